What follows belongs to an exercise in optimizing a design on an open flow for small area; a production flow would make more cautious choices. Where RTL was checked, it was by simulation tests only, not by an equivalence proof against the original. Order is by start time. A run may have started before the one above it ended, and the first run may already hold edits. Some runs may be left out. An edit can pass the tests and still lose a function that they never use. Function not checked in runs 13 and 20: the RTL went through the layout flow alone. The clock cells of runs 10 to 20 come from the design's own scripts or RTL, not from TritonCTS. No driver is modelled on the clock port, so clock power and skew are understated where the tree is cut down; a real chip needs a root buffer or a tree. Power is estimated from default activity; no workload was simulated.

[flow/config.mk]
export PLATFORM = sky130hd
export DESIGN_NAME = main
export DESIGN_NICKNAME = main
export VERILOG_FILES = /design/flow/design.v
export SDC_FILE = /design/flow/constraint.sdc
export NUM_CORES = 4
export LEC_CHECK = 0
export CAP_MARGIN = 20
export CORE_MARGIN = 2
export CORE_UTILIZATION = 40
export SLEW_MARGIN = 20
[flow/constraint.sdc]
create_clock -name core_clock -period 10.0 [get_ports {clk}]
set_input_delay 2.0000 -clock core_clock [delete_from_list [all_inputs] [get_ports {clk}]]
set_output_delay 2.0000 -clock core_clock [all_outputs]
set_load 0.01 [all_outputs]
[flow/design.v]
`timescale 1ns / 1ps
module Debouncer #(parameter CNT_BITS = 20) (
    input clk,
    input rst,
    input signal,   
    output reg signal_state,   
    output signal_up    
);
reg signal_sync_0;  always @(posedge clk) signal_sync_0 <= rst ? 1'b0 : signal;
reg signal_sync_1;  always @(posedge clk) signal_sync_1 <= rst ? 1'b0 : signal_sync_0;
reg [CNT_BITS-1:0] signal_cnt;
wire signal_idle = (signal_state==signal_sync_1);
wire signal_cnt_max = &signal_cnt;	 
always @(posedge clk)
if(rst)
begin
    signal_cnt <= 0;
    signal_state <= 1'b0;
end
else if(signal_idle)
    signal_cnt <= 0;   
else
begin
    signal_cnt <= signal_cnt + 1'b1;   
    if(signal_cnt_max) signal_state <= ~signal_state;   
end
assign signal_up   = ~signal_idle & signal_cnt_max &  signal_state;
endmodule
`timescale 10s / 1s
module clock_divisor #(parameter DIV_MAX = 50000000, parameter DIV_BITS = 26) (
    input clk_100MHz,
    input rst,
	 input reset,
    output reg clk_1Hz 
    );
reg[DIV_BITS-1:0] contador;
reg reset_last;
always @(posedge clk_100MHz)
begin
	if (rst)
	begin
		contador = 0;
		clk_1Hz <= 0;
		reset_last = 0;
	end
	else if (reset && reset != reset_last)
	begin
		contador = 0;
		clk_1Hz <= 0;
		reset_last = reset;
	end
	else
	begin
		if(contador != DIV_MAX)	
		begin
			contador = contador + 1 ; 
		end
		else
		begin
			contador = 0;
			clk_1Hz <= ~clk_1Hz; 
		end
		reset_last = reset;
	end
end
endmodule
`timescale 1ns / 1ps
module temporizador #(parameter DIV_MAX = 50000000, parameter DIV_BITS = 26) (
	 input clk_100MHz,
	 input rst,
    input[1:0]    value,
	 input   start_timer,
    output reg  t_expired, 
	 output reg reset
    );
reg[1:0] counter;
reg counting;
reg add_one;
reg add_one_last;
reg clk_1Hz_last;
wire clk_1Hz;
clock_divisor #(.DIV_MAX(DIV_MAX), .DIV_BITS(DIV_BITS)) clk_dev(
	.clk_100MHz(clk_100MHz),
	.rst(rst),
	.clk_1Hz(clk_1Hz),
	.reset(reset)
 );
always @(posedge clk_100MHz)
begin
	if(rst)
	begin
		counter = 0;
		counting = 0;
		add_one_last = 0;
		t_expired <= 0;
		reset <= 0;
	end
	else if(counting)
	begin
		if(add_one_last != add_one)
		begin
			add_one_last = add_one;
			counter = counter + 1;
		end
		else
		begin
			counter = counter;
		end
		if(counter >= value)
		begin
			t_expired <= 1;
			counting = 0;
			reset <= 0;
			add_one_last = add_one;
		end
		else
		begin
			reset <= 1;
			counting = 1;
			t_expired <= 0;
		end
	end
	else
	begin
		add_one_last = add_one;
		t_expired <= 0;
		if(start_timer)
		begin
			counting = 1;
			reset <= 1;
			counter = 0;
		end
		else
		begin
			counting =0;
			reset <= 0;
			counter = 0;	
		end
	end	
end
always @(posedge clk_100MHz)
begin
	if(rst)
	begin
		clk_1Hz_last <= 0;
		add_one <= 0;
	end
	else
	begin
		clk_1Hz_last <= clk_1Hz;
		if(clk_1Hz && !clk_1Hz_last)
			add_one <= ~ add_one;
	end
end
endmodule
`timescale 1ns / 1ps
module FSM(
    input clk,
    input rst,
    input ok,
    input t_expired,
	 input reset,
	 input [2:0] c_type,
    output reg [2:0]ing_type,
	 output reg start_timer,
	 output reg[7:3] ingredientes,
	 output reg cobrar,
	 output reg [2:0] c_type_saved
    );
  parameter INICIO  = 4'b0000,AGUA = 4'b0010,CAFE = 4'b0100, MILK  = 4'b0110,CHOCO = 4'b1000,AZUC = 4'b1010, COBRAR_WAIT = 4'b1111;
  parameter LAGUA = 4'b0001,LCAFE = 4'b0011, LMILK  = 4'b0101,LCHOCO = 4'b0111,LAZUC = 4'b1001, COBRAR = 4'b1011;
  reg   [3:0] state;
always @ (posedge clk)
begin  
if(rst)
begin
	state <=  INICIO;
	c_type_saved <= 0;
end
else if(reset == 1'b1)
begin
	state <=  INICIO;
end
else begin	
	case(state)
		  INICIO : if (ok == 1'b1)
					  begin
						  state <= LAGUA;
						  c_type_saved <= c_type;
					  end
					  else 
						  state <= INICIO;
		  LAGUA : state <= AGUA;
		  AGUA : if (t_expired) begin
						  state <= LCAFE; end
					  else 
						  state <= AGUA;
		  LCAFE: state <= CAFE;
		  CAFE :if (t_expired)begin
						  state <= LMILK; end
					  else 
						  state <= CAFE;
		  LMILK: state <= MILK;			  
		  MILK :if (t_expired) begin
						  state <= LCHOCO; end
					  else 
						  state <= MILK;
		  LCHOCO : state <= CHOCO;
		  CHOCO : if (t_expired) begin
						  state <= LAZUC; end
					  else 
						  state <= CHOCO;
		  LAZUC: state <= AZUC;
		  AZUC : if (t_expired) begin
						  state <= COBRAR; end
					  else 
						  state <= AZUC;
		  COBRAR: begin
					c_type_saved <= 0;
					state <= COBRAR_WAIT;
					end
		  COBRAR_WAIT: begin
					c_type_saved <= 0;
					state <= INICIO;
					end
		  default : state <= INICIO;
		 endcase
 end
end
always @(state) 
     begin
	  case(state)
      INICIO : begin
			ing_type =  3'b000;
			start_timer =  1'b0;
			ingredientes =  5'b00000;
			cobrar = 0;
               end
		LAGUA : begin
			 ing_type =  3'b001;
			 start_timer =  1'b0;
			 ingredientes =  5'b10000;
			 cobrar = 0;
             end
      AGUA : begin
			 ing_type =  3'b001;
			 start_timer =  1'b1;
			 ingredientes =  5'b10000;
			 cobrar = 0;
             end
		LCAFE : begin
             ing_type =  3'b010;
	          start_timer =  1'b0;
	          ingredientes =  5'b01000;
		       cobrar = 0;
             end
      CAFE : begin
             ing_type =  3'b010;
	          start_timer =  1'b1;
	          ingredientes =  5'b01000;
			    cobrar = 0;
             end
		LMILK: begin
             ing_type =  3'b011;
	          start_timer =  1'b0;
	          ingredientes =  5'b00100;
			    cobrar = 0;
             end		 
	   MILK: begin
             ing_type =  3'b011;
	          start_timer =  1'b1;
	          ingredientes =  5'b00100;
			    cobrar = 0;
             end
		LCHOCO : begin
				ing_type =  3'b100;
				start_timer =  1'b0;
				ingredientes =  5'b00010;
			   cobrar = 0;
				end
      CHOCO : begin
				ing_type =  3'b100;
				start_timer =  1'b1;
				ingredientes =  5'b00010;
			   cobrar = 0;
				end
		LAZUC : begin
			ing_type =  3'b101;
			start_timer=  1'b0;
			ingredientes=  5'b00001;
			cobrar = 0;
			end
      AZUC : begin
			ing_type =  3'b101;
			start_timer=  1'b1;
			ingredientes=  5'b00001;
			cobrar = 0;
			end
		COBRAR : begin
			ing_type =  3'b000;
			start_timer=  1'b0;
			ingredientes=  5'b00000;
			cobrar = 1;
			end
		COBRAR_WAIT : begin
			ing_type =  3'b000;
			start_timer=  1'b0;
			ingredientes=  5'b00000;
			cobrar = 0;
			end
     default : begin
					ing_type =  3'b000;
					start_timer=  1'b0;
               ingredientes =  5'b00000;
					cobrar = 0;
               end
    endcase
   end
 endmodule  
`timescale 1ns / 1ps
module Comparador(
	 input clk,
	 input rst,
    input [3:0] dinero,
    input [2:0] c_type,
    output reg ok,
    output reg [3:0] cambio
    );
reg [3:0] precio;
always @ (posedge clk)
begin
	case(c_type)
		3'b001: precio = 3;
		3'b010: precio = 4;
		3'b011: precio = 5;
		3'b100: precio = 7;
		default: precio = 0;	
	endcase
	if (rst)
	begin
		ok <= 0;
		cambio <= 0;
	end
	else if (precio !=0)
	begin
		if(dinero >= precio)
		begin
			ok <= 1;
			cambio  <= dinero - precio;
		end
      else
		begin
			ok <= 0;
			cambio <= 0;
		end
	end
	else
	begin
		ok <= 0;
		cambio <= 0;
	end
end
endmodule
`timescale 1ns / 1ps
module Contador(
	 input clk,
	 input rst,
    input one,
    input five,
    input reset,
    output reg [3:0] total
    );
	always @(posedge clk)
		if (rst || reset) total <= 0 ;
		else 
		begin
			if (one) total <= total + 1 ;
			if (five) total <= total + 5 ;
		end
endmodule
`timescale 1ns / 1ps
module SelectBebida(
    input [3:0] switches,
    output reg [2:0] c_type
    );
always @(*)
begin
	case (switches)
			4'b0001 : c_type = 3'b001;
			4'b0010 : c_type = 3'b010;
			4'b0100 : c_type = 3'b011;
			4'b1000 : c_type = 3'b100;
			default : c_type = 3'b000;
	endcase
end
endmodule
`timescale 1ns / 1ps
module TimeSelector(
    input [2:0] c_type,
    input [2:0] ing_type,
    output reg [1:0] t_value
    );
always @(*)
begin
		if (c_type == 3'b001)
			case(ing_type)
				3'b001: t_value = 2;
				3'b010: t_value = 3;
				3'b011: t_value = 0;
				3'b100: t_value = 0;
				3'b101: t_value = 1;
				default: t_value = 0;
			endcase
		else if (c_type == 3'b010)
			case(ing_type)
				3'b001: t_value = 2;
				3'b010: t_value = 2;
				3'b011: t_value = 1;
				3'b100: t_value = 0;
				3'b101: t_value = 1;
				default: t_value = 0;
			endcase
		else if (c_type == 3'b011)
			case(ing_type)
				3'b001: t_value = 2;
				3'b010: t_value = 1;
				3'b011: t_value = 2;
				3'b100: t_value = 0;
				3'b101: t_value = 1;
				default: t_value = 0;
			endcase
		else if (c_type == 3'b100)
			case(ing_type)
				3'b001: t_value = 1;
				3'b010: t_value = 1;
				3'b011: t_value = 1;
				3'b100: t_value = 2;
				3'b101: t_value = 1;
				default: t_value = 0;
			endcase
		else
			t_value = 0;	
end
endmodule
`timescale 1ns / 1ps
module binto7seg(
	 input clk,
	 input rst,
    input  [3:0] binary,
    output reg [6:0] seg
    );
always @(posedge clk)
if (rst)
seg <= 7'b1000000;
else
case (binary)
4'b0000 :       
seg <= 7'b1000000;
4'b0001 :    	 
seg <= 7'b1111001;
4'b0010 :  		 
seg <= 7'b0100100; 
4'b0011 : 		 
seg <= 7'b0110000;
4'b0100 :		 
seg <= 7'b0011001;
4'b0101 :		 
seg <= 7'b0010010;  
4'b0110 :		 
seg <= 7'b0000010;
4'b0111 :		 
seg <= 7'b1111000;
4'b1000 :     	 
seg <= 7'b0000000;
4'b1001 :    	 
seg <= 7'b0010000;
4'b1010 :  		 
seg <= 7'b0001000; 
4'b1011 : 		 
seg <= 7'b0000011;
4'b1100 :		 
seg <= 7'b1000110;
4'b1101 :		 
seg <= 7'b0100001;
4'b1110 :		 
seg <= 7'b0000110;
4'b1111 :		 
seg <= 7'b0001110;
endcase
endmodule
`timescale 1ns / 1ps
module deco(
	 input clk,
	 input rst,
    input [1:0] in,
    output reg [3:0] out
    );
always@(posedge clk)
begin
	if (rst)
	  out <= 4'b1111;
	else
	case (in)
	  2'b00 : out <= 4'b1110;
	  2'b01 : out <= 4'b1101;
	  2'b10 : out <= 4'b1011;
	  2'b11 : out <= 4'b0111;
	  default : out <= 0;
	endcase
end
endmodule
`timescale 1ns / 1ps
module seven_segment #(parameter SEG_BITS = 17) (
	 input clk,
	 input rst,
    input [3:0] in,
    output [6:0] seg,
    output [3:0] an
  );
reg [SEG_BITS-1:0] contador; 
reg [1:0] an_select;
reg [3:0] x;
reg [3:0] unidades;
reg decenas;
binto7seg toseg (
		.clk(clk),
		.rst(rst),
		.binary(x),
		.seg(seg)
);
deco deco (
		.clk(clk),
		.rst(rst),
		.in(an_select),
		.out(an)
);
always @(posedge clk)
if (rst)
begin
contador <= 0;
an_select <= 0;
x <= 0;
unidades <= 0;
decenas <= 0;
end
else
begin
contador <= contador + 1; 
if(&contador)
 begin
	if (in > 9)
	begin
		decenas <= 1;
		unidades <= in - 10;
	end
	else
	begin
		decenas <= 0;
		unidades <= in;
	end
	contador <= 0;
	an_select <= an_select + 1;
	case (an_select)
			2'b01 : x <= unidades;
			2'b10 : x <= decenas;
			2'b11 : x <= 0;
			2'b00 : x <= 0;
			default : x <= 0;
	endcase
 end
end
endmodule
`timescale 1ns / 1ps
module main(
    input clk,
    input rst,
    input btnl,
	 input btnd,
	 input btnr,
	 input btnp,
	 input [3:0] speed,
    output [7:0] led,
	 output [6:0] seg,
	 output [3:0] an
    );
localparam DB_BITS  = 10;    
localparam DIV_MAX  = 2999;  
localparam DIV_BITS = 12;
localparam SEG_BITS = 10;    
wire [3:0] bebida;
wire [3:0] total;
wire [3:0] cambio;
reg [3:0] display;
wire reset_wire; 
wire reset_contador_wire;
wire cobrar_wire;
wire cancel_wire; 
wire hundred_wire; 
wire five_hundred_wire;
wire [2:0] c_type;
wire [2:0] c_type_saved;
wire t_expired;
wire [2:0] ing_type;
wire [1:0] t_value;
wire on_temp;
wire start_timer;
wire ok;
assign led[1:0] = 2'b00;
Debouncer #(.CNT_BITS(DB_BITS)) coffee(
	.clk(clk),
	.rst(rst),
	.signal(speed[0]),
	.signal_state(bebida[0])
);
Debouncer #(.CNT_BITS(DB_BITS)) coffee_milk(
	.clk(clk),
	.rst(rst),
	.signal(speed[1]),
	.signal_state(bebida[1])
);
Debouncer #(.CNT_BITS(DB_BITS)) cappuc(
	.clk(clk),
	.rst(rst),
	.signal(speed[2]),
	.signal_state(bebida[2])
);
Debouncer #(.CNT_BITS(DB_BITS)) mocca(
	.clk(clk),
	.rst(rst),
	.signal(speed[3]),
	.signal_state(bebida[3])
);
Debouncer #(.CNT_BITS(DB_BITS)) cancel(
		.clk(clk),
	.rst(rst),
		.signal(btnd),
		.signal_state(cancel_wire)
);
Debouncer #(.CNT_BITS(DB_BITS)) reset(
		.clk(clk),
	.rst(rst),
		.signal(btnp),
		.signal_state(reset_wire)
);
Debouncer #(.CNT_BITS(DB_BITS)) hundred_coin(
		.clk(clk),
	.rst(rst),
		.signal(btnl),
		.signal_up(hundred_wire)
);
Debouncer #(.CNT_BITS(DB_BITS)) five_hundred_coin(
		.clk(clk),
	.rst(rst),
		.signal(btnr),
		.signal_up(five_hundred_wire)
);
SelectBebida selector(
	.switches(bebida),
	.c_type(c_type)
);
seven_segment #(.SEG_BITS(SEG_BITS)) seven_seg(
		.clk(clk),
	.rst(rst),
		.in(display),
		.seg(seg),
		.an(an)
);
Comparador comparador (
	.clk(clk),
	.rst(rst),
	.dinero(total),
	.c_type(c_type),
	.cambio(cambio),
	.ok(ok)
);
assign reset_contador_wire = cancel_wire||cobrar_wire;
Contador monedero(
		.clk(clk),
	.rst(rst),
		.one(hundred_wire),
		.five(five_hundred_wire),
		.reset(reset_contador_wire),
		.total(total)
);
temporizador #(.DIV_MAX(DIV_MAX), .DIV_BITS(DIV_BITS)) temp(
	.clk_100MHz(clk),
	.rst(rst),
	.value(t_value),
	.start_timer(start_timer),
	.t_expired(t_expired),	
	.reset(on_temp)
);
clock_divisor #(.DIV_MAX(DIV_MAX), .DIV_BITS(DIV_BITS)) clk_1Hz(
	.clk_100MHz(clk),
	.rst(rst),
	.clk_1Hz(led[2]),
	.reset(on_temp)
 );
TimeSelector time_select(
	.c_type(c_type_saved),
	.ing_type(ing_type),
	.t_value(t_value)
 );
FSM fsm(
		.clk(clk),
	.rst(rst),
		.ok(ok),
		.c_type(c_type),
		.t_expired(t_expired),
		.reset(reset_wire),
		.ing_type(ing_type),
		.start_timer(start_timer),
		.ingredientes(led[7:3]),
		.cobrar(cobrar_wire),
		.c_type_saved(c_type_saved)
    );
always@(posedge clk)
begin
	if(rst)
		display <= 0;
	else if(cambio !=0)
		display <= cambio;
	else
		display <= total;
end
endmodule
[flow/run.sh]
#!/bin/bash
# synth_recipe.tcl (not shown) runs the flow's synth.tcl, then flattens the netlist and writes it again
# the make line also repeats each setting of config.mk as NAME=value (left out here)
make -C /OpenROAD-flow-scripts/flow DESIGN_CONFIG=/design/flow/config.mk WORK_HOME=/design/flow/orfs CLKGATE_MAP_FILE= SYNTH_SCRIPT=/design/flow/synth_recipe.tcl finish
==> flow_summary.ini, run 1 <==
[global_routing]
gr-total-overflow = 0
grt_pass1_wl_mm = 25.0
antenna_found_initial = 0
grt_pass1_vias = 5640
track_usage = 0.133
grt_max_degree = 82

[detailed_routing]
route.antenna.remaining_nets = 0
dr.first_iter.drc_count = 300
wire_per_inst_um = 11.1
via_per_inst = 4.81
vias = 6057
first_pass_iters = 5
drc_errors = 0
wl_mm = 13.9

[finish]
utilization = 0.458
multi_input_area_um2 = 4300
nets = 1016
antenna_cells = 0
seqCellArea_um2 = 4000
finish.instance_area_um2 = 9660
final_cells = 1258
area_delta_synth_final_pct = 12.0
drive_above_1_share = 0.0468
fillers = 2039

[setup_path]
crit_path_start = rst
reg2regPathDepth = 9
path_cells = buf_2 > buf_4 > or2_2 > a21oi_1 > o21a_1 > o21a_1 > ha_1 > a21boi_0 > o21ai_0 > a21o_1 > a21oi_1
worstPathMaxFanout = 81
crit_type = in2reg
end_kind = register
cpMaxStageDelayCell = or2_2
crit_path_max_incr_delay_ns = 0.48
r2r-start = fsm.state[3]
reg2reg_setup_slack_ns = 7.41
cp-start-kind = primary input
cp.arrival_ns = 4.44
cp.required_ns = 10.36

[clock_tree]
root_buffer = clkbuf_16
cts_resized = 0
insertion_delay_ns = 0.42
clk_pin_slew_ns = 0.07
cts_sinks = 200
htreeDepth = 4
cts_hold_buf = 0
cts_buffers = 17
cts_tree = built
cts_setup_buffers = 0
cts.path.max_buffers = 2

[placement]
portBuffers = 26
place_inst = 1228
gp_congestion = 0.786
hpwl_mm = 9.29
placed_cell_area_um2 = 9060

[pwr]
p_per_area_nw_per_um2 = 159
ir_worst_vdd_mv = 0.107
leakagePower_nw = 3.40

[timing]
worst_pin_slew_ns = 0.917
fmax_mhz = 245
setup_violations = 0
slew_viol_final = 0
rsz0062_at_grt = false
finalCritPeriodShare = 0.408
finalHoldViolCount = 0
relSlewSlack = 0.384
finalClockSkew_ns = 0.00895
min_period_ns = 4.08
setup_tns_ns = 0

[synth]
ys_seq_elements = 200
yosys_warnings = 12
synth_edf_count = 0
synth_largest_area_cell = dfxtp_1
yosysUniqueCellTypes = 59
synthTopCellsByCount = 200 x dfxtp_1, 151 x nor2_1, 63 x xor2_1
synth_top_flop_cell = dfxtp_1
post-synth-top-area-fraction = 0.464
synth-seq-area-share = 0.464
async_flop_share = 0
synth_cells = 965
syn_area_um2 = 8630
synth_most_common_cell = dfxtp_1
synth.top_cells.by_area = dfxtp_1 46%, nor2_1 6.6%, xor2_1 6.4%
syn_avg_cell_area_um2 = 8.94

[floorplan]
fp.dieH_um = 151
die_w_um = 151
io_pins = 29
core_area_um2 = 21100
fp-row-count = 53
initial_utilization = 0.409
dieArea_um2 = 22800

[min_path]
hold_class = reg2reg
hold_depth = 1
hp-start = clk_1Hz.contador[0]

[run]
cap_violations = 0

[run_status]
status = complete, no violations
## per-layer routing
layer / up-vias / part of all wire / GRT usage
li1: 3273 / - / -
met1: 2731 / 0.52 / 0.176
met2: 44 / 0.44 / 0.212
met3: 9 / 0.027 / 0.0370
met4: 0 / 0.010 / 0.0421
met5: - / 0 / 0
## worst paths after layout
check | end
min reg2reg | clk_1Hz.contador[0]
max reg2reg | led[4]
min | clk_1Hz.contador[0]
max | led[4]
## report_power, final
group	total (mW)	internal, mW	switching (mW)
combinational	0.0270	0.0113	0.0157
clock	0.700	0.408	0.292
sequential	0.809	0.804	0.00534
total	1.54	1.22	0.313
## per-stage QoR
stage | worst slack (ns) | hold WS [ns] | total power, mW
floorplan | 6.04 | 0.413 | 0.847
global placement | 5.52 | 0.419 | 0.855
detailed placement | 5.45 | 0.425 | 0.855
CTS | 5.90 | 0.442 | 1.56
global route | 5.68 | 0.464 | 1.60
finish | 5.92 | 0.436 | 1.54
## sequential cells by signal (all words and copies together), names as in the netlist, 5 cells and up
name / flops
coffee.signal_cnt: 10
seven_seg.toseg.seg: 7
hundred_coin.signal_cnt: 10
coffee_milk.signal_cnt: 10
seven_seg.contador: 10
reset.signal_cnt: 10
clk_1Hz.contador: 12
five_hundred_coin.signal_cnt: 10
cancel.signal_cnt: 10
cappuc.signal_cnt: 10
temp.clk_dev.contador: 12
led: 5
mocca.signal_cnt: 10
## worst max-delay path, delay by kind of cell
family | cells | cell delay [ns]
adders and majority gates | 1 | 0.25
buffers and inverters | 2 | 0.44
AOI/OAI and AO/OA | 7 | 1.25
and+or+nand+nor | 1 | 0.48
## cells by family (layout without fill, tap and decap cells)
logic type | Yosys count | count (layout) | share of synthesized area
AO/OA/AOI/OAI | 106 | 106 | 0.0744
XOR/XNOR | 107 | 107 | 0.109
adder cells (fa/ha/maj) | 34 | 34 | 0.0502
buffers and inverters | 81 | 98 | 0.0384
flip-flops | 200 | 200 | 0.464
multiplexers | 11 | 11 | 0.0132
other | 1 | 2 | 0.000434
AND/OR/NAND/NOR | 425 | 425 | 0.251
## cells in the final DEF, fill, tap and decap left out, types with 3 or more instances in the layout
cell,instances
nor3_1,24
and2_1,7
nor2_1,151
nand4_1,28
inv_6,3
clkdlybuf4s50_1,25
a21oi_1,41
a311oi_1,3
or2_2,3
nand3b_1,5
clkbuf_16,17
nand4b_1,3
ha_1,33
or3_1,8
and4_1,11
nand2b_1,20
o21ai_0,27
and3_1,13
a211oi_1,4
a31oi_1,6
nor3b_1,3
mux2i_1,8
a21o_1,5
nand3_1,47
nand2_1,54
inv_1,40
o21a_1,5
nor2b_1,24
bufinv_16,3
nor4b_1,3
dfxtp_1,200
xnor2_1,44
nor4_1,11
or4_4,3
xor2_1,63
## layout make-up
cell class | count | area share
multi-input cells | 685 | 0.445
flip-flops and latches | 200 | 0.414
clock buffers | 21 | 0.0476
well taps | 275 | 0.0356
repair buffers | 27 | 0.0272
inverters | 41 | 0.0159
clock inverters | 9 | 0.0145
==> run 2: changes to the inputs <==
==> flow/design.v (replaced) <==
module Debouncer (
    input  clk,
    input  rst,
    input  signal,
    output reg signal_state,
    output signal_up
);
reg s0, s1;
reg [9:0] cnt;
wire idle = (signal_state == s1);
wire low_zero = ~|cnt[8:0];
wire term = cnt[9] & low_zero;
wire fb = cnt[9] ^ cnt[6] ^ low_zero;
always @(posedge clk) begin
    s0 <= ~rst & signal;
    s1 <= ~rst & s0;
    if (rst | idle) cnt <= 10'd0;
    else cnt <= {cnt[8:0], fb};
    if (rst) signal_state <= 1'b0;
    else if (term) signal_state <= s1;
end
assign signal_up = term & signal_state & ~s1;
endmodule
module clock_divisor (
    input  clk,
    input  rst,
    input  restart,
    output reg out,
    output tick
);
reg [11:0] cnt;
assign tick = (cnt == 12'h742);
wire clr = rst | restart;
always @(posedge clk) begin
    if (clr | tick) cnt <= 12'd0;
    else cnt <= {cnt[10:0], ~(cnt[11] ^ cnt[10])};
    if (clr) out <= 1'b0;
    else if (tick) out <= ~out;
end
endmodule
module temporizador (
    input  clk,
    input  rst,
    input  [1:0] value,
    input  start_timer,
    output led_blink,
    output reg t_expired
);
reg counting;        
reg started;         
reg [1:0] counter;
reg blink_last;
reg pulse;
clock_divisor div (
    .clk(clk),
    .rst(rst),
    .restart(started),
    .out(led_blink),
    .tick()
);
wire [1:0] ctmp = counter + {1'b0, pulse};
wire expire = (ctmp >= value);
always @(posedge clk) begin
    blink_last <= ~rst & led_blink;
    pulse      <= ~rst & led_blink & ~blink_last;
    started    <= ~rst & ~counting & start_timer;
    t_expired  <= ~rst & counting & expire;
    counting   <= ~rst & (counting ? ~expire : start_timer);
    counter    <= counting ? ctmp : 2'd0;
end
endmodule
`timescale 1ns / 1ps
module FSM(
    input clk,
    input rst,
    input ok,
    input t_expired,
	 input reset,
	 input [2:0] c_type,
    output reg [2:0]ing_type,
	 output reg start_timer,
	 output reg[7:3] ingredientes,
	 output reg cobrar,
	 output reg [2:0] c_type_saved
    );
  parameter INICIO  = 4'b0000,AGUA = 4'b0010,CAFE = 4'b0100, MILK  = 4'b0110,CHOCO = 4'b1000,AZUC = 4'b1010, COBRAR_WAIT = 4'b1111;
  parameter LAGUA = 4'b0001,LCAFE = 4'b0011, LMILK  = 4'b0101,LCHOCO = 4'b0111,LAZUC = 4'b1001, COBRAR = 4'b1011;
  reg   [3:0] state;
always @ (posedge clk)
begin  
if(rst)
begin
	state <=  INICIO;
	c_type_saved <= 0;
end
else if(reset == 1'b1)
begin
	state <=  INICIO;
end
else begin	
	case(state)
		  INICIO : if (ok == 1'b1)
					  begin
						  state <= LAGUA;
						  c_type_saved <= c_type;
					  end
					  else 
						  state <= INICIO;
		  LAGUA : state <= AGUA;
		  AGUA : if (t_expired) begin
						  state <= LCAFE; end
					  else 
						  state <= AGUA;
		  LCAFE: state <= CAFE;
		  CAFE :if (t_expired)begin
						  state <= LMILK; end
					  else 
						  state <= CAFE;
		  LMILK: state <= MILK;			  
		  MILK :if (t_expired) begin
						  state <= LCHOCO; end
					  else 
						  state <= MILK;
		  LCHOCO : state <= CHOCO;
		  CHOCO : if (t_expired) begin
						  state <= LAZUC; end
					  else 
						  state <= CHOCO;
		  LAZUC: state <= AZUC;
		  AZUC : if (t_expired) begin
						  state <= COBRAR; end
					  else 
						  state <= AZUC;
		  COBRAR: begin
					c_type_saved <= 0;
					state <= COBRAR_WAIT;
					end
		  COBRAR_WAIT: begin
					c_type_saved <= 0;
					state <= INICIO;
					end
		  default : state <= INICIO;
		 endcase
 end
end
always @(state) 
     begin
	  case(state)
      INICIO : begin
			ing_type =  3'b000;
			start_timer =  1'b0;
			ingredientes =  5'b00000;
			cobrar = 0;
               end
		LAGUA : begin
			 ing_type =  3'b001;
			 start_timer =  1'b0;
			 ingredientes =  5'b10000;
			 cobrar = 0;
             end
      AGUA : begin
			 ing_type =  3'b001;
			 start_timer =  1'b1;
			 ingredientes =  5'b10000;
			 cobrar = 0;
             end
		LCAFE : begin
             ing_type =  3'b010;
	          start_timer =  1'b0;
	          ingredientes =  5'b01000;
		       cobrar = 0;
             end
      CAFE : begin
             ing_type =  3'b010;
	          start_timer =  1'b1;
	          ingredientes =  5'b01000;
			    cobrar = 0;
             end
		LMILK: begin
             ing_type =  3'b011;
	          start_timer =  1'b0;
	          ingredientes =  5'b00100;
			    cobrar = 0;
             end		 
	   MILK: begin
             ing_type =  3'b011;
	          start_timer =  1'b1;
	          ingredientes =  5'b00100;
			    cobrar = 0;
             end
		LCHOCO : begin
				ing_type =  3'b100;
				start_timer =  1'b0;
				ingredientes =  5'b00010;
			   cobrar = 0;
				end
      CHOCO : begin
				ing_type =  3'b100;
				start_timer =  1'b1;
				ingredientes =  5'b00010;
			   cobrar = 0;
				end
		LAZUC : begin
			ing_type =  3'b101;
			start_timer=  1'b0;
			ingredientes=  5'b00001;
			cobrar = 0;
			end
      AZUC : begin
			ing_type =  3'b101;
			start_timer=  1'b1;
			ingredientes=  5'b00001;
			cobrar = 0;
			end
		COBRAR : begin
			ing_type =  3'b000;
			start_timer=  1'b0;
			ingredientes=  5'b00000;
			cobrar = 1;
			end
		COBRAR_WAIT : begin
			ing_type =  3'b000;
			start_timer=  1'b0;
			ingredientes=  5'b00000;
			cobrar = 0;
			end
     default : begin
					ing_type =  3'b000;
					start_timer=  1'b0;
               ingredientes =  5'b00000;
					cobrar = 0;
               end
    endcase
   end
 endmodule  
module Comparador(
    input clk,
    input rst,
    input [3:0] dinero,
    input [2:0] c_type,
    output reg ok,
    output reg [3:0] cambio
    );
reg [3:0] precio;
always @(*)
	case(c_type)
		3'b001: precio = 4'd3;
		3'b010: precio = 4'd4;
		3'b011: precio = 4'd5;
		3'b100: precio = 4'd7;
		default: precio = 4'd0;
	endcase
wire hit = (precio != 4'd0) && (dinero >= precio);
always @(posedge clk) begin
	ok     <= ~rst & hit;
	cambio <= (~rst & hit) ? dinero - precio : 4'd0;
end
endmodule
module Contador(
    input clk,
    input rst,
    input one,
    input five,
    input reset,
    output reg [3:0] total
    );
always @(posedge clk)
	if (rst || reset) total <= 4'd0;
	else if (five) total <= total + 4'd5;
	else if (one) total <= total + 4'd1;
endmodule
module SelectBebida(
    input [3:0] switches,
    output reg [2:0] c_type
    );
always @(*)
begin
	case (switches)
		4'b0001 : c_type = 3'b001;
		4'b0010 : c_type = 3'b010;
		4'b0100 : c_type = 3'b011;
		4'b1000 : c_type = 3'b100;
		default : c_type = 3'b000;
	endcase
end
endmodule
`timescale 1ns / 1ps
module TimeSelector(
    input [2:0] c_type,
    input [2:0] ing_type,
    output reg [1:0] t_value
    );
always @(*)
begin
		if (c_type == 3'b001)
			case(ing_type)
				3'b001: t_value = 2;
				3'b010: t_value = 3;
				3'b011: t_value = 0;
				3'b100: t_value = 0;
				3'b101: t_value = 1;
				default: t_value = 0;
			endcase
		else if (c_type == 3'b010)
			case(ing_type)
				3'b001: t_value = 2;
				3'b010: t_value = 2;
				3'b011: t_value = 1;
				3'b100: t_value = 0;
				3'b101: t_value = 1;
				default: t_value = 0;
			endcase
		else if (c_type == 3'b011)
			case(ing_type)
				3'b001: t_value = 2;
				3'b010: t_value = 1;
				3'b011: t_value = 2;
				3'b100: t_value = 0;
				3'b101: t_value = 1;
				default: t_value = 0;
			endcase
		else if (c_type == 3'b100)
			case(ing_type)
				3'b001: t_value = 1;
				3'b010: t_value = 1;
				3'b011: t_value = 1;
				3'b100: t_value = 2;
				3'b101: t_value = 1;
				default: t_value = 0;
			endcase
		else
			t_value = 0;	
end
endmodule
module binto7seg(
    input  [3:0] binary,
    output reg [6:0] seg
    );
always @(*)
case (binary)
4'd0 : seg = 7'b1000000;
4'd1 : seg = 7'b1111001;
4'd2 : seg = 7'b0100100;
4'd3 : seg = 7'b0110000;
4'd4 : seg = 7'b0011001;
4'd5 : seg = 7'b0010010;
4'd6 : seg = 7'b0000010;
4'd7 : seg = 7'b1111000;
4'd8 : seg = 7'b0000000;
4'd9 : seg = 7'b0010000;
4'd10: seg = 7'b0001000;
4'd11: seg = 7'b0000011;
4'd12: seg = 7'b1000110;
4'd13: seg = 7'b0100001;
4'd14: seg = 7'b0000110;
default: seg = 7'b0001110;
endcase
endmodule
module deco(
    input clk,
    input rst,
    input step,
    output reg [3:0] out
    );
always @(posedge clk)
	if (rst) out <= 4'b1111;
	else if (step) out <= {out[2:0], ~&out[2:0]};
endmodule
module seven_segment (
    input clk,
    input rst,
    input [3:0] in,       
    output [6:0] seg,
    output [3:0] an
  );
reg [9:0] cnt;
reg [3:0] unidades;
reg decenas;
wire low_zero = ~|cnt[7:0];
wire at_zero = low_zero & ~cnt[8] & ~cnt[9];
wire at_load = low_zero & cnt[8] & ~cnt[9];
wire fb = cnt[9] ^ cnt[6] ^ (low_zero & ~cnt[8]);
deco deco (
	.clk(clk),
	.rst(rst),
	.step(at_zero),
	.out(an)
);
always @(posedge clk) begin
	if (rst) cnt <= 10'd0;
	else cnt <= {cnt[8:0], fb};
	if (at_load & ~an[0]) unidades <= (in > 4'd9) ? in - 4'd10 : in;
	if (at_load & ~an[1]) decenas <= (in > 4'd9);
end
wire [3:0] x = ~an[2] ? unidades : {3'b000, ~an[3] & decenas};
binto7seg toseg (
	.binary(x),
	.seg(seg)
);
endmodule
module main(
    input clk,
    input rst,
    input btnl,
    input btnd,
    input btnr,
    input btnp,
    input [3:0] speed,
    output [7:0] led,
    output [6:0] seg,
    output [3:0] an
    );
wire [3:0] bebida;
wire [3:0] total;
wire [3:0] cambio;
wire reset_wire;
wire cobrar_wire;
wire cancel_wire;
wire hundred_wire;
wire five_hundred_wire;
wire [2:0] c_type;
wire [2:0] c_type_saved;
wire t_expired;
wire [2:0] ing_type;
wire [1:0] t_value;
wire start_timer;
wire ok;
assign led[1:0] = 2'b00;
Debouncer coffee      (.clk(clk), .rst(rst), .signal(speed[0]), .signal_state(bebida[0]), .signal_up());
Debouncer coffee_milk (.clk(clk), .rst(rst), .signal(speed[1]), .signal_state(bebida[1]), .signal_up());
Debouncer cappuc      (.clk(clk), .rst(rst), .signal(speed[2]), .signal_state(bebida[2]), .signal_up());
Debouncer mocca       (.clk(clk), .rst(rst), .signal(speed[3]), .signal_state(bebida[3]), .signal_up());
Debouncer cancel      (.clk(clk), .rst(rst), .signal(btnd), .signal_state(cancel_wire), .signal_up());
Debouncer reset       (.clk(clk), .rst(rst), .signal(btnp), .signal_state(reset_wire), .signal_up());
Debouncer hundred_coin      (.clk(clk), .rst(rst), .signal(btnl), .signal_state(), .signal_up(hundred_wire));
Debouncer five_hundred_coin (.clk(clk), .rst(rst), .signal(btnr), .signal_state(), .signal_up(five_hundred_wire));
SelectBebida selector(.switches(bebida), .c_type(c_type));
Comparador comparador (.clk(clk), .rst(rst), .dinero(total), .c_type(c_type), .cambio(cambio), .ok(ok));
Contador monedero(.clk(clk), .rst(rst), .one(hundred_wire), .five(five_hundred_wire),
	.reset(cancel_wire | cobrar_wire), .total(total));
temporizador temp(.clk(clk), .rst(rst), .value(t_value), .start_timer(start_timer),
	.led_blink(led[2]), .t_expired(t_expired));
TimeSelector time_select(.c_type(c_type_saved), .ing_type(ing_type), .t_value(t_value));
FSM fsm(.clk(clk), .rst(rst), .ok(ok), .c_type(c_type), .t_expired(t_expired), .reset(reset_wire),
	.ing_type(ing_type), .start_timer(start_timer), .ingredientes(led[7:3]), .cobrar(cobrar_wire),
	.c_type_saved(c_type_saved));
seven_segment seven_seg(.clk(clk), .rst(rst), .in((cambio != 4'd0) ? cambio : total), .seg(seg), .an(an));
endmodule
==> run 2 against run 1 <==
Against the previous run:
- sequential share of layout area increased by 4.1 points
- still clean
- global-route usage about the same
- area after synthesis decreased by 25%
- cell count shrank 28%
- utilization grew 1.6 points
- synthesized cell count decreased by 32%
- clock power shrank 8.6%
==> flow_summary.ini, run 2 <==
[finish]
largest_register_ffs = 12
final_cell_mix = 164 x dfxtp_1, 90 x and2_1, 53 x nor2_1
drive_above_1_share = 0.0590
final_cells = 911
utilization = 0.474
finish.instance_area_um2 = 7530
antenna_cells = 0
final_common_cell = dfxtp_1
area_delta_synth_final_pct = 15.7
nets = 712
regMostFlops = temp.div.cnt

[setup_path]
cpMaxStageDelayCell = dfxtp_1
cp.required_ns = 8.00
cp.arrival_ns = 2.89
end_kind = output port
cp-start-kind = register
r2r_end = led[4]
r2r-start = fsm.state[3]
critPathTopFamily = multiplexers
reg2reg_setup_slack_ns = 7.35
path_cells = mux2i_1 > inv_1 > ha_1 > mux2_2 > a21oi_1 > o22ai_1 > clkdlybuf4s50_1
worst-path-buf-inv = 2
worstPathMaxFanout = 14
crit_path_max_incr_delay_ns = 0.57
reg2regPathDepth = 9
crit_type = reg2out

[detailed_routing]
first_pass_iters = 5
route.antenna.remaining_nets = 0
wire_per_inst_um = 11.7
vias = 4375
dr.first_iter.drc_count = 227
drc_errors = 0
via_per_inst = 4.80
wl_mm = 10.7

[floorplan]
io_pins = 29
dieArea_um2 = 17300
die_w_um = 132
fp-row-count = 46
initial_utilization = 0.410
fp.dieH_um = 132
core_area_um2 = 15900

[synth]
syn_area_um2 = 6510
synth-seq-area-share = 0.527
synth_most_common_cell = dfxtp_1
async_flop_share = 0
synth_largest_area_cell = dfxtp_1
synth_cells = 659
synthTopCellsByCount = 164 x dfxtp_1, 90 x and2_1, 53 x nor2_1
post-synth-top-area-fraction = 0.504
ys_seq_elements = 169
yosysUniqueCellTypes = 54
synth.top_cells.by_area = dfxtp_1 50%, and2_1 8.6%, ha_1 3.7%
syn_avg_cell_area_um2 = 9.88
synth_top_flop_cell = dfxtp_1
synth_edf_count = 5
yosys_warnings = 11

[global_routing]
gr-total-overflow = 0
grt_max_degree = 67
track_usage = 0.133
grt_pass1_vias = 4316
antenna_found_initial = 0
grt_pass1_wl_mm = 19.1

[timing]
finalCritPeriodShare = 0.489
min_period_ns = 4.89
relSlewSlack = 0.387
worst_pin_slew_ns = 0.917
fmax_mhz = 204
final.setup.worst_slack_ns = 5.11
setup_tns_ns = 0
whs_ns = 0.387
finalHoldViolCount = 0
setup_violations = 0
finalClockSkew_ns = 0.00770
rsz0062_at_grt = false
slew_viol_final = 0

[placement]
gp_congestion = 0.781
place_inst = 879
portBuffers = 26
pre_cts_ws_ns = 5.52
hpwl_mm = 7.37
placed_cell_area_um2 = 6940

[min_path]
hold_depth = 1
hp-start = temp.blink_last
whs_endpoint = temp.pulse
hold_class = reg2reg

[clock_tree]
cts_hold_buf = 0
cts.path.max_buffers = 2
cts_sinks = 169
root_buffer = clkbuf_16
insertion_delay_ns = 0.41
cts_setup_buffers = 0
cts_tree = built
cts_buffers = 17
clk_pin_slew_ns = 0.06
cts_resized = 0
htreeDepth = 4

[pwr]
leakagePower_nw = 3.00
p_per_area_nw_per_um2 = 186
total_power_mw = 1.40
ir_worst_vdd_mv = 0.171

[run_status]
status = complete, no violations

[run]
cap_violations = 0
[run 2: kinds of logic after synthesis]
family                     Yosys count  share of synthesized area
other                                1                   0.000576
and+or+nand+nor                    284                      0.250
xor gates and xnor gates            35                     0.0471
buffers and inverters               47                     0.0294
adders and majority gates           20                     0.0396
AOI/OAI and AO/OA                   89                     0.0840
muxes                               14                     0.0221
DFF                                169                      0.527
[run 2: how the worst max path moves through the flow]
stage | startpoint | end | slack [ns] | depth (start not counted)
2_1_floorplan | seven_seg.deco.out[2] | seg[3] | 6.04 | 7
3_3_place_gp | seven_seg.deco.out[2] | seg[3] | 5.60 | 7
3_5_place_dp | seven_seg.deco.out[2] | seg[3] | 5.52 | 7
4_1_cts | seven_seg.deco.out[2] | seg[3] | 5.06 | 7
5_1_grt | seven_seg.deco.out[2] | seg[3] | 4.85 | 7
6_report | seven_seg.deco.out[2] | seg[3] | 5.11 | 7
[run 2: cell type report]
cell class / count / area [um2]
clock buffers: 22 / 474
clock inverters: 10 / 118
fillers: 1489 / 8350
inverters: 23 / 86.3
multi-input cells: 444 / 2890
flip-flops and latches: 169 / 3430
well taps: 216 / 270
repair buffers: 27 / 263
[run 2: per-layer routing]
| layer | vias up | wire length [um] | track usage |
|---|---|---|---|
| met5 | - | 0 | 0 |
| met4 | 0 | 141 | 0.0459 |
| met3 | 11 | 413 | 0.0448 |
| met2 | 69 | 4860 | 0.214 |
| met1 | 2003 | 5240 | 0.166 |
| li1 | 2292 | - | - |
[run 2: where the power goes]
group	leakage [nW]	switching, mW	internal (mW)
Sequential	1.37	0.00771	0.685
Clock	0.290	0.251	0.388
Combinational	1.33	0.0317	0.0346
==> run 3: changes to the inputs <==
==> flow/design.v (replaced) <==
module Debouncer #(parameter N = 10, parameter K = 6) (
    input  clk,
    input  rst,
    input  signal,
    output reg signal_state,
    output signal_up
);
localparam [N-1:0] P = {(N+1)/2{2'b10}};    
reg s0_n;           
reg s1;
reg [N-1:0] f;
wire [N-1:0] c = f ^ P;
wire idle = ~(signal_state ^ s1);
wire low_zero = (f[N-2:0] == P[N-2:0]);
wire term = c[N-1] & low_zero;
wire fb = c[N-1] ^ c[K] ^ low_zero;
integer i;
always @(posedge clk) begin
    s0_n <= ~(~rst & signal);
    s1   <= ~(rst | s0_n);
    f[0] <= ~idle & fb;
    for (i = 1; i < N; i = i + 1)
        f[i] <= P[i] ? ~(~idle & f[i-1]) : ~(idle | f[i-1]);
    if (rst) signal_state <= 1'b0;
    else if (term) signal_state <= s1;
end
assign signal_up = term & signal_state & ~s1;
endmodule
module clock_divisor #(parameter W = 12, parameter K = 10, parameter [W-1:0] TERM = 12'h742) (
    input  clk,
    input  rst,
    input  restart,
    output reg out
);
localparam [W-1:0] P = {(W+1)/2{2'b10}};
reg [W-1:0] f;
wire [W-1:0] c = f ^ P;
wire tick = (f == (TERM ^ P));
wire clr = rst | restart | tick;
integer i;
always @(posedge clk) begin
    f[0] <= ~clr & ~(c[W-1] ^ c[K]);
    for (i = 1; i < W; i = i + 1)
        f[i] <= P[i] ? ~(~clr & f[i-1]) : ~(clr | f[i-1]);
    if (rst | restart) out <= 1'b0;
    else if (tick) out <= ~out;
end
endmodule
module temporizador #(parameter W = 12, parameter K = 10, parameter [W-1:0] TERM = 12'h742) (
    input  clk,
    input  rst,
    input  [1:0] value,
    input  start_timer,
    output led_blink,
    output reg t_expired
);
reg counting;        
reg started;         
reg [1:0] counter;   
reg blink_last;      
reg pulse;           
clock_divisor #(.W(W), .K(K), .TERM(TERM)) div (
    .clk(clk),
    .rst(rst),
    .restart(started),
    .out(led_blink)
);
wire [1:0] ctmp = counter + {1'b0, pulse};
wire expire = (ctmp >= value);
always @(posedge clk) begin
    blink_last <= led_blink;
    pulse      <= led_blink & ~blink_last;
    started    <= ~rst & ~counting & start_timer;
    t_expired  <= counting & expire;
    counting   <= ~rst & (counting ? ~expire : start_timer);
    counter    <= counting ? ctmp : 2'd0;
end
endmodule
module FSM(
    input clk,
    input rst,
    input ok,
    input t_expired,
    input reset,
    input [2:0] c_type,
    output [2:0] ing_type,
    output start_timer,
    output [7:3] ingredientes,
    output cobrar,
    output reg [2:0] c_type_saved
    );
reg [2:0] ph;
reg l;
always @(posedge clk) begin
	if (rst | reset) begin
		ph <= 3'd0;
		l <= 1'b0;
	end else if (l) begin
		l <= 1'b0;
	end else if (ph == 3'd0) begin
		if (ok) begin
			ph <= 3'd1;
			l <= 1'b1;
		end
	end else if (ph == 3'd6) begin
		ph <= 3'd0;
	end else if (t_expired) begin
		ph <= ph + 3'd1;
		l <= 1'b1;
	end
	if (~rst & ~reset & ~l & (ph == 3'd0) & ok)
		c_type_saved <= c_type;
end
assign ing_type = ph;
assign ingredientes = {ph == 3'd1, ph == 3'd2, ph == 3'd3, ph == 3'd4, ph == 3'd5};
assign start_timer = ~l & (ph != 3'd0) & (ph != 3'd6);
assign cobrar = l & (ph == 3'd6);
endmodule
module Comparador(
    input clk,
    input rst,
    input [3:0] dinero,
    input [2:0] c_type,
    output reg ok,
    output reg [3:0] cambio
    );
reg [3:0] precio;
always @(*)
	case(c_type)
		3'b001: precio = 4'd3;
		3'b010: precio = 4'd4;
		3'b011: precio = 4'd5;
		3'b100: precio = 4'd7;
		default: precio = 4'd0;
	endcase
wire hit = (precio != 4'd0) && (dinero >= precio);
always @(posedge clk) begin
	ok     <= ~rst & hit;
	cambio <= hit ? dinero - precio : 4'd0;
end
endmodule
module Contador(
    input clk,
    input rst,
    input one,
    input five,
    input reset,
    output reg [3:0] total
    );
always @(posedge clk)
	if (rst || reset) total <= 4'd0;
	else if (five) total <= total + 4'd5;
	else if (one) total <= total + 4'd1;
endmodule
module SelectBebida(
    input [3:0] switches,
    output reg [2:0] c_type
    );
always @(*)
begin
	case (switches)
		4'b0001 : c_type = 3'b001;
		4'b0010 : c_type = 3'b010;
		4'b0100 : c_type = 3'b011;
		4'b1000 : c_type = 3'b100;
		default : c_type = 3'b000;
	endcase
end
endmodule
`timescale 1ns / 1ps
module TimeSelector(
    input [2:0] c_type,
    input [2:0] ing_type,
    output reg [1:0] t_value
    );
always @(*)
begin
		if (c_type == 3'b001)
			case(ing_type)
				3'b001: t_value = 2;
				3'b010: t_value = 3;
				3'b011: t_value = 0;
				3'b100: t_value = 0;
				3'b101: t_value = 1;
				default: t_value = 0;
			endcase
		else if (c_type == 3'b010)
			case(ing_type)
				3'b001: t_value = 2;
				3'b010: t_value = 2;
				3'b011: t_value = 1;
				3'b100: t_value = 0;
				3'b101: t_value = 1;
				default: t_value = 0;
			endcase
		else if (c_type == 3'b011)
			case(ing_type)
				3'b001: t_value = 2;
				3'b010: t_value = 1;
				3'b011: t_value = 2;
				3'b100: t_value = 0;
				3'b101: t_value = 1;
				default: t_value = 0;
			endcase
		else if (c_type == 3'b100)
			case(ing_type)
				3'b001: t_value = 1;
				3'b010: t_value = 1;
				3'b011: t_value = 1;
				3'b100: t_value = 2;
				3'b101: t_value = 1;
				default: t_value = 0;
			endcase
		else
			t_value = 0;	
end
endmodule
module binto7seg(
    input  [3:0] binary,
    output [6:0] seg
    );
wire x3 = binary[3], x2 = binary[2], x1 = binary[1], x0 = binary[0];
wire a = x3 | x1 | ~(x2 ^ x0);
wire b = ~x2 | ~(x1 ^ x0);
wire c = x2 | ~x1 | x0;
wire d = x3 | (~x2 & ~x0) | (x1 & ~x0) | (~x2 & x1) | (x2 & ~x1 & x0);
wire e = (~x2 & ~x0) | (x1 & ~x0);
wire f = x3 | (~x1 & ~x0) | (x2 & ~x1) | (x2 & ~x0);
wire g = x3 | (x2 ^ x1) | (x1 & ~x0);
assign seg = ~{g, f, e, d, c, b, a};
endmodule
module deco(
    input clk,
    input rst,
    input step,
    output reg [3:0] out
    );
always @(posedge clk)
	if (rst) out <= 4'b1111;
	else if (step) out <= {out[2:0], ~&out[2:0]};
endmodule
module seven_segment #(parameter N = 10, parameter K = 6) (
    input clk,
    input rst,
    input [3:0] in,       
    output [6:0] seg,
    output [3:0] an
  );
localparam [N-1:0] P = {(N+1)/2{2'b10}};
reg [N-1:0] f;
wire [N-1:0] c = f ^ P;
reg [3:0] unidades;
reg decenas;
wire low_zero = (f[N-3:0] == P[N-3:0]);
wire at_zero = low_zero & ~c[N-2] & ~c[N-1];
wire at_load = low_zero & c[N-2] & ~c[N-1];
wire fb = c[N-1] ^ c[K] ^ (low_zero & ~c[N-2]);
deco deco (
	.clk(clk),
	.rst(rst),
	.step(at_zero),
	.out(an)
);
integer i;
always @(posedge clk) begin
	f[0] <= ~rst & fb;
	for (i = 1; i < N; i = i + 1)
		f[i] <= P[i] ? ~(~rst & f[i-1]) : ~(rst | f[i-1]);
	if (at_load & ~an[0]) unidades <= (in > 4'd9) ? in - 4'd10 : in;
	if (at_load & ~an[1]) decenas <= (in > 4'd9);
end
wire [3:0] x = ~an[2] ? unidades : {3'b000, ~an[3] & decenas};
binto7seg toseg (
	.binary(x),
	.seg(seg)
);
endmodule
module main(
    input clk,
    input rst,
    input btnl,
    input btnd,
    input btnr,
    input btnp,
    input [3:0] speed,
    output [7:0] led,
    output [6:0] seg,
    output [3:0] an
    );
wire [3:0] bebida;
wire [3:0] total;
wire [3:0] cambio;
wire reset_wire;
wire cobrar_wire;
wire cancel_wire;
wire hundred_wire;
wire five_hundred_wire;
wire [2:0] c_type;
wire [2:0] c_type_saved;
wire t_expired;
wire [2:0] ing_type;
wire [1:0] t_value;
wire start_timer;
wire ok;
localparam DB_N = 10, DB_K = 6;
localparam DIV_W = 12, DIV_K = 10;
localparam [DIV_W-1:0] DIV_TERM = 12'h742;
localparam SEG_N = 10, SEG_K = 6;
assign led[1:0] = 2'b00;
Debouncer #(.N(DB_N), .K(DB_K)) coffee      (.clk(clk), .rst(rst), .signal(speed[0]), .signal_state(bebida[0]), .signal_up());
Debouncer #(.N(DB_N), .K(DB_K)) coffee_milk (.clk(clk), .rst(rst), .signal(speed[1]), .signal_state(bebida[1]), .signal_up());
Debouncer #(.N(DB_N), .K(DB_K)) cappuc      (.clk(clk), .rst(rst), .signal(speed[2]), .signal_state(bebida[2]), .signal_up());
Debouncer #(.N(DB_N), .K(DB_K)) mocca       (.clk(clk), .rst(rst), .signal(speed[3]), .signal_state(bebida[3]), .signal_up());
Debouncer #(.N(DB_N), .K(DB_K)) cancel      (.clk(clk), .rst(rst), .signal(btnd), .signal_state(cancel_wire), .signal_up());
Debouncer #(.N(DB_N), .K(DB_K)) reset       (.clk(clk), .rst(rst), .signal(btnp), .signal_state(reset_wire), .signal_up());
Debouncer #(.N(DB_N), .K(DB_K)) hundred_coin      (.clk(clk), .rst(rst), .signal(btnl), .signal_state(), .signal_up(hundred_wire));
Debouncer #(.N(DB_N), .K(DB_K)) five_hundred_coin (.clk(clk), .rst(rst), .signal(btnr), .signal_state(), .signal_up(five_hundred_wire));
SelectBebida selector(.switches(bebida), .c_type(c_type));
Comparador comparador (.clk(clk), .rst(rst), .dinero(total), .c_type(c_type), .cambio(cambio), .ok(ok));
Contador monedero(.clk(clk), .rst(rst), .one(hundred_wire), .five(five_hundred_wire),
	.reset(cancel_wire | cobrar_wire), .total(total));
temporizador #(.W(DIV_W), .K(DIV_K), .TERM(DIV_TERM)) temp(.clk(clk), .rst(rst), .value(t_value), .start_timer(start_timer),
	.led_blink(led[2]), .t_expired(t_expired));
TimeSelector time_select(.c_type(c_type_saved), .ing_type(ing_type), .t_value(t_value));
FSM fsm(.clk(clk), .rst(rst), .ok(ok), .c_type(c_type), .t_expired(t_expired), .reset(reset_wire),
	.ing_type(ing_type), .start_timer(start_timer), .ingredientes(led[7:3]), .cobrar(cobrar_wire),
	.c_type_saved(c_type_saved));
seven_segment #(.N(SEG_N), .K(SEG_K)) seven_seg(.clk(clk), .rst(rst), .in((cambio != 4'd0) ? cambio : total), .seg(seg), .an(an));
endmodule
--- a/flow/config.mk
+++ b/flow/config.mk
@@ -8,4 +8,5 @@
 export CAP_MARGIN = 20
 export CORE_MARGIN = 2
 export CORE_UTILIZATION = 40
+export CTS_BUF_LIST = sky130_fd_sc_hd__clkbuf_4
 export SLEW_MARGIN = 20
==> run 3 against run 2 <==
Against the previous run:
- cell area decreased by 12%
- register-to-register slack better by 0.10 ns
- worst setup slack improved by 0.38 ns
- power fell by 18%
- area after synthesis is 9.9% lower
- via count fell by 12%
- largest power group unchanged
==> flow_summary.ini, run 3 <==
[setup_path]
cpMaxStageDelayCell = clkdlybuf4s50_1
cp.arrival_ns = 2.52
path_cells = nand2b_1 > inv_1 > ha_1 > nor2_1 > nor4b_1 > clkdlybuf4s50_1
crit_type = reg2out
worst-path-buf-inv = 2
end_kind = output port
reg2reg_setup_slack_ns = 7.45
cp.required_ns = 8.00
cp-start-kind = register
critPathTopFamily = buffers and inverters
worstPathMaxFanout = 9
crit_path_max_incr_delay_ns = 0.59

[global_routing]
track_usage = 0.133
gr-total-overflow = 0
grt_pass1_vias = 4002
antenna_found_initial = 1
grt_max_degree = 47
grt_pass1_wl_mm = 17.3

[pwr]
power_frac_seq = 0.575
netSwitchingFraction = 0.218
power_frac_comb = 0.065
p_int_mw = 0.892
p_per_area_nw_per_um2 = 173
clkPwrFrac = 0.361
switchingPower_mw = 0.249
leakagePower_nw = 2.52
ir_worst_vdd_mv = 0.0941

[timing]
min_period_ns = 4.52
fmax_mhz = 221
final.setup.worst_slack_ns = 5.48
finalCritPeriodShare = 0.452
worst_pin_slew_ns = 0.780
rsz0062_at_grt = false
finalClockSkew_ns = 0.0127
finalHoldViolCount = 0
relSlewSlack = 0.480
setup_violations = 0
slew_viol_final = 0
setup_tns_ns = 0

[detailed_routing]
first_pass_iters = 4
dr.first_iter.drc_count = 230
wl_mm = 9.46
vias = 3866
wire_per_inst_um = 11.7
route.antenna.remaining_nets = 0
via_per_inst = 4.79
drc_errors = 0

[finish]
nets = 637
largest_register_ffs = 12
final_cell_mix = 151 x dfxtp_1, 91 x nor2_1, 51 x nand2_1
final_cells = 807
area_delta_synth_final_pct = 12.5
final_common_cell = dfxtp_1
drive_above_1_share = 0.0675
regMostFlops = temp.div.f
fillers = 1357
finish.instance_area_um2 = 6600
utilization = 0.457

[min_path]
hold_class = reg2reg

[synth]
synth_most_common_cell = dfxtp_1
ys_seq_elements = 159
synth_edf_count = 8
post-synth-top-area-fraction = 0.516
synth-seq-area-share = 0.557
synth.top_cells.by_area = dfxtp_1 52%, nor2_1 5.8%, edfxtp_1 4.1%
synth_cells = 579
syn_avg_cell_area_um2 = 10.1
synth_top_flop_cell = dfxtp_1
yosys_warnings = 10
async_flop_share = 0
syn_area_um2 = 5860
synthTopCellsByCount = 151 x dfxtp_1, 91 x nor2_1, 51 x nand2_1
synth_largest_area_cell = dfxtp_1
yosysUniqueCellTypes = 55

[floorplan]
die_w_um = 125
dieArea_um2 = 15600
fp-row-count = 44
core_area_um2 = 14400
io_pins = 29
fp.dieH_um = 125
initial_utilization = 0.406

[clock_tree]
root_buffer = clkbuf_4
clk_pin_slew_ns = 0.12
htreeDepth = 4
cts_buffers = 17
cts_setup_buffers = 0
cts_resized = 0
cts_hold_buf = 0
cts_tree = built
insertion_delay_ns = 0.53
cts.path.max_buffers = 2
cts_sinks = 159

[placement]
pre_cts_ws_ns = 6.08
place_inst = 774
placed_cell_area_um2 = 6280
hpwl_mm = 6.84
portBuffers = 26
gp_congestion = 0.794

[run]
cap_violations = 0

[run_status]
status = complete, no violations
==> run 3: changes by cell type after synthesis, sizes merged, moves of 6 or more <==
cell,change
nor4bb,+8
nand4,-11
dfxtp,-13
inv,-8
nand2b,+14
xor2,+8
clkbuf,-6
nor2b,-18
nand2,+41
o21ai,-18
and4b,+6
a21oi,-10
and2,-83
nor2,+38
==> run 3: final cells by class <==
class / count / area [um2] / area share
multi-input combinational: 389 / 2460 / 0.374
tap: 184 / 230 / 0.0349
antenna: 1 / 2.50 / 0.000379
inverter: 16 / 65.1 / 0.00986
clock inverter: 12 / 166 / 0.0252
clock buffer: 20 / 150 / 0.0228
timing repair buffer: 26 / 255 / 0.0387
sequential: 159 / 3260 / 0.495
==> run 3: power by group through the flow <==
stage               clock network [mW]  registers, mW  logic [mW]
finish                           0.411          0.656      0.0738
global route                     0.457          0.658      0.0817
CTS                              0.429          0.656      0.0749
detailed placement                   0          0.670      0.0746
global placement                     0          0.669      0.0719
floorplan                            0          0.670      0.0426
==> run 3: path summary, 6_finish.rpt <==
| check | start | end | cells after the start |
|---|---|---|---|
| worst max-delay path | seven_seg.deco.out[2] | seg[3] | 6 |
| worst min-delay path | five_hundred_coin.f[0] | five_hundred_coin.f[1] | 1 |
| worst max register to register | coffee.signal_state | comparador.cambio[2] | 9 |
| worst min register to register | five_hundred_coin.f[0] | five_hundred_coin.f[1] | 1 |
==> run 3: cells by family (layout without fill, tap and decap cells) <==
group	after synthesis	count (layout)	synth area share
AO/OA/AOI/OAI	51	51	0.0566
XOR/XNOR	42	42	0.0627
adder cells (fa/ha/maj)	18	18	0.0397
buffers and inverters	32	74	0.0237
flip-flops	159	159	0.557
multiplexers	11	11	0.0188
other	1	3	0.000640
AND/OR/NAND/NOR	265	265	0.241
==> run 3: per-stage QoR <==
stage | total power [mW] | hold slack [ns]
6_report | 1.14 | 0.376
5_1_grt | 1.20 | 0.393
4_1_cts | 1.16 | 0.379
3_5_place_dp | 0.745 | 0.365
3_3_place_gp | 0.741 | 0.355
2_1_floorplan | 0.712 | 0.353
==> run 3: layer usage <==
layer	up-vias	track usage	wire, um
met5	-	0	0
met4	0	0.0614	175
met3	13	0.0398	356
met2	54	0.219	4450
met1	1784	0.159	4480
li1	2015	-	-
==> run 4: changes to the inputs <==
--- a/flow/config.mk
+++ b/flow/config.mk
@@ -7,6 +7,7 @@
 export LEC_CHECK = 0
 export CAP_MARGIN = 20
 export CORE_MARGIN = 2
-export CORE_UTILIZATION = 40
-export CTS_BUF_LIST = sky130_fd_sc_hd__clkbuf_4
+export CORE_UTILIZATION = 70
+export CTS_BUF_LIST = sky130_fd_sc_hd__clkbuf_8
+export CTS_CLUSTER_SIZE = 30
 export SLEW_MARGIN = 20
==> run 4 against run 3 <==
Against the previous run:
- area after synthesis did not move
- still clean
- non-clock buffer count up 1
- via count increased by 2.5%
- register-to-register slack worse by 0.12 ns
- highest routed layer unchanged
==> flow_summary.ini, run 4 <==
[finish]
drive_above_1_share = 0.0690
finish.instance_area_um2 = 6570
regMostFlops = temp.div.f
final_cell_mix = 151 x dfxtp_1, 91 x nor2_1, 51 x nand2_1
largest_register_ffs = 12
area_delta_synth_final_pct = 12.1
final_common_cell = dfxtp_1
antenna_cells = 0
nets = 638

[timing]
rsz0062_at_grt = false
setup_violations = 0
setup_tns_ns = 0
fmax_mhz = 228
finalCritPeriodShare = 0.438
worst_pin_slew_ns = 0.620
min_period_ns = 4.38
relSlewSlack = 0.581
finalHoldViolCount = 0
finalClockSkew_ns = 0.0116
slew_viol_final = 0

[setup_path]
crit_cells = 5
cp.arrival_ns = 2.38
worst-path-buf-inv = 1
crit_path_start = seven_seg.deco.out[2]
crit_type = reg2out
cp-start-kind = register
worstPathMaxFanout = 9
cpMaxStageDelayCell = clkdlybuf4s50_1
cp.required_ns = 8.00
critPathTopFamily = buffers and inverters
path_cells = mux2i_1 > ha_1 > nor2_1 > nor4b_1 > clkdlybuf4s50_1
crit_path_max_incr_delay_ns = 0.59
reg2regPathDepth = 9
r2r-start = coffee.signal_state
end_kind = output port

[synth]
post-synth-top-area-fraction = 0.516
syn_area_um2 = 5860
ys_seq_elements = 159
synth.top_cells.by_area = dfxtp_1 52%, nor2_1 5.8%, edfxtp_1 4.1%
synth_cells = 579
synth_edf_count = 8
synth_largest_area_cell = dfxtp_1
synth_most_common_cell = dfxtp_1
yosysUniqueCellTypes = 55
synth_top_flop_cell = dfxtp_1
yosys_warnings = 10
synth-seq-area-share = 0.557
synthTopCellsByCount = 151 x dfxtp_1, 91 x nor2_1, 51 x nand2_1
syn_avg_cell_area_um2 = 10.1
async_flop_share = 0

[clock_tree]
cts_setup_buffers = 0
cts_hold_buf = 0
cts_sinks = 159
cts.path.max_buffers = 2
root_buffer = clkbuf_8
cts_resized = 0
cts_buffers = 17
insertion_delay_ns = 0.43
clk_pin_slew_ns = 0.08
cts_tree = built
htreeDepth = 4

[run_status]
status = complete, no violations

[placement]
placed_cell_area_um2 = 6190
portBuffers = 26
gp_congestion = 0.789
hpwl_mm = 6.65

[floorplan]
fp.dieH_um = 95.5
dieArea_um2 = 9120
fp-row-count = 33
core_area_um2 = 8180
initial_utilization = 0.717
die_w_um = 95.5
io_pins = 29

[pwr]
netSwitchingFraction = 0.236
ir_worst_vdd_mv = 0.152
power_frac_seq = 0.560
p_int_mw = 0.894
p_per_area_nw_per_um2 = 178
power_frac_comb = 0.063
clkPwrFrac = 0.377
switchingPower_mw = 0.276
leakagePower_nw = 2.54
total_power_mw = 1.17

[detailed_routing]
first_pass_iters = 5
drc_errors = 0
route.antenna.remaining_nets = 0
wl_mm = 9.36
vias = 3963
dr.first_iter.drc_count = 121
wire_per_inst_um = 12.9
via_per_inst = 5.44

[global_routing]
grt_pass1_wl_mm = 16.1
track_usage = 0.227
antenna_found_initial = 0
grt_max_degree = 47
grt_pass1_vias = 3712
gr-total-overflow = 0

[min_path]
hold_class = reg2reg
hold_depth = 1
hp-start = mocca.s0_n

[run]
cap_violations = 0
## run 4: cell counts after synthesis
No cell type changed its count.
## run 4: per-layer routing
metal  share of wire  track usage
met4          0.0089       0.0726
met5               0            0
met1            0.46        0.276
met2            0.49        0.386
met3           0.034       0.0672
## run 4: kinds of logic (layout without fill, tap and decap cells)
family	count (synthesis)	count (layout)	synth area share
simple gates	265	265	0.241
flops	159	159	0.557
compound gates	51	51	0.0566
xor+xnor	42	42	0.0627
buf+inv	32	75	0.0237
fa+ha+maj	18	18	0.0397
mux	11	11	0.0188
other cells	1	2	0.000640
## run 4: worst paths after layout
check,end,slack (ns)
max,seg[3],5.62
min,mocca.s1,0.38
max reg2reg,comparador.cambio[2],7.33
min reg2reg,mocca.s1,0.38
## run 4: cell type report
class,count,area [um2]
Inverter,16,65.1
Clock inverter,14,131
Tap cell,105,131
Multi-Input combinational cell,389,2460
Fill cell,539,1600
Timing Repair Buffer,27,268
Clock buffer,18,248
Sequential cell,159,3260
## run 4: per-stage QoR
stage / util / setup slack [ns] / cells / hold WS (ns)
finish: 0.804 / 5.62 / 728 / 0.378
global route: 0.804 / 5.45 / 728 / 0.395
CTS: 0.804 / 5.61 / 728 / 0.377
detailed placement: 0.757 / 6.02 / 696 / 0.366
global placement: 0.757 / 6.07 / 696 / 0.358
floorplan: - / 6.42 / 580 / 0.353
## run 4: power by group through the flow
stage,registers (mW),clock network [mW],logic [mW]
floorplan,0.670,0,0.0426
global placement,0.669,0,0.0714
detailed placement,0.670,0,0.0737
CTS,0.655,0.453,0.0743
global route,0.657,0.481,0.0816
finish,0.655,0.441,0.0736
==> run 5: changes to the inputs <==
==> flow/flow/run.sh (new file) <==
#!/bin/bash
# Own flow: the standard flow, with three changes to how the layout is made:
#  1. after the standard synthesis, the combinational gates are re-mapped by
#     ABC for area (flip-flops untouched, see remap.tcl); the result is used
#     only if Yosys proves it equivalent to the standard netlist (equiv.tcl);
#  2. port buffers are the smallest buffer (buf_1) instead of the default;
#  3. clock tree synthesis uses clkbuf_4 buffers and inserts no dummy loads.
# Each tool's full output goes to a log file in the work folder.
set -euo pipefail
WORK=$(pwd)
FLOWDIR=$WORK/flow
export RES=$WORK/orfs/results/${FLOW_PLATFORM}/main/base
export ABC_SCRIPT=$FLOWDIR/area.abc

bash standard.sh synth > $WORK/log_synth.txt 2>&1
cp $RES/1_2_yosys.v $RES/1_2_yosys_std.v
if yosys -c $FLOWDIR/remap.tcl > $WORK/log_remap.txt 2>&1 &&
   yosys -c $FLOWDIR/equiv.tcl > $WORK/log_equiv.txt 2>&1; then
  cp $RES/1_2_yosys_remap.v $RES/1_2_yosys.v
  rm -f $RES/1_synth.odb $RES/1_synth.sdc
  echo "using re-mapped netlist"
else
  echo "re-map not proven; using the standard netlist"
fi

export BUFFER_PORTS_ARGS="-buffer_cell sky130_fd_sc_hd__buf_1"
export CTS_ARGS="-sink_clustering_enable -repair_clock_nets -buf_list sky130_fd_sc_hd__clkbuf_4 -dont_use_dummy_load"
bash standard.sh finish > $WORK/log_finish.txt 2>&1
==> flow/flow/area.abc (new file) <==
strash; dch -f; map -a; strash; dch -f; map -a; strash; dch -f; map -a; topo
==> flow/flow/equiv.tcl (new file) <==
# Prove the re-mapped netlist equivalent to the standard one (same flip-flops,
# paired by name; the gates between them must compute the same functions).
yosys -import
set lib $::env(FLOW_HOME)/platforms/sky130hd/lib/sky130_fd_sc_hd__tt_025C_1v80.lib
set res $::env(RES)
read_liberty -ignore_miss_func $lib
read_verilog $res/1_2_yosys_std.v
rename $::env(FLOW_TOP) gold
read_verilog $res/1_2_yosys_remap.v
rename $::env(FLOW_TOP) gate
hierarchy -check
flatten gold gate
opt_clean
rename -hide w:_*
equiv_make gold gate equiv
equiv_simple -seq 2
equiv_induct
equiv_status -assert
==> flow/flow/remap.tcl (new file) <==
# Re-map the combinational logic of the standard synthesis for area. Every
# flip-flop instance of the standard netlist is kept as it is (same name, same
# cell); only the gates between them are re-optimised and re-mapped by ABC.
yosys -import
set lib $::env(FLOW_HOME)/platforms/sky130hd/lib/sky130_fd_sc_hd__tt_025C_1v80.lib
set res $::env(RES)
set seq {sky130_fd_sc_hd__dfbbn_1 sky130_fd_sc_hd__dfbbn_2 sky130_fd_sc_hd__dfbbp_1 sky130_fd_sc_hd__dfrbp_1 sky130_fd_sc_hd__dfrbp_2 sky130_fd_sc_hd__dfrtn_1 sky130_fd_sc_hd__dfrtp_1 sky130_fd_sc_hd__dfrtp_2 sky130_fd_sc_hd__dfrtp_4 sky130_fd_sc_hd__dfsbp_1 sky130_fd_sc_hd__dfsbp_2 sky130_fd_sc_hd__dfstp_1 sky130_fd_sc_hd__dfstp_2 sky130_fd_sc_hd__dfstp_4 sky130_fd_sc_hd__dfxbp_1 sky130_fd_sc_hd__dfxbp_2 sky130_fd_sc_hd__dfxtp_1 sky130_fd_sc_hd__dfxtp_2 sky130_fd_sc_hd__dfxtp_4 sky130_fd_sc_hd__dlclkp_1 sky130_fd_sc_hd__dlclkp_2 sky130_fd_sc_hd__dlclkp_4 sky130_fd_sc_hd__dlrbn_1 sky130_fd_sc_hd__dlrbn_2 sky130_fd_sc_hd__dlrbp_1 sky130_fd_sc_hd__dlrbp_2 sky130_fd_sc_hd__dlrtn_1 sky130_fd_sc_hd__dlrtn_2 sky130_fd_sc_hd__dlrtn_4 sky130_fd_sc_hd__dlrtp_1 sky130_fd_sc_hd__dlrtp_2 sky130_fd_sc_hd__dlrtp_4 sky130_fd_sc_hd__dlxbn_1 sky130_fd_sc_hd__dlxbn_2 sky130_fd_sc_hd__dlxbp_1 sky130_fd_sc_hd__dlxtn_1 sky130_fd_sc_hd__dlxtn_2 sky130_fd_sc_hd__dlxtn_4 sky130_fd_sc_hd__dlxtp_1 sky130_fd_sc_hd__edfxbp_1 sky130_fd_sc_hd__edfxtp_1 sky130_fd_sc_hd__lpflow_inputisolatch_1 sky130_fd_sc_hd__sdfbbn_1 sky130_fd_sc_hd__sdfbbn_2 sky130_fd_sc_hd__sdfbbp_1 sky130_fd_sc_hd__sdfrbp_1 sky130_fd_sc_hd__sdfrbp_2 sky130_fd_sc_hd__sdfrtn_1 sky130_fd_sc_hd__sdfrtp_1 sky130_fd_sc_hd__sdfrtp_2 sky130_fd_sc_hd__sdfrtp_4 sky130_fd_sc_hd__sdfsbp_1 sky130_fd_sc_hd__sdfsbp_2 sky130_fd_sc_hd__sdfstp_1 sky130_fd_sc_hd__sdfstp_2 sky130_fd_sc_hd__sdfstp_4 sky130_fd_sc_hd__sdfxbp_1 sky130_fd_sc_hd__sdfxbp_2 sky130_fd_sc_hd__sdfxtp_1 sky130_fd_sc_hd__sdfxtp_2 sky130_fd_sc_hd__sdfxtp_4 sky130_fd_sc_hd__sdlclkp_1 sky130_fd_sc_hd__sdlclkp_2 sky130_fd_sc_hd__sdlclkp_4 sky130_fd_sc_hd__sedfxbp_1 sky130_fd_sc_hd__sedfxbp_2 sky130_fd_sc_hd__sedfxtp_1 sky130_fd_sc_hd__sedfxtp_2 sky130_fd_sc_hd__sedfxtp_4}
set dont_use {sky130_fd_sc_hd__lpflow_bleeder_1 sky130_fd_sc_hd__lpflow_clkbufkapwr_1 sky130_fd_sc_hd__lpflow_clkbufkapwr_16 sky130_fd_sc_hd__lpflow_clkbufkapwr_2 sky130_fd_sc_hd__lpflow_clkbufkapwr_4 sky130_fd_sc_hd__lpflow_clkbufkapwr_8 sky130_fd_sc_hd__lpflow_clkinvkapwr_1 sky130_fd_sc_hd__lpflow_clkinvkapwr_16 sky130_fd_sc_hd__lpflow_clkinvkapwr_2 sky130_fd_sc_hd__lpflow_clkinvkapwr_4 sky130_fd_sc_hd__lpflow_clkinvkapwr_8 sky130_fd_sc_hd__lpflow_decapkapwr_12 sky130_fd_sc_hd__lpflow_decapkapwr_3 sky130_fd_sc_hd__lpflow_decapkapwr_4 sky130_fd_sc_hd__lpflow_decapkapwr_6 sky130_fd_sc_hd__lpflow_decapkapwr_8 sky130_fd_sc_hd__lpflow_inputiso0n_1 sky130_fd_sc_hd__lpflow_inputiso0p_1 sky130_fd_sc_hd__lpflow_inputiso1n_1 sky130_fd_sc_hd__lpflow_inputiso1p_1 sky130_fd_sc_hd__lpflow_inputisolatch_1 sky130_fd_sc_hd__lpflow_isobufsrc_1 sky130_fd_sc_hd__lpflow_isobufsrc_16 sky130_fd_sc_hd__lpflow_isobufsrc_2 sky130_fd_sc_hd__lpflow_isobufsrc_4 sky130_fd_sc_hd__lpflow_isobufsrc_8 sky130_fd_sc_hd__lpflow_isobufsrckapwr_16 sky130_fd_sc_hd__lpflow_lsbuf_lh_hl_isowell_tap_1 sky130_fd_sc_hd__lpflow_lsbuf_lh_hl_isowell_tap_2 sky130_fd_sc_hd__lpflow_lsbuf_lh_hl_isowell_tap_4 sky130_fd_sc_hd__lpflow_lsbuf_lh_isowell_4 sky130_fd_sc_hd__lpflow_lsbuf_lh_isowell_tap_1 sky130_fd_sc_hd__lpflow_lsbuf_lh_isowell_tap_2 sky130_fd_sc_hd__lpflow_lsbuf_lh_isowell_tap_4 sky130_fd_sc_hd__probe_p_8 sky130_fd_sc_hd__probec_p_8 }
set du_args {}
foreach c $dont_use { lappend du_args -dont_use $c }
read_liberty -ignore_miss_func $lib
foreach c $seq { catch { setattr -mod -set blackbox 1 $c } }
read_verilog $res/1_2_yosys_std.v
hierarchy -top $::env(FLOW_TOP)
flatten
opt_clean
abc -script $::env(ABC_SCRIPT) -liberty $lib {*}$du_args
opt_clean -purge
# the cell modules read above were pruned by hierarchy; re-read them as blackboxes
read_liberty -lib -overwrite $lib
hilomap -singleton -hicell sky130_fd_sc_hd__conb_1 HI -locell sky130_fd_sc_hd__conb_1 LO
splitnets
opt_clean -purge
tee -o $res/remap_stat.txt stat -liberty $lib
check -assert
write_verilog -noattr -nohex -nodec $res/1_2_yosys_remap.v
==> flow/standard.sh (new file) <==
#!/bin/bash
# synth_recipe.tcl (not shown) runs the flow's synth.tcl, then flattens the netlist and writes it again
# the make line also repeats each setting of config.mk as NAME=value (left out here)
make -C /OpenROAD-flow-scripts/flow DESIGN_CONFIG=/design/flow/config.mk WORK_HOME=/design/flow/orfs CLKGATE_MAP_FILE= SYNTH_SCRIPT=/design/flow/synth_recipe.tcl "${@:-finish}"
--- a/flow/config.mk
+++ b/flow/config.mk
@@ -7,7 +7,5 @@
 export LEC_CHECK = 0
 export CAP_MARGIN = 20
 export CORE_MARGIN = 2
-export CORE_UTILIZATION = 70
-export CTS_BUF_LIST = sky130_fd_sc_hd__clkbuf_8
-export CTS_CLUSTER_SIZE = 30
+export CORE_UTILIZATION = 40
 export SLEW_MARGIN = 20
removed: flow/run.sh
==> run 5 against run 4 <==
Against the previous run:
- via count decreased by 2.9%
- first-iteration DRC count is 37% higher
- worst setup slack better by 0.30 ns
- worst hold slack got worse by 0.019 ns
- synthesized cell count did not move
- largest cell class unchanged
- still clean on timing, DRC and antenna
==> flow_summary.ini, run 5 <==
[run_status]
status = complete, no violations

[pwr]
clkPwrFrac = 0.263
leakagePower_nw = 2.36
p_int_mw = 0.750
p_per_area_nw_per_um2 = 155
ir_worst_vdd_mv = 0.0888
total_power_mw = 0.969
power_frac_seq = 0.676
switchingPower_mw = 0.219
power_frac_comb = 0.060
netSwitchingFraction = 0.226

[timing]
min_period_ns = 4.08
relSlewSlack = 0.392
finalHoldViolCount = 0
finalCritPeriodShare = 0.408
rsz0062_at_grt = false
worst_pin_slew_ns = 0.912
setup_violations = 0
setup_tns_ns = 0
fmax_mhz = 245
finalClockSkew_ns = 0.0273
slew_viol_final = 0

[min_path]
hold_class = reg2reg

[synth]
synth_edf_count = 8
synth.top_cells.by_area = dfxtp_1 52%, nor2_1 5.8%, edfxtp_1 4.1%
synth_cells = 579
synth_most_common_cell = dfxtp_1
synthTopCellsByCount = 151 x dfxtp_1, 91 x nor2_1, 51 x nand2_1
synth_top_flop_cell = dfxtp_1
yosys_warnings = 10
synth-seq-area-share = 0.557
post-synth-top-area-fraction = 0.516
yosysUniqueCellTypes = 55
ys_seq_elements = 159
syn_avg_cell_area_um2 = 10.1
syn_area_um2 = 5860
synth_largest_area_cell = dfxtp_1
async_flop_share = 0

[placement]
hpwl_mm = 6.74
placed_cell_area_um2 = 6120
gp_congestion = 0.779
portBuffers = 26

[setup_path]
worst-path-buf-inv = 1
crit_type = reg2out
cp-start-kind = register
path_cells = mux2i_1 > ha_1 > nor2_1 > nor4b_1 > buf_1
cp.required_ns = 8.00
end_kind = output port
critPathTopFamily = flip-flops
cpMaxStageDelayCell = dfxtp_1
worstPathMaxFanout = 9
cp.arrival_ns = 2.08
crit_path_max_incr_delay_ns = 0.50

[floorplan]
initial_utilization = 0.406
io_pins = 29
fp-row-count = 44
core_area_um2 = 14400
die_w_um = 125
dieArea_um2 = 15600
fp.dieH_um = 125

[global_routing]
track_usage = 0.128
antenna_found_initial = 0
grt_pass1_vias = 3818
grt_max_degree = 47
grt_pass1_wl_mm = 16.5
gr-total-overflow = 0

[detailed_routing]
dr.first_iter.drc_count = 166
wl_mm = 9.43
route.antenna.remaining_nets = 0
drc_errors = 0
vias = 3847
first_pass_iters = 4
via_per_inst = 4.86
wire_per_inst_um = 11.9

[finish]
finish.instance_area_um2 = 6250
nets = 637
utilization = 0.433
final_common_cell = dfxtp_1
largest_register_ffs = 12
antenna_cells = 0
drive_above_1_share = 0.0461
area_delta_synth_final_pct = 6.59
final_cell_mix = 151 x dfxtp_1, 91 x nor2_1, 51 x nand2_1
regMostFlops = temp.div.f
fillers = 1396

[clock_tree]
cts.path.max_buffers = 2
cts_hold_buf = 0
clk_pin_slew_ns = 0.11
cts_sinks = 159
cts_tree = built
cts_resized = 0
cts_setup_buffers = 0
htreeDepth = 4
insertion_delay_ns = 0.52
cts_buffers = 17
root_buffer = clkbuf_4

[run]
cap_violations = 0
[run 5: changes by cell type in the layout (fill, tap and decap cells not counted)]
| cell | before | now |
|---|---|---|
| clkdlybuf4s50_1 | 26 | 0 |
| buf_1 | 0 | 25 |
| clkbuf_8 | 18 | 0 |
| clkbuf_4 | 0 | 17 |
| inv_6 | 5 | 0 |
| clkinv_4 | 4 | 1 |
| clkinv_2 | 2 | 0 |
| clkinvlp_4 | 2 | 0 |
| buf_4 | 1 | 0 |
| bufinv_16 | 1 | 0 |
| clkbuf_2 | 0 | 1 |
| inv_4 | 1 | 0 |
[run 5: layout make-up]
cell class                      instances  area, um2  share of cell area
Clock buffer                           17        128              0.0204
Inverter                               16       65.1              0.0104
Multi-Input combinational cell        389       2460               0.394
Sequential cell                       159       3260               0.522
Tap cell                              184        230              0.0368
Timing Repair Buffer                   26       98.8              0.0158
[run 5: metrics by stage]
step / worst slack (ns) / hold slack [ns] / cells
after floorplan: 6.42 / 0.353 / 580
after global placement: 6.10 / 0.357 / 774
after detailed placement: 5.99 / 0.366 / 774
after CTS: 5.84 / 0.364 / 791
after global routing: 5.64 / 0.375 / 791
final: 5.92 / 0.359 / 791
[run 5: logic make-up (layout without fill, tap and decap cells)]
logic type,Yosys count,after routing,share of synthesized area
mux,11,11,0.0188
buf+inv,32,59,0.0237
simple gates,265,265,0.241
xor+xnor,42,42,0.0627
other cells,1,2,0.000640
compound gates,51,51,0.0566
flops,159,159,0.557
fa+ha+maj,18,18,0.0397
[run 5: power groups by stage]
stage / combinational (mW) / sequential, mW / clock, mW
after global placement: 0.0571 / 0.670 / 0
after global routing: 0.0667 / 0.657 / 0.295
after CTS: 0.0594 / 0.656 / 0.272
after floorplan: 0.0426 / 0.670 / 0
final: 0.0586 / 0.655 / 0.255
after detailed placement: 0.0591 / 0.670 / 0
[run 5: final timing paths]
| path | depth (start not counted) | slack (ns) | endpoint | start |
|---|---|---|---|---|
| max | 5 | 5.92 | seg[3] | seven_seg.deco.out[2] |
| min | 1 | 0.36 | reset.f[3] | reset.f[2] |
| min reg2reg | 1 | 0.36 | reset.f[3] | reset.f[2] |
| max reg2reg | 9 | 7.37 | comparador.cambio[2] | coffee.signal_state |
[run 5: worst reg2reg max path, delay by kind of cell, from the launching register on]
| family | cells | cell delay (ns) |
|---|---|---|
| AO/OA/AOI/OAI | 3 | 0.93 |
| adder cells (fa/ha/maj) | 2 | 0.63 |
| flip-flops | 1 | 0.57 |
| AND/OR/NAND/NOR | 2 | 0.16 |
| XOR/XNOR | 1 | 0.15 |
| buffers and inverters | 1 | 0.06 |
[run 5: layer usage]
layer  share of wire  global-route usage  wire length [um]
met1            0.48               0.154              4540
met2            0.46               0.209              4370
met3           0.043              0.0462               410
met4           0.012              0.0477               115
met5               0                   0                 0
==> run 6: changes to the inputs <==
--- a/flow/flow/run.sh
+++ b/flow/flow/run.sh
@@ -24,5 +24,5 @@
 fi
 
 export BUFFER_PORTS_ARGS="-buffer_cell sky130_fd_sc_hd__buf_1"
-export CTS_ARGS="-sink_clustering_enable -repair_clock_nets -buf_list sky130_fd_sc_hd__clkbuf_4 -dont_use_dummy_load"
+export CTS_ARGS="-sink_clustering_enable -repair_clock_nets -buf_list sky130_fd_sc_hd__clkbuf_8 -dont_use_dummy_load"
 bash standard.sh finish > $WORK/log_finish.txt 2>&1
--- a/flow/flow/equiv.tcl
+++ b/flow/flow/equiv.tcl
@@ -5,13 +5,13 @@
 set res $::env(RES)
 read_liberty -ignore_miss_func $lib
 read_verilog $res/1_2_yosys_std.v
-rename $::env(FLOW_TOP) gold
+yosys rename $::env(FLOW_TOP) gold
 read_verilog $res/1_2_yosys_remap.v
-rename $::env(FLOW_TOP) gate
+yosys rename $::env(FLOW_TOP) gate
 hierarchy -check
 flatten gold gate
 opt_clean
-rename -hide w:_*
+yosys rename -hide w:_*
 equiv_make gold gate equiv
 equiv_simple -seq 2
 equiv_induct
--- a/flow/config.mk
+++ b/flow/config.mk
@@ -7,5 +7,5 @@
 export LEC_CHECK = 0
 export CAP_MARGIN = 20
 export CORE_MARGIN = 2
-export CORE_UTILIZATION = 40
+export CORE_UTILIZATION = 60
 export SLEW_MARGIN = 20
==> run 6 against run 5 <==
Against the previous run:
- count of clock-buffer cells in the layout unchanged
- clock skew up 0.0065 ns
- register-to-register slack better by 0.40 ns
- largest cell class unchanged
==> flow_summary.ini, run 6 <==
[run_status]
status = complete, no violations

[finish]
final_common_cell = dfxtp_1
area_delta_synth_final_pct = 8.97
antenna_cells = 0
drive_above_1_share = 0.0404
final_cells = 776
nets = 680
final_cell_mix = 151 x dfxtp_1, 128 x nor2_1, 113 x nand2_1
regMostFlops = temp.div.f
largest_register_ffs = 12

[floorplan]
dieArea_um2 = 9650
fp.dieH_um = 98.2
initial_utilization = 0.614
io_pins = 29
fp-row-count = 34
core_area_um2 = 8680
die_w_um = 98.2

[global_routing]
grt_pass1_wl_mm = 15.5
track_usage = 0.194
gr-total-overflow = 0
grt_max_degree = 24
grt_pass1_vias = 3757
antenna_found_initial = 0

[synth]
syn_area_um2 = 5330
synth_cells = 623
syn_avg_cell_area_um2 = 8.55
yosys_warnings = 10

[setup_path]
crit_path_max_incr_delay_ns = 0.41
end_kind = output port
path_cells = nor2_1 > a31oi_1 > clkinv_1 > a21oi_1 > nor2_1 > nand3_1 > a21oi_1 > buf_1
worst-path-buf-inv = 2
cp-start-kind = register
worstPathMaxFanout = 6
critPathTopFamily = compound AO/OA/AOI/OAI gates
cp.arrival_ns = 1.82
crit_type = reg2out
cpMaxStageDelayCell = dfxtp_1
cp.required_ns = 8.00

[pwr]
total_power_mw = 1.02
ir_worst_vdd_mv = 0.129
p_per_area_nw_per_um2 = 176
leakagePower_nw = 2.22

[placement]
hpwl_mm = 6.18
pre_cts_ws_ns = 6.49
gp_congestion = 0.904
portBuffers = 26
place_inst = 759

[timing]
slew_viol_final = 0
relSlewSlack = 0.548
setup_tns_ns = 0
finalCritPeriodShare = 0.382
finalClockSkew_ns = 0.0338
setup_violations = 0
final.setup.worst_slack_ns = 6.18
worst_pin_slew_ns = 0.674
finalHoldViolCount = 0
fmax_mhz = 262
rsz0062_at_grt = false
min_period_ns = 3.82

[clock_tree]
cts_hold_buf = 0
clk_pin_slew_ns = 0.09
cts_sinks = 159
root_buffer = clkbuf_8
cts_tree = built
cts_setup_buffers = 0
insertion_delay_ns = 0.42
cts_resized = 0
htreeDepth = 4
cts_buffers = 17
cts.path.max_buffers = 2

[run]
cap_violations = 0

[detailed_routing]
vias = 3914
drc_errors = 0
dr.first_iter.drc_count = 113
wire_per_inst_um = 11.1
route.antenna.remaining_nets = 0
via_per_inst = 5.04
wl_mm = 8.64
first_pass_iters = 4

[min_path]
hold_class = reg2reg
## run 6: report_power, final
part	total [mW]	internal (mW)	switching, mW
clock	0.332	0.150	0.182
sequential	0.653	0.647	0.00555
combinational	0.0363	0.0118	0.0245
## run 6: per-stage QoR
step	cell area, um2	utilization	hold slack [ns]
after floorplan	5330	-	0.361
after global placement	5570	0.642	0.364
after detailed placement	5570	0.642	0.367
after CTS	5810	0.669	0.368
after global routing	5810	0.669	0.381
final	5810	0.669	0.368
## run 6: layout make-up
cell class / instances / area [um2]
clock buffers: 17 / 234
flip-flops and latches: 159 / 3260
repair buffers: 27 / 105
well taps: 108 / 135
inverters: 79 / 297
multi-input cells: 386 / 1770
fillers: 723 / 2870
## run 6: path summary, 6_finish.rpt
| path | depth (start not counted) | slack, ns | from | to |
|---|---|---|---|---|
| worst min-delay path | 1 | 0.37 | coffee.s0_n | coffee.s1 |
| worst min register to register | 1 | 0.37 | coffee.s0_n | coffee.s1 |
| worst max-delay path | 8 | 6.18 | seven_seg.deco.out[2] | seg[3] |
| worst max register to register | 11 | 7.77 | coffee_milk.signal_state | comparador.cambio[1] |
## run 6: worst reg2reg max path, delay by kind of cell (launching register included)
family / cells / cell delay (ns)
compound gates: 3 / 0.62
simple gates: 6 / 0.89
buf+inv: 2 / 0.24
flops: 1 / 0.37
## run 6: layer usage
layer  up-vias  track usage  share of wire
met5         -            0              0
met1      1753        0.240           0.50
met3         7       0.0565          0.035
met2        53        0.330           0.46
li1       2101            -              -
met4         0       0.0611         0.0066
==> run 7: changes to the inputs <==
--- a/flow/flow/run.sh
+++ b/flow/flow/run.sh
@@ -24,5 +24,5 @@
 fi
 
 export BUFFER_PORTS_ARGS="-buffer_cell sky130_fd_sc_hd__buf_1"
-export CTS_ARGS="-sink_clustering_enable -repair_clock_nets -buf_list sky130_fd_sc_hd__clkbuf_8 -dont_use_dummy_load"
+export CTS_ARGS="-sink_clustering_enable -repair_clock_nets -buf_list {sky130_fd_sc_hd__clkbuf_4 sky130_fd_sc_hd__clkbuf_8} -dont_use_dummy_load"
 bash standard.sh finish > $WORK/log_finish.txt 2>&1
==> run 7 against run 6 <==
Against the previous run:
- register-to-register slack about the same
- combinational power hardly changed
- worst hold slack is the same
- highest routed layer unchanged
- critical path type unchanged
==> flow_summary.ini, run 7 <==
[run_status]
status = complete, no violations

[global_routing]
track_usage = 0.194
grt_pass1_wl_mm = 15.5
gr-total-overflow = 0
grt_pass1_vias = 3757
antenna_found_initial = 0
grt_max_degree = 24

[detailed_routing]
vias = 3914
first_pass_iters = 4
drc_errors = 0
via_per_inst = 5.04
wire_per_inst_um = 11.1
dr.first_iter.drc_count = 113
wl_mm = 8.64
route.antenna.remaining_nets = 0

[finish]
largest_register_ffs = 12
final_common_cell = dfxtp_1
final_cells = 776
area_delta_synth_final_pct = 8.97
utilization = 0.669
drive_above_1_share = 0.0404
nets = 680
antenna_cells = 0
finish.instance_area_um2 = 5810
regMostFlops = temp.div.f
final_cell_mix = 151 x dfxtp_1, 128 x nor2_1, 113 x nand2_1

[clock_tree]
htreeDepth = 4
cts_buffers = 17
cts_tree = built
cts_resized = 0
cts_sinks = 159
clk_pin_slew_ns = 0.09
insertion_delay_ns = 0.42
root_buffer = clkbuf_8
cts_setup_buffers = 0
cts.path.max_buffers = 2
cts_hold_buf = 0

[min_path]
hold_class = reg2reg

[timing]
setup_violations = 0
worst_pin_slew_ns = 0.674
min_period_ns = 3.82
slew_viol_final = 0
setup_tns_ns = 0
rsz0062_at_grt = false
fmax_mhz = 262
finalCritPeriodShare = 0.382
relSlewSlack = 0.548
finalClockSkew_ns = 0.0338
finalHoldViolCount = 0

[setup_path]
path_cells = nor2_1 > a31oi_1 > clkinv_1 > a21oi_1 > nor2_1 > nand3_1 > a21oi_1 > buf_1
crit_type = reg2out
worst-path-buf-inv = 2
cpMaxStageDelayCell = dfxtp_1
end_kind = output port
cp-start-kind = register
critPathTopFamily = compound AO/OA/AOI/OAI gates
cp.required_ns = 8.00
crit_path_max_incr_delay_ns = 0.41
cp.arrival_ns = 1.82
worstPathMaxFanout = 6

[pwr]
ir_worst_vdd_mv = 0.129
leakagePower_nw = 2.22
p_per_area_nw_per_um2 = 176

[floorplan]
fp.dieH_um = 98.2
io_pins = 29
initial_utilization = 0.614
die_w_um = 98.2
dieArea_um2 = 9650
fp-row-count = 34
core_area_um2 = 8680

[placement]
hpwl_mm = 6.18
placed_cell_area_um2 = 5570
place_inst = 759
gp_congestion = 0.904
portBuffers = 26

[synth]
yosys_warnings = 10
synth_cells = 623
syn_avg_cell_area_um2 = 8.55
syn_area_um2 = 5330

[run]
cap_violations = 0
## run 7: cell counts in the layout (fill, tap and decap cells not counted)
Identical to the previous run, type by type.
## run 7: worst paths after layout
path	startpoint	to	slack (ns)	cells past startpoint
worst max-delay path	seven_seg.deco.out[2]	seg[3]	6.18	8
worst min-delay path	coffee.s0_n	coffee.s1	0.37	1
worst max register to register	coffee_milk.signal_state	comparador.cambio[1]	7.77	11
worst min register to register	coffee.s0_n	coffee.s1	0.37	1
## run 7: area by class of cell
type / instances / area [um2]
Clock buffer: 17 / 234
Fill cell: 723 / 2870
Inverter: 79 / 297
Multi-Input combinational cell: 386 / 1770
Sequential cell: 159 / 3260
Tap cell: 108 / 135
Timing Repair Buffer: 27 / 105
## run 7: worst reg2reg max path: stages (launching register included)
cell,delay [ns]
dfxtp_1,0.37
nor2_1,0.17
clkinv_1,0.10
nor3_1,0.28
clkinv_1,0.14
o21ai_0,0.13
nand2_1,0.15
a21oi_1,0.19
or2_2,0.15
nand2_1,0.06
o22ai_1,0.30
nor2_1,0.08
## run 7: layer usage
metal / vias to the layer above / wire (um) / track usage
li1: 2101 / - / -
met1: 1753 / 4300 / 0.240
met2: 53 / 3970 / 0.330
met3: 7 / 305 / 0.0565
met4: 0 / 57 / 0.0611
met5: - / 0 / 0
## run 7: report_power, final
group / leakage (nW) / internal [mW] / switching, mW
clock network: 0.122 / 0.150 / 0.182
logic: 0.795 / 0.0118 / 0.0245
registers: 1.30 / 0.647 / 0.00555
## run 7: through the flow
step	power (mW)	worst slack (ns)	hold WS [ns]
after floorplan	0.691	6.74	0.361
after global placement	0.702	6.55	0.364
after detailed placement	0.703	6.49	0.367
after CTS	1.03	6.18	0.368
after global routing	1.06	5.94	0.381
final	1.02	6.18	0.368
==> run 8: changes to the inputs <==
--- a/flow/flow/run.sh
+++ b/flow/flow/run.sh
@@ -24,5 +24,5 @@
 fi
 
 export BUFFER_PORTS_ARGS="-buffer_cell sky130_fd_sc_hd__buf_1"
-export CTS_ARGS="-sink_clustering_enable -repair_clock_nets -buf_list {sky130_fd_sc_hd__clkbuf_4 sky130_fd_sc_hd__clkbuf_8} -dont_use_dummy_load"
+export CTS_ARGS="-sink_clustering_enable -repair_clock_nets -buf_list sky130_fd_sc_hd__clkbuf_8 -sink_clustering_size 40 -sink_clustering_max_diameter 100 -dont_use_dummy_load"
 bash standard.sh finish > $WORK/log_finish.txt 2>&1
==> run 8 against run 7 <==
Against the previous run:
- utilization stayed put
- critical path depth unchanged
- clock power about the same
- power stayed put
- die area unchanged
- synthesized cell count did not move
- worst setup slack is the same
- cell area did not move
- wire length did not move
- still clean
- sequential cell count is the same
- first-iteration DRC count is the same
==> flow_summary.ini, run 8 <==
[clock_tree]
cts_hold_buf = 0
cts.path.max_buffers = 2
root_buffer = clkbuf_8
insertion_delay_ns = 0.42
cts_setup_buffers = 0
cts_buffers = 17
cts_tree = built
htreeDepth = 4
clk_pin_slew_ns = 0.09
cts_resized = 0
cts_sinks = 159

[floorplan]
dieArea_um2 = 9650
fp.dieH_um = 98.2
io_pins = 29
core_area_um2 = 8680
die_w_um = 98.2
fp-row-count = 34
initial_utilization = 0.614

[global_routing]
busiest_layer = met2
track_usage = 0.194
grt_use_met3 = 0.0565
grt.met1_usage = 0.240
gr-total-overflow = 0
grt_pass1_wl_mm = 15.5
antenna_found_initial = 0
grt_pass1_vias = 3757
grt_max_degree = 24
use_met2 = 0.330

[finish]
antenna_cells = 0
drive_above_1_share = 0.0404
regMostFlops = temp.div.f
area_delta_synth_final_pct = 8.97
finish.instance_area_um2 = 5810
final_cell_mix = 151 x dfxtp_1, 128 x nor2_1, 113 x nand2_1
final_common_cell = dfxtp_1
largest_register_ffs = 12
nets = 680

[setup_path]
worst-path-buf-inv = 2
cp.required_ns = 8.00
reg2reg_setup_slack_ns = 7.77
r2r_end = comparador.cambio[1]
critPathTopFamily = compound AO/OA/AOI/OAI gates
crit_path_max_incr_delay_ns = 0.41
cp-start-kind = register
cpMaxStageDelayCell = dfxtp_1
r2r-start = coffee_milk.signal_state
crit_path_start = seven_seg.deco.out[2]
cp.arrival_ns = 1.82
crit_type = reg2out
worstPathMaxFanout = 6
reg2regPathDepth = 11
path_cells = nor2_1 > a31oi_1 > clkinv_1 > a21oi_1 > nor2_1 > nand3_1 > a21oi_1 > buf_1
end_kind = output port

[synth]
synth_cells = 623
yosys_warnings = 10
syn_area_um2 = 5330
syn_avg_cell_area_um2 = 8.55

[detailed_routing]
wire_per_inst_um = 11.1
first_pass_iters = 4
dr.first_iter.drc_count = 113
wl_mm = 8.64
vias = 3914
drc_errors = 0
via_per_inst = 5.04
route.antenna.remaining_nets = 0

[placement]
portBuffers = 26
gp_congestion = 0.904
hpwl_mm = 6.18
pre_cts_ws_ns = 6.49
placed_cell_area_um2 = 5570

[min_path]
hp-start = coffee.s0_n
whs_endpoint = coffee.s1
hold_depth = 1
hold_class = reg2reg

[timing]
worst_pin_slew_ns = 0.674
setup_violations = 0
relSlewSlack = 0.548
finalHoldViolCount = 0
setup_tns_ns = 0
rsz0062_at_grt = false
finalCritPeriodShare = 0.382
min_period_ns = 3.82
final.setup.worst_slack_ns = 6.18
finalClockSkew_ns = 0.0338
fmax_mhz = 262
slew_viol_final = 0
whs_ns = 0.368

[pwr]
ir_worst_vdd_mv = 0.129
leakagePower_nw = 2.22
p_per_area_nw_per_um2 = 176
total_power_mw = 1.02

[run]
cap_violations = 0

[run_status]
status = complete, no violations
[run 8: metal layers]
layer  wire length (um)  part of all wire
met1               4300              0.50
met2               3970              0.46
met3                305             0.035
met4                 57            0.0066
met5                  0                 0
[run 8: layout make-up]
cell class,instances,area [um2]
multi-input combinational,386,1770
timing repair buffer,27,105
sequential,159,3260
fill,723,2870
clock buffer,17,234
inverter,79,297
tap,108,135
[run 8: stage by stage]
stage / util / std cells
2_1_floorplan: - / 624
3_3_place_gp: 0.642 / 759
3_5_place_dp: 0.642 / 759
4_1_cts: 0.669 / 776
5_1_grt: 0.669 / 776
6_report: 0.669 / 776
[run 8: how the worst max path moves through the flow]
stage	end	cells past startpoint
final	seg[3]	8
after global routing	seg[3]	8
after CTS	seg[3]	8
after detailed placement	mocca.signal_state	4
after global placement	mocca.signal_state	4
after floorplan	seg[3]	6
[run 8: worst register-to-register path: stages, from the launching register on]
cell,delay (ns)
dfxtp_1,0.37
nor2_1,0.17
clkinv_1,0.10
nor3_1,0.28
clkinv_1,0.14
o21ai_0,0.13
nand2_1,0.15
a21oi_1,0.19
or2_2,0.15
nand2_1,0.06
o22ai_1,0.30
nor2_1,0.08
[run 8: power breakdown]
group | switching [mW] | internal, mW
clock network | 0.182 | 0.150
registers | 0.00555 | 0.647
logic | 0.0245 | 0.0118
total | 0.212 | 0.809
==> run 9: changes to the inputs <==
--- a/flow/design.v
+++ b/flow/design.v
@@ -83,38 +83,57 @@
     input t_expired,
     input reset,
     input [2:0] c_type,
-    output [2:0] ing_type,
+    output reg [2:0] ing_type,
     output start_timer,
     output [7:3] ingredientes,
     output cobrar,
     output reg [2:0] c_type_saved
     );
+localparam [2:0] IDLE = 3'b000, WATER = 3'b001, COFFEE = 3'b011, MILK = 3'b010,
+                 CHOCO = 3'b110, SUGAR = 3'b111, CHARGE = 3'b101;
 reg [2:0] ph;
 reg l;
+reg [2:0] ph_next;
+always @(*)
+	case (ph)
+		WATER:   ph_next = COFFEE;
+		COFFEE:  ph_next = MILK;
+		MILK:    ph_next = CHOCO;
+		CHOCO:   ph_next = SUGAR;
+		default: ph_next = CHARGE;    
+	endcase
 always @(posedge clk) begin
 	if (rst | reset) begin
-		ph <= 3'd0;
+		ph <= IDLE;
 		l <= 1'b0;
 	end else if (l) begin
 		l <= 1'b0;
-	end else if (ph == 3'd0) begin
+	end else if (ph == IDLE) begin
 		if (ok) begin
-			ph <= 3'd1;
+			ph <= WATER;
 			l <= 1'b1;
 		end
-	end else if (ph == 3'd6) begin
-		ph <= 3'd0;
+	end else if (ph == CHARGE) begin
+		ph <= IDLE;
 	end else if (t_expired) begin
-		ph <= ph + 3'd1;
+		ph <= ph_next;
 		l <= 1'b1;
 	end
-	if (~rst & ~reset & ~l & (ph == 3'd0) & ok)
+	if (ph == IDLE)
 		c_type_saved <= c_type;
 end
-assign ing_type = ph;
-assign ingredientes = {ph == 3'd1, ph == 3'd2, ph == 3'd3, ph == 3'd4, ph == 3'd5};
-assign start_timer = ~l & (ph != 3'd0) & (ph != 3'd6);
-assign cobrar = l & (ph == 3'd6);
+always @(*)
+	case (ph)
+		WATER:   ing_type = 3'd1;
+		COFFEE:  ing_type = 3'd2;
+		MILK:    ing_type = 3'd3;
+		CHOCO:   ing_type = 3'd4;
+		SUGAR:   ing_type = 3'd5;
+		default: ing_type = 3'd0;
+	endcase
+assign ingredientes = {ph == WATER, ph == COFFEE, ph == MILK, ph == CHOCO, ph == SUGAR};
+assign start_timer = ~l & (ph != IDLE) & (ph != CHARGE);
+assign cobrar = l & (ph == CHARGE);
 endmodule
 module Comparador(
     input clk,
--- a/flow/flow/run.sh
+++ b/flow/flow/run.sh
@@ -24,5 +24,5 @@
 fi
 
 export BUFFER_PORTS_ARGS="-buffer_cell sky130_fd_sc_hd__buf_1"
-export CTS_ARGS="-sink_clustering_enable -repair_clock_nets -buf_list sky130_fd_sc_hd__clkbuf_8 -sink_clustering_size 40 -sink_clustering_max_diameter 100 -dont_use_dummy_load"
+export CTS_ARGS="-sink_clustering_enable -repair_clock_nets -buf_list sky130_fd_sc_hd__clkbuf_8 -dont_use_dummy_load"
 bash standard.sh finish > $WORK/log_finish.txt 2>&1
==> run 9 against run 8 <==
Against the previous run:
- synthesized cell count fell by 2.9%
- count of clock-buffer cells in the layout did not move
- largest power group unchanged
- global-route usage rose by 0.55 points
- maximum frequency decreased by 1.5%
- worst hold slack better by 0.0044 ns
- wire length increased by 1.5%
- area after synthesis down 1.3%
- sequential cell count unchanged
- still clean
- power rose by 1.3%
- worst setup slack worse by 0.058 ns
- sequential share of layout area up 0.67 points
- utilization fell by 0.14 points
==> flow_summary.ini, run 9 <==
[clock_tree]
insertion_delay_ns = 0.43
cts_tree = built
cts_resized = 0
htreeDepth = 4
clk_pin_slew_ns = 0.06
cts_buffers = 17
root_buffer = clkbuf_8
cts_hold_buf = 0
cts.path.max_buffers = 2
cts_setup_buffers = 0
cts_sinks = 159

[setup_path]
crit_type = reg2out
cp.arrival_ns = 1.88
cp.required_ns = 8.00
worstPathMaxFanout = 5
crit_path_start = seven_seg.deco.out[2]
end_kind = output port
r2r-start = mocca.signal_state
cp-start-kind = register

[floorplan]
die_w_um = 97.6
dieArea_um2 = 9530
initial_utilization = 0.612
fp.dieH_um = 97.6
io_pins = 29
core_area_um2 = 8590
fp-row-count = 34

[finish]
regMostFlops = temp.div.f
antenna_cells = 0
drive_above_1_share = 0.0415
utilization = 0.668
area_delta_synth_final_pct = 9.09
final_common_cell = dfxtp_1
seqCellArea_um2 = 3260
final_cell_mix = 151 x dfxtp_1, 126 x nor2_1, 109 x nand2_1
nets = 662
fillers = 750
largest_register_ffs = 12
multi_input_area_um2 = 1760

[detailed_routing]
route.antenna.remaining_nets = 0
wl_mm = 8.77
dr.first_iter.drc_count = 139
first_pass_iters = 5
drc_errors = 0
wire_per_inst_um = 11.6
vias = 3856
via_per_inst = 5.09

[pwr]
leakagePower_nw = 2.21
clkPwrFrac = 0.323
switchingPower_mw = 0.222
total_power_mw = 1.03
power_frac_seq = 0.632
p_per_area_nw_per_um2 = 180
p_int_mw = 0.813
ir_worst_vdd_mv = 0.110
power_frac_comb = 0.044
netSwitchingFraction = 0.214

[timing]
relSlewSlack = 0.596
setup_tns_ns = 0
rsz0062_at_grt = false
slew_viol_final = 0
finalCritPeriodShare = 0.388
finalHoldViolCount = 0
finalClockSkew_ns = 0.0282
min_period_ns = 3.88
fmax_mhz = 258
worst_pin_slew_ns = 0.602
setup_violations = 0

[global_routing]
gr-total-overflow = 0
track_usage = 0.200
antenna_found_initial = 0
grt_pass1_wl_mm = 15.8
grt_pass1_vias = 3735
grt_max_degree = 25

[synth]
yosys_warnings = 10
synth_cells = 605
syn_avg_cell_area_um2 = 8.69
syn_area_um2 = 5260

[run]
cap_violations = 0

[placement]
gp_congestion = 0.825
hpwl_mm = 6.26
portBuffers = 26

[min_path]
hp-start = temp.div.out
hold_class = reg2reg

[run_status]
status = complete, no violations
==> run 9: cell type report <==
cell class                      instances  area share
Clock buffer                           17      0.0408
Sequential cell                       159       0.569
Inverter                               65      0.0425
Tap cell                              108      0.0236
Multi-Input combinational cell        382       0.306
Timing Repair Buffer                   27      0.0183
==> run 9: worst max-delay path, stage by stage, from the launching register on <==
cell,delay [ns]
dfxtp_1,0.38
nand2_1,0.06
o21ai_0,0.42
nor2_1,0.15
a211oi_1,0.27
buf_1,0.19
==> run 9: final timing paths <==
| check | endpoint | slack (ns) | cells after the start |
|---|---|---|---|
| worst min-delay path | temp.blink_last | 0.37 | 0 |
| worst min register to register | temp.blink_last | 0.37 | 0 |
| worst max-delay path | seg[0] | 6.12 | 5 |
| worst max register to register | comparador.cambio[3] | 7.71 | 10 |
==> run 9: through the flow <==
step / area (um2) / std cells / hold WS, ns / setup slack [ns]
2_1_floorplan: 5260 / 606 / 0.361 / 6.74
3_3_place_gp: 5500 / 741 / 0.362 / 6.36
3_5_place_dp: 5500 / 741 / 0.365 / 6.30
4_1_cts: 5740 / 758 / 0.374 / 6.12
5_1_grt: 5740 / 758 / 0.380 / 5.95
6_report: 5740 / 758 / 0.372 / 6.12
==> run 9: power groups by stage <==
stage | sequential (mW) | combinational [mW] | clock [mW]
after floorplan | 0.669 | 0.0306 | 0
after global placement | 0.668 | 0.0452 | 0
after detailed placement | 0.668 | 0.0461 | 0
after CTS | 0.654 | 0.0463 | 0.344
after global routing | 0.655 | 0.0523 | 0.366
final | 0.654 | 0.0460 | 0.335
==> run 9: per-layer routing <==
| metal | track usage | vias to the layer above | wire, um | share of wire |
|---|---|---|---|---|
| li1 | - | 2040 | - | - |
| met1 | 0.259 | 1743 | 4240 | 0.48 |
| met2 | 0.323 | 66 | 4090 | 0.47 |
| met3 | 0.0597 | 7 | 342 | 0.039 |
| met4 | 0.0630 | 0 | 96 | 0.011 |
| met5 | 0 | - | 0 | 0 |
==> run 10: changes to the inputs <==
==> flow/flow/run.sh (replaced) <==
#!/bin/bash
# Own flow: the standard flow, with three changes to how the layout is made:
#  1. after the standard synthesis (standard.sh synth, unchanged), the gates
#     between the flip-flops are re-mapped by ABC for area with a few scripts
#     (remap.tcl; every flip-flop instance is kept as it is, same name and
#     cell); the smallest result that Yosys proves equivalent to the standard
#     netlist (equiv.tcl) replaces it; if none is proven, the standard one stays;
#  2. port buffers are the smallest buffer (buf_1) instead of the default;
#  3. the clock tree is built by cts.tcl instead of ORFS's CTS: the clock
#     port drives one root buffer, which drives a few leaf buffers, each at
#     the centre of a cluster of flip-flops and driving that cluster.
# Each tool's full output goes to a log file in the work folder.
set -euo pipefail
WORK=$(pwd)
FLOWDIR=$WORK/flow
export RES=$WORK/orfs/results/${FLOW_PLATFORM}/main/base

bash standard.sh synth > $WORK/log_synth.txt 2>&1
cp $RES/1_2_yosys.v $RES/1_2_yosys_std.v

cands=""
for s in $FLOWDIR/m*.abc; do
  t=$(basename $s .abc)
  if TAG=$t ABC_SCRIPT=$s yosys -c $FLOWDIR/remap.tcl > $WORK/log_remap_$t.txt 2>&1; then
    a=$(awk '/Chip area/ {print $NF}' $RES/remap_$t.txt)
    cands="$cands$a $t"$'\n'
  fi
done
echo "$cands" > $WORK/log_remap_areas.txt
chosen=""
for t in $(echo "$cands" | sort -g | awk 'NF==2 {print $2}'); do
  if CAND=$RES/remap_$t.v yosys -c $FLOWDIR/equiv.tcl > $WORK/log_equiv_$t.txt 2>&1; then
    chosen=$t
    break
  fi
done
if [[ -n "$chosen" ]]; then
  cp $RES/remap_$chosen.v $RES/1_2_yosys.v
  rm -f $RES/1_synth.odb $RES/1_synth.sdc
  echo "using re-mapped netlist $chosen"
else
  echo "no re-map proven; using the standard netlist"
fi

export BUFFER_PORTS_ARGS="-buffer_cell sky130_fd_sc_hd__buf_1"
bash standard.sh place > $WORK/log_place.txt 2>&1
FLOWDIR=$FLOWDIR CLK_LEAVES=8 CLK_LEAF_BUF=sky130_fd_sc_hd__clkbuf_16 CLK_ROOT_BUF=sky130_fd_sc_hd__clkbuf_8 \
  openroad -no_init -exit $FLOWDIR/cts.tcl > $WORK/log_cts.txt 2>&1
bash standard.sh finish > $WORK/log_finish.txt 2>&1
==> flow/flow/clocktree.tcl (new file) <==
# Build a two-level clock tree by hand: the clock port drives one root buffer,
# which drives K leaf buffers, each placed at the centre of a k-means cluster
# of flip-flop clock pins and driving that cluster.
proc build_clock_tree { K leaf_master root_master } {
  set db [ord::get_db]
  set block [ord::get_db_block]
  set clk_net [$block findNet clk]
  set sinks {}
  foreach it [$clk_net getITerms] {
    set inst [$it getInst]
    set bb [$inst getBBox]
    set x [expr {([$bb xMin] + [$bb xMax]) / 2.0}]
    set y [expr {([$bb yMin] + [$bb yMax]) / 2.0}]
    lappend sinks [list $it $x $y]
  }
  set n [llength $sinks]
  # k-means, centres seeded along the sorted x+y diagonal
  set sorted [lsort -real -index 1 [lmap s $sinks {list $s [expr {[lindex $s 1] + [lindex $s 2]}]}]]
  set cx {}; set cy {}
  for {set k 0} {$k < $K} {incr k} {
    set s [lindex [lindex $sorted [expr {int(($k + 0.5) * $n / $K)}]] 0]
    lappend cx [lindex $s 1]; lappend cy [lindex $s 2]
  }
  for {set iter 0} {$iter < 50} {incr iter} {
    set sx [lrepeat $K 0.0]; set sy [lrepeat $K 0.0]; set cnt [lrepeat $K 0]
    set assign {}
    foreach s $sinks {
      set best 0; set bd 1e30
      for {set k 0} {$k < $K} {incr k} {
        set d [expr {abs([lindex $s 1] - [lindex $cx $k]) + abs([lindex $s 2] - [lindex $cy $k])}]
        if {$d < $bd} { set bd $d; set best $k }
      }
      lappend assign $best
      lset sx $best [expr {[lindex $sx $best] + [lindex $s 1]}]
      lset sy $best [expr {[lindex $sy $best] + [lindex $s 2]}]
      lset cnt $best [expr {[lindex $cnt $best] + 1}]
    }
    for {set k 0} {$k < $K} {incr k} {
      if {[lindex $cnt $k] > 0} {
        lset cx $k [expr {[lindex $sx $k] / [lindex $cnt $k]}]
        lset cy $k [expr {[lindex $sy $k] / [lindex $cnt $k]}]
      }
    }
  }
  puts "clock tree: $n sinks, cluster sizes $cnt"
  set lm [$db findMaster $leaf_master]
  set rm [$db findMaster $root_master]
  # root buffer at the centre of the leaf buffers
  set rx 0.0; set ry 0.0
  for {set k 0} {$k < $K} {incr k} { set rx [expr {$rx + [lindex $cx $k] / $K}]; set ry [expr {$ry + [lindex $cy $k] / $K}] }
  set root [odb::dbInst_create $block $rm "clkroot_buf"]
  $root setLocation [expr {int($rx)}] [expr {int($ry)}]
  $root setPlacementStatus PLACED
  set root_net [odb::dbNet_create $block "clknet_root"]
  $root_net setSigType CLOCK
  [$root findITerm A] connect $clk_net
  [$root findITerm X] connect $root_net
  set leaf_nets {}
  for {set k 0} {$k < $K} {incr k} {
    set b [odb::dbInst_create $block $lm "clkleaf_buf_$k"]
    $b setLocation [expr {int([lindex $cx $k])}] [expr {int([lindex $cy $k])}]
    $b setPlacementStatus PLACED
    set net [odb::dbNet_create $block "clknet_leaf_$k"]
    $net setSigType CLOCK
    [$b findITerm A] connect $root_net
    [$b findITerm X] connect $net
    lappend leaf_nets $net
  }
  set i 0
  foreach s $sinks {
    set it [lindex $s 0]
    $it disconnect
    $it connect [lindex $leaf_nets [lindex $assign $i]]
    incr i
  }
}
==> flow/flow/cts.tcl (new file) <==
# Clock tree step, in place of ORFS's CTS: reads the placed design, builds a
# two-level clock tree by hand (clocktree.tcl), legalises it, repairs hold and
# writes the results under the names ORFS's later steps read.
set plat $::env(FLOW_HOME)/platforms/sky130hd
set res $::env(RES)
read_lef $plat/lef/sky130_fd_sc_hd.tlef
read_lef $plat/lef/sky130_fd_sc_hd_merged.lef
read_liberty $plat/lib/sky130_fd_sc_hd__tt_025C_1v80.lib
read_db $res/3_place.odb
read_sdc $res/3_place.sdc
source $plat/setRC.tcl
set_dont_use {sky130_fd_sc_hd__lpflow_bleeder_1 sky130_fd_sc_hd__lpflow_clkbufkapwr_1 sky130_fd_sc_hd__lpflow_clkbufkapwr_16 sky130_fd_sc_hd__lpflow_clkbufkapwr_2 sky130_fd_sc_hd__lpflow_clkbufkapwr_4 sky130_fd_sc_hd__lpflow_clkbufkapwr_8 sky130_fd_sc_hd__lpflow_clkinvkapwr_1 sky130_fd_sc_hd__lpflow_clkinvkapwr_16 sky130_fd_sc_hd__lpflow_clkinvkapwr_2 sky130_fd_sc_hd__lpflow_clkinvkapwr_4 sky130_fd_sc_hd__lpflow_clkinvkapwr_8 sky130_fd_sc_hd__lpflow_decapkapwr_12 sky130_fd_sc_hd__lpflow_decapkapwr_3 sky130_fd_sc_hd__lpflow_decapkapwr_4 sky130_fd_sc_hd__lpflow_decapkapwr_6 sky130_fd_sc_hd__lpflow_decapkapwr_8 sky130_fd_sc_hd__lpflow_inputiso0n_1 sky130_fd_sc_hd__lpflow_inputiso0p_1 sky130_fd_sc_hd__lpflow_inputiso1n_1 sky130_fd_sc_hd__lpflow_inputiso1p_1 sky130_fd_sc_hd__lpflow_inputisolatch_1 sky130_fd_sc_hd__lpflow_isobufsrc_1 sky130_fd_sc_hd__lpflow_isobufsrc_16 sky130_fd_sc_hd__lpflow_isobufsrc_2 sky130_fd_sc_hd__lpflow_isobufsrc_4 sky130_fd_sc_hd__lpflow_isobufsrc_8 sky130_fd_sc_hd__lpflow_isobufsrckapwr_16 sky130_fd_sc_hd__lpflow_lsbuf_lh_hl_isowell_tap_1 sky130_fd_sc_hd__lpflow_lsbuf_lh_hl_isowell_tap_2 sky130_fd_sc_hd__lpflow_lsbuf_lh_hl_isowell_tap_4 sky130_fd_sc_hd__lpflow_lsbuf_lh_isowell_4 sky130_fd_sc_hd__lpflow_lsbuf_lh_isowell_tap_1 sky130_fd_sc_hd__lpflow_lsbuf_lh_isowell_tap_2 sky130_fd_sc_hd__lpflow_lsbuf_lh_isowell_tap_4 sky130_fd_sc_hd__probe_p_8 sky130_fd_sc_hd__probec_p_8 }
source $::env(FLOWDIR)/clocktree.tcl
build_clock_tree $::env(CLK_LEAVES) $::env(CLK_LEAF_BUF) $::env(CLK_ROOT_BUF)
detailed_placement
set_propagated_clock [all_clocks]
estimate_parasitics -placement
report_clock_skew
report_worst_slack -max
report_worst_slack -min
repair_timing -hold
detailed_placement
check_placement -verbose
estimate_parasitics -placement
report_worst_slack -max
report_worst_slack -min
set worst 0
foreach pin [get_pins -hierarchical */CLK] {
  set s [get_property $pin slew_max]
  if {$s > $worst} {set worst $s}
}
puts "worst flip-flop clock pin slew (estimate): $worst"
write_db $res/4_1_cts.odb
write_sdc -no_timestamp $res/4_cts.sdc
--- a/flow/flow/equiv.tcl
+++ b/flow/flow/equiv.tcl
@@ -6,7 +6,7 @@
 read_liberty -ignore_miss_func $lib
 read_verilog $res/1_2_yosys_std.v
 yosys rename $::env(FLOW_TOP) gold
-read_verilog $res/1_2_yosys_remap.v
+read_verilog $::env(CAND)
 yosys rename $::env(FLOW_TOP) gate
 hierarchy -check
 flatten gold gate
@@ -15,4 +15,4 @@
 equiv_make gold gate equiv
 equiv_simple -seq 2
 equiv_induct
-equiv_status -assert
+equiv_status -assert equiv
==> flow/flow/m1.abc (new file) <==
strash; dch -f; map -a; strash; dch -f; map -a; strash; dch -f; map -a; topo
==> flow/flow/m2.abc (new file) <==
strash; dc2; dch -f; map -a; strash; dc2; dch -f; map -a; strash; dc2; dch -f; map -a; topo
==> flow/flow/m3.abc (new file) <==
strash; dch -f; amap; strash; dch -f; amap; topo
==> flow/flow/m4.abc (new file) <==
strash; dc2; dc2; dch -f; map -a; strash; dch -f; map -a; strash; dch -f; map -a; topo
==> flow/flow/m5.abc (new file) <==
strash; dch -f -r; map -a; strash; dch -f -r; map -a; strash; dch -f; map -a; topo
==> flow/flow/m6.abc (new file) <==
strash; dch -f; map -a; strash; dch -f; map -a; strash; dch -f; map -a; strash; dch -f; map -a; strash; dch -f; map -a; strash; dch -f; map -a; topo
==> flow/flow/m7.abc (new file) <==
strash; ifraig; dc2; strash; dch -f; map -a; topo
--- a/flow/flow/remap.tcl
+++ b/flow/flow/remap.tcl
@@ -21,6 +21,6 @@
 hilomap -singleton -hicell sky130_fd_sc_hd__conb_1 HI -locell sky130_fd_sc_hd__conb_1 LO
 splitnets
 opt_clean -purge
-tee -o $res/remap_stat.txt stat -liberty $lib
+tee -o $res/remap_$::env(TAG).txt stat -liberty $lib
 check -assert
-write_verilog -noattr -nohex -nodec $res/1_2_yosys_remap.v
+write_verilog -noattr -nohex -nodec $res/remap_$::env(TAG).v
removed: flow/flow/area.abc
==> run 10 against run 9 <==
Against the previous run:
- still clean
- sequential power about the same
- worst setup slack improved by 0.035 ns
- maximum frequency increased by 0.92%
- critical endpoint unchanged
- largest power group unchanged
==> flow_summary.ini, run 10 <==
[pwr]
p_int_mw = 0.813
clkPwrFrac = 0.317
power_frac_comb = 0.045
ir_worst_vdd_mv = 0.152
power_frac_seq = 0.638
total_power_mw = 1.02
netSwitchingFraction = 0.207
switchingPower_mw = 0.212
leakagePower_nw = 2.19
p_per_area_nw_per_um2 = 179

[setup_path]
crit_type = reg2out
path_cells = nand2_1 > o21ai_0 > nor2_1 > a211oi_1 > buf_1
cp.required_ns = 8.00
cp.arrival_ns = 1.84
cpMaxStageDelayCell = o21ai_0
critPathTopFamily = compound AO/OA/AOI/OAI gates
worst-path-buf-inv = 1
cp-start-kind = register
worstPathMaxFanout = 5
crit_path_max_incr_delay_ns = 0.40
end_kind = output port

[finish]
drive_above_1_share = 0.0296
final_cells = 750
final_common_cell = dfxtp_1
antenna_cells = 0
nets = 654
final_cell_mix = 151 x dfxtp_1, 126 x nor2_1, 109 x nand2_1
regMostFlops = temp.div.f
area_delta_synth_final_pct = 8.71
fillers = 753
largest_register_ffs = 12

[global_routing]
track_usage = 0.187
antenna_found_initial = 0
use_met2 = 0.319
grt_pass1_wl_mm = 15.7
grt_max_degree = 28
gr-total-overflow = 0
grt_use_met3 = 0.0245
grt_pass1_vias = 3705
grt.met1_usage = 0.258
busiest_layer = met2

[synth]
syn_area_um2 = 5260
synth_cells = 605
syn_avg_cell_area_um2 = 8.69
yosys_warnings = 10

[timing]
finalClockSkew_ns = 0.0339
rsz0062_at_grt = false
setup_tns_ns = 0
min_period_ns = 3.84
finalHoldViolCount = 0
slew_viol_final = 0
finalCritPeriodShare = 0.384
setup_violations = 0
whs_ns = 0.376
final.setup.worst_slack_ns = 6.16
worst_pin_slew_ns = 0.604
relSlewSlack = 0.595
fmax_mhz = 260

[detailed_routing]
vias = 3825
wl_mm = 8.73
wire_per_inst_um = 11.6
via_per_inst = 5.10
drc_errors = 0
dr.first_iter.drc_count = 128
route.antenna.remaining_nets = 0
first_pass_iters = 4

[clock_tree]
insertion_delay_ns = 0.42
clk_pin_slew_ns = 0.07

[min_path]
hold_class = reg2reg

[run]
cap_violations = 0

[placement]
portBuffers = 26
pre_cts_ws_ns = 6.30
hpwl_mm = 6.26
place_inst = 741
gp_congestion = 0.825

[run_status]
status = complete, no violations

[floorplan]
dieArea_um2 = 9530
fp.dieH_um = 97.6
core_area_um2 = 8590
die_w_um = 97.6
io_pins = 29
initial_utilization = 0.612
fp-row-count = 34
## run 10: cell types whose count changed in the layout (fill, tap and decap cells not counted)
cell | before | now
clkbuf_16 | 0 | 8
clkbuf_8 | 17 | 1
## run 10: power groups by stage
stage	clock network (mW)	registers (mW)	logic, mW
floorplan	0	0.669	0.0306
global placement	0	0.668	0.0452
detailed placement	0	0.668	0.0461
global route	0.357	0.655	0.0527
finish	0.325	0.653	0.0460
## run 10: path summary, 6_finish.rpt
check / cells after the start / slack, ns / start / to
worst max-delay path: 5 / 6.16 / seven_seg.deco.out[2] / seg[0]
worst min-delay path: 1 / 0.38 / coffee_milk.s0_n / coffee_milk.s1
worst max register to register: 10 / 7.66 / mocca.signal_state / comparador.cambio[2]
worst min register to register: 1 / 0.38 / coffee_milk.s0_n / coffee_milk.s1
## run 10: cell type report
| type | count | area, um2 | area share |
|---|---|---|---|
| inverter | 65 | 244 | 0.0427 |
| multi-input combinational | 382 | 1760 | 0.307 |
| timing repair buffer | 27 | 105 | 0.0184 |
| tap | 108 | 135 | 0.0236 |
| buffer | 9 | 214 | 0.0374 |
| sequential | 159 | 3260 | 0.571 |
## run 10: per-stage QoR
step | instance area (um2) | utilization
6_report | 5720 | 0.665
3_5_place_dp | 5500 | 0.641
2_1_floorplan | 5260 | -
3_3_place_gp | 5500 | 0.641
5_1_grt | 5720 | 0.665
## run 10: per-layer routing
layer	routed length, um	vias up
li1	-	2025
met1	4320	1730
met2	4050	60
met3	276	10
met4	88	0
met5	0	-
==> run 11: changes to the inputs <==
--- a/flow/flow/run.sh
+++ b/flow/flow/run.sh
@@ -8,7 +8,8 @@
 #  2. port buffers are the smallest buffer (buf_1) instead of the default;
 #  3. the clock tree is built by cts.tcl instead of ORFS's CTS: the clock
 #     port drives one root buffer, which drives a few leaf buffers, each at
-#     the centre of a cluster of flip-flops and driving that cluster.
+#     the centre of a cluster of flip-flops and driving that cluster, each
+#     sized to the smallest that keeps its flip-flops' clock slew in bounds.
 # Each tool's full output goes to a log file in the work folder.
 set -euo pipefail
 WORK=$(pwd)
@@ -44,6 +45,6 @@
 
 export BUFFER_PORTS_ARGS="-buffer_cell sky130_fd_sc_hd__buf_1"
 bash standard.sh place > $WORK/log_place.txt 2>&1
-FLOWDIR=$FLOWDIR CLK_LEAVES=8 CLK_LEAF_BUF=sky130_fd_sc_hd__clkbuf_16 CLK_ROOT_BUF=sky130_fd_sc_hd__clkbuf_8 \
+FLOWDIR=$FLOWDIR CLK_LEAVES=12 CLK_LEAF_BUF=sky130_fd_sc_hd__clkbuf_8 CLK_ROOT_BUF=sky130_fd_sc_hd__clkbuf_8 CLK_SLEW_TARGET=0.105 \
   openroad -no_init -exit $FLOWDIR/cts.tcl > $WORK/log_cts.txt 2>&1
 bash standard.sh finish > $WORK/log_finish.txt 2>&1
--- a/flow/flow/clocktree.tcl
+++ b/flow/flow/clocktree.tcl
@@ -74,3 +74,30 @@
     incr i
   }
 }
+# Size each leaf buffer to the smallest that keeps its flip-flops' clock pin
+# slew (estimated) under a target; buffers tried smallest first.
+proc leaf_worst_slew { leaf } {
+  set block [ord::get_db_block]
+  set net [[[$block findInst $leaf] findITerm X] getNet]
+  set worst 0
+  foreach it [$net getITerms] {
+    if {[$it isInputSignal]} {
+      set pin [get_pins [[$it getInst] getName]/[[$it getMTerm] getName]]
+      set s [get_property $pin slew_max]
+      if {$s > $worst} { set worst $s }
+    }
+  }
+  return $worst
+}
+proc size_leaves { K target masters } {
+  for {set k 0} {$k < $K} {incr k} {
+    set leaf "clkleaf_buf_$k"
+    foreach m $masters {
+      replace_cell $leaf $m
+      estimate_parasitics -placement
+      set s [leaf_worst_slew $leaf]
+      if {$s <= $target} { break }
+    }
+    puts "leaf $k: $m slew $s"
+  }
+}
--- a/flow/flow/cts.tcl
+++ b/flow/flow/cts.tcl
@@ -14,6 +14,9 @@
 build_clock_tree $::env(CLK_LEAVES) $::env(CLK_LEAF_BUF) $::env(CLK_ROOT_BUF)
 detailed_placement
 set_propagated_clock [all_clocks]
+estimate_parasitics -placement
+size_leaves $::env(CLK_LEAVES) $::env(CLK_SLEW_TARGET) {sky130_fd_sc_hd__clkbuf_2 sky130_fd_sc_hd__clkbuf_4 sky130_fd_sc_hd__clkbuf_8 sky130_fd_sc_hd__clkbuf_16}
+detailed_placement
 estimate_parasitics -placement
 report_clock_skew
 report_worst_slack -max
==> run 11 against run 10 <==
Against the previous run:
- wire length is 0.36% lower
- register-to-register slack gained 0.05 ns
- maximum frequency down 0.83%
- clock power fell by 12%
- critical path depth stayed put
- first-iteration DRC count up 12%
- still clean
- cell area is 0.74% lower
- via count hardly changed
- worst hold slack about the same
- sequential power barely moved
- critical path type unchanged
==> flow_summary.ini, run 11 <==
[global_routing]
track_usage = 0.187
grt_pass1_wl_mm = 15.8
antenna_found_initial = 0
grt_use_met3 = 0.0237
grt_max_degree = 25
busiest_layer = met2
use_met2 = 0.318
grt_pass1_vias = 3717
grt.met1_usage = 0.260
gr-total-overflow = 0

[floorplan]
core_area_um2 = 8590
die_w_um = 97.6
initial_utilization = 0.612
io_pins = 29
fp.dieH_um = 97.6
dieArea_um2 = 9530
fp-row-count = 34

[detailed_routing]
route.antenna.remaining_nets = 0
drc_errors = 0
vias = 3823
first_pass_iters = 4
wire_per_inst_um = 11.5
wl_mm = 8.70
dr.first_iter.drc_count = 143
via_per_inst = 5.07

[run]
cap_violations = 0

[finish]
final_cell_mix = 151 x dfxtp_1, 126 x nor2_1, 109 x nand2_1
drive_above_1_share = 0.0356
regMostFlops = temp.div.f
area_delta_synth_final_pct = 7.90
fillers = 756
largest_register_ffs = 12
antenna_cells = 0
final_common_cell = dfxtp_1
nets = 658

[timing]
min_period_ns = 3.88
slew_viol_final = 0
finalHoldViolCount = 0
fmax_mhz = 258
relSlewSlack = 0.587
rsz0062_at_grt = false
finalClockSkew_ns = 0.0184
setup_tns_ns = 0
setup_violations = 0
worst_pin_slew_ns = 0.615
finalCritPeriodShare = 0.388

[min_path]
hold_class = reg2reg

[setup_path]
worst-path-buf-inv = 1
crit_path_max_incr_delay_ns = 0.40
cp.arrival_ns = 1.88
end_kind = output port
cp.required_ns = 8.00
cpMaxStageDelayCell = dfxtp_1
critPathTopFamily = compound AO/OA/AOI/OAI gates
cp-start-kind = register
worstPathMaxFanout = 5
crit_type = reg2out
path_cells = nand2_1 > o21ai_0 > nor2_1 > a211oi_1 > buf_1

[synth]
synth_cells = 605
syn_avg_cell_area_um2 = 8.69
syn_area_um2 = 5260
yosys_warnings = 10

[placement]
hpwl_mm = 6.26
portBuffers = 26
gp_congestion = 0.825

[clock_tree]
clk_pin_slew_ns = 0.09
insertion_delay_ns = 0.42

[pwr]
total_power_mw = 0.987
leakagePower_nw = 2.17
ir_worst_vdd_mv = 0.124
p_per_area_nw_per_um2 = 174

[run_status]
status = complete, no violations
## run 11: cell type report
type,count,area (um2),area share
Timing Repair Buffer,27,105,0.0185
Tap cell,108,135,0.0238
Buffer,13,171,0.0302
Inverter,65,244,0.0430
Sequential cell,159,3260,0.575
Multi-Input combinational cell,382,1760,0.310
## run 11: metrics by stage
| stage | area (um2) | hold WS, ns | std cells | setup WS (ns) | utilization |
|---|---|---|---|---|---|
| detailed placement | 5500 | 0.365 | 741 | 6.30 | 0.641 |
| global route | 5680 | 0.388 | 754 | 5.90 | 0.660 |
| floorplan | 5260 | 0.361 | 606 | 6.74 | - |
| global placement | 5500 | 0.362 | 741 | 6.36 | 0.641 |
| finish | 5680 | 0.376 | 754 | 6.12 | 0.660 |
## run 11: worst paths after layout
path,from,end,slack [ns],cells after the start
min,cappuc.s0_n,cappuc.s1,0.38,1
min reg2reg,cappuc.s0_n,cappuc.s1,0.38,1
max,seven_seg.deco.out[2],seg[0],6.12,5
max reg2reg,mocca.signal_state,comparador.cambio[3],7.71,10
## run 11: report_power, final
group	internal (mW)	switching, mW
combinational	0.0151	0.0309
clock	0.112	0.175
sequential	0.647	0.00622
total	0.774	0.212
## run 11: per-layer routing
layer | up-vias | share of wire
met3 | 16 | 0.038
li1 | 2032 | -
met5 | - | 0
met4 | 0 | 0.016
met1 | 1712 | 0.49
met2 | 63 | 0.45
==> run 12: changes to the inputs <==
--- a/flow/design.v
+++ b/flow/design.v
@@ -52,10 +52,12 @@
     input  [1:0] value,
     input  start_timer,
     output led_blink,
-    output reg t_expired
+    output t_expired
 );
 reg counting;        
-reg started;         
+reg counting_last;
+wire started = counting & ~counting_last;      
+assign t_expired = ~counting & counting_last;  
 reg [1:0] counter;   
 reg blink_last;      
 reg pulse;           
@@ -70,8 +72,7 @@
 always @(posedge clk) begin
     blink_last <= led_blink;
     pulse      <= led_blink & ~blink_last;
-    started    <= ~rst & ~counting & start_timer;
-    t_expired  <= counting & expire;
+    counting_last <= ~rst & counting;
     counting   <= ~rst & (counting ? ~expire : start_timer);
     counter    <= counting ? ctmp : 2'd0;
 end
@@ -168,8 +169,7 @@
     );
 always @(posedge clk)
 	if (rst || reset) total <= 4'd0;
-	else if (five) total <= total + 4'd5;
-	else if (one) total <= total + 4'd1;
+	else total <= total + {1'b0, five, 1'b0, one | five};
 endmodule
 module SelectBebida(
     input [3:0] switches,
@@ -252,11 +252,24 @@
     input clk,
     input rst,
     input step,
-    output reg [3:0] out
+    output [3:0] out,
+    output [1:0] phase,
+    output valid
     );
-always @(posedge clk)
-	if (rst) out <= 4'b1111;
-	else if (step) out <= {out[2:0], ~&out[2:0]};
+reg [1:0] p;
+reg v;
+always @(posedge clk) begin
+	if (rst) begin
+		p <= 2'd0;
+		v <= 1'b0;
+	end else if (step) begin
+		if (v) p <= p + 2'd1;
+		v <= 1'b1;
+	end
+end
+assign out = ~({4{v}} & (4'b0001 << p));
+assign phase = p;
+assign valid = v;
 endmodule
 module seven_segment #(parameter N = 10, parameter K = 6) (
     input clk,
@@ -274,21 +287,25 @@
 wire at_zero = low_zero & ~c[N-2] & ~c[N-1];
 wire at_load = low_zero & c[N-2] & ~c[N-1];
 wire fb = c[N-1] ^ c[K] ^ (low_zero & ~c[N-2]);
+wire [1:0] ph;
+wire v;
 deco deco (
 	.clk(clk),
 	.rst(rst),
 	.step(at_zero),
-	.out(an)
+	.out(an),
+	.phase(ph),
+	.valid(v)
 );
 integer i;
 always @(posedge clk) begin
 	f[0] <= ~rst & fb;
 	for (i = 1; i < N; i = i + 1)
 		f[i] <= P[i] ? ~(~rst & f[i-1]) : ~(rst | f[i-1]);
-	if (at_load & ~an[0]) unidades <= (in > 4'd9) ? in - 4'd10 : in;
-	if (at_load & ~an[1]) decenas <= (in > 4'd9);
+	if (at_load & (ph == 2'd0)) unidades <= (in > 4'd9) ? in - 4'd10 : in;
+	if (at_load & (ph == 2'd1)) decenas <= (in > 4'd9);
 end
-wire [3:0] x = ~an[2] ? unidades : {3'b000, ~an[3] & decenas};
+wire [3:0] x = (v & (ph == 2'd2)) ? unidades : {3'b000, v & (ph == 2'd3) & decenas};
 binto7seg toseg (
 	.binary(x),
 	.seg(seg)
--- a/flow/flow/run.sh
+++ b/flow/flow/run.sh
@@ -45,6 +45,6 @@
 
 export BUFFER_PORTS_ARGS="-buffer_cell sky130_fd_sc_hd__buf_1"
 bash standard.sh place > $WORK/log_place.txt 2>&1
-FLOWDIR=$FLOWDIR CLK_LEAVES=12 CLK_LEAF_BUF=sky130_fd_sc_hd__clkbuf_8 CLK_ROOT_BUF=sky130_fd_sc_hd__clkbuf_8 CLK_SLEW_TARGET=0.105 \
+FLOWDIR=$FLOWDIR CLK_LEAVES=12 CLK_LEAF_BUF=sky130_fd_sc_hd__clkbuf_8 CLK_ROOT_BUF=sky130_fd_sc_hd__clkbuf_8 CLK_SLEW_TARGET=0.115 \
   openroad -no_init -exit $FLOWDIR/cts.tcl > $WORK/log_cts.txt 2>&1
 bash standard.sh finish > $WORK/log_finish.txt 2>&1
==> run 12 against run 11 <==
Against the previous run:
- clock power fell by 6%
- global-route usage fell by 0.40 points
- highest routed layer unchanged
- still clean
- synthesized cell count fell by 6.4%
- critical endpoint unchanged
- wire length barely moved
- worst setup slack got worse by 0.24 ns
- largest power group unchanged
- clock skew rose by 0.0086 ns
- utilization fell by 0.50 points
- sequential share of layout area fell by 0.28 points
- combinational power fell by 33%
==> flow_summary.ini, run 12 <==
[clock_tree]
clk_pin_slew_ns = 0.10
insertion_delay_ns = 0.43

[setup_path]
reg2reg_setup_slack_ns = 7.63
crit_path_start = seven_seg.deco.p[0]
r2r-start = cappuc.signal_state
end_kind = output port
crit_type = reg2out
cp-start-kind = register
r2r_end = comparador.cambio[2]
cp.required_ns = 8.00
crit_path_max_incr_delay_ns = 0.42
worst-path-buf-inv = 3
path_cells = clkinv_1 > nand4_1 > clkinv_1 > nor2_1 > nor2_1 > nor4_1 > buf_1
critPathTopFamily = simple AND/OR/NAND/NOR gates
cp.arrival_ns = 2.11
worstPathMaxFanout = 6
cpMaxStageDelayCell = dfxtp_1
reg2regPathDepth = 10

[global_routing]
antenna_found_initial = 0
gr-total-overflow = 0
track_usage = 0.183
grt_max_degree = 28
grt_pass1_wl_mm = 15.2
grt_pass1_vias = 3617

[finish]
nets = 619
antenna_cells = 0
largest_register_ffs = 12
drive_above_1_share = 0.0231
multi_input_area_um2 = 1790
regMostFlops = temp.div.f
utilization = 0.656
final_cells = 715
final_cell_mix = 149 x dfxtp_1, 124 x nor2_1, 60 x clkinv_1
finish.instance_area_um2 = 5630
fillers = 733
area_delta_synth_final_pct = 7.60
final_common_cell = dfxtp_1
seqCellArea_um2 = 3220

[detailed_routing]
wire_per_inst_um = 12.2
first_pass_iters = 4
wl_mm = 8.69
via_per_inst = 5.28
route.antenna.remaining_nets = 0
drc_errors = 0
dr.first_iter.drc_count = 99
vias = 3772

[floorplan]
fp-row-count = 34
initial_utilization = 0.609
core_area_um2 = 8590
io_pins = 29
die_w_um = 97.4
fp.dieH_um = 97.4
dieArea_um2 = 9490

[run_status]
status = complete, no violations

[timing]
finalCritPeriodShare = 0.411
whs_ns = 0.381
finalClockSkew_ns = 0.0270
slew_viol_final = 0
rsz0062_at_grt = false
fmax_mhz = 243
relSlewSlack = 0.423
final.setup.worst_slack_ns = 5.89
setup_tns_ns = 0
setup_violations = 0
min_period_ns = 4.11
worst_pin_slew_ns = 0.856
finalHoldViolCount = 0

[run]
cap_violations = 0

[synth]
syn_area_um2 = 5240
yosys_warnings = 10
synth_cells = 566
syn_avg_cell_area_um2 = 9.25

[min_path]
hold_depth = 0
whs_endpoint = temp.blink_last
hp-start = temp.div.out
hold_class = reg2reg

[placement]
hpwl_mm = 6.29
pre_cts_ws_ns = 6.01
placed_cell_area_um2 = 5480
portBuffers = 26
gp_congestion = 0.842
place_inst = 702

[pwr]
switchingPower_mw = 0.198
leakagePower_nw = 2.00
power_frac_seq = 0.681
power_frac_comb = 0.033
total_power_mw = 0.946
p_per_area_nw_per_um2 = 168
netSwitchingFraction = 0.209
ir_worst_vdd_mv = 0.129
p_int_mw = 0.749
clkPwrFrac = 0.287
==> run 12: cell types whose count changed in the layout (fill, tap and decap cells not counted), sizes merged, moves of 4 or more <==
cell and delta:
nand4 +6, a211oi +11, a21oi -4, clkinv -5, o21ai -15, or2 +17
nand2b +25, nand2 -72, xnor2 -7
==> run 12: worst max path at each step <==
stage	endpoint	depth (start not counted)
final	seg[0]	7
after floorplan	seg[0]	4
after global placement	temp.div.f[7]	6
after detailed placement	temp.div.f[9]	6
after global routing	seg[0]	7
==> run 12: worst register-to-register path, cell delays in order (launching register included) <==
cell and delay, ns:
dfxtp_1 0.39, clkinv_1 0.16, a2111oi_0 0.66, nor2_1 0.14
nor2_1 0.16, nor2_1 0.06, a21oi_1 0.15, nor2_1 0.08
a21oi_1 0.18, a21o_1 0.21, a211oi_1 0.06
==> run 12: layout make-up <==
| cell class | instances | share of cell area |
|---|---|---|
| multi-input cells | 350 | 0.318 |
| flip-flops and latches | 157 | 0.572 |
| repair buffers | 27 | 0.0187 |
| well taps | 108 | 0.0240 |
| plain buffers | 13 | 0.0273 |
| inverters | 60 | 0.0400 |
==> run 12: layer usage <==
layer	up-vias	share of wire	global-route usage
met5	-	0	0
met4	0	0.016	0.0353
met3	13	0.039	0.0259
met2	44	0.47	0.323
met1	1745	0.48	0.243
li1	1970	-	-
==> run 12: power groups by stage <==
stage	sequential (mW)	clock (mW)	combinational [mW]
after floorplan	0.657	0	0.0221
after global placement	0.658	0	0.0306
after detailed placement	0.659	0	0.0314
after global routing	0.646	0.304	0.0354
final	0.644	0.271	0.0310
==> run 13: changes to the inputs <==
--- a/flow/design.v
+++ b/flow/design.v
@@ -13,7 +13,7 @@
 wire idle = ~(signal_state ^ s1);
 wire low_zero = (f[N-2:0] == P[N-2:0]);
 wire term = c[N-1] & low_zero;
-wire fb = c[N-1] ^ c[K] ^ low_zero;
+wire fb = c[N-1] ^ (c[K] | low_zero);       
 integer i;
 always @(posedge clk) begin
     s0_n <= ~(~rst & signal);
@@ -123,15 +123,7 @@
 	if (ph == IDLE)
 		c_type_saved <= c_type;
 end
-always @(*)
-	case (ph)
-		WATER:   ing_type = 3'd1;
-		COFFEE:  ing_type = 3'd2;
-		MILK:    ing_type = 3'd3;
-		CHOCO:   ing_type = 3'd4;
-		SUGAR:   ing_type = 3'd5;
-		default: ing_type = 3'd0;
-	endcase
+always @(*) ing_type = ph;    
 assign ingredientes = {ph == WATER, ph == COFFEE, ph == MILK, ph == CHOCO, ph == SUGAR};
 assign start_timer = ~l & (ph != IDLE) & (ph != CHARGE);
 assign cobrar = l & (ph == CHARGE);
@@ -186,53 +178,31 @@
 	endcase
 end
 endmodule
-`timescale 1ns / 1ps
 module TimeSelector(
     input [2:0] c_type,
     input [2:0] ing_type,
     output reg [1:0] t_value
     );
 always @(*)
-begin
-		if (c_type == 3'b001)
-			case(ing_type)
-				3'b001: t_value = 2;
-				3'b010: t_value = 3;
-				3'b011: t_value = 0;
-				3'b100: t_value = 0;
-				3'b101: t_value = 1;
-				default: t_value = 0;
-			endcase
-		else if (c_type == 3'b010)
-			case(ing_type)
-				3'b001: t_value = 2;
-				3'b010: t_value = 2;
-				3'b011: t_value = 1;
-				3'b100: t_value = 0;
-				3'b101: t_value = 1;
-				default: t_value = 0;
-			endcase
-		else if (c_type == 3'b011)
-			case(ing_type)
-				3'b001: t_value = 2;
-				3'b010: t_value = 1;
-				3'b011: t_value = 2;
-				3'b100: t_value = 0;
-				3'b101: t_value = 1;
-				default: t_value = 0;
-			endcase
-		else if (c_type == 3'b100)
-			case(ing_type)
-				3'b001: t_value = 1;
-				3'b010: t_value = 1;
-				3'b011: t_value = 1;
-				3'b100: t_value = 2;
-				3'b101: t_value = 1;
-				default: t_value = 0;
-			endcase
-		else
-			t_value = 0;	
-end
+	case (c_type)
+		3'd1: case (ing_type)
+			3'b001: t_value = 2;  3'b011: t_value = 3;  3'b111: t_value = 1;
+			default: t_value = 0;
+		endcase
+		3'd2: case (ing_type)
+			3'b001: t_value = 2;  3'b011: t_value = 2;  3'b010: t_value = 1;  3'b111: t_value = 1;
+			default: t_value = 0;
+		endcase
+		3'd3: case (ing_type)
+			3'b001: t_value = 2;  3'b011: t_value = 1;  3'b010: t_value = 2;  3'b111: t_value = 1;
+			default: t_value = 0;
+		endcase
+		3'd4: case (ing_type)
+			3'b001: t_value = 1;  3'b011: t_value = 1;  3'b010: t_value = 1;  3'b110: t_value = 2;  3'b111: t_value = 1;
+			default: t_value = 0;
+		endcase
+		default: t_value = 0;
+	endcase
 endmodule
 module binto7seg(
     input  [3:0] binary,
@@ -286,7 +256,7 @@
 wire low_zero = (f[N-3:0] == P[N-3:0]);
 wire at_zero = low_zero & ~c[N-2] & ~c[N-1];
 wire at_load = low_zero & c[N-2] & ~c[N-1];
-wire fb = c[N-1] ^ c[K] ^ (low_zero & ~c[N-2]);
+wire fb = c[N-1] ^ (c[K] | (low_zero & ~c[N-2]));    
 wire [1:0] ph;
 wire v;
 deco deco (
--- a/flow/flow/run.sh
+++ b/flow/flow/run.sh
@@ -3,8 +3,9 @@
 #  1. after the standard synthesis (standard.sh synth, unchanged), the gates
 #     between the flip-flops are re-mapped by ABC for area with a few scripts
 #     (remap.tcl; every flip-flop instance is kept as it is, same name and
-#     cell); the smallest result that Yosys proves equivalent to the standard
-#     netlist (equiv.tcl) replaces it; if none is proven, the standard one stays;
+#     cell), in two rounds (the second starts from the first's smallest); the
+#     smallest result that Yosys proves equivalent to the standard netlist
+#     (equiv.tcl) replaces it; if none is proven, the standard one stays;
 #  2. port buffers are the smallest buffer (buf_1) instead of the default;
 #  3. the clock tree is built by cts.tcl instead of ORFS's CTS: the clock
 #     port drives one root buffer, which drives a few leaf buffers, each at
@@ -20,12 +21,18 @@
 cp $RES/1_2_yosys.v $RES/1_2_yosys_std.v
 
 cands=""
-for s in $FLOWDIR/m*.abc; do
-  t=$(basename $s .abc)
-  if TAG=$t ABC_SCRIPT=$s yosys -c $FLOWDIR/remap.tcl > $WORK/log_remap_$t.txt 2>&1; then
-    a=$(awk '/Chip area/ {print $NF}' $RES/remap_$t.txt)
-    cands="$cands$a $t"$'\n'
-  fi
+# round 1 from the standard netlist, round 2 from round 1's smallest
+IN=$RES/1_2_yosys_std.v
+for round in 1 2; do
+  for s in $FLOWDIR/m*.abc; do
+    t=r${round}$(basename $s .abc)
+    if IN=$IN TAG=$t ABC_SCRIPT=$s yosys -c $FLOWDIR/remap.tcl > $WORK/log_remap_$t.txt 2>&1; then
+      a=$(awk '/Chip area/ {print $NF}' $RES/remap_$t.txt)
+      cands="$cands$a $t"$'\n'
+    fi
+  done
+  best=$(echo "$cands" | sort -g | awk 'NF==2 {print $2; exit}')
+  [[ -n "$best" ]] && IN=$RES/remap_$best.v
 done
 echo "$cands" > $WORK/log_remap_areas.txt
 chosen=""
--- a/flow/flow/remap.tcl
+++ b/flow/flow/remap.tcl
@@ -10,7 +10,7 @@
 foreach c $dont_use { lappend du_args -dont_use $c }
 read_liberty -ignore_miss_func $lib
 foreach c $seq { catch { setattr -mod -set blackbox 1 $c } }
-read_verilog $res/1_2_yosys_std.v
+read_verilog $::env(IN)
 hierarchy -top $::env(FLOW_TOP)
 flatten
 opt_clean
==> run 13 against run 12 <==
Against the previous run:
- register-to-register slack improved by 0.16 ns
- sequential share of layout area increased by 0.71 points
- clock skew increased by 0.0026 ns
- wire length decreased by 3.2%
- cell count increased by 3.5%
- area after synthesis decreased by 1.0%
- via count about the same
- utilization increased by 1.5 points
- first-iteration DRC count increased by 68%
- critical endpoint unchanged
==> flow_summary.ini, run 13 <==
[finish]
area_delta_synth_final_pct = 7.36
antenna_cells = 0
finish.instance_area_um2 = 5560
final_common_cell = dfxtp_1
fillers = 723
largest_register_ffs = 12
drive_above_1_share = 0.0346
final_cell_mix = 149 x dfxtp_1, 114 x nor2_1, 99 x nand2_1
regMostFlops = temp.div.f
multi_input_area_um2 = 1710
nets = 647
seqCellArea_um2 = 3220

[detailed_routing]
dr.first_iter.drc_count = 166
met1_length_mm = 4.13
route.antenna.remaining_nets = 0
wl_mm = 8.41
drc_errors = 0
vias = 3774
top_layer = met4
routed-wl-met3_um = 358
wire_per_inst_um = 11.4
first_pass_iters = 5
dr_wl_met2_mm = 3.77
via_per_inst = 5.10

[pwr]
ir_worst_vdd_mv = 0.110
p_per_area_nw_per_um2 = 167
leakagePower_nw = 2.09
total_power_mw = 0.932

[placement]
gp_congestion = 0.863
placed_cell_area_um2 = 5420
pre_cts_ws_ns = 5.92
hpwl_mm = 6.20
portBuffers = 26

[timing]
rsz0062_at_grt = false
fmax_mhz = 222
worst_pin_slew_ns = 0.755
final.setup.worst_slack_ns = 5.50
slew_viol_final = 0
finalHoldViolCount = 0
setup_violations = 0
whs_ns = 0.365
min_period_ns = 4.50
relSlewSlack = 0.492
setup_tns_ns = 0
finalCritPeriodShare = 0.450
finalClockSkew_ns = 0.0296

[floorplan]
fp.dieH_um = 96.9
die_w_um = 96.9
io_pins = 29
fp-row-count = 33
dieArea_um2 = 9400
initial_utilization = 0.624
core_area_um2 = 8300

[setup_path]
end_kind = output port
path_cells = clkinv_1 > nor3_1 > clkinv_1 > o21ai_0 > clkinv_1 > a211oi_1 > buf_1
crit_type = reg2out
worstPathMaxFanout = 4
cpMaxStageDelayCell = o21ai_0
crit_top_cell = clkinv_1
crit_path_max_incr_delay_ns = 0.40
cp-start-kind = register
cp.required_ns = 8.00
cp.arrival_ns = 2.50

[run_status]
status = complete, no violations

[synth]
syn_avg_cell_area_um2 = 8.72
syn_area_um2 = 5180
yosys_warnings = 10
synth_cells = 594

[global_routing]
antenna_found_initial = 0
gr-total-overflow = 0
grt_max_degree = 26
track_usage = 0.179
grt_pass1_vias = 3508
grt_pass1_wl_mm = 15.0

[clock_tree]
clk_pin_slew_ns = 0.11
insertion_delay_ns = 0.41

[run]
cap_violations = 0

[min_path]
hold_class = reg2reg
run 13: changes by cell type in the layout (fill, tap and decap cells not counted), sizes merged, moves of 5 or more:
cell	delta
nor3	+17
a21oi	+11
nor2	-10
and3	+5
clkinv	+8
or2	-20
a211oi	-15
nand2	+62
o21ai	+11
xnor2	+9
nand2b	-25
run 13: final cells by class:
cell class | instances | area share
Inverter | 68 | 0.0459
Sequential cell | 157 | 0.579
Multi-Input combinational cell | 370 | 0.307
Buffer | 13 | 0.0254
Tap cell | 105 | 0.0236
Timing Repair Buffer | 27 | 0.0189
run 13: stage by stage:
step | std cells | utilization
3_3_place_gp | 727 | 0.653
2_1_floorplan | 595 | -
5_1_grt | 740 | 0.670
6_report | 740 | 0.670
3_5_place_dp | 727 | 0.653
run 13: critical path: cells and delay by family, from the launching register on:
family	cells	cell delay, ns
buffers and inverters	4	0.72
AOI/OAI and AO/OA	2	0.65
and+or+nand+nor	1	0.32
DFF	1	0.39
run 13: path summary, 6_finish.rpt:
| kind | from | endpoint | slack, ns | cells past startpoint |
|---|---|---|---|---|
| hold / removal | reset.s0_n | reset.s1 | 0.36 | 1 |
| hold reg to reg | reset.s0_n | reset.s1 | 0.36 | 1 |
| setup reg to reg | coffee_milk.signal_state | comparador.cambio[2] | 7.79 | 13 |
| setup / recovery | seven_seg.deco.p[1] | seg[0] | 5.50 | 7 |
run 13: per-layer routing:
metal / vias up / track usage
li1: 2010 / -
met1: 1693 / 0.252
met2: 57 / 0.304
met3: 14 / 0.0217
met4: 0 / 0.0303
met5: - / 0
run 13: report_power, final:
part	leakage [nW]	switching, mW	internal (mW)
combinational	0.721	0.0196	0.0101
sequential	1.29	0.00512	0.637
clock	0.0779	0.169	0.0910
total	2.09	0.193	0.739
==> run 14: changes to the inputs <==
--- a/flow/design.v
+++ b/flow/design.v
@@ -94,39 +94,38 @@
                  CHOCO = 3'b110, SUGAR = 3'b111, CHARGE = 3'b101;
 reg [2:0] ph;
 reg l;
-reg [2:0] ph_next;
-always @(*)
-	case (ph)
-		WATER:   ph_next = COFFEE;
-		COFFEE:  ph_next = MILK;
-		MILK:    ph_next = CHOCO;
-		CHOCO:   ph_next = SUGAR;
-		default: ph_next = CHARGE;    
-	endcase
+wire is_idle   = ~ph[1] & ~ph[0];
+wire is_charge = ph[2] & ~ph[1];
+wire is_water  = ~ph[2] & ~ph[1] & ph[0];
+wire is_coffee = ~ph[2] & ph[1] & ph[0];
+wire is_milk   = ~ph[2] & ph[1] & ~ph[0];
+wire is_choco  = ph[2] & ~ph[0];
+wire is_sugar  = ph[2] & ph[1] & ph[0];
+wire [2:0] ph_next = {ph[2] | is_milk, ~(ph[2] & ph[0]), ph[2] | ~ph[1]};
 always @(posedge clk) begin
 	if (rst | reset) begin
 		ph <= IDLE;
 		l <= 1'b0;
 	end else if (l) begin
 		l <= 1'b0;
-	end else if (ph == IDLE) begin
+	end else if (is_idle) begin
 		if (ok) begin
 			ph <= WATER;
 			l <= 1'b1;
 		end
-	end else if (ph == CHARGE) begin
+	end else if (is_charge) begin
 		ph <= IDLE;
 	end else if (t_expired) begin
 		ph <= ph_next;
 		l <= 1'b1;
 	end
-	if (ph == IDLE)
+	if (is_idle)
 		c_type_saved <= c_type;
 end
 always @(*) ing_type = ph;    
-assign ingredientes = {ph == WATER, ph == COFFEE, ph == MILK, ph == CHOCO, ph == SUGAR};
-assign start_timer = ~l & (ph != IDLE) & (ph != CHARGE);
-assign cobrar = l & (ph == CHARGE);
+assign ingredientes = {is_water, is_coffee, is_milk, is_choco, is_sugar};
+assign start_timer = ~l & ~is_idle & ~is_charge;
+assign cobrar = l & is_charge;
 endmodule
 module Comparador(
     input clk,
@@ -181,28 +180,17 @@
 module TimeSelector(
     input [2:0] c_type,
     input [2:0] ing_type,
-    output reg [1:0] t_value
+    output [1:0] t_value
     );
-always @(*)
-	case (c_type)
-		3'd1: case (ing_type)
-			3'b001: t_value = 2;  3'b011: t_value = 3;  3'b111: t_value = 1;
-			default: t_value = 0;
-		endcase
-		3'd2: case (ing_type)
-			3'b001: t_value = 2;  3'b011: t_value = 2;  3'b010: t_value = 1;  3'b111: t_value = 1;
-			default: t_value = 0;
-		endcase
-		3'd3: case (ing_type)
-			3'b001: t_value = 2;  3'b011: t_value = 1;  3'b010: t_value = 2;  3'b111: t_value = 1;
-			default: t_value = 0;
-		endcase
-		3'd4: case (ing_type)
-			3'b001: t_value = 1;  3'b011: t_value = 1;  3'b010: t_value = 1;  3'b110: t_value = 2;  3'b111: t_value = 1;
-			default: t_value = 0;
-		endcase
-		default: t_value = 0;
-	endcase
+wire [2:0] c = c_type, p = ing_type;
+wire water_coffee = ~p[2] & p[0];                        
+wire water_milk   = ~p[2] & (p[1] ^ p[0]);               
+wire choco        = p[2] & ~p[0];                        
+wire coffee_sugar = p[1] & p[0];                         
+wire milk_sugar   = p[1] & ~(p[2] ^ p[0]);               
+wire any_but_choco = (~p[2] & (p[1] | p[0])) | (p[1] & p[0]);   
+assign t_value[1] = ((c[1] ^ c[0]) & water_coffee) | (c[1] & c[0] & water_milk) | (c[2] & choco);
+assign t_value[0] = (c[0] & coffee_sugar) | (c[1] & ~c[0] & milk_sugar) | (c[2] & any_but_choco);
 endmodule
 module binto7seg(
     input  [3:0] binary,
--- a/flow/flow/run.sh
+++ b/flow/flow/run.sh
@@ -52,6 +52,6 @@
 
 export BUFFER_PORTS_ARGS="-buffer_cell sky130_fd_sc_hd__buf_1"
 bash standard.sh place > $WORK/log_place.txt 2>&1
-FLOWDIR=$FLOWDIR CLK_LEAVES=12 CLK_LEAF_BUF=sky130_fd_sc_hd__clkbuf_8 CLK_ROOT_BUF=sky130_fd_sc_hd__clkbuf_8 CLK_SLEW_TARGET=0.115 \
+FLOWDIR=$FLOWDIR CLK_LEAVES=12 CLK_LEAF_BUF=sky130_fd_sc_hd__clkbuf_8 CLK_ROOT_BUF=sky130_fd_sc_hd__clkbuf_8 CLK_SLEW_TARGET=0.110 \
   openroad -no_init -exit $FLOWDIR/cts.tcl > $WORK/log_cts.txt 2>&1
 bash standard.sh finish > $WORK/log_finish.txt 2>&1
==> run 14 against run 13 <==
Against the previous run:
- combinational power up 140%
- still clean
- worst setup slack gained 0.12 ns
- worst hold slack gained 0.0025 ns
- highest routed layer unchanged
- die area unchanged
- largest cell class unchanged
- via count grew 0.58%
==> flow_summary.ini, run 14 <==
[synth]
synth_cells = 591
syn_avg_cell_area_um2 = 8.77
yosys_warnings = 9
syn_area_um2 = 5180

[timing]
worst_pin_slew_ns = 0.682
finalClockSkew_ns = 0.0331
fmax_mhz = 228
relSlewSlack = 0.543
finalCritPeriodShare = 0.438
rsz0062_at_grt = false
min_period_ns = 4.38
slew_viol_final = 0
finalHoldViolCount = 0
setup_tns_ns = 0
setup_violations = 0

[pwr]
p_per_area_nw_per_um2 = 181
ir_worst_vdd_mv = 0.122
leakagePower_nw = 2.12

[run]
cap_violations = 0

[setup_path]
cpMaxStageDelayCell = dfxtp_1
cp.required_ns = 8.00
crit_path_max_incr_delay_ns = 0.41
crit_type = reg2out
cp.arrival_ns = 2.38
worst-path-buf-inv = 5
path_cells = clkinv_1 > nor3_1 > clkinv_1 > nor2_1 > clkinv_1 > nor2_1 > clkinv_1 > nand2_1 > nand3_1 > a21oi_1 > buf_1
end_kind = output port
cp-start-kind = register
critPathTopFamily = simple AND/OR/NAND/NOR gates
crit_top_cell = clkinv_1
worstPathMaxFanout = 5

[floorplan]
dieArea_um2 = 9400
initial_utilization = 0.624
io_pins = 29
die_w_um = 96.9
core_area_um2 = 8300
fp.dieH_um = 96.9
fp-row-count = 33

[finish]
finish.instance_area_um2 = 5580
nets = 644
final_common_cell = dfxtp_1
drive_above_1_share = 0.0443
area_delta_synth_final_pct = 7.61
antenna_cells = 0
largest_register_ffs = 12
regMostFlops = temp.div.f
final_cells = 737
final_cell_mix = 149 x dfxtp_1, 117 x nor2_1, 92 x nand2_1

[global_routing]
gr-total-overflow = 0
antenna_found_initial = 0
track_usage = 0.184
grt_pass1_wl_mm = 15.4
grt_pass1_vias = 3664
grt_max_degree = 25

[placement]
place_inst = 724
hpwl_mm = 6.16
gp_congestion = 0.810
portBuffers = 26
placed_cell_area_um2 = 5420

[detailed_routing]
route.antenna.remaining_nets = 0
vias = 3796
wl_mm = 8.46
via_per_inst = 5.15
dr.first_iter.drc_count = 95
drc_errors = 0
first_pass_iters = 4
wire_per_inst_um = 11.5

[clock_tree]
insertion_delay_ns = 0.42
clk_pin_slew_ns = 0.09

[run_status]
status = complete, no violations

[min_path]
hold_class = reg2reg
## run 14: layout make-up
cell class | count | area [um2]
sequential | 157 | 3220
fill | 690 | 2720
multi-input combinational | 368 | 1710
inverter | 67 | 251
buffer | 13 | 154
tap | 105 | 131
timing repair buffer | 27 | 105
## run 14: layer usage
layer  track usage  part of all wire  routed length (um)  vias to the layer above
met4        0.0347             0.017                 143                        0
met5             0                 0                   0                        -
met2         0.325              0.47                3990                       53
met1         0.245              0.47                4020                     1712
met3        0.0217             0.037                 309                       17
li1              -                 -                   -                     2014
## run 14: metrics by stage
| step | total power, mW | setup WS (ns) | hold slack [ns] | utilization |
|---|---|---|---|---|
| final | 1.01 | 5.62 | 0.367 | 0.672 |
| after global routing | 1.06 | 5.29 | 0.387 | 0.672 |
| after detailed placement | 0.753 | 6.05 | 0.359 | 0.653 |
| after global placement | 0.751 | 6.22 | 0.362 | 0.653 |
| after floorplan | 0.731 | 6.21 | 0.361 | - |
## run 14: final timing paths
kind	start	end	slack, ns	cells after the start
max	seven_seg.deco.p[1]	seg[3]	5.62	11
min reg2reg	temp.div.out	temp.blink_last	0.37	0
max reg2reg	cappuc.signal_state	comparador.cambio[2]	7.75	12
min	temp.div.out	temp.blink_last	0.37	0
## run 14: where the power goes
| group | leakage (nW) | internal [mW] | switching [mW] |
|---|---|---|---|
| Clock | 0.0831 | 0.0993 | 0.169 |
| Combinational | 0.742 | 0.0227 | 0.0497 |
| Sequential | 1.30 | 0.652 | 0.0145 |
## run 14: worst register-to-register path: cells and delay by family, from the launching register on
kind / cells / cell delay [ns]
AO/OA/AOI/OAI: 2 / 0.39
flip-flops: 1 / 0.36
AND/OR/NAND/NOR: 8 / 1.12
buffers and inverters: 2 / 0.26
==> run 15: changes to the inputs <==
--- a/flow/config.mk
+++ b/flow/config.mk
@@ -7,5 +7,5 @@
 export LEC_CHECK = 0
 export CAP_MARGIN = 20
 export CORE_MARGIN = 2
-export CORE_UTILIZATION = 60
+export CORE_UTILIZATION = 45
 export SLEW_MARGIN = 20
==> run 15 against run 14 <==
Against the previous run:
- clock skew is 0.010 ns lower
- first-iteration DRC count rose by 51%
- synthesized cell count is the same
- wire length up 3.4%
- combinational power up 1%
- clock power grew 7.8%
- area after synthesis unchanged
- maximum frequency down 0.40%
- sequential cell count unchanged
- power grew 2.1%
- via count fell by 0.42%
- critical endpoint unchanged
- highest routed layer unchanged
==> flow_summary.ini, run 15 <==
[run_status]
status = complete, no violations

[floorplan]
initial_utilization = 0.458
dieArea_um2 = 12400
core_area_um2 = 11300
die_w_um = 111
io_pins = 29
fp-row-count = 39
fp.dieH_um = 111

[pwr]
clkPwrFrac = 0.281
leakagePower_nw = 2.13
p_int_mw = 0.786
switchingPower_mw = 0.242
ir_worst_vdd_mv = 0.124
p_per_area_nw_per_um2 = 182
netSwitchingFraction = 0.236
power_frac_seq = 0.648
power_frac_comb = 0.071

[detailed_routing]
wire_per_inst_um = 11.3
first_pass_iters = 4
vias = 3780
via_per_inst = 4.88
drc_errors = 0
wl_mm = 8.75
route.antenna.remaining_nets = 0
dr.first_iter.drc_count = 143

[clock_tree]
insertion_delay_ns = 0.44
clk_pin_slew_ns = 0.10

[finish]
final_cell_mix = 149 x dfxtp_1, 117 x nor2_1, 92 x nand2_1
seqCellArea_um2 = 3220
regMostFlops = temp.div.f
antenna_cells = 0
largest_register_ffs = 12
nets = 644
final_common_cell = dfxtp_1
drive_above_1_share = 0.0443
area_delta_synth_final_pct = 8.88
multi_input_area_um2 = 1710
fillers = 1099

[placement]
hpwl_mm = 6.30
portBuffers = 26
gp_congestion = 0.882

[timing]
finalClockSkew_ns = 0.0229
worst_pin_slew_ns = 0.707
finalCritPeriodShare = 0.440
min_period_ns = 4.40
setup_tns_ns = 0
relSlewSlack = 0.526
setup_violations = 0
slew_viol_final = 0
fmax_mhz = 227
whs_ns = 0.365
finalHoldViolCount = 0
rsz0062_at_grt = false

[global_routing]
grt_max_degree = 25
gr-total-overflow = 0
grt_pass1_wl_mm = 15.4
grt_pass1_vias = 3599
track_usage = 0.139
antenna_found_initial = 0

[synth]
syn_area_um2 = 5180
syn_avg_cell_area_um2 = 8.77
yosys_warnings = 9
synth_cells = 591

[run]
cap_violations = 0

[setup_path]
crit_type = reg2out
worstPathMaxFanout = 5
end_kind = output port
cp.arrival_ns = 2.40
cp.required_ns = 8.00
cp-start-kind = register
reg2reg_setup_slack_ns = 7.82

[min_path]
hold_class = reg2reg
run 15: per-stage QoR:
stage	util	worst slack, ns	total power, mW	cell area, um2	cells
2_1_floorplan	-	6.21	0.731	5190	592
3_3_place_gp	0.483	6.19	0.752	5470	762
3_5_place_dp	0.483	6.05	0.754	5470	762
5_1_grt	0.498	5.22	1.08	5640	775
6_report	0.498	5.60	1.03	5640	775
run 15: final cells by class:
| type | count | share of cell area |
|---|---|---|
| inverters | 67 | 0.0446 |
| plain buffers | 13 | 0.0306 |
| multi-input cells | 368 | 0.303 |
| flip-flops and latches | 157 | 0.571 |
| repair buffers | 27 | 0.0186 |
| well taps | 143 | 0.0317 |
run 15: final timing paths:
| check | to | cells after the start | start |
|---|---|---|---|
| max | seg[3] | 11 | seven_seg.deco.p[1] |
| min | mocca.s1 | 1 | mocca.s0_n |
| max reg2reg | comparador.cambio[2] | 12 | cappuc.signal_state |
| min reg2reg | mocca.s1 | 1 | mocca.s0_n |
run 15: critical path, cell delays in order, from the launching register on:
cell and delay, ns:
dfxtp_1 0.41, clkinv_1 0.16, nor3_1 0.28, clkinv_1 0.16, nor2_1 0.15, clkinv_1 0.10, nor2_1 0.16, clkinv_1 0.12
nand2_1 0.10, nand3_1 0.07, a21oi_1 0.12, buf_1 0.16
run 15: power groups by stage:
stage               Clock, mW  Sequential [mW]  Combinational, mW
floorplan                   0            0.677             0.0543
global placement            0            0.680             0.0718
detailed placement          0            0.681             0.0729
global route            0.323            0.670             0.0825
finish                  0.289            0.666             0.0731
run 15: layer usage:
metal	wire, um	GRT usage
met1	4300	0.186
met2	3970	0.246
met3	309	0.0180
met5	0	0
met4	167	0.0255
==> run 16: changes to the inputs <==
--- a/flow/config.mk
+++ b/flow/config.mk
@@ -7,5 +7,5 @@
 export LEC_CHECK = 0
 export CAP_MARGIN = 20
 export CORE_MARGIN = 2
-export CORE_UTILIZATION = 45
+export CORE_UTILIZATION = 80
 export SLEW_MARGIN = 20
==> run 16 against run 15 <==
Against the previous run:
- first-iteration DRC count rose by 21%
- clock power decreased by 6%
- register-to-register slack lost 0.17 ns
- via count increased by 6.3%
- critical endpoint unchanged
- combinational power up 3%
- wire length grew 14%
- power down 1.4%
- global-route usage up 14 points
- maximum frequency is 3.8% lower
- die area shrank 42%
- critical path depth unchanged
==> flow_summary.ini, run 16 <==
[detailed_routing]
wl_mm = 10.0
drc_errors = 0
wire_per_inst_um = 14.1
first_pass_iters = 5
met1_length_mm = 4.07
vias = 4019
dr_wl_met2_mm = 5.17
route.antenna.remaining_nets = 0
via_per_inst = 5.67
dr.first_iter.drc_count = 173
routed-wl-met3_um = 532
top_layer = met4

[global_routing]
grt_max_degree = 25
grt_pass1_wl_mm = 16.9
grt_pass1_vias = 3940
track_usage = 0.280
antenna_found_initial = 0
gr-total-overflow = 0

[floorplan]
fp-row-count = 29
core_area_um2 = 6310
die_w_um = 84.5
initial_utilization = 0.821
io_pins = 29
fp.dieH_um = 84.5
dieArea_um2 = 7140

[pwr]
switchingPower_mw = 0.241
ir_worst_vdd_mv = 0.171
p_int_mw = 0.774
p_per_area_nw_per_um2 = 183
total_power_mw = 1.01
clkPwrFrac = 0.268
netSwitchingFraction = 0.237
leakagePower_nw = 2.12
power_frac_seq = 0.658
power_frac_comb = 0.074

[finish]
area_delta_synth_final_pct = 6.93
final_common_cell = dfxtp_1
fillers = 333
regMostFlops = temp.div.f
drive_above_1_share = 0.0443
antenna_cells = 0
nets = 644
largest_register_ffs = 12
final_cell_mix = 149 x dfxtp_1, 117 x nor2_1, 92 x nand2_1

[timing]
finalHoldViolCount = 0
final.setup.worst_slack_ns = 5.43
finalCritPeriodShare = 0.457
min_period_ns = 4.57
rsz0062_at_grt = false
relSlewSlack = 0.535
finalClockSkew_ns = 0.0358
slew_viol_final = 0
worst_pin_slew_ns = 0.693
setup_violations = 0
setup_tns_ns = 0
fmax_mhz = 219

[setup_path]
crit_type = reg2out
cp.required_ns = 8.00
cpMaxStageDelayCell = dfxtp_1
cp.arrival_ns = 2.57
cp-start-kind = register
crit_top_cell = clkinv_1
r2r-start = cappuc.signal_state
crit_path_max_incr_delay_ns = 0.44
reg2regPathDepth = 12
end_kind = output port
path_cells = clkinv_1 > nor3_1 > clkinv_1 > nor2_1 > clkinv_1 > nor2_1 > clkinv_1 > nand2_1 > nand3_1 > a21oi_1 > buf_1
worstPathMaxFanout = 5
r2r_end = comparador.cambio[2]
reg2reg_setup_slack_ns = 7.65

[run]
cap_violations = 0

[synth]
synth_cells = 591
syn_avg_cell_area_um2 = 8.77
yosys_warnings = 9
syn_area_um2 = 5180

[placement]
pre_cts_ws_ns = 6.01
hpwl_mm = 7.00
gp_congestion = 0.852
portBuffers = 26

[min_path]
hold_depth = 0
whs_endpoint = temp.blink_last
hp-start = temp.div.out
hold_class = reg2reg

[clock_tree]
clk_pin_slew_ns = 0.11
insertion_delay_ns = 0.43

[run_status]
status = complete, no violations
## run 16: cell types whose count changed in the layout (fill, tap and decap cells not counted)
cell,before,now
clkbuf_4,1,4
clkbuf_8,12,9
## run 16: worst max-delay path by stage
stage,slack [ns],startpoint,end
after global routing,5.16,seven_seg.deco.p[1],seg[3]
after detailed placement,6.01,seven_seg.deco.p[1],seg[3]
after global placement,6.24,seven_seg.deco.p[1],seg[3]
after floorplan,6.21,seven_seg.deco.p[1],seg[3]
final,5.43,seven_seg.deco.p[1],seg[3]
## run 16: layout make-up
| type | count | area, um2 | share of cell area |
|---|---|---|---|
| flip-flops and latches | 157 | 3220 | 0.582 |
| multi-input cells | 368 | 1710 | 0.309 |
| inverters | 67 | 251 | 0.0454 |
| plain buffers | 13 | 154 | 0.0278 |
| repair buffers | 27 | 105 | 0.0190 |
| well taps | 77 | 96.3 | 0.0174 |
## run 16: layer usage
layer / GRT usage / vias to the layer above
li1: - / 2004
met1: 0.336 / 1855
met2: 0.531 / 132
met3: 0.0265 / 28
met4: 0.0823 / 0
met5: 0 / -
## run 16: power by group through the flow
| stage | sequential, mW | clock, mW | combinational (mW) |
|---|---|---|---|
| 3_5_place_dp | 0.681 | 0 | 0.0729 |
| 6_report | 0.667 | 0.272 | 0.0750 |
| 5_1_grt | 0.670 | 0.293 | 0.0848 |
| 2_1_floorplan | 0.677 | 0 | 0.0543 |
| 3_3_place_gp | 0.680 | 0 | 0.0692 |
## run 16: critical path: cells and delay by family, from the launching register on
kind	cells	cell delay, ns
DFF	1	0.44
AOI/OAI and AO/OA	1	0.11
and+or+nand+nor	5	0.83
buffers and inverters	5	0.78
## run 16: through the flow
step                      cell area, um2  hold slack, ns  utilization  std cells
after floorplan                     5190           0.361            -        592
final                               5540           0.343        0.878        709
after global placement              5390           0.358        0.853        696
after detailed placement            5390           0.368        0.853        696
after global routing                5540           0.356        0.878        709
==> run 17: changes to the inputs <==
--- a/flow/flow/run.sh
+++ b/flow/flow/run.sh
@@ -26,7 +26,7 @@
 for round in 1 2; do
   for s in $FLOWDIR/m*.abc; do
     t=r${round}$(basename $s .abc)
-    if IN=$IN TAG=$t ABC_SCRIPT=$s yosys -c $FLOWDIR/remap.tcl > $WORK/log_remap_$t.txt 2>&1; then
+    if FLOWDIR=$FLOWDIR IN=$IN TAG=$t ABC_SCRIPT=$s yosys -c $FLOWDIR/remap.tcl > $WORK/log_remap_$t.txt 2>&1; then
       a=$(awk '/Chip area/ {print $NF}' $RES/remap_$t.txt)
       cands="$cands$a $t"$'\n'
     fi
==> flow/flow/downsize.txt (new file) <==
sky130_fd_sc_hd__a2111o_2 sky130_fd_sc_hd__a2111o_1
sky130_fd_sc_hd__a2111o_4 sky130_fd_sc_hd__a2111o_1
sky130_fd_sc_hd__a2111oi_1 sky130_fd_sc_hd__a2111oi_0
sky130_fd_sc_hd__a2111oi_2 sky130_fd_sc_hd__a2111oi_0
sky130_fd_sc_hd__a2111oi_4 sky130_fd_sc_hd__a2111oi_0
sky130_fd_sc_hd__a211o_2 sky130_fd_sc_hd__a211o_1
sky130_fd_sc_hd__a211o_4 sky130_fd_sc_hd__a211o_1
sky130_fd_sc_hd__a211oi_2 sky130_fd_sc_hd__a211oi_1
sky130_fd_sc_hd__a211oi_4 sky130_fd_sc_hd__a211oi_1
sky130_fd_sc_hd__a21bo_4 sky130_fd_sc_hd__a21bo_2
sky130_fd_sc_hd__a21boi_2 sky130_fd_sc_hd__a21boi_1
sky130_fd_sc_hd__a21boi_4 sky130_fd_sc_hd__a21boi_1
sky130_fd_sc_hd__a21o_2 sky130_fd_sc_hd__a21o_1
sky130_fd_sc_hd__a21o_4 sky130_fd_sc_hd__a21o_1
sky130_fd_sc_hd__a21oi_2 sky130_fd_sc_hd__a21oi_1
sky130_fd_sc_hd__a21oi_4 sky130_fd_sc_hd__a21oi_1
sky130_fd_sc_hd__a221o_2 sky130_fd_sc_hd__a221o_1
sky130_fd_sc_hd__a221o_4 sky130_fd_sc_hd__a221o_1
sky130_fd_sc_hd__a221oi_2 sky130_fd_sc_hd__a221oi_1
sky130_fd_sc_hd__a221oi_4 sky130_fd_sc_hd__a221oi_1
sky130_fd_sc_hd__a22o_2 sky130_fd_sc_hd__a22o_1
sky130_fd_sc_hd__a22o_4 sky130_fd_sc_hd__a22o_1
sky130_fd_sc_hd__a22oi_2 sky130_fd_sc_hd__a22oi_1
sky130_fd_sc_hd__a22oi_4 sky130_fd_sc_hd__a22oi_1
sky130_fd_sc_hd__a2bb2o_2 sky130_fd_sc_hd__a2bb2o_1
sky130_fd_sc_hd__a2bb2o_4 sky130_fd_sc_hd__a2bb2o_1
sky130_fd_sc_hd__a2bb2oi_2 sky130_fd_sc_hd__a2bb2oi_1
sky130_fd_sc_hd__a2bb2oi_4 sky130_fd_sc_hd__a2bb2oi_1
sky130_fd_sc_hd__a311o_2 sky130_fd_sc_hd__a311o_1
sky130_fd_sc_hd__a311o_4 sky130_fd_sc_hd__a311o_1
sky130_fd_sc_hd__a311oi_2 sky130_fd_sc_hd__a311oi_1
sky130_fd_sc_hd__a311oi_4 sky130_fd_sc_hd__a311oi_1
sky130_fd_sc_hd__a31o_4 sky130_fd_sc_hd__a31o_2
sky130_fd_sc_hd__a31oi_2 sky130_fd_sc_hd__a31oi_1
sky130_fd_sc_hd__a31oi_4 sky130_fd_sc_hd__a31oi_1
sky130_fd_sc_hd__a32o_2 sky130_fd_sc_hd__a32o_1
sky130_fd_sc_hd__a32o_4 sky130_fd_sc_hd__a32o_1
sky130_fd_sc_hd__a32oi_2 sky130_fd_sc_hd__a32oi_1
sky130_fd_sc_hd__a32oi_4 sky130_fd_sc_hd__a32oi_1
sky130_fd_sc_hd__a41o_2 sky130_fd_sc_hd__a41o_1
sky130_fd_sc_hd__a41o_4 sky130_fd_sc_hd__a41o_1
sky130_fd_sc_hd__a41oi_2 sky130_fd_sc_hd__a41oi_1
sky130_fd_sc_hd__a41oi_4 sky130_fd_sc_hd__a41oi_1
sky130_fd_sc_hd__and2_2 sky130_fd_sc_hd__and2_1
sky130_fd_sc_hd__and2_4 sky130_fd_sc_hd__and2_1
sky130_fd_sc_hd__and2b_2 sky130_fd_sc_hd__and2b_1
sky130_fd_sc_hd__and2b_4 sky130_fd_sc_hd__and2b_1
sky130_fd_sc_hd__and3_2 sky130_fd_sc_hd__and3_1
sky130_fd_sc_hd__and3_4 sky130_fd_sc_hd__and3_1
sky130_fd_sc_hd__and3b_2 sky130_fd_sc_hd__and3b_1
sky130_fd_sc_hd__and3b_4 sky130_fd_sc_hd__and3b_1
sky130_fd_sc_hd__and4_2 sky130_fd_sc_hd__and4_1
sky130_fd_sc_hd__and4_4 sky130_fd_sc_hd__and4_1
sky130_fd_sc_hd__and4b_2 sky130_fd_sc_hd__and4b_1
sky130_fd_sc_hd__and4b_4 sky130_fd_sc_hd__and4b_1
sky130_fd_sc_hd__and4bb_4 sky130_fd_sc_hd__and4bb_2
sky130_fd_sc_hd__fa_2 sky130_fd_sc_hd__fa_1
sky130_fd_sc_hd__fa_4 sky130_fd_sc_hd__fa_1
sky130_fd_sc_hd__ha_2 sky130_fd_sc_hd__ha_1
sky130_fd_sc_hd__ha_4 sky130_fd_sc_hd__ha_1
sky130_fd_sc_hd__maj3_2 sky130_fd_sc_hd__maj3_1
sky130_fd_sc_hd__maj3_4 sky130_fd_sc_hd__maj3_1
sky130_fd_sc_hd__mux2_4 sky130_fd_sc_hd__mux2_2
sky130_fd_sc_hd__mux2_8 sky130_fd_sc_hd__mux2_2
sky130_fd_sc_hd__mux2i_2 sky130_fd_sc_hd__mux2i_1
sky130_fd_sc_hd__mux2i_4 sky130_fd_sc_hd__mux2i_1
sky130_fd_sc_hd__mux4_4 sky130_fd_sc_hd__mux4_2
sky130_fd_sc_hd__mux4_1 sky130_fd_sc_hd__mux4_2
sky130_fd_sc_hd__nand2_2 sky130_fd_sc_hd__nand2_1
sky130_fd_sc_hd__nand2_4 sky130_fd_sc_hd__nand2_1
sky130_fd_sc_hd__nand2_8 sky130_fd_sc_hd__nand2_1
sky130_fd_sc_hd__nand2b_2 sky130_fd_sc_hd__nand2b_1
sky130_fd_sc_hd__nand2b_4 sky130_fd_sc_hd__nand2b_1
sky130_fd_sc_hd__nand3_2 sky130_fd_sc_hd__nand3_1
sky130_fd_sc_hd__nand3_4 sky130_fd_sc_hd__nand3_1
sky130_fd_sc_hd__nand3b_2 sky130_fd_sc_hd__nand3b_1
sky130_fd_sc_hd__nand3b_4 sky130_fd_sc_hd__nand3b_1
sky130_fd_sc_hd__nand4_2 sky130_fd_sc_hd__nand4_1
sky130_fd_sc_hd__nand4_4 sky130_fd_sc_hd__nand4_1
sky130_fd_sc_hd__nand4b_2 sky130_fd_sc_hd__nand4b_1
sky130_fd_sc_hd__nand4b_4 sky130_fd_sc_hd__nand4b_1
sky130_fd_sc_hd__nand4bb_2 sky130_fd_sc_hd__nand4bb_1
sky130_fd_sc_hd__nand4bb_4 sky130_fd_sc_hd__nand4bb_1
sky130_fd_sc_hd__nor2_2 sky130_fd_sc_hd__nor2_1
sky130_fd_sc_hd__nor2_4 sky130_fd_sc_hd__nor2_1
sky130_fd_sc_hd__nor2_8 sky130_fd_sc_hd__nor2_1
sky130_fd_sc_hd__nor2b_2 sky130_fd_sc_hd__nor2b_1
sky130_fd_sc_hd__nor2b_4 sky130_fd_sc_hd__nor2b_1
sky130_fd_sc_hd__nor3_2 sky130_fd_sc_hd__nor3_1
sky130_fd_sc_hd__nor3_4 sky130_fd_sc_hd__nor3_1
sky130_fd_sc_hd__nor3b_2 sky130_fd_sc_hd__nor3b_1
sky130_fd_sc_hd__nor3b_4 sky130_fd_sc_hd__nor3b_1
sky130_fd_sc_hd__nor4_2 sky130_fd_sc_hd__nor4_1
sky130_fd_sc_hd__nor4_4 sky130_fd_sc_hd__nor4_1
sky130_fd_sc_hd__nor4b_2 sky130_fd_sc_hd__nor4b_1
sky130_fd_sc_hd__nor4b_4 sky130_fd_sc_hd__nor4b_1
sky130_fd_sc_hd__nor4bb_2 sky130_fd_sc_hd__nor4bb_1
sky130_fd_sc_hd__nor4bb_4 sky130_fd_sc_hd__nor4bb_1
sky130_fd_sc_hd__o2111a_2 sky130_fd_sc_hd__o2111a_1
sky130_fd_sc_hd__o2111a_4 sky130_fd_sc_hd__o2111a_1
sky130_fd_sc_hd__o2111ai_2 sky130_fd_sc_hd__o2111ai_1
sky130_fd_sc_hd__o2111ai_4 sky130_fd_sc_hd__o2111ai_1
sky130_fd_sc_hd__o211a_4 sky130_fd_sc_hd__o211a_2
sky130_fd_sc_hd__o211ai_2 sky130_fd_sc_hd__o211ai_1
sky130_fd_sc_hd__o211ai_4 sky130_fd_sc_hd__o211ai_1
sky130_fd_sc_hd__o21a_2 sky130_fd_sc_hd__o21a_1
sky130_fd_sc_hd__o21a_4 sky130_fd_sc_hd__o21a_1
sky130_fd_sc_hd__o21ai_2 sky130_fd_sc_hd__o21ai_1
sky130_fd_sc_hd__o21ai_4 sky130_fd_sc_hd__o21ai_1
sky130_fd_sc_hd__o21ba_4 sky130_fd_sc_hd__o21ba_2
sky130_fd_sc_hd__o21bai_2 sky130_fd_sc_hd__o21bai_1
sky130_fd_sc_hd__o21bai_4 sky130_fd_sc_hd__o21bai_1
sky130_fd_sc_hd__o221a_4 sky130_fd_sc_hd__o221a_2
sky130_fd_sc_hd__o221ai_2 sky130_fd_sc_hd__o221ai_1
sky130_fd_sc_hd__o221ai_4 sky130_fd_sc_hd__o221ai_1
sky130_fd_sc_hd__o22a_2 sky130_fd_sc_hd__o22a_1
sky130_fd_sc_hd__o22a_4 sky130_fd_sc_hd__o22a_1
sky130_fd_sc_hd__o22ai_2 sky130_fd_sc_hd__o22ai_1
sky130_fd_sc_hd__o22ai_4 sky130_fd_sc_hd__o22ai_1
sky130_fd_sc_hd__o2bb2a_2 sky130_fd_sc_hd__o2bb2a_1
sky130_fd_sc_hd__o2bb2a_4 sky130_fd_sc_hd__o2bb2a_1
sky130_fd_sc_hd__o2bb2ai_2 sky130_fd_sc_hd__o2bb2ai_1
sky130_fd_sc_hd__o2bb2ai_4 sky130_fd_sc_hd__o2bb2ai_1
sky130_fd_sc_hd__o311a_2 sky130_fd_sc_hd__o311a_1
sky130_fd_sc_hd__o311a_4 sky130_fd_sc_hd__o311a_1
sky130_fd_sc_hd__o311ai_2 sky130_fd_sc_hd__o311ai_1
sky130_fd_sc_hd__o311ai_4 sky130_fd_sc_hd__o311ai_1
sky130_fd_sc_hd__o31a_2 sky130_fd_sc_hd__o31a_1
sky130_fd_sc_hd__o31a_4 sky130_fd_sc_hd__o31a_1
sky130_fd_sc_hd__o31ai_2 sky130_fd_sc_hd__o31ai_1
sky130_fd_sc_hd__o31ai_4 sky130_fd_sc_hd__o31ai_1
sky130_fd_sc_hd__o32a_2 sky130_fd_sc_hd__o32a_1
sky130_fd_sc_hd__o32a_4 sky130_fd_sc_hd__o32a_1
sky130_fd_sc_hd__o32ai_2 sky130_fd_sc_hd__o32ai_1
sky130_fd_sc_hd__o32ai_4 sky130_fd_sc_hd__o32ai_1
sky130_fd_sc_hd__o41a_2 sky130_fd_sc_hd__o41a_1
sky130_fd_sc_hd__o41a_4 sky130_fd_sc_hd__o41a_1
sky130_fd_sc_hd__o41ai_2 sky130_fd_sc_hd__o41ai_1
sky130_fd_sc_hd__o41ai_4 sky130_fd_sc_hd__o41ai_1
sky130_fd_sc_hd__or2_4 sky130_fd_sc_hd__or2_2
sky130_fd_sc_hd__or2b_2 sky130_fd_sc_hd__or2b_1
sky130_fd_sc_hd__or2b_4 sky130_fd_sc_hd__or2b_1
sky130_fd_sc_hd__or3_2 sky130_fd_sc_hd__or3_1
sky130_fd_sc_hd__or3_4 sky130_fd_sc_hd__or3_1
sky130_fd_sc_hd__or3b_4 sky130_fd_sc_hd__or3b_2
sky130_fd_sc_hd__or4_2 sky130_fd_sc_hd__or4_1
sky130_fd_sc_hd__or4_4 sky130_fd_sc_hd__or4_1
sky130_fd_sc_hd__or4b_4 sky130_fd_sc_hd__or4b_2
sky130_fd_sc_hd__or4bb_2 sky130_fd_sc_hd__or4bb_1
sky130_fd_sc_hd__or4bb_4 sky130_fd_sc_hd__or4bb_1
sky130_fd_sc_hd__xnor2_2 sky130_fd_sc_hd__xnor2_1
sky130_fd_sc_hd__xnor2_4 sky130_fd_sc_hd__xnor2_1
sky130_fd_sc_hd__xnor3_2 sky130_fd_sc_hd__xnor3_1
sky130_fd_sc_hd__xnor3_4 sky130_fd_sc_hd__xnor3_1
sky130_fd_sc_hd__xor2_2 sky130_fd_sc_hd__xor2_1
sky130_fd_sc_hd__xor2_4 sky130_fd_sc_hd__xor2_1
sky130_fd_sc_hd__xor3_2 sky130_fd_sc_hd__xor3_1
sky130_fd_sc_hd__xor3_4 sky130_fd_sc_hd__xor3_1
--- a/flow/flow/remap.tcl
+++ b/flow/flow/remap.tcl
@@ -16,6 +16,14 @@
 opt_clean
 abc -script $::env(ABC_SCRIPT) -liberty $lib {*}$du_args
 opt_clean -purge
+# ABC sometimes picks a stronger variant of a gate at a larger area: use the
+# smallest variant of the same gate (same function and pins) instead; the
+# placement's repair upsizes again wherever a load needs it
+set fp [open $::env(FLOWDIR)/downsize.txt]
+foreach line [split [read $fp] "\n"] {
+  if {[llength $line] == 2} { chtype -map [lindex $line 0] [lindex $line 1] }
+}
+close $fp
 # the cell modules read above were pruned by hierarchy; re-read them as blackboxes
 read_liberty -lib -overwrite $lib
 hilomap -singleton -hicell sky130_fd_sc_hd__conb_1 HI -locell sky130_fd_sc_hd__conb_1 LO
--- a/flow/config.mk
+++ b/flow/config.mk
@@ -7,5 +7,5 @@
 export LEC_CHECK = 0
 export CAP_MARGIN = 20
 export CORE_MARGIN = 2
-export CORE_UTILIZATION = 80
+export CORE_UTILIZATION = 60
 export SLEW_MARGIN = 20
==> run 17 against run 16 <==
Against the previous run:
- highest routed layer unchanged
- utilization decreased by 21 points
- clock skew fell by 0.0094 ns
- global-route usage shrank 10 points
- critical path type unchanged
- synthesized cell count grew 1.2%
- clock power is 2% higher
==> flow_summary.ini, run 17 <==
[floorplan]
fp-row-count = 33
dieArea_um2 = 9360
fp.dieH_um = 96.8
die_w_um = 96.8
io_pins = 29
initial_utilization = 0.622
core_area_um2 = 8300

[placement]
place_inst = 731
gp_congestion = 0.790
pre_cts_ws_ns = 6.02
hpwl_mm = 6.12
portBuffers = 26

[pwr]
leakagePower_nw = 2.11
switchingPower_mw = 0.215
clkPwrFrac = 0.283
p_per_area_nw_per_um2 = 177
ir_worst_vdd_mv = 0.119
netSwitchingFraction = 0.219
power_frac_seq = 0.666
power_frac_comb = 0.052
p_int_mw = 0.769

[setup_path]
r2r-start = cappuc.signal_state
end_kind = output port
reg2reg_setup_slack_ns = 7.88
worstPathMaxFanout = 4
path_cells = clkinv_1 > nor3_1 > clkinv_1 > nor2_1 > clkinv_1 > nor2_1 > clkinv_1 > o21ai_0 > nor3_1 > buf_1
crit_top_cell = clkinv_1
reg2regPathDepth = 11
worst-path-buf-inv = 5
cp.required_ns = 8.00
crit_path_max_incr_delay_ns = 0.41
r2r_end = comparador.cambio[0]
cp-start-kind = register
cpMaxStageDelayCell = nor3_1
critPathTopFamily = simple AND/OR/NAND/NOR gates
crit_type = reg2out
cp.arrival_ns = 2.41

[timing]
whs_ns = 0.381
finalCritPeriodShare = 0.441
worst_pin_slew_ns = 0.709
fmax_mhz = 227
setup_violations = 0
setup_tns_ns = 0
relSlewSlack = 0.521
final.setup.worst_slack_ns = 5.59
rsz0062_at_grt = false
finalHoldViolCount = 0
slew_viol_final = 0
finalClockSkew_ns = 0.0264
min_period_ns = 4.41

[global_routing]
grt_max_degree = 25
gr-total-overflow = 0
grt_pass1_wl_mm = 14.7
track_usage = 0.176
grt_pass1_vias = 3523
antenna_found_initial = 0

[finish]
final_common_cell = dfxtp_1
final_cells = 744
fillers = 687
final_cell_mix = 149 x dfxtp_1, 136 x nor2_1, 99 x nand2_1
largest_register_ffs = 12
nets = 651
drive_above_1_share = 0.0250
area_delta_synth_final_pct = 7.83
regMostFlops = temp.div.f
antenna_cells = 0

[detailed_routing]
dr.first_iter.drc_count = 121
wl_mm = 8.25
via_per_inst = 5.07
drc_errors = 0
vias = 3770
wire_per_inst_um = 11.1
first_pass_iters = 4
route.antenna.remaining_nets = 0

[synth]
yosys_warnings = 9
syn_area_um2 = 5160
synth_cells = 598
syn_avg_cell_area_um2 = 8.63

[min_path]
whs_endpoint = five_hundred_coin.f[9]
hold_class = reg2reg
hp-start = five_hundred_coin.f[8]
hold_depth = 1

[clock_tree]
insertion_delay_ns = 0.42
clk_pin_slew_ns = 0.09

[run_status]
status = complete, no violations

[run]
cap_violations = 0
[run 17: cell types whose count changed in the layout (fill, tap and decap cells not counted), moves of 3 or more]
cell and delta:
nand2_1 +7, nor2_1 +19, and3_1 +3, clkbuf_8 -4, nand3_1 -5, and3_2 -9
nand4_1 +5, nor3b_1 -3, a21oi_1 -6, o21ai_0 -3
[run 17: power by group through the flow]
stage / clock network (mW) / registers (mW) / logic [mW]
detailed placement: 0 / 0.669 / 0.0508
floorplan: 0 / 0.667 / 0.0371
global placement: 0 / 0.669 / 0.0491
global route: 0.316 / 0.657 / 0.0591
finish: 0.278 / 0.655 / 0.0509
[run 17: how the worst max path moves through the flow]
| stage | cells past startpoint | endpoint | slack, ns | startpoint |
|---|---|---|---|---|
| after detailed placement | 10 | seg[3] | 6.02 | seven_seg.deco.v |
| final | 10 | seg[3] | 5.59 | seven_seg.deco.v |
| after floorplan | 8 | seg[3] | 6.28 | seven_seg.deco.v |
| after global routing | 10 | seg[3] | 5.26 | seven_seg.deco.v |
| after global placement | 10 | seg[3] | 6.23 | seven_seg.deco.v |
[run 17: per-layer routing]
layer | wire (um) | vias up | GRT usage
li1 | - | 2013 | -
met1 | 3990 | 1684 | 0.240
met2 | 3820 | 60 | 0.306
met3 | 271 | 13 | 0.0166
met4 | 168 | 0 | 0.0390
met5 | 0 | - | 0
[run 17: cell type report]
class                      count  area, um2  share of cell area
sequential                   157       3220               0.579
multi-input combinational    376       1700               0.305
inverter                      66        248              0.0445
buffer                        13        164              0.0294
tap                          105        131              0.0236
timing repair buffer          27        105              0.0189
[run 17: through the flow]
stage | total power [mW] | area [um2] | utilization
floorplan | 0.704 | 5170 | -
global placement | 0.718 | 5400 | 0.651
detailed placement | 0.720 | 5400 | 0.651
global route | 1.03 | 5570 | 0.671
finish | 0.984 | 5570 | 0.671
==> run 18: changes to the inputs <==
--- a/flow/flow/run.sh
+++ b/flow/flow/run.sh
@@ -52,6 +52,6 @@
 
 export BUFFER_PORTS_ARGS="-buffer_cell sky130_fd_sc_hd__buf_1"
 bash standard.sh place > $WORK/log_place.txt 2>&1
-FLOWDIR=$FLOWDIR CLK_LEAVES=12 CLK_LEAF_BUF=sky130_fd_sc_hd__clkbuf_8 CLK_ROOT_BUF=sky130_fd_sc_hd__clkbuf_8 CLK_SLEW_TARGET=0.110 \
+FLOWDIR=$FLOWDIR CLK_LEAVES=18 CLK_LEAF_BUF=sky130_fd_sc_hd__clkbuf_8 CLK_ROOT_BUF=sky130_fd_sc_hd__clkbuf_8 CLK_SLEW_TARGET=0.110 \
   openroad -no_init -exit $FLOWDIR/cts.tcl > $WORK/log_cts.txt 2>&1
 bash standard.sh finish > $WORK/log_finish.txt 2>&1
==> run 18 against run 17 <==
Against the previous run:
- cell area fell by 0.22%
- sequential share of layout area is 0.13 points higher
- still clean
- wire length increased by 0.52%
- via count up 0.53%
- cell count grew 0.81%
- global-route usage barely moved
- critical path type unchanged
==> flow_summary.ini, run 18 <==
[global_routing]
grt_max_degree = 25
gr-total-overflow = 0
grt_pass1_vias = 3594
antenna_found_initial = 0
track_usage = 0.176
grt_pass1_wl_mm = 14.7

[floorplan]
initial_utilization = 0.622
die_w_um = 96.8
dieArea_um2 = 9360
fp.dieH_um = 96.8
core_area_um2 = 8300
fp-row-count = 33
io_pins = 29

[timing]
finalClockSkew_ns = 0.0579
setup_tns_ns = 0
worst_pin_slew_ns = 0.789
finalHoldViolCount = 0
slew_viol_final = 0
fmax_mhz = 225
relSlewSlack = 0.468
setup_violations = 0
finalCritPeriodShare = 0.444
rsz0062_at_grt = false
final.setup.worst_slack_ns = 5.56
min_period_ns = 4.44

[setup_path]
cp.required_ns = 8.00
worstPathMaxFanout = 4
reg2reg_setup_slack_ns = 7.81
cp.arrival_ns = 2.44
cp-start-kind = register
end_kind = output port
crit_type = reg2out

[detailed_routing]
drc_errors = 0
vias = 3790
wl_mm = 8.29
dr.first_iter.drc_count = 107
dr_wl_met2_mm = 3.83
wire_per_inst_um = 11.1
routed-wl-met3_um = 327
first_pass_iters = 4
met1_length_mm = 3.97
route.antenna.remaining_nets = 0
top_layer = met4
via_per_inst = 5.05

[pwr]
ir_worst_vdd_mv = 0.0927
p_per_area_nw_per_um2 = 175
leakagePower_nw = 2.11

[placement]
gp_congestion = 0.790
pre_cts_ws_ns = 6.02
hpwl_mm = 6.12
portBuffers = 26

[run_status]
status = complete, no violations

[synth]
syn_avg_cell_area_um2 = 8.63
syn_area_um2 = 5160
yosys_warnings = 9
synth_cells = 598

[finish]
drive_above_1_share = 0.0341
regMostFlops = temp.div.f
nets = 657
final_cell_mix = 149 x dfxtp_1, 136 x nor2_1, 99 x nand2_1
largest_register_ffs = 12
area_delta_synth_final_pct = 7.58
antenna_cells = 0
final_common_cell = dfxtp_1

[clock_tree]
insertion_delay_ns = 0.44
clk_pin_slew_ns = 0.10

[run]
cap_violations = 0

[min_path]
hold_class = reg2reg
-- run 18: cell types whose count changed in the layout (fill, tap and decap cells not counted), sizes merged --
cell    previous run  this run
clkbuf            13        19
-- run 18: path summary, 6_finish.rpt --
check	start	endpoint	depth (start not counted)
setup reg to reg	cappuc.signal_state	comparador.cambio[0]	11
setup / recovery	seven_seg.deco.v	seg[3]	10
hold reg to reg	cancel.s0_n	cancel.s1	1
hold / removal	cancel.s0_n	cancel.s1	1
-- run 18: worst max-delay path: stages (launching register included) --
cell	delay, ns
dfxtp_1	0.37
clkinv_1	0.13
nor3_1	0.41
clkinv_1	0.20
nor2_1	0.16
clkinv_1	0.12
nor2_1	0.14
clkinv_1	0.12
o21ai_0	0.17
nor3_1	0.06
buf_1	0.13
-- run 18: report_power, final --
part	internal, mW	switching [mW]
sequential	0.645	0.0105
clock	0.0929	0.172
combinational	0.0161	0.0347
total	0.754	0.217
-- run 18: metrics by stage --
step	hold slack (ns)	power (mW)	cell area, um2	util	cells
floorplan	0.361	0.704	5170	-	599
global placement	0.368	0.718	5400	0.651	731
detailed placement	0.372	0.720	5400	0.651	731
global route	0.380	1.02	5560	0.669	750
finish	0.367	0.971	5560	0.669	750
-- run 18: cell type report --
cell class / count / area [um2]
timing repair buffer: 27 / 105
tap: 105 / 131
multi-input combinational: 376 / 1700
buffer: 19 / 151
sequential: 157 / 3220
inverter: 66 / 248
fill: 691 / 2740
-- run 18: routing by layer --
layer	up-vias	global-route usage
li1	2019	-
met1	1696	0.235
met2	55	0.304
met3	20	0.0246
met4	0	0.0401
met5	-	0
==> run 19: changes to the inputs <==
--- a/flow/flow/run.sh
+++ b/flow/flow/run.sh
@@ -52,6 +52,6 @@
 
 export BUFFER_PORTS_ARGS="-buffer_cell sky130_fd_sc_hd__buf_1"
 bash standard.sh place > $WORK/log_place.txt 2>&1
-FLOWDIR=$FLOWDIR CLK_LEAVES=18 CLK_LEAF_BUF=sky130_fd_sc_hd__clkbuf_8 CLK_ROOT_BUF=sky130_fd_sc_hd__clkbuf_8 CLK_SLEW_TARGET=0.110 \
+FLOWDIR=$FLOWDIR CLK_LEAVES=18 CLK_LEAF_BUF=sky130_fd_sc_hd__clkbuf_8 CLK_ROOT_BUF=sky130_fd_sc_hd__clkbuf_4 CLK_SLEW_TARGET=0.110 \
   openroad -no_init -exit $FLOWDIR/cts.tcl > $WORK/log_cts.txt 2>&1
 bash standard.sh finish > $WORK/log_finish.txt 2>&1
--- a/flow/flow/cts.tcl
+++ b/flow/flow/cts.tcl
@@ -15,7 +15,7 @@
 detailed_placement
 set_propagated_clock [all_clocks]
 estimate_parasitics -placement
-size_leaves $::env(CLK_LEAVES) $::env(CLK_SLEW_TARGET) {sky130_fd_sc_hd__clkbuf_2 sky130_fd_sc_hd__clkbuf_4 sky130_fd_sc_hd__clkbuf_8 sky130_fd_sc_hd__clkbuf_16}
+size_leaves $::env(CLK_LEAVES) $::env(CLK_SLEW_TARGET) {sky130_fd_sc_hd__clkbuf_1 sky130_fd_sc_hd__clkbuf_2 sky130_fd_sc_hd__clkbuf_4 sky130_fd_sc_hd__clkbuf_8 sky130_fd_sc_hd__clkbuf_16}
 detailed_placement
 estimate_parasitics -placement
 report_clock_skew
==> run 19 against run 18 <==
Against the previous run:
- highest routed layer unchanged
- critical path type unchanged
- synthesized cell count is the same
- via count shrank 0.13%
- worst setup slack lost 0.12 ns
- utilization is the same
- wire length grew 0.45%
- still clean
- cell area is the same
==> flow_summary.ini, run 19 <==
[setup_path]
cp.arrival_ns = 2.56
critPathTopFamily = simple AND/OR/NAND/NOR gates
path_cells = clkinv_1 > nor3_1 > clkinv_1 > nor2_1 > clkinv_1 > nor2_1 > clkinv_1 > o21ai_0 > nor3_1 > buf_1
cp-start-kind = register
worst-path-buf-inv = 5
crit_top_cell = clkinv_1
crit_type = reg2out
worstPathMaxFanout = 4
cpMaxStageDelayCell = dfxtp_1
cp.required_ns = 8.00
end_kind = output port
crit_path_max_incr_delay_ns = 0.38

[floorplan]
io_pins = 29
fp-row-count = 33
initial_utilization = 0.622
fp.dieH_um = 96.8
core_area_um2 = 8300
die_w_um = 96.8
dieArea_um2 = 9360

[placement]
portBuffers = 26
placed_cell_area_um2 = 5400
gp_congestion = 0.790
hpwl_mm = 6.12

[finish]
drive_above_1_share = 0.0341
regMostFlops = temp.div.f
antenna_cells = 0
finish.instance_area_um2 = 5560
area_delta_synth_final_pct = 7.58
final_common_cell = dfxtp_1
fillers = 691
final_cell_mix = 149 x dfxtp_1, 136 x nor2_1, 99 x nand2_1
largest_register_ffs = 12
nets = 657

[detailed_routing]
wl_mm = 8.33
dr.first_iter.drc_count = 106
via_per_inst = 5.05
drc_errors = 0
first_pass_iters = 5
route.antenna.remaining_nets = 0
wire_per_inst_um = 11.1
vias = 3785

[timing]
finalClockSkew_ns = 0.0564
slew_viol_final = 0
setup_tns_ns = 0
finalHoldViolCount = 0
min_period_ns = 4.56
rsz0062_at_grt = false
fmax_mhz = 219
worst_pin_slew_ns = 0.796
finalCritPeriodShare = 0.456
setup_violations = 0
relSlewSlack = 0.463

[synth]
syn_area_um2 = 5160
syn_avg_cell_area_um2 = 8.63
yosys_warnings = 9
synth_cells = 598

[global_routing]
grt_max_degree = 25
antenna_found_initial = 0
grt_pass1_vias = 3593
track_usage = 0.176
gr-total-overflow = 0
grt_pass1_wl_mm = 14.7

[pwr]
leakagePower_nw = 2.11
p_per_area_nw_per_um2 = 174
ir_worst_vdd_mv = 0.0916

[run]
cap_violations = 0

[min_path]
hold_class = reg2reg

[clock_tree]
clk_pin_slew_ns = 0.10
insertion_delay_ns = 0.55

[run_status]
status = complete, no violations
-- run 19: cell counts in the layout (fill, tap and decap cells not counted) --
Identical to the previous run, type by type.
-- run 19: final timing paths --
kind                             from                   end  slack (ns)  cells after the start
setup / recovery  seven_seg.deco.p[1]                seg[3]        5.44                     10
hold / removal            cancel.s0_n             cancel.s1        0.36                      1
setup reg to reg  cappuc.signal_state  comparador.cambio[0]        7.80                     11
hold reg to reg           cancel.s0_n             cancel.s1        0.36                      1
-- run 19: metal layers --
metal / global-route usage / wire length [um] / part of all wire
met4: 0.0423 / 141 / 0.017
met2: 0.304 / 3890 / 0.47
met3: 0.0246 / 284 / 0.034
met1: 0.235 / 4010 / 0.48
met5: 0 / 0 / 0
-- run 19: cell type report --
| type | instances | area (um2) | share of cell area |
|---|---|---|---|
| Sequential cell | 157 | 3220 | 0.580 |
| Multi-Input combinational cell | 376 | 1700 | 0.305 |
| Inverter | 66 | 248 | 0.0446 |
| Buffer | 19 | 151 | 0.0273 |
| Tap cell | 105 | 131 | 0.0236 |
| Timing Repair Buffer | 27 | 105 | 0.0189 |
-- run 19: worst register-to-register path: stages, from the launching register on --
cell and delay (ns):
dfxtp_1 0.36, nor2_1 0.16, clkinv_1 0.10, nor3_1 0.33
nor2_1 0.10, nor2_1 0.21, a21oi_1 0.12, and3_1 0.17
nor2_1 0.12, nand2_1 0.07, o21ai_0 0.20, a21oi_1 0.08
-- run 19: metrics by stage --
step | utilization | power, mW | hold slack [ns] | cells | setup WS [ns]
2_1_floorplan | - | 0.704 | 0.361 | 599 | 6.28
3_3_place_gp | 0.651 | 0.718 | 0.368 | 731 | 6.23
3_5_place_dp | 0.651 | 0.720 | 0.372 | 731 | 6.02
5_1_grt | 0.669 | 1.02 | 0.371 | 750 | 5.06
6_report | 0.669 | 0.969 | 0.359 | 750 | 5.44
-- run 19: power breakdown --
group | leakage, nW | internal [mW] | switching [mW]
Sequential | 1.29 | 0.645 | 0.0105
Combinational | 0.729 | 0.0161 | 0.0348
Clock | 0.0934 | 0.0912 | 0.172
==> run 20: changes to the inputs <==
--- a/flow/design.v
+++ b/flow/design.v
@@ -131,23 +131,20 @@
     input clk,
     input rst,
     input [3:0] dinero,
-    input [2:0] c_type,
+    input [3:0] d,
     output reg ok,
     output reg [3:0] cambio
     );
-reg [3:0] precio;
-always @(*)
-	case(c_type)
-		3'b001: precio = 4'd3;
-		3'b010: precio = 4'd4;
-		3'b011: precio = 4'd5;
-		3'b100: precio = 4'd7;
-		default: precio = 4'd0;
-	endcase
-wire hit = (precio != 4'd0) && (dinero >= precio);
+wire [3:0] t = dinero;
+wire ge3 = t[3] | t[2] | (t[1] & t[0]);
+wire ge4 = t[3] | t[2];
+wire ge5 = t[3] | (t[2] & (t[1] | t[0]));
+wire ge7 = t[3] | (t[2] & t[1] & t[0]);
+wire hit = (d[0] & ge3) | (d[1] & ge4) | (d[2] & ge5) | (d[3] & ge7);
+wire [3:0] precio = {1'b0, d[1] | d[2] | d[3], d[0] | d[3], d[0] | d[2] | d[3]};
 always @(posedge clk) begin
 	ok     <= ~rst & hit;
-	cambio <= hit ? dinero - precio : 4'd0;
+	cambio <= hit ? t - precio : 4'd0;
 end
 endmodule
 module Contador(
@@ -164,18 +161,16 @@
 endmodule
 module SelectBebida(
     input [3:0] switches,
-    output reg [2:0] c_type
+    output [3:0] d,
+    output [2:0] c_type
     );
-always @(*)
-begin
-	case (switches)
-		4'b0001 : c_type = 3'b001;
-		4'b0010 : c_type = 3'b010;
-		4'b0100 : c_type = 3'b011;
-		4'b1000 : c_type = 3'b100;
-		default : c_type = 3'b000;
-	endcase
-end
+wire lo = switches[0] | switches[1];
+wire hi = switches[2] | switches[3];
+assign d[0] = switches[0] & ~switches[1] & ~hi;
+assign d[1] = switches[1] & ~switches[0] & ~hi;
+assign d[2] = switches[2] & ~switches[3] & ~lo;
+assign d[3] = switches[3] & ~switches[2] & ~lo;
+assign c_type = {d[3], d[1] | d[2], d[0] | d[2]};
 endmodule
 module TimeSelector(
     input [2:0] c_type,
@@ -290,6 +285,7 @@
 wire hundred_wire;
 wire five_hundred_wire;
 wire [2:0] c_type;
+wire [3:0] drink;        
 wire [2:0] c_type_saved;
 wire t_expired;
 wire [2:0] ing_type;
@@ -309,8 +305,8 @@
 Debouncer #(.N(DB_N), .K(DB_K)) reset       (.clk(clk), .rst(rst), .signal(btnp), .signal_state(reset_wire), .signal_up());
 Debouncer #(.N(DB_N), .K(DB_K)) hundred_coin      (.clk(clk), .rst(rst), .signal(btnl), .signal_state(), .signal_up(hundred_wire));
 Debouncer #(.N(DB_N), .K(DB_K)) five_hundred_coin (.clk(clk), .rst(rst), .signal(btnr), .signal_state(), .signal_up(five_hundred_wire));
-SelectBebida selector(.switches(bebida), .c_type(c_type));
-Comparador comparador (.clk(clk), .rst(rst), .dinero(total), .c_type(c_type), .cambio(cambio), .ok(ok));
+SelectBebida selector(.switches(bebida), .d(drink), .c_type(c_type));
+Comparador comparador (.clk(clk), .rst(rst), .dinero(total), .d(drink), .cambio(cambio), .ok(ok));
 Contador monedero(.clk(clk), .rst(rst), .one(hundred_wire), .five(five_hundred_wire),
 	.reset(cancel_wire | cobrar_wire), .total(total));
 temporizador #(.W(DIV_W), .K(DIV_K), .TERM(DIV_TERM)) temp(.clk(clk), .rst(rst), .value(t_value), .start_timer(start_timer),
--- a/flow/flow/run.sh
+++ b/flow/flow/run.sh
@@ -52,6 +52,6 @@
 
 export BUFFER_PORTS_ARGS="-buffer_cell sky130_fd_sc_hd__buf_1"
 bash standard.sh place > $WORK/log_place.txt 2>&1
-FLOWDIR=$FLOWDIR CLK_LEAVES=18 CLK_LEAF_BUF=sky130_fd_sc_hd__clkbuf_8 CLK_ROOT_BUF=sky130_fd_sc_hd__clkbuf_4 CLK_SLEW_TARGET=0.110 \
+FLOWDIR=$FLOWDIR CLK_LEAVES=18 CLK_LEAF_BUF=sky130_fd_sc_hd__clkbuf_8 CLK_ROOT_BUF=sky130_fd_sc_hd__clkbuf_8 CLK_SLEW_TARGET=0.110 \
   openroad -no_init -exit $FLOWDIR/cts.tcl > $WORK/log_cts.txt 2>&1
 bash standard.sh finish > $WORK/log_finish.txt 2>&1
--- a/flow/flow/cts.tcl
+++ b/flow/flow/cts.tcl
@@ -15,7 +15,7 @@
 detailed_placement
 set_propagated_clock [all_clocks]
 estimate_parasitics -placement
-size_leaves $::env(CLK_LEAVES) $::env(CLK_SLEW_TARGET) {sky130_fd_sc_hd__clkbuf_1 sky130_fd_sc_hd__clkbuf_2 sky130_fd_sc_hd__clkbuf_4 sky130_fd_sc_hd__clkbuf_8 sky130_fd_sc_hd__clkbuf_16}
+size_leaves $::env(CLK_LEAVES) $::env(CLK_SLEW_TARGET) {sky130_fd_sc_hd__clkbuf_2 sky130_fd_sc_hd__clkbuf_4 sky130_fd_sc_hd__clkbuf_8 sky130_fd_sc_hd__clkbuf_16}
 detailed_placement
 estimate_parasitics -placement
 report_clock_skew
==> run 20 against run 19 <==
Against the previous run:
- synthesized cell count decreased by 0.50%
- global-route usage is 0.59 points higher
- worst hold slack worse by 0.0018 ns
- power decreased by 3.5%
- critical path depth fell by 1
- combinational power decreased by 42%
- cell area grew 0.27%
- sequential power fell by 2%
- register-to-register slack got worse by 0.24 ns
- wire length up 1.3%
==> flow_summary.ini, run 20 <==
[setup_path]
worstPathMaxFanout = 5
reg2reg_setup_slack_ns = 7.56
crit_top_cell = clkinv_1
cp.arrival_ns = 2.27
cp.required_ns = 8.00
crit_path_max_incr_delay_ns = 0.37
worst-path-buf-inv = 5
path_cells = clkinv_1 > nor3_1 > clkinv_1 > nor2_1 > clkinv_1 > nor2_1 > clkinv_1 > a211oi_1 > buf_1
cp-start-kind = register
end_kind = output port
r2r_end = monedero.total[3]
cpMaxStageDelayCell = dfxtp_1
critPathTopFamily = buffers and inverters
r2r-start = hundred_coin.f[0]
crit_type = reg2out
reg2regPathDepth = 10

[finish]
utilization = 0.671
largest_register_ffs = 12
final_cell_mix = 149 x dfxtp_1, 121 x nor2_1, 102 x nand2_1
final_cells = 747
antenna_cells = 0
fillers = 706
finish.instance_area_um2 = 5570
drive_above_1_share = 0.0343
regMostFlops = temp.div.f
nets = 654
area_delta_synth_final_pct = 7.48
final_common_cell = dfxtp_1

[pwr]
leakagePower_nw = 2.11
total_power_mw = 0.935
p_per_area_nw_per_um2 = 168
ir_worst_vdd_mv = 0.121

[timing]
finalHoldViolCount = 0
min_period_ns = 4.27
whs_ns = 0.357
setup_tns_ns = 0
fmax_mhz = 234
final.setup.worst_slack_ns = 5.73
slew_viol_final = 0
rsz0062_at_grt = false
finalClockSkew_ns = 0.0676
setup_violations = 0
relSlewSlack = 0.572
finalCritPeriodShare = 0.427
worst_pin_slew_ns = 0.637

[global_routing]
grt_pass1_vias = 3612
grt_max_degree = 23
grt_pass1_wl_mm = 15.2
antenna_found_initial = 0
gr-total-overflow = 0
track_usage = 0.182

[clock_tree]
clk_pin_slew_ns = 0.10
insertion_delay_ns = 0.43

[detailed_routing]
wl_mm = 8.44
drc_errors = 0
via_per_inst = 5.05
route.antenna.remaining_nets = 0
wire_per_inst_um = 11.3
dr.first_iter.drc_count = 87
vias = 3770
first_pass_iters = 4

[min_path]
hold_depth = 1
whs_endpoint = temp.div.f[1]
hp-start = temp.div.f[0]
hold_class = reg2reg

[synth]
yosys_warnings = 8
syn_avg_cell_area_um2 = 8.71
syn_area_um2 = 5180
synth_cells = 595

[floorplan]
fp-row-count = 33
core_area_um2 = 8300
fp.dieH_um = 96.9
dieArea_um2 = 9400
io_pins = 29
initial_utilization = 0.624
die_w_um = 96.9

[run_status]
status = complete, no violations

[placement]
hpwl_mm = 6.12
placed_cell_area_um2 = 5420
pre_cts_ws_ns = 5.96
gp_congestion = 0.866
portBuffers = 26
place_inst = 728

[run]
cap_violations = 0
## run 20: how the worst max path moves through the flow
stage                                    from             to  slack, ns  cells after the start
after detailed placement                  rst  temp.div.f[0]       5.96                      9
after global placement                    rst  temp.div.f[0]       6.04                      9
final                     seven_seg.deco.p[1]         seg[0]       5.73                      9
after global routing      seven_seg.deco.p[1]         seg[0]       5.38                      9
after floorplan           seven_seg.deco.p[1]         seg[3]       6.28                      8
## run 20: layer usage
metal | GRT usage | part of all wire | vias to the layer above
li1 | - | - | 2020
met1 | 0.246 | 0.49 | 1687
met2 | 0.315 | 0.46 | 53
met3 | 0.0275 | 0.041 | 10
met4 | 0.0293 | 0.013 | 0
met5 | 0 | 0 | -
## run 20: area by class of cell
class,instances,area [um2],area share
Sequential cell,157,3220,0.579
Timing Repair Buffer,27,105,0.0189
Buffer,19,148,0.0265
Tap cell,105,131,0.0236
Inverter,71,267,0.0478
Multi-Input combinational cell,368,1700,0.305
## run 20: report_power, final
part	switching [mW]	internal (mW)
clock network	0.173	0.0907
logic	0.0200	0.00967
registers	0.00476	0.637

-- re-timing with driven ports --
Ports are ideal in the flow. The routed layouts listed here were re-timed in OpenROAD.
Step 1 sets driving cells, clkbuf_16 on the clock port and buf_2 on the other inputs (assumed; they add their load-dependent delay and slew).
Step 2, shift: input delay + t, output delay - t, t = (earliest + latest rising clock arrival at the registers) / 2. This alone moves slack from input paths to output paths.
Three values: no drivers, after step 1, after step 2; two values: the first two.
| run | t (ns) | setup WS [ns] | worst setup path after step 2 |
|---|---|---|---|
| run 1 | 0.463 | 5.916 / 5.941 / 5.478 | input to register |
| run 2 | 0.448 | 5.105 / 5.065 / 5.513 | register to output |
| run 3 | 0.554 | 5.484 / 5.452 / 6.006 | register to output |
| run 4 | 0.459 | 5.622 / 5.588 / 6.011 | input to register |
| run 5 | 0.535 | 5.918 / 5.885 / 5.973 | input to register |
| run 6 | 0.433 | 6.179 / 6.149 / 6.521 | input to register |
| run 7 | 0.433 | 6.179 / 6.149 / 6.521 | input to register |
| run 8 | 0.433 | 6.179 / 6.149 / 6.521 | input to register |
| run 9 | 0.445 | 6.122 / 6.088 / 6.304 | input to register |
| run 10 | 0.435 | 6.157 / 6.128 / 6.330 | input to register |
| run 11 | 0.438 | 6.125 / 6.095 / 6.297 | input to register |
| run 12 | 0.446 | 5.886 / 5.856 / 6.024 | input to register |
| run 13 | 0.429 | 5.498 / 5.467 / 5.897 | register to output |
| run 14 | 0.432 | 5.620 / 5.588 / 6.020 | register to output |
| run 15 | 0.458 | 5.602 / 5.569 / 6.027 | register to output |
| run 16 | 0.442 | 5.430 / 5.400 / 5.842 | register to output |
| run 17 | 0.433 | 5.594 / 5.564 / 5.997 | register to output |
| run 18 | 0.438 | 5.562 / 5.532 / 5.970 | register to output |
| run 19 | 0.552 | 5.439 / 5.411 / 5.963 | register to output |
| run 20 | 0.428 | 5.725 / 5.694 / 5.981 | input to register |
After both steps setup and hold are still met in every run listed. The setup slack of run 1, which loses most, moves by +0.025 ns with the drivers and by -0.438 ns with both steps.
